What follows belongs to an exercise in optimizing a design on an open flow for small area and few clock cycles per item; a production flow would make more cautious choices.
The RTL was checked by simulation tests, not by an equivalence proof against the original design.
Order is by start time. A run may have started before the one above it ended, and the first run may already hold edits.
Not every run is shown, and edits may drop behaviour that the tests do not exercise.
Power figures rest on the tool's default switching activity, not on a simulated workload.

File: config.mk
export PLATFORM = sky130hd
export DESIGN_NAME = neural_network
export DESIGN_NICKNAME = neural_network
export VERILOG_FILES = /design/flow/design.v
export SDC_FILE = /design/flow/constraint.sdc
export NUM_CORES = 4
export LEC_CHECK = 0
export CAP_MARGIN = 20
export CORE_MARGIN = 2
export CORE_UTILIZATION = 40
export SLEW_MARGIN = 20
File: constraint.sdc
create_clock -name core_clock -period 25.0 [get_ports {clk}]
set_input_delay 5.0000 -clock core_clock [delete_from_list [all_inputs] [get_ports {clk}]]
set_output_delay 5.0000 -clock core_clock [all_outputs]
set_load 0.01 [all_outputs]
File: design.v
module mac(clk, clr, pe, w, acc);
input clk, clr;
input [7:0] pe;
input [9:0] w;
output reg [24:0] acc;
wire [24:0] base = clr ? 25'd0 : acc;
wire m1 = base[9] ^ ~(pe[0] & w[9]);
wire m2 = base[9] & ~(pe[0] & w[9]);
wire m3 = base[5] ^ (pe[0] & w[5]);
wire m4 = base[5] & (pe[0] & w[5]);
wire m5 = base[6] ^ (pe[0] & w[6]) ^ (pe[1] & w[5]);
wire m6 = (base[6] & (pe[0] & w[6])) | ((pe[1] & w[5]) & (base[6] ^ (pe[0] & w[6])));
wire m7 = (pe[2] & w[4]) ^ (pe[3] & w[3]);
wire m8 = (pe[2] & w[4]) & (pe[3] & w[3]);
wire m9 = base[7] ^ (pe[0] & w[7]) ^ (pe[1] & w[6]);
wire m10 = (base[7] & (pe[0] & w[7])) | ((pe[1] & w[6]) & (base[7] ^ (pe[0] & w[7])));
wire m11 = (pe[2] & w[5]) ^ (pe[3] & w[4]) ^ (pe[4] & w[3]);
wire m12 = ((pe[2] & w[5]) & (pe[3] & w[4])) | ((pe[4] & w[3]) & ((pe[2] & w[5]) ^ (pe[3] & w[4])));
wire m13 = (pe[5] & w[2]) ^ (pe[6] & w[1]);
wire m14 = (pe[5] & w[2]) & (pe[6] & w[1]);
wire m15 = base[8] ^ (pe[0] & w[8]) ^ (pe[1] & w[7]);
wire m16 = (base[8] & (pe[0] & w[8])) | ((pe[1] & w[7]) & (base[8] ^ (pe[0] & w[8])));
wire m17 = (pe[2] & w[6]) ^ (pe[3] & w[5]) ^ (pe[4] & w[4]);
wire m18 = ((pe[2] & w[6]) & (pe[3] & w[5])) | ((pe[4] & w[4]) & ((pe[2] & w[6]) ^ (pe[3] & w[5])));
wire m19 = (pe[5] & w[3]) ^ (pe[6] & w[2]) ^ (pe[7] & w[1]);
wire m20 = ((pe[5] & w[3]) & (pe[6] & w[2])) | ((pe[7] & w[1]) & ((pe[5] & w[3]) ^ (pe[6] & w[2])));
wire m21 = m1 ^ (pe[1] & w[8]) ^ (pe[2] & w[7]);
wire m22 = (m1 & (pe[1] & w[8])) | ((pe[2] & w[7]) & (m1 ^ (pe[1] & w[8])));
wire m23 = (pe[3] & w[6]) ^ (pe[4] & w[5]) ^ (pe[5] & w[4]);
wire m24 = ((pe[3] & w[6]) & (pe[4] & w[5])) | ((pe[5] & w[4]) & ((pe[3] & w[6]) ^ (pe[4] & w[5])));
wire m25 = (pe[6] & w[3]) ^ (pe[7] & w[2]) ^ 1'b1;
wire m26 = ((pe[6] & w[3]) & (pe[7] & w[2])) | (1'b1 & ((pe[6] & w[3]) ^ (pe[7] & w[2])));
wire m27 = m2 ^ base[10] ^ ~(pe[1] & w[9]);
wire m28 = (m2 & base[10]) | (~(pe[1] & w[9]) & (m2 ^ base[10]));
wire m29 = (pe[2] & w[8]) ^ (pe[3] & w[7]) ^ (pe[4] & w[6]);
wire m30 = ((pe[2] & w[8]) & (pe[3] & w[7])) | ((pe[4] & w[6]) & ((pe[2] & w[8]) ^ (pe[3] & w[7])));
wire m31 = (pe[5] & w[5]) ^ (pe[6] & w[4]) ^ (pe[7] & w[3]);
wire m32 = ((pe[5] & w[5]) & (pe[6] & w[4])) | ((pe[7] & w[3]) & ((pe[5] & w[5]) ^ (pe[6] & w[4])));
wire m33 = base[11] ^ ~(pe[2] & w[9]) ^ (pe[3] & w[8]);
wire m34 = (base[11] & ~(pe[2] & w[9])) | ((pe[3] & w[8]) & (base[11] ^ ~(pe[2] & w[9])));
wire m35 = (pe[4] & w[7]) ^ (pe[5] & w[6]) ^ (pe[6] & w[5]);
wire m36 = ((pe[4] & w[7]) & (pe[5] & w[6])) | ((pe[6] & w[5]) & ((pe[4] & w[7]) ^ (pe[5] & w[6])));
wire m37 = base[12] ^ ~(pe[3] & w[9]) ^ (pe[4] & w[8]);
wire m38 = (base[12] & ~(pe[3] & w[9])) | ((pe[4] & w[8]) & (base[12] ^ ~(pe[3] & w[9])));
wire m39 = base[3] ^ (pe[0] & w[3]);
wire m40 = base[3] & (pe[0] & w[3]);
wire m41 = base[4] ^ (pe[0] & w[4]) ^ (pe[1] & w[3]);
wire m42 = (base[4] & (pe[0] & w[4])) | ((pe[1] & w[3]) & (base[4] ^ (pe[0] & w[4])));
wire m43 = (pe[2] & w[2]) ^ (pe[3] & w[1]);
wire m44 = (pe[2] & w[2]) & (pe[3] & w[1]);
wire m45 = m3 ^ (pe[1] & w[4]) ^ (pe[2] & w[3]);
wire m46 = (m3 & (pe[1] & w[4])) | ((pe[2] & w[3]) & (m3 ^ (pe[1] & w[4])));
wire m47 = (pe[3] & w[2]) ^ (pe[4] & w[1]) ^ (pe[5] & w[0]);
wire m48 = ((pe[3] & w[2]) & (pe[4] & w[1])) | ((pe[5] & w[0]) & ((pe[3] & w[2]) ^ (pe[4] & w[1])));
wire m49 = m4 ^ m5 ^ m7;
wire m50 = (m4 & m5) | (m7 & (m4 ^ m5));
wire m51 = (pe[4] & w[2]) ^ (pe[5] & w[1]) ^ (pe[6] & w[0]);
wire m52 = ((pe[4] & w[2]) & (pe[5] & w[1])) | ((pe[6] & w[0]) & ((pe[4] & w[2]) ^ (pe[5] & w[1])));
wire m53 = m6 ^ m8 ^ m9;
wire m54 = (m6 & m8) | (m9 & (m6 ^ m8));
wire m55 = m11 ^ m13 ^ (pe[7] & w[0]);
wire m56 = (m11 & m13) | ((pe[7] & w[0]) & (m11 ^ m13));
wire m57 = m10 ^ m12 ^ m14;
wire m58 = (m10 & m12) | (m14 & (m10 ^ m12));
wire m59 = m15 ^ m17 ^ m19;
wire m60 = (m15 & m17) | (m19 & (m15 ^ m17));
wire m61 = m16 ^ m18 ^ m20;
wire m62 = (m16 & m18) | (m20 & (m16 ^ m18));
wire m63 = m21 ^ m23 ^ m25;
wire m64 = (m21 & m23) | (m25 & (m21 ^ m23));
wire m65 = m22 ^ m24 ^ m26;
wire m66 = (m22 & m24) | (m26 & (m22 ^ m24));
wire m67 = m27 ^ m29 ^ m31;
wire m68 = (m27 & m29) | (m31 & (m27 ^ m29));
wire m69 = m28 ^ m30 ^ m32;
wire m70 = (m28 & m30) | (m32 & (m28 ^ m30));
wire m71 = m33 ^ m35 ^ (pe[7] & w[4]);
wire m72 = (m33 & m35) | ((pe[7] & w[4]) & (m33 ^ m35));
wire m73 = m34 ^ m36 ^ m37;
wire m74 = (m34 & m36) | (m37 & (m34 ^ m36));
wire m75 = (pe[5] & w[7]) ^ (pe[6] & w[6]) ^ (pe[7] & w[5]);
wire m76 = ((pe[5] & w[7]) & (pe[6] & w[6])) | ((pe[7] & w[5]) & ((pe[5] & w[7]) ^ (pe[6] & w[6])));
wire m77 = m38 ^ base[13] ^ ~(pe[4] & w[9]);
wire m78 = (m38 & base[13]) | (~(pe[4] & w[9]) & (m38 ^ base[13]));
wire m79 = (pe[5] & w[8]) ^ (pe[6] & w[7]) ^ (pe[7] & w[6]);
wire m80 = ((pe[5] & w[8]) & (pe[6] & w[7])) | ((pe[7] & w[6]) & ((pe[5] & w[8]) ^ (pe[6] & w[7])));
wire m81 = base[14] ^ ~(pe[5] & w[9]) ^ (pe[6] & w[8]);
wire m82 = (base[14] & ~(pe[5] & w[9])) | ((pe[6] & w[8]) & (base[14] ^ ~(pe[5] & w[9])));
wire m83 = base[2] ^ (pe[0] & w[2]);
wire m84 = base[2] & (pe[0] & w[2]);
wire m85 = m39 ^ (pe[1] & w[2]) ^ (pe[2] & w[1]);
wire m86 = (m39 & (pe[1] & w[2])) | ((pe[2] & w[1]) & (m39 ^ (pe[1] & w[2])));
wire m87 = m40 ^ m41 ^ m43;
wire m88 = (m40 & m41) | (m43 & (m40 ^ m41));
wire m89 = m42 ^ m44 ^ m45;
wire m90 = (m42 & m44) | (m45 & (m42 ^ m44));
wire m91 = m46 ^ m48 ^ m49;
wire m92 = (m46 & m48) | (m49 & (m46 ^ m48));
wire m93 = m50 ^ m52 ^ m53;
wire m94 = (m50 & m52) | (m53 & (m50 ^ m52));
wire m95 = m54 ^ m56 ^ m57;
wire m96 = (m54 & m56) | (m57 & (m54 ^ m56));
wire m97 = m58 ^ m60 ^ m61;
wire m98 = (m58 & m60) | (m61 & (m58 ^ m60));
wire m99 = m62 ^ m64 ^ m65;
wire m100 = (m62 & m64) | (m65 & (m62 ^ m64));
wire m101 = m66 ^ m68 ^ m69;
wire m102 = (m66 & m68) | (m69 & (m66 ^ m68));
wire m103 = m70 ^ m72 ^ m73;
wire m104 = (m70 & m72) | (m73 & (m70 ^ m72));
wire m105 = m74 ^ m76 ^ m77;
wire m106 = (m74 & m76) | (m77 & (m74 ^ m76));
wire m107 = m78 ^ m80 ^ m81;
wire m108 = (m78 & m80) | (m81 & (m78 ^ m80));
wire m109 = m82 ^ base[15] ^ ~(pe[6] & w[9]);
wire m110 = (m82 & base[15]) | (~(pe[6] & w[9]) & (m82 ^ base[15]));
wire m111 = base[1] ^ (pe[0] & w[1]);
wire m112 = base[1] & (pe[0] & w[1]);
wire m113 = m83 ^ (pe[1] & w[1]) ^ (pe[2] & w[0]);
wire m114 = (m83 & (pe[1] & w[1])) | ((pe[2] & w[0]) & (m83 ^ (pe[1] & w[1])));
wire m115 = m84 ^ m85 ^ (pe[3] & w[0]);
wire m116 = (m84 & m85) | ((pe[3] & w[0]) & (m84 ^ m85));
wire m117 = m86 ^ m87 ^ (pe[4] & w[0]);
wire m118 = (m86 & m87) | ((pe[4] & w[0]) & (m86 ^ m87));
wire m119 = m88 ^ m89 ^ m47;
wire m120 = (m88 & m89) | (m47 & (m88 ^ m89));
wire m121 = m90 ^ m91 ^ m51;
wire m122 = (m90 & m91) | (m51 & (m90 ^ m91));
wire m123 = m92 ^ m93 ^ m55;
wire m124 = (m92 & m93) | (m55 & (m92 ^ m93));
wire m125 = m94 ^ m95 ^ m59;
wire m126 = (m94 & m95) | (m59 & (m94 ^ m95));
wire m127 = m96 ^ m97 ^ m63;
wire m128 = (m96 & m97) | (m63 & (m96 ^ m97));
wire m129 = m98 ^ m99 ^ m67;
wire m130 = (m98 & m99) | (m67 & (m98 ^ m99));
wire m131 = m100 ^ m101 ^ m71;
wire m132 = (m100 & m101) | (m71 & (m100 ^ m101));
wire m133 = m102 ^ m103 ^ m75;
wire m134 = (m102 & m103) | (m75 & (m102 ^ m103));
wire m135 = m104 ^ m105 ^ m79;
wire m136 = (m104 & m105) | (m79 & (m104 ^ m105));
wire m137 = m106 ^ m107 ^ (pe[7] & w[7]);
wire m138 = (m106 & m107) | ((pe[7] & w[7]) & (m106 ^ m107));
wire m139 = m108 ^ m109 ^ (pe[7] & w[8]);
wire m140 = (m108 & m109) | ((pe[7] & w[8]) & (m108 ^ m109));
wire m141 = m110 ^ base[16] ^ ~(pe[7] & w[9]);
wire m142 = (m110 & base[16]) | (~(pe[7] & w[9]) & (m110 ^ base[16]));
wire m143 = base[17] ^ 1'b1;
wire m144 = base[17] & 1'b1;
wire m145 = base[18] ^ 1'b1;
wire m146 = base[18] & 1'b1;
wire m147 = base[19] ^ 1'b1;
wire m148 = base[19] & 1'b1;
wire m149 = base[20] ^ 1'b1;
wire m150 = base[20] & 1'b1;
wire m151 = base[21] ^ 1'b1;
wire m152 = base[21] & 1'b1;
wire m153 = base[22] ^ 1'b1;
wire m154 = base[22] & 1'b1;
wire m155 = base[23] ^ 1'b1;
wire m156 = base[23] & 1'b1;
wire m157 = base[24] ^ 1'b1;
wire m158 = base[24] & 1'b1;
wire m159 = base[0] ^ (pe[0] & w[0]);
wire m160 = base[0] & (pe[0] & w[0]);
wire m161 = m111 ^ (pe[1] & w[0]) ^ m160;
wire m162 = (m111 & (pe[1] & w[0])) | (m160 & (m111 ^ (pe[1] & w[0])));
wire m163 = m112 ^ m113 ^ m162;
wire m164 = (m112 & m113) | (m162 & (m112 ^ m113));
wire m165 = m114 ^ m115 ^ m164;
wire m166 = (m114 & m115) | (m164 & (m114 ^ m115));
wire m167 = m116 ^ m117 ^ m166;
wire m168 = (m116 & m117) | (m166 & (m116 ^ m117));
wire m169 = m118 ^ m119 ^ m168;
wire m170 = (m118 & m119) | (m168 & (m118 ^ m119));
wire m171 = m120 ^ m121 ^ m170;
wire m172 = (m120 & m121) | (m170 & (m120 ^ m121));
wire m173 = m122 ^ m123 ^ m172;
wire m174 = (m122 & m123) | (m172 & (m122 ^ m123));
wire m175 = m124 ^ m125 ^ m174;
wire m176 = (m124 & m125) | (m174 & (m124 ^ m125));
wire m177 = m126 ^ m127 ^ m176;
wire m178 = (m126 & m127) | (m176 & (m126 ^ m127));
wire m179 = m128 ^ m129 ^ m178;
wire m180 = (m128 & m129) | (m178 & (m128 ^ m129));
wire m181 = m130 ^ m131 ^ m180;
wire m182 = (m130 & m131) | (m180 & (m130 ^ m131));
wire m183 = m132 ^ m133 ^ m182;
wire m184 = (m132 & m133) | (m182 & (m132 ^ m133));
wire m185 = m134 ^ m135 ^ m184;
wire m186 = (m134 & m135) | (m184 & (m134 ^ m135));
wire m187 = m136 ^ m137 ^ m186;
wire m188 = (m136 & m137) | (m186 & (m136 ^ m137));
wire m189 = m138 ^ m139 ^ m188;
wire m190 = (m138 & m139) | (m188 & (m138 ^ m139));
wire m191 = m140 ^ m141 ^ m190;
wire m192 = (m140 & m141) | (m190 & (m140 ^ m141));
wire m193 = m142 ^ m143 ^ m192;
wire m194 = (m142 & m143) | (m192 & (m142 ^ m143));
wire m195 = m144 ^ m145 ^ m194;
wire m196 = (m144 & m145) | (m194 & (m144 ^ m145));
wire m197 = m146 ^ m147 ^ m196;
wire m198 = (m146 & m147) | (m196 & (m146 ^ m147));
wire m199 = m148 ^ m149 ^ m198;
wire m200 = (m148 & m149) | (m198 & (m148 ^ m149));
wire m201 = m150 ^ m151 ^ m200;
wire m202 = (m150 & m151) | (m200 & (m150 ^ m151));
wire m203 = m152 ^ m153 ^ m202;
wire m204 = (m152 & m153) | (m202 & (m152 ^ m153));
wire m205 = m154 ^ m155 ^ m204;
wire m206 = (m154 & m155) | (m204 & (m154 ^ m155));
wire m207 = m156 ^ m157 ^ m206;
wire m208 = (m156 & m157) | (m206 & (m156 ^ m157));
wire [24:0] sum = {m207, m205, m203, m201, m199, m197, m195, m193, m191, m189, m187, m185, m183, m181, m179, m177, m175, m173, m171, m169, m167, m165, m163, m161, m159};
always @(posedge clk) acc <= sum;
endmodule
module mac2(h, w, base, out);
input [23:0] h;
input [9:0] w;
input [24:0] base;
output [24:0] out;
wire n1 = w[9] ^ (w[0] & h[8]);
wire n2 = w[9] & (w[0] & h[8]);
wire n3 = base[0] ^ (w[0] & h[9]) ^ (w[1] & h[8]);
wire n4 = (base[0] & (w[0] & h[9])) | ((w[1] & h[8]) & (base[0] ^ (w[0] & h[9])));
wire n5 = (w[2] & h[7]) ^ (w[3] & h[6]) ^ (w[4] & h[5]);
wire n6 = ((w[2] & h[7]) & (w[3] & h[6])) | ((w[4] & h[5]) & ((w[2] & h[7]) ^ (w[3] & h[6])));
wire n7 = base[1] ^ (w[0] & h[10]) ^ (w[1] & h[9]);
wire n8 = (base[1] & (w[0] & h[10])) | ((w[1] & h[9]) & (base[1] ^ (w[0] & h[10])));
wire n9 = (w[2] & h[8]) ^ (w[3] & h[7]) ^ (w[4] & h[6]);
wire n10 = ((w[2] & h[8]) & (w[3] & h[7])) | ((w[4] & h[6]) & ((w[2] & h[8]) ^ (w[3] & h[7])));
wire n11 = base[2] ^ (w[0] & h[11]) ^ (w[1] & h[10]);
wire n12 = (base[2] & (w[0] & h[11])) | ((w[1] & h[10]) & (base[2] ^ (w[0] & h[11])));
wire n13 = (w[2] & h[9]) ^ (w[3] & h[8]) ^ (w[4] & h[7]);
wire n14 = ((w[2] & h[9]) & (w[3] & h[8])) | ((w[4] & h[7]) & ((w[2] & h[9]) ^ (w[3] & h[8])));
wire n15 = base[3] ^ (w[0] & h[12]) ^ (w[1] & h[11]);
wire n16 = (base[3] & (w[0] & h[12])) | ((w[1] & h[11]) & (base[3] ^ (w[0] & h[12])));
wire n17 = (w[2] & h[10]) ^ (w[3] & h[9]) ^ (w[4] & h[8]);
wire n18 = ((w[2] & h[10]) & (w[3] & h[9])) | ((w[4] & h[8]) & ((w[2] & h[10]) ^ (w[3] & h[9])));
wire n19 = base[4] ^ (w[0] & h[13]) ^ (w[1] & h[12]);
wire n20 = (base[4] & (w[0] & h[13])) | ((w[1] & h[12]) & (base[4] ^ (w[0] & h[13])));
wire n21 = (w[2] & h[11]) ^ (w[3] & h[10]) ^ (w[4] & h[9]);
wire n22 = ((w[2] & h[11]) & (w[3] & h[10])) | ((w[4] & h[9]) & ((w[2] & h[11]) ^ (w[3] & h[10])));
wire n23 = base[5] ^ (w[0] & h[14]) ^ (w[1] & h[13]);
wire n24 = (base[5] & (w[0] & h[14])) | ((w[1] & h[13]) & (base[5] ^ (w[0] & h[14])));
wire n25 = (w[2] & h[12]) ^ (w[3] & h[11]) ^ (w[4] & h[10]);
wire n26 = ((w[2] & h[12]) & (w[3] & h[11])) | ((w[4] & h[10]) & ((w[2] & h[12]) ^ (w[3] & h[11])));
wire n27 = base[6] ^ (w[0] & h[15]) ^ (w[1] & h[14]);
wire n28 = (base[6] & (w[0] & h[15])) | ((w[1] & h[14]) & (base[6] ^ (w[0] & h[15])));
wire n29 = (w[2] & h[13]) ^ (w[3] & h[12]) ^ (w[4] & h[11]);
wire n30 = ((w[2] & h[13]) & (w[3] & h[12])) | ((w[4] & h[11]) & ((w[2] & h[13]) ^ (w[3] & h[12])));
wire n31 = base[7] ^ (w[0] & h[16]) ^ (w[1] & h[15]);
wire n32 = (base[7] & (w[0] & h[16])) | ((w[1] & h[15]) & (base[7] ^ (w[0] & h[16])));
wire n33 = (w[2] & h[14]) ^ (w[3] & h[13]) ^ (w[4] & h[12]);
wire n34 = ((w[2] & h[14]) & (w[3] & h[13])) | ((w[4] & h[12]) & ((w[2] & h[14]) ^ (w[3] & h[13])));
wire n35 = base[8] ^ (w[0] & h[17]) ^ (w[1] & h[16]);
wire n36 = (base[8] & (w[0] & h[17])) | ((w[1] & h[16]) & (base[8] ^ (w[0] & h[17])));
wire n37 = (w[2] & h[15]) ^ (w[3] & h[14]) ^ (w[4] & h[13]);
wire n38 = ((w[2] & h[15]) & (w[3] & h[14])) | ((w[4] & h[13]) & ((w[2] & h[15]) ^ (w[3] & h[14])));
wire n39 = base[9] ^ (w[0] & h[18]) ^ (w[1] & h[17]);
wire n40 = (base[9] & (w[0] & h[18])) | ((w[1] & h[17]) & (base[9] ^ (w[0] & h[18])));
wire n41 = (w[2] & h[16]) ^ (w[3] & h[15]) ^ (w[4] & h[14]);
wire n42 = ((w[2] & h[16]) & (w[3] & h[15])) | ((w[4] & h[14]) & ((w[2] & h[16]) ^ (w[3] & h[15])));
wire n43 = base[10] ^ (w[0] & h[19]) ^ (w[1] & h[18]);
wire n44 = (base[10] & (w[0] & h[19])) | ((w[1] & h[18]) & (base[10] ^ (w[0] & h[19])));
wire n45 = (w[2] & h[17]) ^ (w[3] & h[16]) ^ (w[4] & h[15]);
wire n46 = ((w[2] & h[17]) & (w[3] & h[16])) | ((w[4] & h[15]) & ((w[2] & h[17]) ^ (w[3] & h[16])));
wire n47 = base[11] ^ (w[0] & h[20]) ^ (w[1] & h[19]);
wire n48 = (base[11] & (w[0] & h[20])) | ((w[1] & h[19]) & (base[11] ^ (w[0] & h[20])));
wire n49 = (w[2] & h[18]) ^ (w[3] & h[17]) ^ (w[4] & h[16]);
wire n50 = ((w[2] & h[18]) & (w[3] & h[17])) | ((w[4] & h[16]) & ((w[2] & h[18]) ^ (w[3] & h[17])));
wire n51 = base[12] ^ (w[0] & h[21]) ^ (w[1] & h[20]);
wire n52 = (base[12] & (w[0] & h[21])) | ((w[1] & h[20]) & (base[12] ^ (w[0] & h[21])));
wire n53 = (w[2] & h[19]) ^ (w[3] & h[18]) ^ (w[4] & h[17]);
wire n54 = ((w[2] & h[19]) & (w[3] & h[18])) | ((w[4] & h[17]) & ((w[2] & h[19]) ^ (w[3] & h[18])));
wire n55 = base[13] ^ (w[0] & h[22]) ^ (w[1] & h[21]);
wire n56 = (base[13] & (w[0] & h[22])) | ((w[1] & h[21]) & (base[13] ^ (w[0] & h[22])));
wire n57 = (w[2] & h[20]) ^ (w[3] & h[19]) ^ (w[4] & h[18]);
wire n58 = ((w[2] & h[20]) & (w[3] & h[19])) | ((w[4] & h[18]) & ((w[2] & h[20]) ^ (w[3] & h[19])));
wire n59 = base[14] ^ (w[0] & h[23]) ^ (w[1] & h[22]);
wire n60 = (base[14] & (w[0] & h[23])) | ((w[1] & h[22]) & (base[14] ^ (w[0] & h[23])));
wire n61 = (w[2] & h[21]) ^ (w[3] & h[20]) ^ (w[4] & h[19]);
wire n62 = ((w[2] & h[21]) & (w[3] & h[20])) | ((w[4] & h[19]) & ((w[2] & h[21]) ^ (w[3] & h[20])));
wire n63 = base[15] ^ (w[1] & h[23]) ^ (w[2] & h[22]);
wire n64 = (base[15] & (w[1] & h[23])) | ((w[2] & h[22]) & (base[15] ^ (w[1] & h[23])));
wire n65 = (w[3] & h[21]) ^ (w[4] & h[20]);
wire n66 = (w[3] & h[21]) & (w[4] & h[20]);
wire n67 = base[16] ^ (w[2] & h[23]) ^ (w[3] & h[22]);
wire n68 = (base[16] & (w[2] & h[23])) | ((w[3] & h[22]) & (base[16] ^ (w[2] & h[23])));
wire n69 = w[9] ^ (w[0] & h[5]);
wire n70 = w[9] & (w[0] & h[5]);
wire n71 = w[9] ^ (w[0] & h[6]) ^ (w[1] & h[5]);
wire n72 = (w[9] & (w[0] & h[6])) | ((w[1] & h[5]) & (w[9] ^ (w[0] & h[6])));
wire n73 = (w[2] & h[4]) ^ (w[3] & h[3]);
wire n74 = (w[2] & h[4]) & (w[3] & h[3]);
wire n75 = w[9] ^ (w[0] & h[7]) ^ (w[1] & h[6]);
wire n76 = (w[9] & (w[0] & h[7])) | ((w[1] & h[6]) & (w[9] ^ (w[0] & h[7])));
wire n77 = (w[2] & h[5]) ^ (w[3] & h[4]) ^ (w[4] & h[3]);
wire n78 = ((w[2] & h[5]) & (w[3] & h[4])) | ((w[4] & h[3]) & ((w[2] & h[5]) ^ (w[3] & h[4])));
wire n79 = (w[5] & h[2]) ^ (w[6] & h[1]);
wire n80 = (w[5] & h[2]) & (w[6] & h[1]);
wire n81 = n1 ^ (w[1] & h[7]) ^ (w[2] & h[6]);
wire n82 = (n1 & (w[1] & h[7])) | ((w[2] & h[6]) & (n1 ^ (w[1] & h[7])));
wire n83 = (w[3] & h[5]) ^ (w[4] & h[4]) ^ (w[5] & h[3]);
wire n84 = ((w[3] & h[5]) & (w[4] & h[4])) | ((w[5] & h[3]) & ((w[3] & h[5]) ^ (w[4] & h[4])));
wire n85 = (w[6] & h[2]) ^ (w[7] & h[1]) ^ (w[8] & h[0]);
wire n86 = ((w[6] & h[2]) & (w[7] & h[1])) | ((w[8] & h[0]) & ((w[6] & h[2]) ^ (w[7] & h[1])));
wire n87 = n2 ^ n3 ^ n5;
wire n88 = (n2 & n3) | (n5 & (n2 ^ n3));
wire n89 = (w[5] & h[4]) ^ (w[6] & h[3]) ^ (w[7] & h[2]);
wire n90 = ((w[5] & h[4]) & (w[6] & h[3])) | ((w[7] & h[2]) & ((w[5] & h[4]) ^ (w[6] & h[3])));
wire n91 = (w[8] & h[1]) ^ ~(w[9] & h[0]) ^ 1'b1;
wire n92 = ((w[8] & h[1]) & ~(w[9] & h[0])) | (1'b1 & ((w[8] & h[1]) ^ ~(w[9] & h[0])));
wire n93 = n4 ^ n6 ^ n7;
wire n94 = (n4 & n6) | (n7 & (n4 ^ n6));
wire n95 = n9 ^ (w[5] & h[5]) ^ (w[6] & h[4]);
wire n96 = (n9 & (w[5] & h[5])) | ((w[6] & h[4]) & (n9 ^ (w[5] & h[5])));
wire n97 = (w[7] & h[3]) ^ (w[8] & h[2]) ^ ~(w[9] & h[1]);
wire n98 = ((w[7] & h[3]) & (w[8] & h[2])) | (~(w[9] & h[1]) & ((w[7] & h[3]) ^ (w[8] & h[2])));
wire n99 = n8 ^ n10 ^ n11;
wire n100 = (n8 & n10) | (n11 & (n8 ^ n10));
wire n101 = n13 ^ (w[5] & h[6]) ^ (w[6] & h[5]);
wire n102 = (n13 & (w[5] & h[6])) | ((w[6] & h[5]) & (n13 ^ (w[5] & h[6])));
wire n103 = (w[7] & h[4]) ^ (w[8] & h[3]) ^ ~(w[9] & h[2]);
wire n104 = ((w[7] & h[4]) & (w[8] & h[3])) | (~(w[9] & h[2]) & ((w[7] & h[4]) ^ (w[8] & h[3])));
wire n105 = n12 ^ n14 ^ n15;
wire n106 = (n12 & n14) | (n15 & (n12 ^ n14));
wire n107 = n17 ^ (w[5] & h[7]) ^ (w[6] & h[6]);
wire n108 = (n17 & (w[5] & h[7])) | ((w[6] & h[6]) & (n17 ^ (w[5] & h[7])));
wire n109 = (w[7] & h[5]) ^ (w[8] & h[4]) ^ ~(w[9] & h[3]);
wire n110 = ((w[7] & h[5]) & (w[8] & h[4])) | (~(w[9] & h[3]) & ((w[7] & h[5]) ^ (w[8] & h[4])));
wire n111 = n16 ^ n18 ^ n19;
wire n112 = (n16 & n18) | (n19 & (n16 ^ n18));
wire n113 = n21 ^ (w[5] & h[8]) ^ (w[6] & h[7]);
wire n114 = (n21 & (w[5] & h[8])) | ((w[6] & h[7]) & (n21 ^ (w[5] & h[8])));
wire n115 = (w[7] & h[6]) ^ (w[8] & h[5]) ^ ~(w[9] & h[4]);
wire n116 = ((w[7] & h[6]) & (w[8] & h[5])) | (~(w[9] & h[4]) & ((w[7] & h[6]) ^ (w[8] & h[5])));
wire n117 = n20 ^ n22 ^ n23;
wire n118 = (n20 & n22) | (n23 & (n20 ^ n22));
wire n119 = n25 ^ (w[5] & h[9]) ^ (w[6] & h[8]);
wire n120 = (n25 & (w[5] & h[9])) | ((w[6] & h[8]) & (n25 ^ (w[5] & h[9])));
wire n121 = (w[7] & h[7]) ^ (w[8] & h[6]) ^ ~(w[9] & h[5]);
wire n122 = ((w[7] & h[7]) & (w[8] & h[6])) | (~(w[9] & h[5]) & ((w[7] & h[7]) ^ (w[8] & h[6])));
wire n123 = n24 ^ n26 ^ n27;
wire n124 = (n24 & n26) | (n27 & (n24 ^ n26));
wire n125 = n29 ^ (w[5] & h[10]) ^ (w[6] & h[9]);
wire n126 = (n29 & (w[5] & h[10])) | ((w[6] & h[9]) & (n29 ^ (w[5] & h[10])));
wire n127 = (w[7] & h[8]) ^ (w[8] & h[7]) ^ ~(w[9] & h[6]);
wire n128 = ((w[7] & h[8]) & (w[8] & h[7])) | (~(w[9] & h[6]) & ((w[7] & h[8]) ^ (w[8] & h[7])));
wire n129 = n28 ^ n30 ^ n31;
wire n130 = (n28 & n30) | (n31 & (n28 ^ n30));
wire n131 = n33 ^ (w[5] & h[11]) ^ (w[6] & h[10]);
wire n132 = (n33 & (w[5] & h[11])) | ((w[6] & h[10]) & (n33 ^ (w[5] & h[11])));
wire n133 = (w[7] & h[9]) ^ (w[8] & h[8]) ^ ~(w[9] & h[7]);
wire n134 = ((w[7] & h[9]) & (w[8] & h[8])) | (~(w[9] & h[7]) & ((w[7] & h[9]) ^ (w[8] & h[8])));
wire n135 = n32 ^ n34 ^ n35;
wire n136 = (n32 & n34) | (n35 & (n32 ^ n34));
wire n137 = n37 ^ (w[5] & h[12]) ^ (w[6] & h[11]);
wire n138 = (n37 & (w[5] & h[12])) | ((w[6] & h[11]) & (n37 ^ (w[5] & h[12])));
wire n139 = (w[7] & h[10]) ^ (w[8] & h[9]) ^ ~(w[9] & h[8]);
wire n140 = ((w[7] & h[10]) & (w[8] & h[9])) | (~(w[9] & h[8]) & ((w[7] & h[10]) ^ (w[8] & h[9])));
wire n141 = n36 ^ n38 ^ n39;
wire n142 = (n36 & n38) | (n39 & (n36 ^ n38));
wire n143 = n41 ^ (w[5] & h[13]) ^ (w[6] & h[12]);
wire n144 = (n41 & (w[5] & h[13])) | ((w[6] & h[12]) & (n41 ^ (w[5] & h[13])));
wire n145 = (w[7] & h[11]) ^ (w[8] & h[10]) ^ ~(w[9] & h[9]);
wire n146 = ((w[7] & h[11]) & (w[8] & h[10])) | (~(w[9] & h[9]) & ((w[7] & h[11]) ^ (w[8] & h[10])));
wire n147 = n40 ^ n42 ^ n43;
wire n148 = (n40 & n42) | (n43 & (n40 ^ n42));
wire n149 = n45 ^ (w[5] & h[14]) ^ (w[6] & h[13]);
wire n150 = (n45 & (w[5] & h[14])) | ((w[6] & h[13]) & (n45 ^ (w[5] & h[14])));
wire n151 = (w[7] & h[12]) ^ (w[8] & h[11]) ^ ~(w[9] & h[10]);
wire n152 = ((w[7] & h[12]) & (w[8] & h[11])) | (~(w[9] & h[10]) & ((w[7] & h[12]) ^ (w[8] & h[11])));
wire n153 = n44 ^ n46 ^ n47;
wire n154 = (n44 & n46) | (n47 & (n44 ^ n46));
wire n155 = n49 ^ (w[5] & h[15]) ^ (w[6] & h[14]);
wire n156 = (n49 & (w[5] & h[15])) | ((w[6] & h[14]) & (n49 ^ (w[5] & h[15])));
wire n157 = (w[7] & h[13]) ^ (w[8] & h[12]) ^ ~(w[9] & h[11]);
wire n158 = ((w[7] & h[13]) & (w[8] & h[12])) | (~(w[9] & h[11]) & ((w[7] & h[13]) ^ (w[8] & h[12])));
wire n159 = n48 ^ n50 ^ n51;
wire n160 = (n48 & n50) | (n51 & (n48 ^ n50));
wire n161 = n53 ^ (w[5] & h[16]) ^ (w[6] & h[15]);
wire n162 = (n53 & (w[5] & h[16])) | ((w[6] & h[15]) & (n53 ^ (w[5] & h[16])));
wire n163 = (w[7] & h[14]) ^ (w[8] & h[13]) ^ ~(w[9] & h[12]);
wire n164 = ((w[7] & h[14]) & (w[8] & h[13])) | (~(w[9] & h[12]) & ((w[7] & h[14]) ^ (w[8] & h[13])));
wire n165 = n52 ^ n54 ^ n55;
wire n166 = (n52 & n54) | (n55 & (n52 ^ n54));
wire n167 = n57 ^ (w[5] & h[17]) ^ (w[6] & h[16]);
wire n168 = (n57 & (w[5] & h[17])) | ((w[6] & h[16]) & (n57 ^ (w[5] & h[17])));
wire n169 = (w[7] & h[15]) ^ (w[8] & h[14]) ^ ~(w[9] & h[13]);
wire n170 = ((w[7] & h[15]) & (w[8] & h[14])) | (~(w[9] & h[13]) & ((w[7] & h[15]) ^ (w[8] & h[14])));
wire n171 = n56 ^ n58 ^ n59;
wire n172 = (n56 & n58) | (n59 & (n56 ^ n58));
wire n173 = n61 ^ (w[5] & h[18]) ^ (w[6] & h[17]);
wire n174 = (n61 & (w[5] & h[18])) | ((w[6] & h[17]) & (n61 ^ (w[5] & h[18])));
wire n175 = (w[7] & h[16]) ^ (w[8] & h[15]) ^ ~(w[9] & h[14]);
wire n176 = ((w[7] & h[16]) & (w[8] & h[15])) | (~(w[9] & h[14]) & ((w[7] & h[16]) ^ (w[8] & h[15])));
wire n177 = n60 ^ n62 ^ n63;
wire n178 = (n60 & n62) | (n63 & (n60 ^ n62));
wire n179 = n65 ^ (w[5] & h[19]) ^ (w[6] & h[18]);
wire n180 = (n65 & (w[5] & h[19])) | ((w[6] & h[18]) & (n65 ^ (w[5] & h[19])));
wire n181 = (w[7] & h[17]) ^ (w[8] & h[16]) ^ ~(w[9] & h[15]);
wire n182 = ((w[7] & h[17]) & (w[8] & h[16])) | (~(w[9] & h[15]) & ((w[7] & h[17]) ^ (w[8] & h[16])));
wire n183 = n64 ^ n66 ^ n67;
wire n184 = (n64 & n66) | (n67 & (n64 ^ n66));
wire n185 = (w[4] & h[21]) ^ (w[5] & h[20]) ^ (w[6] & h[19]);
wire n186 = ((w[4] & h[21]) & (w[5] & h[20])) | ((w[6] & h[19]) & ((w[4] & h[21]) ^ (w[5] & h[20])));
wire n187 = (w[7] & h[18]) ^ (w[8] & h[17]) ^ ~(w[9] & h[16]);
wire n188 = ((w[7] & h[18]) & (w[8] & h[17])) | (~(w[9] & h[16]) & ((w[7] & h[18]) ^ (w[8] & h[17])));
wire n189 = n68 ^ base[17] ^ (w[3] & h[23]);
wire n190 = (n68 & base[17]) | ((w[3] & h[23]) & (n68 ^ base[17]));
wire n191 = (w[4] & h[22]) ^ (w[5] & h[21]) ^ (w[6] & h[20]);
wire n192 = ((w[4] & h[22]) & (w[5] & h[21])) | ((w[6] & h[20]) & ((w[4] & h[22]) ^ (w[5] & h[21])));
wire n193 = (w[7] & h[19]) ^ (w[8] & h[18]) ^ ~(w[9] & h[17]);
wire n194 = ((w[7] & h[19]) & (w[8] & h[18])) | (~(w[9] & h[17]) & ((w[7] & h[19]) ^ (w[8] & h[18])));
wire n195 = base[18] ^ (w[4] & h[23]) ^ (w[5] & h[22]);
wire n196 = (base[18] & (w[4] & h[23])) | ((w[5] & h[22]) & (base[18] ^ (w[4] & h[23])));
wire n197 = (w[6] & h[21]) ^ (w[7] & h[20]) ^ (w[8] & h[19]);
wire n198 = ((w[6] & h[21]) & (w[7] & h[20])) | ((w[8] & h[19]) & ((w[6] & h[21]) ^ (w[7] & h[20])));
wire n199 = base[19] ^ (w[5] & h[23]) ^ (w[6] & h[22]);
wire n200 = (base[19] & (w[5] & h[23])) | ((w[6] & h[22]) & (base[19] ^ (w[5] & h[23])));
wire n201 = w[9] ^ (w[0] & h[3]);
wire n202 = w[9] & (w[0] & h[3]);
wire n203 = w[9] ^ (w[0] & h[4]) ^ (w[1] & h[3]);
wire n204 = (w[9] & (w[0] & h[4])) | ((w[1] & h[3]) & (w[9] ^ (w[0] & h[4])));
wire n205 = (w[2] & h[2]) ^ (w[3] & h[1]);
wire n206 = (w[2] & h[2]) & (w[3] & h[1]);
wire n207 = n69 ^ (w[1] & h[4]) ^ (w[2] & h[3]);
wire n208 = (n69 & (w[1] & h[4])) | ((w[2] & h[3]) & (n69 ^ (w[1] & h[4])));
wire n209 = (w[3] & h[2]) ^ (w[4] & h[1]) ^ (w[5] & h[0]);
wire n210 = ((w[3] & h[2]) & (w[4] & h[1])) | ((w[5] & h[0]) & ((w[3] & h[2]) ^ (w[4] & h[1])));
wire n211 = n70 ^ n71 ^ n73;
wire n212 = (n70 & n71) | (n73 & (n70 ^ n71));
wire n213 = (w[4] & h[2]) ^ (w[5] & h[1]) ^ (w[6] & h[0]);
wire n214 = ((w[4] & h[2]) & (w[5] & h[1])) | ((w[6] & h[0]) & ((w[4] & h[2]) ^ (w[5] & h[1])));
wire n215 = n72 ^ n74 ^ n75;
wire n216 = (n72 & n74) | (n75 & (n72 ^ n74));
wire n217 = n77 ^ n79 ^ (w[7] & h[0]);
wire n218 = (n77 & n79) | ((w[7] & h[0]) & (n77 ^ n79));
wire n219 = n76 ^ n78 ^ n80;
wire n220 = (n76 & n78) | (n80 & (n76 ^ n78));
wire n221 = n81 ^ n83 ^ n85;
wire n222 = (n81 & n83) | (n85 & (n81 ^ n83));
wire n223 = n82 ^ n84 ^ n86;
wire n224 = (n82 & n84) | (n86 & (n82 ^ n84));
wire n225 = n87 ^ n89 ^ n91;
wire n226 = (n87 & n89) | (n91 & (n87 ^ n89));
wire n227 = n88 ^ n90 ^ n92;
wire n228 = (n88 & n90) | (n92 & (n88 ^ n90));
wire n229 = n93 ^ n95 ^ n97;
wire n230 = (n93 & n95) | (n97 & (n93 ^ n95));
wire n231 = n94 ^ n96 ^ n98;
wire n232 = (n94 & n96) | (n98 & (n94 ^ n96));
wire n233 = n99 ^ n101 ^ n103;
wire n234 = (n99 & n101) | (n103 & (n99 ^ n101));
wire n235 = n100 ^ n102 ^ n104;
wire n236 = (n100 & n102) | (n104 & (n100 ^ n102));
wire n237 = n105 ^ n107 ^ n109;
wire n238 = (n105 & n107) | (n109 & (n105 ^ n107));
wire n239 = n106 ^ n108 ^ n110;
wire n240 = (n106 & n108) | (n110 & (n106 ^ n108));
wire n241 = n111 ^ n113 ^ n115;
wire n242 = (n111 & n113) | (n115 & (n111 ^ n113));
wire n243 = n112 ^ n114 ^ n116;
wire n244 = (n112 & n114) | (n116 & (n112 ^ n114));
wire n245 = n117 ^ n119 ^ n121;
wire n246 = (n117 & n119) | (n121 & (n117 ^ n119));
wire n247 = n118 ^ n120 ^ n122;
wire n248 = (n118 & n120) | (n122 & (n118 ^ n120));
wire n249 = n123 ^ n125 ^ n127;
wire n250 = (n123 & n125) | (n127 & (n123 ^ n125));
wire n251 = n124 ^ n126 ^ n128;
wire n252 = (n124 & n126) | (n128 & (n124 ^ n126));
wire n253 = n129 ^ n131 ^ n133;
wire n254 = (n129 & n131) | (n133 & (n129 ^ n131));
wire n255 = n130 ^ n132 ^ n134;
wire n256 = (n130 & n132) | (n134 & (n130 ^ n132));
wire n257 = n135 ^ n137 ^ n139;
wire n258 = (n135 & n137) | (n139 & (n135 ^ n137));
wire n259 = n136 ^ n138 ^ n140;
wire n260 = (n136 & n138) | (n140 & (n136 ^ n138));
wire n261 = n141 ^ n143 ^ n145;
wire n262 = (n141 & n143) | (n145 & (n141 ^ n143));
wire n263 = n142 ^ n144 ^ n146;
wire n264 = (n142 & n144) | (n146 & (n142 ^ n144));
wire n265 = n147 ^ n149 ^ n151;
wire n266 = (n147 & n149) | (n151 & (n147 ^ n149));
wire n267 = n148 ^ n150 ^ n152;
wire n268 = (n148 & n150) | (n152 & (n148 ^ n150));
wire n269 = n153 ^ n155 ^ n157;
wire n270 = (n153 & n155) | (n157 & (n153 ^ n155));
wire n271 = n154 ^ n156 ^ n158;
wire n272 = (n154 & n156) | (n158 & (n154 ^ n156));
wire n273 = n159 ^ n161 ^ n163;
wire n274 = (n159 & n161) | (n163 & (n159 ^ n161));
wire n275 = n160 ^ n162 ^ n164;
wire n276 = (n160 & n162) | (n164 & (n160 ^ n162));
wire n277 = n165 ^ n167 ^ n169;
wire n278 = (n165 & n167) | (n169 & (n165 ^ n167));
wire n279 = n166 ^ n168 ^ n170;
wire n280 = (n166 & n168) | (n170 & (n166 ^ n168));
wire n281 = n171 ^ n173 ^ n175;
wire n282 = (n171 & n173) | (n175 & (n171 ^ n173));
wire n283 = n172 ^ n174 ^ n176;
wire n284 = (n172 & n174) | (n176 & (n172 ^ n174));
wire n285 = n177 ^ n179 ^ n181;
wire n286 = (n177 & n179) | (n181 & (n177 ^ n179));
wire n287 = n178 ^ n180 ^ n182;
wire n288 = (n178 & n180) | (n182 & (n178 ^ n180));
wire n289 = n183 ^ n185 ^ n187;
wire n290 = (n183 & n185) | (n187 & (n183 ^ n185));
wire n291 = n184 ^ n186 ^ n188;
wire n292 = (n184 & n186) | (n188 & (n184 ^ n186));
wire n293 = n189 ^ n191 ^ n193;
wire n294 = (n189 & n191) | (n193 & (n189 ^ n191));
wire n295 = n190 ^ n192 ^ n194;
wire n296 = (n190 & n192) | (n194 & (n190 ^ n192));
wire n297 = n195 ^ n197 ^ ~(w[9] & h[18]);
wire n298 = (n195 & n197) | (~(w[9] & h[18]) & (n195 ^ n197));
wire n299 = n196 ^ n198 ^ n199;
wire n300 = (n196 & n198) | (n199 & (n196 ^ n198));
wire n301 = (w[7] & h[21]) ^ (w[8] & h[20]) ^ ~(w[9] & h[19]);
wire n302 = ((w[7] & h[21]) & (w[8] & h[20])) | (~(w[9] & h[19]) & ((w[7] & h[21]) ^ (w[8] & h[20])));
wire n303 = n200 ^ base[20] ^ (w[6] & h[23]);
wire n304 = (n200 & base[20]) | ((w[6] & h[23]) & (n200 ^ base[20]));
wire n305 = (w[7] & h[22]) ^ (w[8] & h[21]) ^ ~(w[9] & h[20]);
wire n306 = ((w[7] & h[22]) & (w[8] & h[21])) | (~(w[9] & h[20]) & ((w[7] & h[22]) ^ (w[8] & h[21])));
wire n307 = base[21] ^ (w[7] & h[23]) ^ (w[8] & h[22]);
wire n308 = (base[21] & (w[7] & h[23])) | ((w[8] & h[22]) & (base[21] ^ (w[7] & h[23])));
wire n309 = w[9] ^ (w[0] & h[2]);
wire n310 = w[9] & (w[0] & h[2]);
wire n311 = n201 ^ (w[1] & h[2]) ^ (w[2] & h[1]);
wire n312 = (n201 & (w[1] & h[2])) | ((w[2] & h[1]) & (n201 ^ (w[1] & h[2])));
wire n313 = n202 ^ n203 ^ n205;
wire n314 = (n202 & n203) | (n205 & (n202 ^ n203));
wire n315 = n204 ^ n206 ^ n207;
wire n316 = (n204 & n206) | (n207 & (n204 ^ n206));
wire n317 = n208 ^ n210 ^ n211;
wire n318 = (n208 & n210) | (n211 & (n208 ^ n210));
wire n319 = n212 ^ n214 ^ n215;
wire n320 = (n212 & n214) | (n215 & (n212 ^ n214));
wire n321 = n216 ^ n218 ^ n219;
wire n322 = (n216 & n218) | (n219 & (n216 ^ n218));
wire n323 = n220 ^ n222 ^ n223;
wire n324 = (n220 & n222) | (n223 & (n220 ^ n222));
wire n325 = n224 ^ n226 ^ n227;
wire n326 = (n224 & n226) | (n227 & (n224 ^ n226));
wire n327 = n228 ^ n230 ^ n231;
wire n328 = (n228 & n230) | (n231 & (n228 ^ n230));
wire n329 = n232 ^ n234 ^ n235;
wire n330 = (n232 & n234) | (n235 & (n232 ^ n234));
wire n331 = n236 ^ n238 ^ n239;
wire n332 = (n236 & n238) | (n239 & (n236 ^ n238));
wire n333 = n240 ^ n242 ^ n243;
wire n334 = (n240 & n242) | (n243 & (n240 ^ n242));
wire n335 = n244 ^ n246 ^ n247;
wire n336 = (n244 & n246) | (n247 & (n244 ^ n246));
wire n337 = n248 ^ n250 ^ n251;
wire n338 = (n248 & n250) | (n251 & (n248 ^ n250));
wire n339 = n252 ^ n254 ^ n255;
wire n340 = (n252 & n254) | (n255 & (n252 ^ n254));
wire n341 = n256 ^ n258 ^ n259;
wire n342 = (n256 & n258) | (n259 & (n256 ^ n258));
wire n343 = n260 ^ n262 ^ n263;
wire n344 = (n260 & n262) | (n263 & (n260 ^ n262));
wire n345 = n264 ^ n266 ^ n267;
wire n346 = (n264 & n266) | (n267 & (n264 ^ n266));
wire n347 = n268 ^ n270 ^ n271;
wire n348 = (n268 & n270) | (n271 & (n268 ^ n270));
wire n349 = n272 ^ n274 ^ n275;
wire n350 = (n272 & n274) | (n275 & (n272 ^ n274));
wire n351 = n276 ^ n278 ^ n279;
wire n352 = (n276 & n278) | (n279 & (n276 ^ n278));
wire n353 = n280 ^ n282 ^ n283;
wire n354 = (n280 & n282) | (n283 & (n280 ^ n282));
wire n355 = n284 ^ n286 ^ n287;
wire n356 = (n284 & n286) | (n287 & (n284 ^ n286));
wire n357 = n288 ^ n290 ^ n291;
wire n358 = (n288 & n290) | (n291 & (n288 ^ n290));
wire n359 = n292 ^ n294 ^ n295;
wire n360 = (n292 & n294) | (n295 & (n292 ^ n294));
wire n361 = n296 ^ n298 ^ n299;
wire n362 = (n296 & n298) | (n299 & (n296 ^ n298));
wire n363 = n300 ^ n302 ^ n303;
wire n364 = (n300 & n302) | (n303 & (n300 ^ n302));
wire n365 = n304 ^ n306 ^ n307;
wire n366 = (n304 & n306) | (n307 & (n304 ^ n306));
wire n367 = n308 ^ base[22] ^ (w[8] & h[23]);
wire n368 = (n308 & base[22]) | ((w[8] & h[23]) & (n308 ^ base[22]));
wire n369 = w[9] ^ (w[0] & h[1]);
wire n370 = w[9] & (w[0] & h[1]);
wire n371 = n309 ^ (w[1] & h[1]) ^ (w[2] & h[0]);
wire n372 = (n309 & (w[1] & h[1])) | ((w[2] & h[0]) & (n309 ^ (w[1] & h[1])));
wire n373 = n310 ^ n311 ^ (w[3] & h[0]);
wire n374 = (n310 & n311) | ((w[3] & h[0]) & (n310 ^ n311));
wire n375 = n312 ^ n313 ^ (w[4] & h[0]);
wire n376 = (n312 & n313) | ((w[4] & h[0]) & (n312 ^ n313));
wire n377 = n314 ^ n315 ^ n209;
wire n378 = (n314 & n315) | (n209 & (n314 ^ n315));
wire n379 = n316 ^ n317 ^ n213;
wire n380 = (n316 & n317) | (n213 & (n316 ^ n317));
wire n381 = n318 ^ n319 ^ n217;
wire n382 = (n318 & n319) | (n217 & (n318 ^ n319));
wire n383 = n320 ^ n321 ^ n221;
wire n384 = (n320 & n321) | (n221 & (n320 ^ n321));
wire n385 = n322 ^ n323 ^ n225;
wire n386 = (n322 & n323) | (n225 & (n322 ^ n323));
wire n387 = n324 ^ n325 ^ n229;
wire n388 = (n324 & n325) | (n229 & (n324 ^ n325));
wire n389 = n326 ^ n327 ^ n233;
wire n390 = (n326 & n327) | (n233 & (n326 ^ n327));
wire n391 = n328 ^ n329 ^ n237;
wire n392 = (n328 & n329) | (n237 & (n328 ^ n329));
wire n393 = n330 ^ n331 ^ n241;
wire n394 = (n330 & n331) | (n241 & (n330 ^ n331));
wire n395 = n332 ^ n333 ^ n245;
wire n396 = (n332 & n333) | (n245 & (n332 ^ n333));
wire n397 = n334 ^ n335 ^ n249;
wire n398 = (n334 & n335) | (n249 & (n334 ^ n335));
wire n399 = n336 ^ n337 ^ n253;
wire n400 = (n336 & n337) | (n253 & (n336 ^ n337));
wire n401 = n338 ^ n339 ^ n257;
wire n402 = (n338 & n339) | (n257 & (n338 ^ n339));
wire n403 = n340 ^ n341 ^ n261;
wire n404 = (n340 & n341) | (n261 & (n340 ^ n341));
wire n405 = n342 ^ n343 ^ n265;
wire n406 = (n342 & n343) | (n265 & (n342 ^ n343));
wire n407 = n344 ^ n345 ^ n269;
wire n408 = (n344 & n345) | (n269 & (n344 ^ n345));
wire n409 = n346 ^ n347 ^ n273;
wire n410 = (n346 & n347) | (n273 & (n346 ^ n347));
wire n411 = n348 ^ n349 ^ n277;
wire n412 = (n348 & n349) | (n277 & (n348 ^ n349));
wire n413 = n350 ^ n351 ^ n281;
wire n414 = (n350 & n351) | (n281 & (n350 ^ n351));
wire n415 = n352 ^ n353 ^ n285;
wire n416 = (n352 & n353) | (n285 & (n352 ^ n353));
wire n417 = n354 ^ n355 ^ n289;
wire n418 = (n354 & n355) | (n289 & (n354 ^ n355));
wire n419 = n356 ^ n357 ^ n293;
wire n420 = (n356 & n357) | (n293 & (n356 ^ n357));
wire n421 = n358 ^ n359 ^ n297;
wire n422 = (n358 & n359) | (n297 & (n358 ^ n359));
wire n423 = n360 ^ n361 ^ n301;
wire n424 = (n360 & n361) | (n301 & (n360 ^ n361));
wire n425 = n362 ^ n363 ^ n305;
wire n426 = (n362 & n363) | (n305 & (n362 ^ n363));
wire n427 = n364 ^ n365 ^ ~(w[9] & h[21]);
wire n428 = (n364 & n365) | (~(w[9] & h[21]) & (n364 ^ n365));
wire n429 = n366 ^ n367 ^ ~(w[9] & h[22]);
wire n430 = (n366 & n367) | (~(w[9] & h[22]) & (n366 ^ n367));
wire n431 = n368 ^ base[23] ^ ~(w[9] & h[23]);
wire n432 = (n368 & base[23]) | (~(w[9] & h[23]) & (n368 ^ base[23]));
wire n433 = base[24] ^ 1'b1;
wire n434 = base[24] & 1'b1;
wire n435 = w[9] ^ (w[0] & h[0]);
wire n436 = w[9] & (w[0] & h[0]);
wire n437 = n369 ^ (w[1] & h[0]) ^ n436;
wire n438 = (n369 & (w[1] & h[0])) | (n436 & (n369 ^ (w[1] & h[0])));
wire n439 = n370 ^ n371 ^ n438;
wire n440 = (n370 & n371) | (n438 & (n370 ^ n371));
wire n441 = n372 ^ n373 ^ n440;
wire n442 = (n372 & n373) | (n440 & (n372 ^ n373));
wire n443 = n374 ^ n375 ^ n442;
wire n444 = (n374 & n375) | (n442 & (n374 ^ n375));
wire n445 = n376 ^ n377 ^ n444;
wire n446 = (n376 & n377) | (n444 & (n376 ^ n377));
wire n447 = n378 ^ n379 ^ n446;
wire n448 = (n378 & n379) | (n446 & (n378 ^ n379));
wire n449 = n380 ^ n381 ^ n448;
wire n450 = (n380 & n381) | (n448 & (n380 ^ n381));
wire n451 = n382 ^ n383 ^ n450;
wire n452 = (n382 & n383) | (n450 & (n382 ^ n383));
wire n453 = n384 ^ n385 ^ n452;
wire n454 = (n384 & n385) | (n452 & (n384 ^ n385));
wire n455 = n386 ^ n387 ^ n454;
wire n456 = (n386 & n387) | (n454 & (n386 ^ n387));
wire n457 = n388 ^ n389 ^ n456;
wire n458 = (n388 & n389) | (n456 & (n388 ^ n389));
wire n459 = n390 ^ n391 ^ n458;
wire n460 = (n390 & n391) | (n458 & (n390 ^ n391));
wire n461 = n392 ^ n393 ^ n460;
wire n462 = (n392 & n393) | (n460 & (n392 ^ n393));
wire n463 = n394 ^ n395 ^ n462;
wire n464 = (n394 & n395) | (n462 & (n394 ^ n395));
wire n465 = n396 ^ n397 ^ n464;
wire n466 = (n396 & n397) | (n464 & (n396 ^ n397));
wire n467 = n398 ^ n399 ^ n466;
wire n468 = (n398 & n399) | (n466 & (n398 ^ n399));
wire n469 = n400 ^ n401 ^ n468;
wire n470 = (n400 & n401) | (n468 & (n400 ^ n401));
wire n471 = n402 ^ n403 ^ n470;
wire n472 = (n402 & n403) | (n470 & (n402 ^ n403));
wire n473 = n404 ^ n405 ^ n472;
wire n474 = (n404 & n405) | (n472 & (n404 ^ n405));
wire n475 = n406 ^ n407 ^ n474;
wire n476 = (n406 & n407) | (n474 & (n406 ^ n407));
wire n477 = n408 ^ n409 ^ n476;
wire n478 = (n408 & n409) | (n476 & (n408 ^ n409));
wire n479 = n410 ^ n411 ^ n478;
wire n480 = (n410 & n411) | (n478 & (n410 ^ n411));
wire n481 = n412 ^ n413 ^ n480;
wire n482 = (n412 & n413) | (n480 & (n412 ^ n413));
wire n483 = n414 ^ n415 ^ n482;
wire n484 = (n414 & n415) | (n482 & (n414 ^ n415));
wire n485 = n416 ^ n417 ^ n484;
wire n486 = (n416 & n417) | (n484 & (n416 ^ n417));
wire n487 = n418 ^ n419 ^ n486;
wire n488 = (n418 & n419) | (n486 & (n418 ^ n419));
wire n489 = n420 ^ n421 ^ n488;
wire n490 = (n420 & n421) | (n488 & (n420 ^ n421));
wire n491 = n422 ^ n423 ^ n490;
wire n492 = (n422 & n423) | (n490 & (n422 ^ n423));
wire n493 = n424 ^ n425 ^ n492;
wire n494 = (n424 & n425) | (n492 & (n424 ^ n425));
wire n495 = n426 ^ n427 ^ n494;
wire n496 = (n426 & n427) | (n494 & (n426 ^ n427));
wire n497 = n428 ^ n429 ^ n496;
wire n498 = (n428 & n429) | (n496 & (n428 ^ n429));
wire n499 = n430 ^ n431 ^ n498;
wire n500 = (n430 & n431) | (n498 & (n430 ^ n431));
wire n501 = n432 ^ n433 ^ n500;
wire n502 = (n432 & n433) | (n500 & (n432 ^ n433));
assign out = {n501, n499, n497, n495, n493, n491, n489, n487, n485, n483, n481, n479, n477, n475, n473, n471, n469, n467, n465, n463, n461, n459, n457, n455, n453};
endmodule
module compare(clk,act,first,pos,r0,r1,max_number,max_value_out);
input clk,act,first;
input [2:0] pos;
input [24:0] r0,r1;
output reg [3:0] max_number;
output reg [24:0] max_value_out;
wire [24:0] o0=r0[24]?25'd0:r0;
wire [24:0] o1=r1[24]?25'd0:r1;
wire c1=(o1>o0);
wire [24:0] cv=c1?o1:o0;
wire [3:0] ci={pos,c1};
wire [24:0] bv=first?25'd0:max_value_out;
wire [3:0] bi=first?4'd0:max_number;
always@(posedge clk)
begin
if(act)
begin
if(cv>bv)
begin
max_value_out<=cv;
max_number<=ci;
end
else
begin
max_value_out<=bv;
max_number<=bi;
end
end
end
endmodule
module signal_control(clk,rst,in_valid,in_ready,cnt,pos,l1_clr,l1_en,l2_act,l2_first,l2_bias,
  cmp_first,cmp_act,done);
input clk,rst,in_valid;
output in_ready;
output reg [9:0] cnt;
output reg [2:0] pos;
output l1_clr,l1_en,l2_act,l2_first,l2_bias,cmp_first,cmp_act;
output reg done;
reg [2:0] q;
reg pend,run;
wire l2=(cnt>=10'd785);
assign in_ready=~l2|(q==3'd4);
wire accept=in_valid&in_ready;
assign l1_clr=in_valid&&(cnt==10'd0);
assign l1_en=in_valid&&!l2&&(cnt!=10'd0);
assign l2_act=in_valid&&l2&&(cnt!=10'd805);
assign l2_bias=in_valid&&(cnt==10'd805);
assign l2_first=in_valid&&(cnt==10'd785);
assign cmp_first=pend&&(pos==3'd0);
assign cmp_act=cmp_first|run;
always@(posedge clk)
begin
if(rst)
begin
cnt<=10'd0;
q<=3'd0;
pos<=3'd0;
pend<=1'b0;
run<=1'b0;
done<=1'b0;
end
else
begin
pos<=(pos==3'd4)?3'd0:pos+3'd1;
if(accept)
cnt<=(cnt==10'd805)?10'd0:cnt+10'd1;
if(l2&&in_valid)
q<=(q==3'd4)?3'd0:q+3'd1;
if(accept&&(cnt==10'd805))
pend<=1'b1;
else if(cmp_first)
pend<=1'b0;
if(cmp_first)
run<=1'b1;
else if(pos==3'd4)
run<=1'b0;
done<=run&&(pos==3'd4);
end
end
endmodule
module neural_network(clk,rst,in_valid,in_ready,in_pixel,in_weights,done,result,score);
input clk,rst,in_valid;
output in_ready;
input [7:0]in_pixel;
input [199:0]in_weights;
output done;
output [3:0]result;
output [24:0]score;
wire [9:0] cnt;
wire [2:0] pos;
wire l1_clr,l1_en,l2_act,l2_first,l2_bias,cmp_first,cmp_act;
signal_control ctl(clk,rst,in_valid,in_ready,cnt,pos,l1_clr,l1_en,l2_act,l2_first,l2_bias,
  cmp_first,cmp_act,done);
wire [7:0] pe=l1_clr?8'd1:(l1_en?in_pixel:8'd0);
wire [24:0] acc [0:19];
genvar g;
generate
for(g=0;g<20;g=g+1) begin : l1
mac neu(clk,l1_clr,pe,in_weights[10*g+9:10*g],acc[g]);
end
endgenerate
wire [9:0] jw=cnt-10'd785;
wire [24:0] asel=acc[jw[4:0]];
wire [23:0] h=l2_bias?24'd512:((l2_act&&!asel[24])?asel[23:0]:24'd0);
reg [249:0] ring;
wire [24:0] u0,u1;
wire [24:0] base0=l2_first?25'd0:ring[24:0];
wire [24:0] base1=l2_first?25'd0:ring[49:25];
reg [9:0] w0,w1;
always@(*)
begin
case(pos)
3'd0: begin w0=in_weights[9:0]; w1=in_weights[19:10]; end
3'd1: begin w0=in_weights[29:20]; w1=in_weights[39:30]; end
3'd2: begin w0=in_weights[49:40]; w1=in_weights[59:50]; end
3'd3: begin w0=in_weights[69:60]; w1=in_weights[79:70]; end
default: begin w0=in_weights[89:80]; w1=in_weights[99:90]; end
endcase
end
mac2 un0(h,w0,base0,u0);
mac2 un1(h,w1,base1,u1);
always@(posedge clk)
ring<={u1,u0,ring[249:50]};
compare cmp(clk,cmp_act,cmp_first,pos,ring[24:0],ring[49:25],result,score);
endmodule
File: run.sh
#!/bin/bash
# synth_recipe.tcl (not shown) runs the flow's synth.tcl, then flattens the netlist and writes it again
# the make line also repeats each setting of config.mk as NAME=value (left out here)
make -C /OpenROAD-flow-scripts/flow DESIGN_CONFIG=/design/flow/config.mk WORK_HOME=/design/flow/orfs CLKGATE_MAP_FILE= SYNTH_SCRIPT=/design/flow/synth_recipe.tcl finish
==> results.toml, run 1 <==
[critical_path]
cp_num_buf_inv = 2
cp-end-kind = "register"
start_kind = "input pin"
worstSetupPathType = "in2reg"
critPathMostFrequentCell = "fa_1"
crit_fanout = 22
required_ns = 25.73
cpLargestDelayFamily = "adder cells"
max_stage_delay_ns = 0.98
cp_slowest_cell = "nor3_4"
cp.arrival_ns = 21.09

[clock_tree]
insertion_delay_ns = 0.81
cts_tree = "built"
cts_buffer_depth = 3
holdBufCountCts = 0
cts_buffers = 106
path_clk_slew_ns = 0.06
h-tree-depth = 3
cts_setup_buffers = 0
cts_resized = 0
cts-root-buf = "clkbuf_16"
clock_sinks = 798

[power]
powerDensity_nw_per_um2 = 92.2
leakagePower_nw = 48.9
ir_drop_v = 0.0000653

[layout]
fin_area_um2 = 104000
register_area_um2 = 16300
multiInputGateArea_um2 = 68000
drive_above_1_share_pct = 4.27
fin_util_pct = 44.3
fillers = 22300
area_delta_synth_final_pct = 10.1
fin_nets = 12200

[timing]
period_minus_slack_ns = 20.36
finalSetupViolations = 0
tightestPinTransition_ns = 1.21
slew-limit-headroom_pct = 19.2
fmax_mhz = 49.1
tns_ns = 0
drv_slew = 0
period_share_pct = 81.4
fin_skew_ns = 0.0788
hold_viol_final = 0
rsz0062_at_grt = "false"
setup_ws_ns = 4.64

[floorplan]
core_area_um2 = 235000
fp-row-count = 178
die_y_um = 490
die_w_um = 490
die-area_um2 = 240000
boundaryPins = 242
start_util_pct = 40.2

[detailed_routing]
vias = 68500
wl_met1_um = 132000
dr_wl_met2_um = 143000
dr.pass1.iters = 8
routed_via_density = 5.37
drt-initial-drc-count = 6183
antenna_left = 0
routed.top_layer = "met5"
wl_um = 329000
met3_length_um = 36700
avgRoutedWirePerCell_um = 25.8
drcViolationCount = 0

[yosys]
yosys-top-cells-area = "fa_1, dfxtp_1, inv_1"
synth-main-ff-cell = "dfxtp_1"
synth-seq-cells = 798
syn_inst = 9540
synth_top_area_share_pct = 45.8
seq_area_frac_synth_pct = 17.2
ys_top_cells_by_count = "inv_1, fa_1, and3_1, nand2_1, dfxtp_1"
syn_area_per_cell_um2 = 9.90
synthArstFlopShare_pct = 0
synth_area_um2 = 94500
synth_nets = 12200
synth.distinct_cells = 79
yosysTopAreaCell = "fa_1"
synthMostInstantiatedCell = "inv_1"
synth_warnings = 4
synth_edf_count = 29

[placed_design]
place_area_um2 = 99900
io_buffers = 241
dpl.hpwl_um = 251000
preCtsSetupSlack_ns = 3.83
place.gp.congestion = 0.979

[global_routing]
grt_max_degree = 200
grt_pass1_vias = 74900
overflow = 0
grt_pass1_wl_um = 497000
antenna_found_initial = 65
grt_usage_pct = 27.9

[hold_path]
hp-class = "reg2reg"

[job]
drv_cap = 0

[status]
outcome = "complete, no violations"
## flip-flops by register name, summed over array words and instances, names as in the netlist
signal and cells:
ctl.q 3, cmp.max_value_out 25, ctl.run 1, ring 250
ctl.pos 3, l1.neu.acc 500, ctl.pend 1, ctl.cnt 10
cmp.max_number 4, ctl.done 1
## layer usage
layer,vias up,global-route usage [%]
met1,35900,37.2
met2,3176,41.7
li1,28600,-
met3,746,8.66
met5,-,0
met4,68,12.5
## worst reg2reg max path: cells and delay by family (launching register included)
| kind | cells | cell delay [ns] |
|---|---|---|
| flops | 1 | 0.53 |
| xor+xnor | 3 | 0.89 |
| buf+inv | 3 | 0.32 |
| fa+ha+maj | 30 | 12.36 |
| compound gates | 4 | 1.68 |
| simple gates | 6 | 2.68 |
## path summary, 6_finish.rpt
path | startpoint | to | slack [ns] | cells after the start
worst max register to register | ctl.cnt[0]$_SDFFE_PP0P_ | ring[224]$_DFF_P_ | 6.44 | 46
worst min-delay path | ring[69]$_DFF_P_ | ring[19]$_DFF_P_ | 0.32 | 0
worst min register to register | ring[69]$_DFF_P_ | ring[19]$_DFF_P_ | 0.32 | 0
worst max-delay path | in_valid | ring[224]$_DFF_P_ | 4.64 | 43
## power breakdown
group | internal [mW] | switching (mW) | total, mW
clock network | 1.04 | 0.707 | 1.75
logic | 2.15 | 3.22 | 5.37
registers | 1.84 | 0.638 | 2.48
## cell usage in the layout (no fill, tap or decap), types with 107 or more instances in the layout
cell / n
inv_1: 2176
fa_1: 2160
and3_1: 1078
nand2_1: 937
dfxtp_1: 769
and2_1: 526
ha_1: 294
clkdlybuf4s50_1: 234
nor2b_1: 172
buf_4: 139
a22oi_1: 126
clkbuf_16: 107
## area by class of cell
type | instances | area share (%)
tap | 3150 | 3.79
antenna | 25 | 0.0602
sequential | 798 | 15.6
multi-input combinational | 6020 | 65.4
clock buffer | 127 | 2.76
clock inverter | 70 | 1.06
inverter | 2176 | 7.85
timing repair buffer | 387 | 3.44
## metrics by stage
step	total power, mW	hold WS (ns)	cells
2_1_floorplan	5.77	0.310	9540
3_3_place_gp	7.59	0.310	12500
3_5_place_dp	7.79	0.312	12500
4_1_cts	9.60	0.307	12700
5_1_grt	10.6	0.324	12700
6_report	9.59	0.321	12800
## cell families after synthesis
family | after synthesis | synth area share, %
buffers and inverters | 2722 | 11.0
DFF | 798 | 17.2
xor gates and xnor gates | 51 | 0.473
AOI/OAI and AO/OA | 430 | 3.49
and+or+nand+nor | 3005 | 17.3
adders and majority gates | 2457 | 49.7
muxes | 77 | 0.826
Testbench counts, summed over its fixed seeds: cycles 21,448, items 24.
==> run 2: changes to the inputs <==
--- a/design.v
+++ b/design.v
@@ -730,27 +730,28 @@
 input [24:0] r0,r1;
 output reg [3:0] max_number;
 output reg [24:0] max_value_out;
-wire [24:0] o0=r0[24]?25'd0:r0;
-wire [24:0] o1=r1[24]?25'd0:r1;
-wire c1=(o1>o0);
-wire [24:0] cv=c1?o1:o0;
-wire [3:0] ci={pos,c1};
-wire [24:0] bv=first?25'd0:max_value_out;
-wire [3:0] bi=first?4'd0:max_number;
+wire [23:0] o0=r0[24]?24'd0:r0[23:0];
+wire [23:0] o1=r1[24]?24'd0:r1[23:0];
+wire [24:0] g1,g2;
+assign g1[0]=1'b0;
+assign g2[0]=1'b0;
+wire [23:0] cv;
+genvar i;
+generate
+for(i=0;i<24;i=i+1) begin : cmp
+assign g1[i+1]=(o1[i]&~o0[i])|(o1[i]&g1[i])|(~o0[i]&g1[i]);
+assign cv[i]=g1[24]?o1[i]:o0[i];
+assign g2[i+1]=(cv[i]&~max_value_out[i])|(cv[i]&g2[i])|(~max_value_out[i]&g2[i]);
+end
+endgenerate
+wire c1=g1[24];
+wire gt=g2[24];
 always@(posedge clk)
 begin
-if(act)
-begin
-if(cv>bv)
+if(act&&(first||gt))
 begin
-max_value_out<=cv;
-max_number<=ci;
-end
-else
-begin
-max_value_out<=bv;
-max_number<=bi;
-end
+max_value_out<={1'b0,cv};
+max_number<={pos,c1};
 end
 end
 endmodule
--- a/config.mk
+++ b/config.mk
@@ -7,5 +7,6 @@
 export LEC_CHECK = 0
 export CAP_MARGIN = 20
 export CORE_MARGIN = 2
-export CORE_UTILIZATION = 40
+export CORE_UTILIZATION = 60
+export PLACE_DENSITY = 0.7
 export SLEW_MARGIN = 20
==> results.toml, run 2 <==
[placed_design]
place_area_um2 = 96900
place.gp.congestion = 0.981
io_buffers = 240
preCtsSetupSlack_ns = 3.79
placedCellCount = 11300
dpl.hpwl_um = 218000

[clock_tree]
h-tree-depth = 3
cts_tree = "built"
path_clk_slew_ns = 0.06
holdBufCountCts = 0
cts_resized = 0
cts-root-buf = "clkbuf_16"
cts_setup_buffers = 0
insertion_delay_ns = 0.77
clock_sinks = 797
cts_buffer_depth = 3
cts_buffers = 93

[floorplan]
core_area_um2 = 154000
boundaryPins = 242
die_w_um = 396
die-area_um2 = 157000
start_util_pct = 60.2
die_y_um = 396
fp-row-count = 144

[critical_path]
cpLargestDelayFamily = "adder cells"
critPathMostFrequentCell = "fa_1"
crit_fanout = 33
r2r_cells = 53
cp.arrival_ns = 21.15
timing.rr.end = "ring[224]$_DFF_P_"
cp_num_buf_inv = 6
cp_slowest_cell = "a21oi_2"
max_stage_delay_ns = 0.84
regToRegStartpoint = "ctl.cnt[0]$_SDFFE_PP0P_"
required_ns = 25.61
r2r_setup_slack_ns = 7.19
cp-end-kind = "register"
worstSetupPathType = "in2reg"
start_kind = "input pin"

[timing]
finalSetupViolations = 0
fmax_mhz = 48.7
period_minus_slack_ns = 20.54
drv_slew = 0
tns_ns = 0
tightestPinTransition_ns = 1.24
setup_ws_ns = 4.46
rsz0062_at_grt = "false"
fin_skew_ns = 0.0644
hold_viol_final = 0
slew-limit-headroom_pct = 17.7
period_share_pct = 82.2

[layout]
area_delta_synth_final_pct = 8.49
largest_reg_flops = 500
fin_area_um2 = 100000
fin_nets = 12000
reg.largest.list = "l1.neu.acc: 500 flops, ring: 250 flops, cmp.max_value_out: 24 flops"
final_cells = 11500
largest_register = "l1.neu.acc"
drive_above_1_share_pct = 3.77
final_common_cell = "inv_1"
mostFrequentLayoutCells = "inv_1, fa_1, and2_1"

[power]
seqPwrFrac_pct = 26.8
swShare_pct = 46.2
pwr-share-clk_pct = 16.9
leakagePower_nw = 44.9
pwr-share-comb_pct = 56.3
internal-power_mw = 4.73
ir_drop_v = 0.0000745
powerDensity_nw_per_um2 = 87.6
netSwitchingPower_mw = 4.06

[detailed_routing]
vias = 64800
drcViolationCount = 0
antenna_left = 0
wl_um = 284000
avgRoutedWirePerCell_um = 24.7
dr.pass1.iters = 8
drt-initial-drc-count = 5649
routed_via_density = 5.62

[yosys]
synth-seq-cells = 797
synth.distinct_cells = 79
syn_inst = 9331
ys_top_cells_by_count = "inv_1, fa_1, and2_1, nand2_1, dfxtp_1"
synth_fa_ha_area_share_pct = 50.2
synth_nets = 12000
synth_warnings = 4
synthMostInstantiatedCell = "inv_1"
synth_compound_area_share_pct = 3.86
synth_area_um2 = 92400
synth_top_area_share_pct = 46.8
yosys-top-cells-area = "fa_1, dfxtp_1, and2_1"
synthSimpleGateAreaFrac_pct = 16.6
syn_area_per_cell_um2 = 9.90
synth_edf_count = 28
seq_area_frac_synth_pct = 17.6
synth_top_family_by_area = "adder cells"
synth_xor_area_share_pct = 0.493
synthArstFlopShare_pct = 0
muxShareOfSynthArea_pct = 0.486
yosysTopAreaCell = "fa_1"
synth-main-ff-cell = "dfxtp_1"

[hold_path]
hp-class = "reg2reg"
worstHoldStart = "ring[108]$_DFF_P_"
hold-path-endpoint = "ring[58]$_DFF_P_"
holdPathStages = 0

[global_routing]
overflow = 0
antenna_found_initial = 55
grt_max_degree = 144
grt_pass1_vias = 71200
grt_usage_pct = 38.0
grt_pass1_wl_um = 441000

[job]
drv_cap = 0

[status]
outcome = "complete, no violations"
[run 2: how the worst max path moves through the flow]
stage / slack [ns] / startpoint / cells after the start / end
2_1_floorplan: 6.11 / in_valid / 48 / ring[249]$_DFF_P_
3_3_place_gp: 3.98 / in_valid / 48 / ring[224]$_DFF_P_
3_5_place_dp: 3.79 / in_valid / 48 / ring[224]$_DFF_P_
4_1_cts: 4.54 / in_valid / 48 / ring[224]$_DFF_P_
5_1_grt: 3.97 / in_valid / 48 / ring[224]$_DFF_P_
6_report: 4.46 / in_valid / 48 / ring[224]$_DFF_P_
[run 2: power by group through the flow]
| stage | logic (mW) | registers [mW] | clock network, mW |
|---|---|---|---|
| floorplan | 3.56 | 2.01 | 0 |
| global placement | 4.68 | 2.34 | 0 |
| detailed placement | 4.91 | 2.34 | 0 |
| CTS | 4.98 | 2.32 | 1.49 |
| global route | 5.80 | 2.37 | 1.55 |
| finish | 4.95 | 2.36 | 1.48 |
[run 2: cell type report]
type,instances,area [µm²]
multi-input cells,5924,66500
fillers,12600,53300
flip-flops and latches,797,16200
inverters,2209,8290
repair buffers,352,3340
clock buffers,130,2710
well taps,2044,2560
clock inverters,40,586
diodes,23,57.6
[run 2: metrics by stage]
step	hold WS, ns	power [mW]	util, %
final	0.303	8.78	65.3
after floorplan	0.310	5.57	-
after global placement	0.310	7.02	63.1
after detailed placement	0.312	7.25	63.1
after CTS	0.308	8.80	65.2
after global routing	0.319	9.72	65.3
[run 2: cells by family (layout without fill, tap and decap cells)]
family,after synthesis,count (layout)
AOI/OAI and AO/OA,467,467
xor gates and xnor gates,52,52
adders and majority gates,2413,2413
buffers and inverters,2610,2731
DFF,797,797
muxes,43,43
other,1,24
and+or+nand+nor,2948,2948
[run 2: layer usage]
layer  track usage, %  vias to the layer above  share of wire (%)
li1                 -                    27100                  -
met1             50.2                    33800                 38
met2             58.6                     3103                 45
met3             9.65                      692                 11
met4             18.9                       38                5.8
met5                0                        -              0.089
[run 2: worst reg2reg max path: cells and delay by family (launching register included)]
| kind | cells | cell delay, ns |
|---|---|---|
| adders and majority gates | 30 | 12.12 |
| AOI/OAI and AO/OA | 7 | 2.19 |
| and+or+nand+nor | 7 | 1.33 |
| buffers and inverters | 6 | 1.13 |
| xor gates and xnor gates | 3 | 0.51 |
| DFF | 1 | 0.44 |
Testbench counts for the RTL of run 2, summed over its fixed seeds: cycles 21,448, items 24.
==> run 3: changes to the inputs <==
==> flow/run.sh (new file) <==
#!/bin/bash
# Standard layout, with one extra step between synthesis and floorplan:
# flow/polopt.py removes the inverters Yosys leaves between full adders by
# choosing, per full adder, whether it works on complemented signals (a full
# adder is self-dual), and adds back one inverter per signal that still needs
# both polarities. Registers and ports are untouched; the netlist stays
# equivalent. Every tool writes its full output to a log in this folder.
set -euo pipefail
R=orfs/results/${FLOW_PLATFORM}/neural_network/base
bash standard.sh synth > synth.log 2>&1
cp $R/1_2_yosys.v 1_2_yosys.standard.v
python3 flow/polopt.py 1_2_yosys.standard.v $R/1_2_yosys.v > polopt.log 2>&1
rm -f $R/1_synth.odb $R/1_synth.sdc
bash standard.sh finish > finish.log 2>&1
==> flow/polopt.py (new file) <==
#!/usr/bin/env python3
"""Inverter-polarity optimisation of a Yosys gate-level netlist (sky130hd).

Full adders are self-dual: FA(~a,~b,~c) = (~sum, ~cout). Yosys's adder
extraction leaves many inverters between full adders. This pass removes all
inverters and buffers that drive internal nets, chooses for every full adder
(and maj3) whether it works on complemented signals, swaps gates for their
complement (and2 <-> nand2 ...) where that saves area, and adds back one
inverter per signal that still needs its other polarity. Registers, ports and
every cell's function are kept; the netlist stays equivalent.

usage: polopt.py in.v out.v
"""
import re, sys, random

PFX = "sky130_fd_sc_hd__"
OUT_PINS = {"X", "Y", "Q", "Q_N", "SUM", "COUT", "HI", "LO"}

AREA = {}
OUTPIN = {}
def load_areas(lib):
    t = open(lib).read()
    for m in re.finditer(r'cell \("?' + PFX + r'(\w+)"?\)', t):
        nxt = t.find("cell (", m.end())
        seg = t[m.end():nxt if nxt > 0 else len(t)]
        outs = re.findall(r'pin \("?(\w+)"?\)\s*\{[^{}]*?direction\s*:\s*"?output', seg)
        OUTPIN[m.group(1)] = outs
    starts = [(m.start(), m.group(1)) for m in re.finditer(r'cell \("?' + PFX + r'(\w+)"?\)', t)]
    for st, name in starts:
        m = re.compile(r'area\s*:\s*([\d.]+)').search(t, st)
        AREA[name] = float(m.group(1))

PAIRS = [("and2", "nand2"), ("and3", "nand3"), ("and4", "nand4"), ("or2", "nor2"), ("or3", "nor3"),
         ("or4", "nor4"), ("xor2", "xnor2"), ("xor3", "xnor3"), ("a21o", "a21oi"), ("a22o", "a22oi"),
         ("a31o", "a31oi"), ("a32o", "a32oi"), ("a41o", "a41oi"), ("a211o", "a211oi"),
         ("a221o", "a221oi"), ("a311o", "a311oi"), ("a2111o", "a2111oi"), ("o21a", "o21ai"),
         ("o22a", "o22ai"), ("o31a", "o31ai"), ("o32a", "o32ai"), ("o41a", "o41ai"),
         ("o211a", "o211ai"), ("o221a", "o221ai"), ("o311a", "o311ai"), ("o2111a", "o2111ai"),
         ("a2bb2o", "a2bb2oi"), ("o2bb2a", "o2bb2ai"), ("a21bo", "a21boi"), ("o21ba", "o21bai"),
         ("mux2", "mux2i"), ("and2b", "nand2b"), ("or2b", "nor2b"), ("and3b", "nand3b"),
         ("and4b", "nand4b"), ("and4bb", "nand4bb"), ("or3b", "nor3b"), ("or4b", "nor4b"),
         ("or4bb", "nor4bb")]
COMP = {}
for a, b in PAIRS:
    COMP[a] = b
    COMP[b] = a
SELF_DUAL = {"fa", "maj3"}

def split_type(t):
    base, _, size = t.rpartition("_")
    return base, size

def comp_cell(t):
    """complement cell type and new output pin name, or None"""
    base, size = split_type(t)
    if base not in COMP:
        return None
    cb = COMP[base]
    cands = [c for c in AREA if split_type(c)[0] == cb]
    if not cands:
        return None
    best = cb + "_" + size if (cb + "_" + size) in AREA else None
    if best is None:
        # nearest drive: prefer _1
        best = cb + "_1" if (cb + "_1") in AREA else sorted(cands)[0]
    return best

def outpin(t):
    base, _ = split_type(t)
    if base in ("fa", "ha"):
        return None
    # inverting outputs are Y, others X
    return None

def parse(text):
    m = re.search(r"^module\s+(\S+)\s*\((.*?)\);", text, re.M | re.S)
    head_end = m.end()
    endm = text.rfind("endmodule")
    body = text[head_end:endm]
    cells = []
    decls = []
    pos = 0
    cell_re = re.compile(r"\s*(" + PFX + r"\w+)\s+(\S+)\s*\((.*?)\);\s*$", re.S)
    # split body into statements by ';'
    stmts = []
    cur = []
    i = 0
    # statements end with ';' but escaped names never contain ';'
    for part in body.split(";"):
        stmts.append(part)
    stmts = stmts[:-1] if stmts and not stmts[-1].strip() else stmts
    for s in stmts:
        st = s.strip()
        if not st:
            continue
        if st.startswith(PFX):
            mm = re.match(r"(" + PFX + r"\w+)\s+(\S+)\s*\((.*)\)\s*$", st, re.S)
            if not mm:
                raise SystemExit("cannot parse cell: " + st[:200])
            typ, name, pins = mm.group(1), mm.group(2), mm.group(3)
            conns = []
            for pm in re.finditer(r"\.(\w+)\(\s*((?:\\\S+\s)|[^()\s]+(?:\[\d+\])?)\s*\)", pins):
                conns.append([pm.group(1), pm.group(2).strip()])
            npins = len(re.findall(r"(?m)^\s*\.\w+\(", pins))
            if len(conns) != npins:
                raise SystemExit("pin parse mismatch: " + st[:300])
            cells.append({"type": typ[len(PFX):], "name": name, "pins": conns})
        else:
            if st.startswith("assign"):
                raise SystemExit("assign statements not supported: " + st[:200])
            decls.append(st)
    return text[:head_end], decls, cells, text[endm:]

def netname(n):
    # normalise escaped names: keep as written without trailing space
    return n.strip()

def main():
    src, dst = sys.argv[1], sys.argv[2]
    lib = sys.argv[3] if len(sys.argv) > 3 else "/OpenROAD-flow-scripts/flow/platforms/sky130hd/lib/sky130_fd_sc_hd__tt_025C_1v80.lib"
    load_areas(lib)
    text = open(src).read()
    head, decls, cells, tail = parse(text)
    ports = set()
    for d in decls:
        mm = re.match(r"(input|output|inout)\s+(\[\d+:\d+\]\s+)?(\S+)", d)
        if mm:
            ports.add(mm.group(3))
    def is_port(net):
        base = re.sub(r"\[\d+\]$", "", net)
        return base in ports or net in ports
    driver = {}
    for ci, c in enumerate(cells):
        for p, n in c["pins"]:
            if p in OUT_PINS:
                n = netname(n)
                if n in driver:
                    raise SystemExit("multiple drivers " + n)
                driver[n] = (ci, p)
    # removable cells: inverters / buffers whose output is not a port
    removable = set()
    for ci, c in enumerate(cells):
        b, _ = split_type(c["type"])
        if b in ("inv", "clkinv", "buf", "clkbuf"):
            out = [n for p, n in c["pins"] if p in OUT_PINS][0]
            inp = [n for p, n in c["pins"] if p == "A"][0]
            if not is_port(out) and not inp.startswith(("1'", "0'")):
                removable.add(ci)
    def parity_of(c):
        return 1 if split_type(c["type"])[0] in ("inv", "clkinv") else 0
    rootcache = {}
    def root(net):
        net = netname(net)
        if net in rootcache:
            return rootcache[net]
        par = 0
        n = net
        seen = 0
        while n in driver and driver[n][0] in removable:
            c = cells[driver[n][0]]
            par ^= parity_of(c)
            n = netname([x for p, x in c["pins"] if p == "A"][0])
            seen += 1
            if seen > 1000:
                raise SystemExit("loop")
        rootcache[net] = (n, par)
        return n, par
    # references: (cell index, pin index) -> (root, parity)
    refs = {}  # root -> list of [ci, pi, parity]
    for ci, c in enumerate(cells):
        if ci in removable:
            continue
        for pi, (p, n) in enumerate(c["pins"]):
            if p in OUT_PINS:
                continue
            if n.startswith(("1'", "0'")):
                continue
            r, par = root(n)
            refs.setdefault(r, []).append([ci, pi, par])
    # output ports driven by removable cells would have been excluded; ports are fixed consumers
    # output-port nets driven through removable chains: treat the port net itself as root consumer
    # (only if a port net is the output of a removable cell, which we excluded above)
    flip = [0] * len(cells)
    selfdual = [split_type(c["type"])[0] in SELF_DUAL for c in cells]
    # root driver info
    def drv_cell(r):
        d = driver.get(r)
        return d[0] if d else None
    swappable = {}
    for r in refs:
        ci = drv_cell(r)
        if ci is not None and not selfdual[ci]:
            cc = comp_cell(cells[ci]["type"])
            if cc:
                # only if the cell has a single output
                outs = [p for p, n in cells[ci]["pins"] if p in OUT_PINS]
                if len(outs) == 1:
                    swappable[r] = cc
    INV = AREA["inv_1"]
    def root_cost(r):
        ci = drv_cell(r)
        fd = flip[ci] if (ci is not None and selfdual[ci]) else 0
        need0 = need1 = False
        for cj, pi, par in refs[r]:
            q = par ^ fd ^ (flip[cj] if selfdual[cj] else 0)
            if q:
                need1 = True
            else:
                need0 = True
        if not need1:
            return 0.0, 0
        if not need0 and r in swappable:
            d = AREA[swappable[r]] - AREA[cells[ci]["type"]]
            if d < INV:
                return d, 2
        return INV, 1
    # roots touched by each self-dual cell
    touch = {}
    for ci, c in enumerate(cells):
        if not selfdual[ci]:
            continue
        rs = set()
        for p, n in c["pins"]:
            if p in OUT_PINS:
                if netname(n) in refs:
                    rs.add(netname(n))
            elif not n.startswith(("1'", "0'")):
                rs.add(root(n)[0])
        touch[ci] = [r for r in rs if r in refs]
    def total():
        return sum(root_cost(r)[0] for r in refs)
    before = total()
    removed_area = sum(AREA[cells[ci]["type"]] for ci in removable)
    order = [ci for ci in range(len(cells)) if selfdual[ci]]
    rng = random.Random(1)
    for it in range(30):
        improved = 0
        rng.shuffle(order)
        for ci in order:
            rs = touch[ci]
            old = sum(root_cost(r)[0] for r in rs)
            flip[ci] ^= 1
            new = sum(root_cost(r)[0] for r in rs)
            if new < old - 1e-9:
                improved += 1
            else:
                flip[ci] ^= 1
        if not improved:
            break
    # simulated annealing on top of the greedy result
    import math
    cur = total()
    best = cur
    bestflip = flip[:]
    T = 4.0
    steps = int(__import__("os").environ.get("POLOPT_STEPS", "2000000"))
    for st in range(steps):
        T = 4.0 * (1 - st / steps) + 0.05
        ci = order[rng.randrange(len(order))]
        rs = touch[ci]
        old = sum(root_cost(r)[0] for r in rs)
        flip[ci] ^= 1
        new = sum(root_cost(r)[0] for r in rs)
        dlt = new - old
        if dlt <= 0 or rng.random() < math.exp(-dlt / T):
            cur += dlt
            if cur < best - 1e-9:
                best = cur
                bestflip = flip[:]
        else:
            flip[ci] ^= 1
    flip[:] = bestflip
    after = total()
    # rebuild
    newcells = []
    newwires = []
    k = 0
    invnet = {}
    for r in refs:
        cost, kind = root_cost(r)
        ci = drv_cell(r)
        fd = flip[ci] if (ci is not None and selfdual[ci]) else 0
        if kind == 2:
            # swap driver to complement; physical polarity of r inverts
            c = cells[ci]
            old_t = c["type"]
            new_t = swappable[r]
            oldb = split_type(old_t)[0]
            c["type"] = new_t
            assert len(OUTPIN[new_t]) == 1, new_t
            newout = OUTPIN[new_t][0]
            for pp in c["pins"]:
                if pp[0] in OUT_PINS:
                    pp[0] = newout
            fd ^= 1
        for cj, pi, par in refs[r]:
            q = par ^ fd ^ (flip[cj] if selfdual[cj] else 0)
            if q:
                if r not in invnet:
                    k += 1
                    w = "_polinv_%d_" % k
                    newwires.append(w)
                    invnet[r] = w
                    newcells.append({"type": "inv_1", "name": "_polinvc_%d_" % k,
                                     "pins": [["A", r], ["Y", w]]})
                cells[cj]["pins"][pi][1] = invnet[r]
            else:
                cells[cj]["pins"][pi][1] = r
    out = [head]
    for d in decls:
        out.append("  " + d + " ;")
    for w in newwires:
        out.append("  wire %s;" % w)
    def fmt(n):
        return n + " " if n.startswith("\\") else n
    for ci, c in enumerate(cells + newcells):
        if ci < len(cells) and ci in removable:
            continue
        pins = ",\n".join("    .%s(%s)" % (p, fmt(n)) for p, n in c["pins"])
        out.append("  %s%s %s (\n%s\n  );" % (PFX, c["type"], c["name"], pins))
    out.append(tail)
    open(dst, "w").write("\n".join(out))
    nflip = sum(flip)
    sys.stderr.write("removed %d inv/buf cells (%.1f um2); added %d inverters; flipped %d self-dual cells; "
                     "cost before %.1f after %.1f\n" % (len(removable), removed_area, k, nflip, before, after))

if __name__ == "__main__":
    main()
==> standard.sh (new file) <==
#!/bin/bash
# synth_recipe.tcl (not shown) runs the flow's synth.tcl, then flattens the netlist and writes it again
# the make line also repeats each setting of config.mk as NAME=value (left out here)
make -C /OpenROAD-flow-scripts/flow DESIGN_CONFIG=/design/flow/config.mk WORK_HOME=/design/flow/orfs CLKGATE_MAP_FILE= SYNTH_SCRIPT=/design/flow/synth_recipe.tcl "${@:-finish}"
removed: run.sh
==> results.toml, run 3 <==
[status]
outcome = "complete, no violations"

[power]
pwr-share-clk_pct = 16.3
seqPwrFrac_pct = 25.9
p_total_mw = 9.12
leakagePower_nw = 33.4
ir_drop_v = 0.000101
internal-power_mw = 5.04
powerDensity_nw_per_um2 = 97.5
netSwitchingPower_mw = 4.09
swShare_pct = 44.8
pwr-share-comb_pct = 57.8

[clock_tree]
cts_buffers = 92
cts_setup_buffers = 0
insertion_delay_ns = 0.74
holdBufCountCts = 0
cts_resized = 0
clock_sinks = 797
path_clk_slew_ns = 0.06
cts-root-buf = "clkbuf_16"
cts_buffer_depth = 3
h-tree-depth = 3
cts_tree = "built"

[timing]
whs_ns = 0.318
rsz0062_at_grt = "false"
hold_viol_final = 0
tns_ns = 0
fin_skew_ns = 0.0559
period_share_pct = 77.7
period_minus_slack_ns = 19.43
setup_ws_ns = 5.57
finalSetupViolations = 0
drv_slew = 0
fmax_mhz = 51.5
slew-limit-headroom_pct = 17.7
tightestPinTransition_ns = 1.23

[layout]
largest_register = "l1.neu.acc"
drive_above_1_share_pct = 9.34
fin_area_um2 = 93600
fin_util_pct = 67.9
area_delta_synth_final_pct = 12.0
final_common_cell = "nand2_1"
fin_nets = 10600
final_cells = 9896
mostFrequentLayoutCells = "nand2_1, fa_1, inv_1"
largest_reg_flops = 500
fillers = 10600
reg.largest.list = "l1.neu.acc: 500 flops, ring: 250 flops, cmp.max_value_out: 24 flops"

[critical_path]
cp_slowest_cell = "a41oi_4"
cp.arrival_ns = 20.02
regToRegStartpoint = "ctl.cnt[0]$_SDFFE_PP0P_"
crit_start = "in_valid"
r2r_setup_slack_ns = 7.32
timing.rr.end = "ring[224]$_DFF_P_"
worstSetupPathType = "in2reg"
critPathMostFrequentCell = "fa_1"
max_stage_delay_ns = 0.66
cpLargestDelayFamily = "adder cells"
required_ns = 25.59
cp-end-kind = "register"
r2r_cells = 49
cp_num_buf_inv = 6
crit_fanout = 33
start_kind = "input pin"

[yosys]
synth_warnings = 4
synth_area_um2 = 83600
synth_nets = 10200
syn_inst = 7556
syn_area_per_cell_um2 = 11.1

[floorplan]
fp-row-count = 136
core_area_um2 = 138000
die-area_um2 = 142000
boundaryPins = 242
start_util_pct = 60.6
die_w_um = 377
die_y_um = 377

[placed_design]
io_buffers = 240
place_area_um2 = 90300
place.gp.congestion = 0.989
placedCellCount = 9699
dpl.hpwl_um = 210000
preCtsSetupSlack_ns = 4.73

[global_routing]
grt_pass1_wl_um = 417000
grt_usage_pct = 40.1
grt_pass1_vias = 66600
grt_max_degree = 123
antenna_found_initial = 42
overflow = 0

[hold_path]
worstHoldStart = "ring[200]$_DFF_P_"
hp-class = "reg2reg"
hold-path-endpoint = "ring[150]$_DFF_P_"
holdPathStages = 0

[detailed_routing]
drcViolationCount = 0
avgRoutedWirePerCell_um = 27.2
wl_um = 269000
dr.pass1.iters = 7
routed_via_density = 6.04
drt-initial-drc-count = 6107
antenna_left = 0
vias = 59700

[job]
drv_cap = 0
run 3: per-layer routing:
metal	track usage (%)	part of all wire, %
met1	53.6	37
met4	22.2	6.7
met3	10.8	11
met2	60.0	45
met5	0	0.035
run 3: worst max path at each step:
stage	endpoint	slack (ns)	cells after the start
3_3_place_gp	ring[249]$_DFF_P_	5.01	44
3_5_place_dp	ring[248]$_DFF_P_	4.73	42
4_1_cts	ring[248]$_DFF_P_	5.52	42
6_report	ring[224]$_DFF_P_	5.57	45
5_1_grt	ring[249]$_DFF_P_	5.00	44
2_1_floorplan	l1[3].neu.acc[23]$_DFF_P_	-2.48	31
run 3: cell type report:
cell class	count	area (µm²)	share of cell area (%)
clock inverter	50	687	0.734
timing repair buffer	352	3350	3.58
antenna	26	65.1	0.0695
tap	1794	2240	2.40
inverter	834	3130	3.34
clock buffer	119	2570	2.74
multi-input combinational	5924	65300	69.8
sequential	797	16200	17.3
run 3: worst register-to-register path: cells and delay by family, from the launching register on:
kind            cells  cell delay (ns)
compound gates      4             2.42
xor+xnor            3             0.39
fa+ha+maj          30            11.84
buf+inv             6             1.12
flops               1             0.45
simple gates        6             1.32
run 3: power groups by stage:
stage	clock, mW	sequential (mW)	combinational (mW)
3_3_place_gp	0	2.35	5.02
4_1_cts	1.50	2.33	5.32
6_report	1.49	2.36	5.27
5_1_grt	1.55	2.37	6.10
2_1_floorplan	0	2.02	3.91
3_5_place_dp	0	2.35	5.25
==> run 4: changes to the inputs <==
==> flow/run.sh (replaced) <==
#!/bin/bash
# Standard layout, with one extra step between synthesis and floorplan:
# flow/polopt.py removes the inverters Yosys leaves between full adders by
# choosing, per full adder, whether it works on complemented signals (a full
# adder is self-dual), and adds back one inverter per signal that still needs
# both polarities. Registers and ports are untouched; the netlist stays
# equivalent. Port buffers use the smallest buffer cell. Every tool writes
# its full output to a log in this folder.
set -euo pipefail
R=orfs/results/${FLOW_PLATFORM}/neural_network/base
bash standard.sh synth > synth.log 2>&1
cp $R/1_2_yosys.v 1_2_yosys.standard.v
python3 flow/polopt.py 1_2_yosys.standard.v $R/1_2_yosys.v > polopt.log 2>&1
rm -f $R/1_synth.odb $R/1_synth.sdc
bash standard.sh finish "BUFFER_PORTS_ARGS=-buffer_cell sky130_fd_sc_hd__buf_1" > finish.log 2>&1
--- a/flow/polopt.py
+++ b/flow/polopt.py
@@ -44,7 +44,7 @@
 for a, b in PAIRS:
     COMP[a] = b
     COMP[b] = a
-SELF_DUAL = {"fa", "maj3"}
+SELF_DUAL = {"fa", "maj3", "buf", "clkbuf"}
 
 def split_type(t):
     base, _, size = t.rpartition("_")
@@ -129,6 +129,8 @@
     def is_port(net):
         base = re.sub(r"\[\d+\]$", "", net)
         return base in ports or net in ports
+    def is_const(n):
+        return n.startswith(("1'", "0'"))
     driver = {}
     for ci, c in enumerate(cells):
         for p, n in c["pins"]:
@@ -137,17 +139,14 @@
                 if n in driver:
                     raise SystemExit("multiple drivers " + n)
                 driver[n] = (ci, p)
-    # removable cells: inverters / buffers whose output is not a port
+    base_of = [split_type(c["type"])[0] for c in cells]
     removable = set()
     for ci, c in enumerate(cells):
-        b, _ = split_type(c["type"])
-        if b in ("inv", "clkinv", "buf", "clkbuf"):
+        if base_of[ci] in ("inv", "clkinv"):
             out = [n for p, n in c["pins"] if p in OUT_PINS][0]
             inp = [n for p, n in c["pins"] if p == "A"][0]
-            if not is_port(out) and not inp.startswith(("1'", "0'")):
+            if not is_port(netname(out)) and not is_const(inp):
                 removable.add(ci)
-    def parity_of(c):
-        return 1 if split_type(c["type"])[0] in ("inv", "clkinv") else 0
     rootcache = {}
     def root(net):
         net = netname(net)
@@ -155,115 +154,182 @@
             return rootcache[net]
         par = 0
         n = net
-        seen = 0
         while n in driver and driver[n][0] in removable:
             c = cells[driver[n][0]]
-            par ^= parity_of(c)
+            par ^= 1
             n = netname([x for p, x in c["pins"] if p == "A"][0])
-            seen += 1
-            if seen > 1000:
-                raise SystemExit("loop")
         rootcache[net] = (n, par)
         return n, par
-    # references: (cell index, pin index) -> (root, parity)
-    refs = {}  # root -> list of [ci, pi, parity]
+    SD, HA, FIX = 1, 2, 0
+    kind = []
+    for ci, c in enumerate(cells):
+        b = base_of[ci]
+        if b in SELF_DUAL:
+            kind.append(SD)
+        elif b == "ha" and c["type"] == "ha_1":
+            kind.append(HA)
+        else:
+            kind.append(FIX)
+    refs = {}
     for ci, c in enumerate(cells):
         if ci in removable:
             continue
         for pi, (p, n) in enumerate(c["pins"]):
-            if p in OUT_PINS:
-                continue
-            if n.startswith(("1'", "0'")):
+            if p in OUT_PINS or is_const(n):
                 continue
             r, par = root(n)
-            refs.setdefault(r, []).append([ci, pi, par])
-    # output ports driven by removable cells would have been excluded; ports are fixed consumers
-    # output-port nets driven through removable chains: treat the port net itself as root consumer
-    # (only if a port net is the output of a removable cell, which we excluded above)
+            refs.setdefault(r, []).append((ci, pi, par))
     flip = [0] * len(cells)
-    selfdual = [split_type(c["type"])[0] in SELF_DUAL for c in cells]
-    # root driver info
     def drv_cell(r):
         d = driver.get(r)
         return d[0] if d else None
     swappable = {}
     for r in refs:
         ci = drv_cell(r)
-        if ci is not None and not selfdual[ci]:
+        if ci is not None and kind[ci] == FIX:
             cc = comp_cell(cells[ci]["type"])
-            if cc:
-                # only if the cell has a single output
-                outs = [p for p, n in cells[ci]["pins"] if p in OUT_PINS]
-                if len(outs) == 1:
-                    swappable[r] = cc
+            outs = [p for p, n in cells[ci]["pins"] if p in OUT_PINS]
+            if cc and len(outs) == 1 and len(OUTPIN.get(cc, [])) == 1:
+                swappable[r] = (cc, AREA[cc] - AREA[cells[ci]["type"]])
     INV = AREA["inv_1"]
-    def root_cost(r):
-        ci = drv_cell(r)
-        fd = flip[ci] if (ci is not None and selfdual[ci]) else 0
-        need0 = need1 = False
-        for cj, pi, par in refs[r]:
-            q = par ^ fd ^ (flip[cj] if selfdual[cj] else 0)
+    HA_EXTRA = AREA["xnor2_1"] + AREA["or2_1"] - AREA["ha_1"]
+    def needs(r, ph):
+        """(any consumer wants phase 0, any wants 1) when r is driven with phase ph"""
+        n0 = n1 = False
+        for cj, pi, par in refs.get(r, ()):
+            q = par ^ ph ^ (flip[cj] if kind[cj] else 0)
             if q:
-                need1 = True
+                n1 = True
             else:
-                need0 = True
-        if not need1:
-            return 0.0, 0
-        if not need0 and r in swappable:
-            d = AREA[swappable[r]] - AREA[cells[ci]["type"]]
-            if d < INV:
-                return d, 2
-        return INV, 1
-    # roots touched by each self-dual cell
-    touch = {}
+                n0 = True
+        return n0, n1
+    def root_cost(r):
+        """cost, phase for a root not driven by a half adder"""
+        ci = drv_cell(r)
+        if ci is not None and kind[ci] == SD:
+            ph = flip[ci]
+            return (INV if needs(r, ph)[1] else 0.0), ph
+        n0, n1 = needs(r, 0)
+        c0 = INV if n1 else 0.0
+        if r in swappable:
+            c1 = swappable[r][1] + (INV if n0 else 0.0)
+            if c1 < c0 - 1e-9:
+                return c1, 1
+        return c0, 0
+    ha_out = {}
     for ci, c in enumerate(cells):
-        if not selfdual[ci]:
-            continue
-        rs = set()
-        for p, n in c["pins"]:
-            if p in OUT_PINS:
-                if netname(n) in refs:
-                    rs.add(netname(n))
-            elif not n.startswith(("1'", "0'")):
-                rs.add(root(n)[0])
-        touch[ci] = [r for r in rs if r in refs]
+        if kind[ci] == HA:
+            pins = dict((p, netname(n)) for p, n in c["pins"])
+            ha_out[ci] = (pins["SUM"], pins["COUT"])
+    def ha_extra(f, phs, phc):
+        if f == 0:
+            return HA_EXTRA if (phs == 1 and phc == 0) else 0.0
+        return HA_EXTRA if phc == 1 else 0.0
+    def ha_cost(h):
+        rs, rc = ha_out[h]
+        f = flip[h]
+        best = None
+        for phs in (0, 1):
+            ns = needs(rs, phs)
+            cs = INV if ns[1] else 0.0
+            for phc in (0, 1):
+                nc = needs(rc, phc)
+                cc = INV if nc[1] else 0.0
+                v = ha_extra(f, phs, phc) + cs + cc
+                if best is None or v < best[0] - 1e-9:
+                    best = (v, phs, phc)
+        return best
+    ha_driven = {}
+    for h, (rs, rc) in ha_out.items():
+        ha_driven[rs] = h
+        ha_driven[rc] = h
+    var = [ci for ci in range(len(cells)) if kind[ci] in (SD, HA)]
+    affected = {}
+    for ci in var:
+        items = set()
+        for p, n in cells[ci]["pins"]:
+            if is_const(n):
+                continue
+            r = netname(n) if p in OUT_PINS else root(n)[0]
+            if r in ha_driven:
+                items.add(("h", ha_driven[r]))
+            elif r in refs:
+                items.add(("r", r))
+        if kind[ci] == HA:
+            items.add(("h", ci))
+        affected[ci] = list(items)
+    def item_cost(it):
+        return ha_cost(it[1])[0] if it[0] == "h" else root_cost(it[1])[0]
     def total():
-        return sum(root_cost(r)[0] for r in refs)
+        t = sum(ha_cost(h)[0] for h in ha_out)
+        t += sum(root_cost(r)[0] for r in refs if r not in ha_driven)
+        return t
     before = total()
-    removed_area = sum(AREA[cells[ci]["type"]] for ci in removable)
-    order = [ci for ci in range(len(cells)) if selfdual[ci]]
-    rng = random.Random(1)
-    for it in range(30):
-        improved = 0
-        rng.shuffle(order)
-        for ci in order:
-            rs = touch[ci]
-            old = sum(root_cost(r)[0] for r in rs)
+    # 1. 2-colour self-dual cells (and half adders) joined by signals from self-dual cells
+    adj = {}
+    for r, lst in refs.items():
+        u = drv_cell(r)
+        if u is None or kind[u] != SD:
+            continue
+        for cj, pi, par in lst:
+            if kind[cj] in (SD, HA):
+                adj.setdefault(u, []).append((cj, par))
+                adj.setdefault(cj, []).append((u, par))
+    comp_of = {}
+    comps = []
+    for s0 in var:
+        if s0 in comp_of or s0 not in adj:
+            continue
+        comp = [s0]
+        comp_of[s0] = len(comps)
+        flip[s0] = 0
+        stack = [s0]
+        while stack:
+            u = stack.pop()
+            for v, par in adj[u]:
+                if v not in comp_of:
+                    comp_of[v] = len(comps)
+                    flip[v] = flip[u] ^ par
+                    comp.append(v)
+                    stack.append(v)
+        comps.append(comp)
+    def move_delta(cis):
+        items = set()
+        for ci in cis:
+            items.update(affected[ci])
+        old = sum(item_cost(it) for it in items)
+        for ci in cis:
             flip[ci] ^= 1
-            new = sum(root_cost(r)[0] for r in rs)
-            if new < old - 1e-9:
+        new = sum(item_cost(it) for it in items)
+        return new - old
+    for it in range(20):
+        improved = 0
+        for comp in comps:
+            if move_delta(comp) < -1e-9:
+                improved += 1
+            else:
+                for ci in comp:
+                    flip[ci] ^= 1
+        for ci in var:
+            if move_delta([ci]) < -1e-9:
                 improved += 1
             else:
                 flip[ci] ^= 1
         if not improved:
             break
-    # simulated annealing on top of the greedy result
+    # 2. annealing from there, keeping the best state
     import math
+    rng = random.Random(1)
     cur = total()
     best = cur
     bestflip = flip[:]
-    T = 4.0
-    steps = int(__import__("os").environ.get("POLOPT_STEPS", "2000000"))
+    steps = int(__import__("os").environ.get("POLOPT_STEPS", "1000000"))
     for st in range(steps):
-        T = 4.0 * (1 - st / steps) + 0.05
-        ci = order[rng.randrange(len(order))]
-        rs = touch[ci]
-        old = sum(root_cost(r)[0] for r in rs)
-        flip[ci] ^= 1
-        new = sum(root_cost(r)[0] for r in rs)
-        dlt = new - old
-        if dlt <= 0 or rng.random() < math.exp(-dlt / T):
-            cur += dlt
+        T = 2.0 * (1 - st / steps) + 0.02
+        ci = var[rng.randrange(len(var))]
+        d = move_delta([ci])
+        if d <= 0 or rng.random() < math.exp(-d / T):
+            cur += d
             if cur < best - 1e-9:
                 best = cur
                 bestflip = flip[:]
@@ -274,38 +340,60 @@
     # rebuild
     newcells = []
     newwires = []
-    k = 0
+    counter = [0]
     invnet = {}
-    for r in refs:
-        cost, kind = root_cost(r)
-        ci = drv_cell(r)
-        fd = flip[ci] if (ci is not None and selfdual[ci]) else 0
-        if kind == 2:
-            # swap driver to complement; physical polarity of r inverts
-            c = cells[ci]
-            old_t = c["type"]
-            new_t = swappable[r]
-            oldb = split_type(old_t)[0]
-            c["type"] = new_t
-            assert len(OUTPIN[new_t]) == 1, new_t
-            newout = OUTPIN[new_t][0]
-            for pp in c["pins"]:
-                if pp[0] in OUT_PINS:
-                    pp[0] = newout
-            fd ^= 1
-        for cj, pi, par in refs[r]:
-            q = par ^ fd ^ (flip[cj] if selfdual[cj] else 0)
+    def connect(r, ph):
+        for cj, pi, par in refs.get(r, ()):
+            q = par ^ ph ^ (flip[cj] if kind[cj] else 0)
             if q:
                 if r not in invnet:
-                    k += 1
-                    w = "_polinv_%d_" % k
+                    counter[0] += 1
+                    w = "_polinv_%d_" % counter[0]
                     newwires.append(w)
                     invnet[r] = w
-                    newcells.append({"type": "inv_1", "name": "_polinvc_%d_" % k,
+                    newcells.append({"type": "inv_1", "name": "_polinvc_%d_" % counter[0],
                                      "pins": [["A", r], ["Y", w]]})
                 cells[cj]["pins"][pi][1] = invnet[r]
             else:
                 cells[cj]["pins"][pi][1] = r
+    for r in refs:
+        if r in ha_driven:
+            continue
+        cost, ph = root_cost(r)
+        ci = drv_cell(r)
+        if ph == 1 and (ci is None or kind[ci] != SD):
+            c = cells[ci]
+            new_t = swappable[r][0]
+            c["type"] = new_t
+            for pp in c["pins"]:
+                if pp[0] in OUT_PINS:
+                    pp[0] = OUTPIN[new_t][0]
+        connect(r, ph)
+    ha_plan = {}
+    for h in ha_out:
+        v, phs, phc = ha_cost(h)
+        ha_plan[h] = (phs, phc)
+        rs, rc = ha_out[h]
+        connect(rs, phs)
+        connect(rc, phc)
+    dropped = set()
+    for h, (phs, phc) in ha_plan.items():
+        f = flip[h]
+        if f == 0 and phs == 0 and phc == 0:
+            continue
+        pins = dict((p, n) for p, n in cells[h]["pins"])
+        a, b = pins["A"], pins["B"]
+        rs, rc = ha_out[h]
+        st = "xnor2_1" if phs else "xor2_1"
+        if f == 0:
+            ct = "nand2_1" if phc else "and2_1"
+        else:
+            ct = "or2_1" if phc else "nor2_1"
+        dropped.add(h)
+        newcells.append({"type": st, "name": cells[h]["name"] + "_s",
+                         "pins": [["A", a], ["B", b], [OUTPIN[st][0], rs]]})
+        newcells.append({"type": ct, "name": cells[h]["name"] + "_c",
+                         "pins": [["A", a], ["B", b], [OUTPIN[ct][0], rc]]})
     out = [head]
     for d in decls:
         out.append("  " + d + " ;")
@@ -314,15 +402,14 @@
     def fmt(n):
         return n + " " if n.startswith("\\") else n
     for ci, c in enumerate(cells + newcells):
-        if ci < len(cells) and ci in removable:
+        if ci < len(cells) and (ci in removable or ci in dropped):
             continue
         pins = ",\n".join("    .%s(%s)" % (p, fmt(n)) for p, n in c["pins"])
         out.append("  %s%s %s (\n%s\n  );" % (PFX, c["type"], c["name"], pins))
     out.append(tail)
     open(dst, "w").write("\n".join(out))
-    nflip = sum(flip)
-    sys.stderr.write("removed %d inv/buf cells (%.1f um2); added %d inverters; flipped %d self-dual cells; "
-                     "cost before %.1f after %.1f\n" % (len(removable), removed_area, k, nflip, before, after))
+    sys.stderr.write("removed %d inverters; added %d; flipped %d cells; decomposed %d half adders; "
+                     "cost before %.1f after %.1f\n" % (len(removable), counter[0], sum(flip), len(dropped), before, after))
 
 if __name__ == "__main__":
     main()
--- a/config.mk
+++ b/config.mk
@@ -8,5 +8,8 @@
 export CAP_MARGIN = 20
 export CORE_MARGIN = 2
 export CORE_UTILIZATION = 60
+export CTS_BUF_LIST = sky130_fd_sc_hd__clkbuf_8 sky130_fd_sc_hd__clkbuf_16
+export CTS_CLUSTER_DIAMETER = 60
+export CTS_CLUSTER_SIZE = 30
 export PLACE_DENSITY = 0.7
 export SLEW_MARGIN = 20
==> results.toml, run 4 <==
[global_routing]
use_met2_pct = 58.3
antenna_found_initial = 40
overflow = 0
grt_pass1_vias = 65600
grtUsageMet1_pct = 52.8
grt_pass1_wl_um = 409000
busiest_layer = "met2"
grt.met3_usage_pct = 12.4
grt_usage_pct = 39.2
grt_max_degree = 114

[critical_path]
r2r_setup_slack_ns = 7.16
cp_num_buf_inv = 5
crit_fanout = 33
max_stage_delay_ns = 0.75
cp_slowest_cell = "a21oi_2"
cp-end-kind = "register"
critPathMostFrequentCell = "fa_1"
start_kind = "input pin"
cpLargestDelayFamily = "adder cells"
cp.arrival_ns = 20.35
worstSetupPathType = "in2reg"
required_ns = 25.64

[power]
leakagePower_nw = 29.9
pwr-share-clk_pct = 18.1
seqPwrFrac_pct = 26.1
internal-power_mw = 4.84
p_total_mw = 9.00
powerDensity_nw_per_um2 = 99.8
swShare_pct = 46.2
ir_drop_v = 0.0000661
netSwitchingPower_mw = 4.16
pwr-share-comb_pct = 55.9

[clock_tree]
cts_setup_buffers = 0
holdBufCountCts = 0
cts_buffers = 95
clock_sinks = 797
cts_tree = "built"
h-tree-depth = 3
insertion_delay_ns = 0.76
cts-root-buf = "clkbuf_16"
cts_buffer_depth = 3
path_clk_slew_ns = 0.10
cts_resized = 0

[layout]
reg.largest.list = "l1.neu.acc: 500 flops, ring: 250 flops, cmp.max_value_out: 24 flops"
fillers = 10800
fin_nets = 10400
largest_reg_flops = 500
fin_util_pct = 65.4
mostFrequentLayoutCells = "nand2_1, fa_1, dfxtp_1"
largest_register = "l1.neu.acc"
area_delta_synth_final_pct = 7.80
register_area_um2 = 16200
drive_above_1_share_pct = 4.61
multiInputGateArea_um2 = 63500
final_common_cell = "nand2_1"

[floorplan]
core_area_um2 = 138000
die-area_um2 = 142000
start_util_pct = 60.6
die_y_um = 377
fp-row-count = 136
boundaryPins = 242
die_w_um = 377

[yosys]
syn_area_per_cell_um2 = 10.5
synth_area_um2 = 83600
synth_warnings = 4
syn_inst = 7973
synth_nets = 10400

[timing]
slew-limit-headroom_pct = 13.3
drv_slew = 0
tightestPinTransition_ns = 1.30
whs_ns = 0.305
period_minus_slack_ns = 19.71
hold_viol_final = 0
fmax_mhz = 50.7
period_share_pct = 78.8
fin_skew_ns = 0.0476
setup_ws_ns = 5.29
tns_ns = 0
finalSetupViolations = 0
rsz0062_at_grt = "false"

[placed_design]
place.gp.congestion = 1.02
dpl.hpwl_um = 204000
preCtsSetupSlack_ns = 4.57
io_buffers = 240

[detailed_routing]
wl_um = 265000
routed_via_density = 6.05
drcViolationCount = 0
vias = 60000
drt-initial-drc-count = 6371
avgRoutedWirePerCell_um = 26.7
dr.pass1.iters = 8
antenna_left = 0

[status]
outcome = "complete, no violations"

[hold_path]
hp-class = "reg2reg"

[job]
drv_cap = 0
-- run 4: final cells by class --
class | instances | area share, %
Sequential cell | 797 | 18.0
Inverter | 650 | 2.71
Tap cell | 1794 | 2.49
Clock buffer | 95 | 2.64
Multi-Input combinational cell | 6125 | 70.5
Antenna cell | 21 | 0.0583
Clock inverter | 84 | 1.55
Timing Repair Buffer | 348 | 2.02
-- run 4: path summary, 6_finish.rpt --
kind,cells past startpoint,to,start
worst min-delay path,0,ring[176]$_DFF_P_,ring[226]$_DFF_P_
worst max-delay path,45,ring[223]$_DFF_P_,in_valid
worst min register to register,0,ring[176]$_DFF_P_,ring[226]$_DFF_P_
worst max register to register,49,ring[223]$_DFF_P_,ctl.cnt[0]$_SDFFE_PP0P_
-- run 4: routing by layer --
metal	share of wire, %	up-vias	wire (µm)
met2	44	3595	117000
met5	0.076	-	200
li1	-	24400	-
met1	37	31300	99100
met4	5.4	32	14400
met3	13	644	34000
-- run 4: power groups by stage --
stage	Clock (mW)	Sequential, mW	Combinational, mW
finish	1.63	2.34	5.03
global route	1.69	2.36	5.86
CTS	1.64	2.31	5.07
detailed placement	0	2.33	5.00
global placement	0	2.33	4.78
floorplan	0	2.03	3.70
-- run 4: metrics by stage --
stage | area (µm²) | instances
2_1_floorplan | 83600 | 7973
3_3_place_gp | 86300 | 9713
3_5_place_dp | 86300 | 9714
4_1_cts | 90100 | 9893
5_1_grt | 90100 | 9906
6_report | 90100 | 9914
-- run 4: worst reg2reg max path, delay by kind of cell (launching register included) --
family	cells	cell delay (ns)
AND/OR/NAND/NOR	8	2.52
buffers and inverters	4	1.07
AO/OA/AOI/OAI	7	1.83
XOR/XNOR	2	0.33
flip-flops	1	0.46
adder cells (fa/ha/maj)	28	11.55
==> run 5: changes to the inputs <==
--- a/design.v
+++ b/design.v
@@ -4,215 +4,197 @@
 input [9:0] w;
 output reg [24:0] acc;
 wire [24:0] base = clr ? 25'd0 : acc;
-wire m1 = base[9] ^ ~(pe[0] & w[9]);
-wire m2 = base[9] & ~(pe[0] & w[9]);
-wire m3 = base[5] ^ (pe[0] & w[5]);
-wire m4 = base[5] & (pe[0] & w[5]);
-wire m5 = base[6] ^ (pe[0] & w[6]) ^ (pe[1] & w[5]);
-wire m6 = (base[6] & (pe[0] & w[6])) | ((pe[1] & w[5]) & (base[6] ^ (pe[0] & w[6])));
-wire m7 = (pe[2] & w[4]) ^ (pe[3] & w[3]);
-wire m8 = (pe[2] & w[4]) & (pe[3] & w[3]);
-wire m9 = base[7] ^ (pe[0] & w[7]) ^ (pe[1] & w[6]);
-wire m10 = (base[7] & (pe[0] & w[7])) | ((pe[1] & w[6]) & (base[7] ^ (pe[0] & w[7])));
-wire m11 = (pe[2] & w[5]) ^ (pe[3] & w[4]) ^ (pe[4] & w[3]);
-wire m12 = ((pe[2] & w[5]) & (pe[3] & w[4])) | ((pe[4] & w[3]) & ((pe[2] & w[5]) ^ (pe[3] & w[4])));
-wire m13 = (pe[5] & w[2]) ^ (pe[6] & w[1]);
-wire m14 = (pe[5] & w[2]) & (pe[6] & w[1]);
-wire m15 = base[8] ^ (pe[0] & w[8]) ^ (pe[1] & w[7]);
-wire m16 = (base[8] & (pe[0] & w[8])) | ((pe[1] & w[7]) & (base[8] ^ (pe[0] & w[8])));
-wire m17 = (pe[2] & w[6]) ^ (pe[3] & w[5]) ^ (pe[4] & w[4]);
-wire m18 = ((pe[2] & w[6]) & (pe[3] & w[5])) | ((pe[4] & w[4]) & ((pe[2] & w[6]) ^ (pe[3] & w[5])));
-wire m19 = (pe[5] & w[3]) ^ (pe[6] & w[2]) ^ (pe[7] & w[1]);
-wire m20 = ((pe[5] & w[3]) & (pe[6] & w[2])) | ((pe[7] & w[1]) & ((pe[5] & w[3]) ^ (pe[6] & w[2])));
-wire m21 = m1 ^ (pe[1] & w[8]) ^ (pe[2] & w[7]);
-wire m22 = (m1 & (pe[1] & w[8])) | ((pe[2] & w[7]) & (m1 ^ (pe[1] & w[8])));
-wire m23 = (pe[3] & w[6]) ^ (pe[4] & w[5]) ^ (pe[5] & w[4]);
-wire m24 = ((pe[3] & w[6]) & (pe[4] & w[5])) | ((pe[5] & w[4]) & ((pe[3] & w[6]) ^ (pe[4] & w[5])));
-wire m25 = (pe[6] & w[3]) ^ (pe[7] & w[2]) ^ 1'b1;
-wire m26 = ((pe[6] & w[3]) & (pe[7] & w[2])) | (1'b1 & ((pe[6] & w[3]) ^ (pe[7] & w[2])));
-wire m27 = m2 ^ base[10] ^ ~(pe[1] & w[9]);
-wire m28 = (m2 & base[10]) | (~(pe[1] & w[9]) & (m2 ^ base[10]));
-wire m29 = (pe[2] & w[8]) ^ (pe[3] & w[7]) ^ (pe[4] & w[6]);
-wire m30 = ((pe[2] & w[8]) & (pe[3] & w[7])) | ((pe[4] & w[6]) & ((pe[2] & w[8]) ^ (pe[3] & w[7])));
-wire m31 = (pe[5] & w[5]) ^ (pe[6] & w[4]) ^ (pe[7] & w[3]);
-wire m32 = ((pe[5] & w[5]) & (pe[6] & w[4])) | ((pe[7] & w[3]) & ((pe[5] & w[5]) ^ (pe[6] & w[4])));
-wire m33 = base[11] ^ ~(pe[2] & w[9]) ^ (pe[3] & w[8]);
-wire m34 = (base[11] & ~(pe[2] & w[9])) | ((pe[3] & w[8]) & (base[11] ^ ~(pe[2] & w[9])));
-wire m35 = (pe[4] & w[7]) ^ (pe[5] & w[6]) ^ (pe[6] & w[5]);
-wire m36 = ((pe[4] & w[7]) & (pe[5] & w[6])) | ((pe[6] & w[5]) & ((pe[4] & w[7]) ^ (pe[5] & w[6])));
-wire m37 = base[12] ^ ~(pe[3] & w[9]) ^ (pe[4] & w[8]);
-wire m38 = (base[12] & ~(pe[3] & w[9])) | ((pe[4] & w[8]) & (base[12] ^ ~(pe[3] & w[9])));
-wire m39 = base[3] ^ (pe[0] & w[3]);
-wire m40 = base[3] & (pe[0] & w[3]);
-wire m41 = base[4] ^ (pe[0] & w[4]) ^ (pe[1] & w[3]);
-wire m42 = (base[4] & (pe[0] & w[4])) | ((pe[1] & w[3]) & (base[4] ^ (pe[0] & w[4])));
-wire m43 = (pe[2] & w[2]) ^ (pe[3] & w[1]);
-wire m44 = (pe[2] & w[2]) & (pe[3] & w[1]);
-wire m45 = m3 ^ (pe[1] & w[4]) ^ (pe[2] & w[3]);
-wire m46 = (m3 & (pe[1] & w[4])) | ((pe[2] & w[3]) & (m3 ^ (pe[1] & w[4])));
-wire m47 = (pe[3] & w[2]) ^ (pe[4] & w[1]) ^ (pe[5] & w[0]);
-wire m48 = ((pe[3] & w[2]) & (pe[4] & w[1])) | ((pe[5] & w[0]) & ((pe[3] & w[2]) ^ (pe[4] & w[1])));
-wire m49 = m4 ^ m5 ^ m7;
-wire m50 = (m4 & m5) | (m7 & (m4 ^ m5));
-wire m51 = (pe[4] & w[2]) ^ (pe[5] & w[1]) ^ (pe[6] & w[0]);
-wire m52 = ((pe[4] & w[2]) & (pe[5] & w[1])) | ((pe[6] & w[0]) & ((pe[4] & w[2]) ^ (pe[5] & w[1])));
-wire m53 = m6 ^ m8 ^ m9;
-wire m54 = (m6 & m8) | (m9 & (m6 ^ m8));
-wire m55 = m11 ^ m13 ^ (pe[7] & w[0]);
-wire m56 = (m11 & m13) | ((pe[7] & w[0]) & (m11 ^ m13));
-wire m57 = m10 ^ m12 ^ m14;
-wire m58 = (m10 & m12) | (m14 & (m10 ^ m12));
-wire m59 = m15 ^ m17 ^ m19;
-wire m60 = (m15 & m17) | (m19 & (m15 ^ m17));
-wire m61 = m16 ^ m18 ^ m20;
-wire m62 = (m16 & m18) | (m20 & (m16 ^ m18));
-wire m63 = m21 ^ m23 ^ m25;
-wire m64 = (m21 & m23) | (m25 & (m21 ^ m23));
-wire m65 = m22 ^ m24 ^ m26;
-wire m66 = (m22 & m24) | (m26 & (m22 ^ m24));
-wire m67 = m27 ^ m29 ^ m31;
-wire m68 = (m27 & m29) | (m31 & (m27 ^ m29));
-wire m69 = m28 ^ m30 ^ m32;
-wire m70 = (m28 & m30) | (m32 & (m28 ^ m30));
-wire m71 = m33 ^ m35 ^ (pe[7] & w[4]);
-wire m72 = (m33 & m35) | ((pe[7] & w[4]) & (m33 ^ m35));
-wire m73 = m34 ^ m36 ^ m37;
-wire m74 = (m34 & m36) | (m37 & (m34 ^ m36));
-wire m75 = (pe[5] & w[7]) ^ (pe[6] & w[6]) ^ (pe[7] & w[5]);
-wire m76 = ((pe[5] & w[7]) & (pe[6] & w[6])) | ((pe[7] & w[5]) & ((pe[5] & w[7]) ^ (pe[6] & w[6])));
-wire m77 = m38 ^ base[13] ^ ~(pe[4] & w[9]);
-wire m78 = (m38 & base[13]) | (~(pe[4] & w[9]) & (m38 ^ base[13]));
-wire m79 = (pe[5] & w[8]) ^ (pe[6] & w[7]) ^ (pe[7] & w[6]);
-wire m80 = ((pe[5] & w[8]) & (pe[6] & w[7])) | ((pe[7] & w[6]) & ((pe[5] & w[8]) ^ (pe[6] & w[7])));
-wire m81 = base[14] ^ ~(pe[5] & w[9]) ^ (pe[6] & w[8]);
-wire m82 = (base[14] & ~(pe[5] & w[9])) | ((pe[6] & w[8]) & (base[14] ^ ~(pe[5] & w[9])));
-wire m83 = base[2] ^ (pe[0] & w[2]);
-wire m84 = base[2] & (pe[0] & w[2]);
-wire m85 = m39 ^ (pe[1] & w[2]) ^ (pe[2] & w[1]);
-wire m86 = (m39 & (pe[1] & w[2])) | ((pe[2] & w[1]) & (m39 ^ (pe[1] & w[2])));
-wire m87 = m40 ^ m41 ^ m43;
-wire m88 = (m40 & m41) | (m43 & (m40 ^ m41));
-wire m89 = m42 ^ m44 ^ m45;
-wire m90 = (m42 & m44) | (m45 & (m42 ^ m44));
-wire m91 = m46 ^ m48 ^ m49;
-wire m92 = (m46 & m48) | (m49 & (m46 ^ m48));
-wire m93 = m50 ^ m52 ^ m53;
-wire m94 = (m50 & m52) | (m53 & (m50 ^ m52));
-wire m95 = m54 ^ m56 ^ m57;
-wire m96 = (m54 & m56) | (m57 & (m54 ^ m56));
-wire m97 = m58 ^ m60 ^ m61;
-wire m98 = (m58 & m60) | (m61 & (m58 ^ m60));
-wire m99 = m62 ^ m64 ^ m65;
-wire m100 = (m62 & m64) | (m65 & (m62 ^ m64));
-wire m101 = m66 ^ m68 ^ m69;
-wire m102 = (m66 & m68) | (m69 & (m66 ^ m68));
-wire m103 = m70 ^ m72 ^ m73;
-wire m104 = (m70 & m72) | (m73 & (m70 ^ m72));
-wire m105 = m74 ^ m76 ^ m77;
-wire m106 = (m74 & m76) | (m77 & (m74 ^ m76));
-wire m107 = m78 ^ m80 ^ m81;
-wire m108 = (m78 & m80) | (m81 & (m78 ^ m80));
-wire m109 = m82 ^ base[15] ^ ~(pe[6] & w[9]);
-wire m110 = (m82 & base[15]) | (~(pe[6] & w[9]) & (m82 ^ base[15]));
-wire m111 = base[1] ^ (pe[0] & w[1]);
-wire m112 = base[1] & (pe[0] & w[1]);
-wire m113 = m83 ^ (pe[1] & w[1]) ^ (pe[2] & w[0]);
-wire m114 = (m83 & (pe[1] & w[1])) | ((pe[2] & w[0]) & (m83 ^ (pe[1] & w[1])));
-wire m115 = m84 ^ m85 ^ (pe[3] & w[0]);
-wire m116 = (m84 & m85) | ((pe[3] & w[0]) & (m84 ^ m85));
-wire m117 = m86 ^ m87 ^ (pe[4] & w[0]);
-wire m118 = (m86 & m87) | ((pe[4] & w[0]) & (m86 ^ m87));
-wire m119 = m88 ^ m89 ^ m47;
-wire m120 = (m88 & m89) | (m47 & (m88 ^ m89));
-wire m121 = m90 ^ m91 ^ m51;
-wire m122 = (m90 & m91) | (m51 & (m90 ^ m91));
-wire m123 = m92 ^ m93 ^ m55;
-wire m124 = (m92 & m93) | (m55 & (m92 ^ m93));
-wire m125 = m94 ^ m95 ^ m59;
-wire m126 = (m94 & m95) | (m59 & (m94 ^ m95));
-wire m127 = m96 ^ m97 ^ m63;
-wire m128 = (m96 & m97) | (m63 & (m96 ^ m97));
-wire m129 = m98 ^ m99 ^ m67;
-wire m130 = (m98 & m99) | (m67 & (m98 ^ m99));
-wire m131 = m100 ^ m101 ^ m71;
-wire m132 = (m100 & m101) | (m71 & (m100 ^ m101));
-wire m133 = m102 ^ m103 ^ m75;
-wire m134 = (m102 & m103) | (m75 & (m102 ^ m103));
-wire m135 = m104 ^ m105 ^ m79;
-wire m136 = (m104 & m105) | (m79 & (m104 ^ m105));
-wire m137 = m106 ^ m107 ^ (pe[7] & w[7]);
-wire m138 = (m106 & m107) | ((pe[7] & w[7]) & (m106 ^ m107));
-wire m139 = m108 ^ m109 ^ (pe[7] & w[8]);
-wire m140 = (m108 & m109) | ((pe[7] & w[8]) & (m108 ^ m109));
-wire m141 = m110 ^ base[16] ^ ~(pe[7] & w[9]);
-wire m142 = (m110 & base[16]) | (~(pe[7] & w[9]) & (m110 ^ base[16]));
-wire m143 = base[17] ^ 1'b1;
-wire m144 = base[17] & 1'b1;
-wire m145 = base[18] ^ 1'b1;
-wire m146 = base[18] & 1'b1;
-wire m147 = base[19] ^ 1'b1;
-wire m148 = base[19] & 1'b1;
-wire m149 = base[20] ^ 1'b1;
-wire m150 = base[20] & 1'b1;
-wire m151 = base[21] ^ 1'b1;
-wire m152 = base[21] & 1'b1;
-wire m153 = base[22] ^ 1'b1;
-wire m154 = base[22] & 1'b1;
-wire m155 = base[23] ^ 1'b1;
-wire m156 = base[23] & 1'b1;
-wire m157 = base[24] ^ 1'b1;
-wire m158 = base[24] & 1'b1;
-wire m159 = base[0] ^ (pe[0] & w[0]);
-wire m160 = base[0] & (pe[0] & w[0]);
-wire m161 = m111 ^ (pe[1] & w[0]) ^ m160;
-wire m162 = (m111 & (pe[1] & w[0])) | (m160 & (m111 ^ (pe[1] & w[0])));
-wire m163 = m112 ^ m113 ^ m162;
-wire m164 = (m112 & m113) | (m162 & (m112 ^ m113));
-wire m165 = m114 ^ m115 ^ m164;
-wire m166 = (m114 & m115) | (m164 & (m114 ^ m115));
-wire m167 = m116 ^ m117 ^ m166;
-wire m168 = (m116 & m117) | (m166 & (m116 ^ m117));
-wire m169 = m118 ^ m119 ^ m168;
-wire m170 = (m118 & m119) | (m168 & (m118 ^ m119));
-wire m171 = m120 ^ m121 ^ m170;
-wire m172 = (m120 & m121) | (m170 & (m120 ^ m121));
-wire m173 = m122 ^ m123 ^ m172;
-wire m174 = (m122 & m123) | (m172 & (m122 ^ m123));
-wire m175 = m124 ^ m125 ^ m174;
-wire m176 = (m124 & m125) | (m174 & (m124 ^ m125));
-wire m177 = m126 ^ m127 ^ m176;
-wire m178 = (m126 & m127) | (m176 & (m126 ^ m127));
-wire m179 = m128 ^ m129 ^ m178;
-wire m180 = (m128 & m129) | (m178 & (m128 ^ m129));
-wire m181 = m130 ^ m131 ^ m180;
-wire m182 = (m130 & m131) | (m180 & (m130 ^ m131));
-wire m183 = m132 ^ m133 ^ m182;
-wire m184 = (m132 & m133) | (m182 & (m132 ^ m133));
-wire m185 = m134 ^ m135 ^ m184;
-wire m186 = (m134 & m135) | (m184 & (m134 ^ m135));
-wire m187 = m136 ^ m137 ^ m186;
-wire m188 = (m136 & m137) | (m186 & (m136 ^ m137));
-wire m189 = m138 ^ m139 ^ m188;
-wire m190 = (m138 & m139) | (m188 & (m138 ^ m139));
-wire m191 = m140 ^ m141 ^ m190;
-wire m192 = (m140 & m141) | (m190 & (m140 ^ m141));
-wire m193 = m142 ^ m143 ^ m192;
-wire m194 = (m142 & m143) | (m192 & (m142 ^ m143));
-wire m195 = m144 ^ m145 ^ m194;
-wire m196 = (m144 & m145) | (m194 & (m144 ^ m145));
-wire m197 = m146 ^ m147 ^ m196;
-wire m198 = (m146 & m147) | (m196 & (m146 ^ m147));
-wire m199 = m148 ^ m149 ^ m198;
-wire m200 = (m148 & m149) | (m198 & (m148 ^ m149));
-wire m201 = m150 ^ m151 ^ m200;
-wire m202 = (m150 & m151) | (m200 & (m150 ^ m151));
-wire m203 = m152 ^ m153 ^ m202;
-wire m204 = (m152 & m153) | (m202 & (m152 ^ m153));
-wire m205 = m154 ^ m155 ^ m204;
-wire m206 = (m154 & m155) | (m204 & (m154 ^ m155));
-wire m207 = m156 ^ m157 ^ m206;
-wire m208 = (m156 & m157) | (m206 & (m156 ^ m157));
-wire [24:0] sum = {m207, m205, m203, m201, m199, m197, m195, m193, m191, m189, m187, m185, m183, m181, m179, m177, m175, m173, m171, m169, m167, m165, m163, m161, m159};
+wire m1 = base[5] ^ (pe[0] & w[5]);
+wire m2 = base[5] & (pe[0] & w[5]);
+wire m3 = base[6] ^ (pe[0] & w[6]) ^ (pe[1] & w[5]);
+wire m4 = (base[6] & (pe[0] & w[6])) | ((pe[1] & w[5]) & (base[6] ^ (pe[0] & w[6])));
+wire m5 = (pe[2] & w[4]) ^ (pe[3] & w[3]);
+wire m6 = (pe[2] & w[4]) & (pe[3] & w[3]);
+wire m7 = base[7] ^ (pe[0] & w[7]) ^ (pe[1] & w[6]);
+wire m8 = (base[7] & (pe[0] & w[7])) | ((pe[1] & w[6]) & (base[7] ^ (pe[0] & w[7])));
+wire m9 = (pe[2] & w[5]) ^ (pe[3] & w[4]) ^ (pe[4] & w[3]);
+wire m10 = ((pe[2] & w[5]) & (pe[3] & w[4])) | ((pe[4] & w[3]) & ((pe[2] & w[5]) ^ (pe[3] & w[4])));
+wire m11 = (pe[5] & w[2]) ^ (pe[6] & w[1]);
+wire m12 = (pe[5] & w[2]) & (pe[6] & w[1]);
+wire m13 = base[8] ^ (pe[0] & w[8]) ^ (pe[1] & w[7]);
+wire m14 = (base[8] & (pe[0] & w[8])) | ((pe[1] & w[7]) & (base[8] ^ (pe[0] & w[8])));
+wire m15 = (pe[2] & w[6]) ^ (pe[3] & w[5]) ^ (pe[4] & w[4]);
+wire m16 = ((pe[2] & w[6]) & (pe[3] & w[5])) | ((pe[4] & w[4]) & ((pe[2] & w[6]) ^ (pe[3] & w[5])));
+wire m17 = (pe[5] & w[3]) ^ (pe[6] & w[2]) ^ (pe[7] & w[1]);
+wire m18 = ((pe[5] & w[3]) & (pe[6] & w[2])) | ((pe[7] & w[1]) & ((pe[5] & w[3]) ^ (pe[6] & w[2])));
+wire m19 = base[9] ^ (pe[0] & ~w[9]) ^ (pe[1] & w[8]);
+wire m20 = (base[9] & (pe[0] & ~w[9])) | ((pe[1] & w[8]) & (base[9] ^ (pe[0] & ~w[9])));
+wire m21 = (pe[2] & w[7]) ^ (pe[3] & w[6]) ^ (pe[4] & w[5]);
+wire m22 = ((pe[2] & w[7]) & (pe[3] & w[6])) | ((pe[4] & w[5]) & ((pe[2] & w[7]) ^ (pe[3] & w[6])));
+wire m23 = (pe[5] & w[4]) ^ (pe[6] & w[3]) ^ (pe[7] & w[2]);
+wire m24 = ((pe[5] & w[4]) & (pe[6] & w[3])) | ((pe[7] & w[2]) & ((pe[5] & w[4]) ^ (pe[6] & w[3])));
+wire m25 = base[10] ^ (pe[1] & ~w[9]) ^ (pe[2] & w[8]);
+wire m26 = (base[10] & (pe[1] & ~w[9])) | ((pe[2] & w[8]) & (base[10] ^ (pe[1] & ~w[9])));
+wire m27 = (pe[3] & w[7]) ^ (pe[4] & w[6]) ^ (pe[5] & w[5]);
+wire m28 = ((pe[3] & w[7]) & (pe[4] & w[6])) | ((pe[5] & w[5]) & ((pe[3] & w[7]) ^ (pe[4] & w[6])));
+wire m29 = (pe[6] & w[4]) ^ (pe[7] & w[3]);
+wire m30 = (pe[6] & w[4]) & (pe[7] & w[3]);
+wire m31 = base[11] ^ (pe[2] & ~w[9]) ^ (pe[3] & w[8]);
+wire m32 = (base[11] & (pe[2] & ~w[9])) | ((pe[3] & w[8]) & (base[11] ^ (pe[2] & ~w[9])));
+wire m33 = (pe[4] & w[7]) ^ (pe[5] & w[6]) ^ (pe[6] & w[5]);
+wire m34 = ((pe[4] & w[7]) & (pe[5] & w[6])) | ((pe[6] & w[5]) & ((pe[4] & w[7]) ^ (pe[5] & w[6])));
+wire m35 = base[12] ^ (pe[3] & ~w[9]) ^ (pe[4] & w[8]);
+wire m36 = (base[12] & (pe[3] & ~w[9])) | ((pe[4] & w[8]) & (base[12] ^ (pe[3] & ~w[9])));
+wire m37 = base[3] ^ (pe[0] & w[3]);
+wire m38 = base[3] & (pe[0] & w[3]);
+wire m39 = base[4] ^ (pe[0] & w[4]) ^ (pe[1] & w[3]);
+wire m40 = (base[4] & (pe[0] & w[4])) | ((pe[1] & w[3]) & (base[4] ^ (pe[0] & w[4])));
+wire m41 = (pe[2] & w[2]) ^ (pe[3] & w[1]);
+wire m42 = (pe[2] & w[2]) & (pe[3] & w[1]);
+wire m43 = m1 ^ (pe[1] & w[4]) ^ (pe[2] & w[3]);
+wire m44 = (m1 & (pe[1] & w[4])) | ((pe[2] & w[3]) & (m1 ^ (pe[1] & w[4])));
+wire m45 = (pe[3] & w[2]) ^ (pe[4] & w[1]) ^ (pe[5] & w[0]);
+wire m46 = ((pe[3] & w[2]) & (pe[4] & w[1])) | ((pe[5] & w[0]) & ((pe[3] & w[2]) ^ (pe[4] & w[1])));
+wire m47 = m2 ^ m3 ^ m5;
+wire m48 = (m2 & m3) | (m5 & (m2 ^ m3));
+wire m49 = (pe[4] & w[2]) ^ (pe[5] & w[1]) ^ (pe[6] & w[0]);
+wire m50 = ((pe[4] & w[2]) & (pe[5] & w[1])) | ((pe[6] & w[0]) & ((pe[4] & w[2]) ^ (pe[5] & w[1])));
+wire m51 = m4 ^ m6 ^ m7;
+wire m52 = (m4 & m6) | (m7 & (m4 ^ m6));
+wire m53 = m9 ^ m11 ^ (pe[7] & w[0]);
+wire m54 = (m9 & m11) | ((pe[7] & w[0]) & (m9 ^ m11));
+wire m55 = m8 ^ m10 ^ m12;
+wire m56 = (m8 & m10) | (m12 & (m8 ^ m10));
+wire m57 = m13 ^ m15 ^ m17;
+wire m58 = (m13 & m15) | (m17 & (m13 ^ m15));
+wire m59 = m14 ^ m16 ^ m18;
+wire m60 = (m14 & m16) | (m18 & (m14 ^ m16));
+wire m61 = m19 ^ m21 ^ m23;
+wire m62 = (m19 & m21) | (m23 & (m19 ^ m21));
+wire m63 = m20 ^ m22 ^ m24;
+wire m64 = (m20 & m22) | (m24 & (m20 ^ m22));
+wire m65 = m25 ^ m27 ^ m29;
+wire m66 = (m25 & m27) | (m29 & (m25 ^ m27));
+wire m67 = m26 ^ m28 ^ m30;
+wire m68 = (m26 & m28) | (m30 & (m26 ^ m28));
+wire m69 = m31 ^ m33 ^ (pe[7] & w[4]);
+wire m70 = (m31 & m33) | ((pe[7] & w[4]) & (m31 ^ m33));
+wire m71 = m32 ^ m34 ^ m35;
+wire m72 = (m32 & m34) | (m35 & (m32 ^ m34));
+wire m73 = (pe[5] & w[7]) ^ (pe[6] & w[6]) ^ (pe[7] & w[5]);
+wire m74 = ((pe[5] & w[7]) & (pe[6] & w[6])) | ((pe[7] & w[5]) & ((pe[5] & w[7]) ^ (pe[6] & w[6])));
+wire m75 = m36 ^ base[13] ^ (pe[4] & ~w[9]);
+wire m76 = (m36 & base[13]) | ((pe[4] & ~w[9]) & (m36 ^ base[13]));
+wire m77 = (pe[5] & w[8]) ^ (pe[6] & w[7]) ^ (pe[7] & w[6]);
+wire m78 = ((pe[5] & w[8]) & (pe[6] & w[7])) | ((pe[7] & w[6]) & ((pe[5] & w[8]) ^ (pe[6] & w[7])));
+wire m79 = base[14] ^ (pe[5] & ~w[9]) ^ (pe[6] & w[8]);
+wire m80 = (base[14] & (pe[5] & ~w[9])) | ((pe[6] & w[8]) & (base[14] ^ (pe[5] & ~w[9])));
+wire m81 = base[2] ^ (pe[0] & w[2]);
+wire m82 = base[2] & (pe[0] & w[2]);
+wire m83 = m37 ^ (pe[1] & w[2]) ^ (pe[2] & w[1]);
+wire m84 = (m37 & (pe[1] & w[2])) | ((pe[2] & w[1]) & (m37 ^ (pe[1] & w[2])));
+wire m85 = m38 ^ m39 ^ m41;
+wire m86 = (m38 & m39) | (m41 & (m38 ^ m39));
+wire m87 = m40 ^ m42 ^ m43;
+wire m88 = (m40 & m42) | (m43 & (m40 ^ m42));
+wire m89 = m44 ^ m46 ^ m47;
+wire m90 = (m44 & m46) | (m47 & (m44 ^ m46));
+wire m91 = m48 ^ m50 ^ m51;
+wire m92 = (m48 & m50) | (m51 & (m48 ^ m50));
+wire m93 = m52 ^ m54 ^ m55;
+wire m94 = (m52 & m54) | (m55 & (m52 ^ m54));
+wire m95 = m56 ^ m58 ^ m59;
+wire m96 = (m56 & m58) | (m59 & (m56 ^ m58));
+wire m97 = m60 ^ m62 ^ m63;
+wire m98 = (m60 & m62) | (m63 & (m60 ^ m62));
+wire m99 = m64 ^ m66 ^ m67;
+wire m100 = (m64 & m66) | (m67 & (m64 ^ m66));
+wire m101 = m68 ^ m70 ^ m71;
+wire m102 = (m68 & m70) | (m71 & (m68 ^ m70));
+wire m103 = m72 ^ m74 ^ m75;
+wire m104 = (m72 & m74) | (m75 & (m72 ^ m74));
+wire m105 = m76 ^ m78 ^ m79;
+wire m106 = (m76 & m78) | (m79 & (m76 ^ m78));
+wire m107 = m80 ^ base[15] ^ (pe[6] & ~w[9]);
+wire m108 = (m80 & base[15]) | ((pe[6] & ~w[9]) & (m80 ^ base[15]));
+wire m109 = base[1] ^ (pe[0] & w[1]);
+wire m110 = base[1] & (pe[0] & w[1]);
+wire m111 = m81 ^ (pe[1] & w[1]) ^ (pe[2] & w[0]);
+wire m112 = (m81 & (pe[1] & w[1])) | ((pe[2] & w[0]) & (m81 ^ (pe[1] & w[1])));
+wire m113 = m82 ^ m83 ^ (pe[3] & w[0]);
+wire m114 = (m82 & m83) | ((pe[3] & w[0]) & (m82 ^ m83));
+wire m115 = m84 ^ m85 ^ (pe[4] & w[0]);
+wire m116 = (m84 & m85) | ((pe[4] & w[0]) & (m84 ^ m85));
+wire m117 = m86 ^ m87 ^ m45;
+wire m118 = (m86 & m87) | (m45 & (m86 ^ m87));
+wire m119 = m88 ^ m89 ^ m49;
+wire m120 = (m88 & m89) | (m49 & (m88 ^ m89));
+wire m121 = m90 ^ m91 ^ m53;
+wire m122 = (m90 & m91) | (m53 & (m90 ^ m91));
+wire m123 = m92 ^ m93 ^ m57;
+wire m124 = (m92 & m93) | (m57 & (m92 ^ m93));
+wire m125 = m94 ^ m95 ^ m61;
+wire m126 = (m94 & m95) | (m61 & (m94 ^ m95));
+wire m127 = m96 ^ m97 ^ m65;
+wire m128 = (m96 & m97) | (m65 & (m96 ^ m97));
+wire m129 = m98 ^ m99 ^ m69;
+wire m130 = (m98 & m99) | (m69 & (m98 ^ m99));
+wire m131 = m100 ^ m101 ^ m73;
+wire m132 = (m100 & m101) | (m73 & (m100 ^ m101));
+wire m133 = m102 ^ m103 ^ m77;
+wire m134 = (m102 & m103) | (m77 & (m102 ^ m103));
+wire m135 = m104 ^ m105 ^ (pe[7] & w[7]);
+wire m136 = (m104 & m105) | ((pe[7] & w[7]) & (m104 ^ m105));
+wire m137 = m106 ^ m107 ^ (pe[7] & w[8]);
+wire m138 = (m106 & m107) | ((pe[7] & w[8]) & (m106 ^ m107));
+wire m139 = m108 ^ base[16] ^ (pe[7] & ~w[9]);
+wire m140 = (m108 & base[16]) | ((pe[7] & ~w[9]) & (m108 ^ base[16]));
+wire m141 = base[0] ^ (pe[0] & w[0]);
+wire m142 = base[0] & (pe[0] & w[0]);
+wire m143 = m109 ^ (pe[1] & w[0]) ^ m142;
+wire m144 = (m109 & (pe[1] & w[0])) | (m142 & (m109 ^ (pe[1] & w[0])));
+wire m145 = m110 ^ m111 ^ m144;
+wire m146 = (m110 & m111) | (m144 & (m110 ^ m111));
+wire m147 = m112 ^ m113 ^ m146;
+wire m148 = (m112 & m113) | (m146 & (m112 ^ m113));
+wire m149 = m114 ^ m115 ^ m148;
+wire m150 = (m114 & m115) | (m148 & (m114 ^ m115));
+wire m151 = m116 ^ m117 ^ m150;
+wire m152 = (m116 & m117) | (m150 & (m116 ^ m117));
+wire m153 = m118 ^ m119 ^ m152;
+wire m154 = (m118 & m119) | (m152 & (m118 ^ m119));
+wire m155 = m120 ^ m121 ^ m154;
+wire m156 = (m120 & m121) | (m154 & (m120 ^ m121));
+wire m157 = m122 ^ m123 ^ m156;
+wire m158 = (m122 & m123) | (m156 & (m122 ^ m123));
+wire m159 = m124 ^ m125 ^ m158;
+wire m160 = (m124 & m125) | (m158 & (m124 ^ m125));
+wire m161 = m126 ^ m127 ^ m160;
+wire m162 = (m126 & m127) | (m160 & (m126 ^ m127));
+wire m163 = m128 ^ m129 ^ m162;
+wire m164 = (m128 & m129) | (m162 & (m128 ^ m129));
+wire m165 = m130 ^ m131 ^ m164;
+wire m166 = (m130 & m131) | (m164 & (m130 ^ m131));
+wire m167 = m132 ^ m133 ^ m166;
+wire m168 = (m132 & m133) | (m166 & (m132 ^ m133));
+wire m169 = m134 ^ m135 ^ m168;
+wire m170 = (m134 & m135) | (m168 & (m134 ^ m135));
+wire m171 = m136 ^ m137 ^ m170;
+wire m172 = (m136 & m137) | (m170 & (m136 ^ m137));
+wire m173 = m138 ^ m139 ^ m172;
+wire m174 = (m138 & m139) | (m172 & (m138 ^ m139));
+wire m175 = m140 ^ base[17] ^ m174;
+wire m176 = (m140 & base[17]) | (m174 & (m140 ^ base[17]));
+wire m177 = base[18] ^ m176;
+wire m178 = base[18] & m176;
+wire m179 = base[19] ^ m178;
+wire m180 = base[19] & m178;
+wire m181 = base[20] ^ m180;
+wire m182 = base[20] & m180;
+wire m183 = base[21] ^ m182;
+wire m184 = base[21] & m182;
+wire m185 = base[22] ^ m184;
+wire m186 = base[22] & m184;
+wire m187 = base[23] ^ m186;
+wire m188 = base[23] & m186;
+wire m189 = base[24] ^ m188;
+wire m190 = base[24] & m188;
+wire [24:0] sum = {m189, m187, m185, m183, m181, m179, m177, m175, m173, m171, m169, m167, m165, m163, m161, m159, m157, m155, m153, m151, m149, m147, m145, m143, m141};
 always @(posedge clk) acc <= sum;
 endmodule
 module mac2(h, w, base, out);
@@ -826,9 +808,22 @@
 mac neu(clk,l1_clr,pe,in_weights[10*g+9:10*g],acc[g]);
 end
 endgenerate
+reg [15:0] psum;
+wire [15:0] pbase=l1_clr?16'd0:psum;
+wire [16:0] pc;
+assign pc[0]=1'b0;
+generate
+for(g=0;g<16;g=g+1) begin : pacc
+wire pb=(g<8)?pe[g]:1'b0;
+assign pc[g+1]=(pbase[g]&pb)|(pc[g]&(pbase[g]^pb));
+end
+endgenerate
+always@(posedge clk)
+psum<=pbase^{8'd0,pe}^pc[15:0];
 wire [9:0] jw=cnt-10'd785;
 wire [24:0] asel=acc[jw[4:0]];
-wire [23:0] h=l2_bias?24'd512:((l2_act&&!asel[24])?asel[23:0]:24'd0);
+wire [24:0] hid={asel[24:9]-psum,asel[8:0]};
+wire [23:0] h=l2_bias?24'd512:((l2_act&&!hid[24])?hid[23:0]:24'd0);
 reg [249:0] ring;
 wire [24:0] u0,u1;
 wire [24:0] base0=l2_first?25'd0:ring[24:0];
--- a/config.mk
+++ b/config.mk
@@ -5,6 +5,7 @@
 export SDC_FILE = /design/flow/constraint.sdc
 export NUM_CORES = 4
 export LEC_CHECK = 0
+export ABC_AREA = 1
 export CAP_MARGIN = 20
 export CORE_MARGIN = 2
 export CORE_UTILIZATION = 60
==> results.toml, run 5 <==
[status]
outcome = "complete, no violations"

[critical_path]
required_ns = 25.69
worstSetupPathType = "reg2reg"
start_kind = "register"
cpLargestDelayFamily = "adder cells"
cp_slowest_cell = "nor2_1"
max_stage_delay_ns = 0.76
cp-end-kind = "register"
cp_num_buf_inv = 7
crit_fanout = 30
cp.arrival_ns = 20.82
critPathMostFrequentCell = "fa_1"

[global_routing]
grtUsageMet1_pct = 49.9
grt_max_degree = 146
busiest_layer = "met2"
use_met2_pct = 58.3
grt_pass1_vias = 65600
overflow = 0
grt.met3_usage_pct = 10.3
antenna_found_initial = 22
grt_usage_pct = 37.6
grt_pass1_wl_um = 395000

[timing]
tightestPinTransition_ns = 1.19
fmax_mhz = 49.7
period_share_pct = 80.5
rsz0062_at_grt = "false"
setup_ws_ns = 4.87
hold_viol_final = 0
tns_ns = 0
slew-limit-headroom_pct = 20.7
fin_skew_ns = 0.0674
drv_slew = 0
finalSetupViolations = 0
period_minus_slack_ns = 20.13

[yosys]
synth_warnings = 4
synth_nets = 10700
syn_inst = 8097
synth_area_um2 = 83000
syn_area_per_cell_um2 = 10.3

[floorplan]
fp-row-count = 136
core_area_um2 = 137000
die_y_um = 376
start_util_pct = 60.4
die-area_um2 = 141000
die_w_um = 376
boundaryPins = 242

[clock_tree]
path_clk_slew_ns = 0.09
cts_resized = 0
insertion_delay_ns = 0.76
cts_buffers = 94
clock_sinks = 813
cts_buffer_depth = 3
cts_setup_buffers = 0
cts-root-buf = "clkbuf_16"
holdBufCountCts = 0
h-tree-depth = 3
cts_tree = "built"

[placed_design]
io_buffers = 240
dpl.hpwl_um = 200000
preCtsSetupSlack_ns = 5.09
place.gp.congestion = 0.998
placedCellCount = 9893

[hold_path]
hp-class = "reg2reg"

[detailed_routing]
wl_um = 252000
drt-initial-drc-count = 5551
antenna_left = 0
dr.pass1.iters = 6
vias = 59200
drcViolationCount = 0
avgRoutedWirePerCell_um = 25.0
routed_via_density = 5.88

[layout]
fin_nets = 10800
mostFrequentLayoutCells = "fa_1, nor2_1, inv_1"
largest_register = "l1.neu.acc"
reg.largest.list = "l1.neu.acc: 500 flops, ring: 250 flops, cmp.max_value_out: 24 flops"
multiInputGateArea_um2 = 61900
final_cells = 10100
final_common_cell = "fa_1"
fillers = 11000
largest_reg_flops = 500
drive_above_1_share_pct = 4.07
fin_util_pct = 65.0
register_area_um2 = 16600
area_delta_synth_final_pct = 7.59

[power]
leakagePower_nw = 42.6
powerDensity_nw_per_um2 = 86.3
ir_drop_v = 0.0000653

[job]
drv_cap = 0
[run 5: cell types whose count changed in the layout (fill, tap and decap cells not counted), moves of 52 or more]
cell	before	now
a222oi_1	52	0
a22oi_1	140	15
and2_1	229	294
fa_1	2160	2048
ha_1	44	340
inv_1	651	892
nand2_1	2363	622
nor2_1	209	2042
o22ai_1	14	158
or2_1	171	73
xnor2_1	169	38
xor2_1	82	30
[run 5: through the flow]
stage	area [µm²]	hold WS (ns)	power, mW
6_report	89300	0.321	7.71
3_5_place_dp	85800	0.312	6.17
3_3_place_gp	85800	0.310	6.00
5_1_grt	89300	0.328	8.42
2_1_floorplan	83000	0.310	4.82
4_1_cts	89300	0.312	7.74
[run 5: cell type report]
cell class | count | share of cell area (%)
diodes | 11 | 0.0308
clock buffers | 100 | 2.75
clock inverters | 75 | 1.16
inverters | 891 | 3.75
multi-input cells | 6049 | 69.3
flip-flops and latches | 813 | 18.5
well taps | 1794 | 2.51
repair buffers | 346 | 1.93
[run 5: path summary, 6_finish.rpt]
| path | slack, ns | cells after the start | startpoint | end |
|---|---|---|---|---|
| setup / recovery | 4.87 | 75 | ctl.cnt[0]$_SDFFE_PP0P_ | ring[249]$_DFF_P_ |
| hold / removal | 0.32 | 0 | ring[200]$_DFF_P_ | ring[150]$_DFF_P_ |
| setup reg to reg | 4.87 | 75 | ctl.cnt[0]$_SDFFE_PP0P_ | ring[249]$_DFF_P_ |
| hold reg to reg | 0.32 | 0 | ring[200]$_DFF_P_ | ring[150]$_DFF_P_ |
[run 5: worst reg2reg max path, delay by kind of cell, from the launching register on]
family	cells	cell delay, ns
AOI/OAI and AO/OA	10	1.25
xor gates and xnor gates	3	0.64
adders and majority gates	30	11.71
buffers and inverters	7	2.11
DFF	1	0.36
and+or+nand+nor	25	4.01
[run 5: where the power goes]
group	leakage [nW]	internal, mW	switching (mW)
combinational	34.2	1.67	2.54
clock	1.70	0.801	0.742
sequential	6.75	1.73	0.227
total	42.6	4.19	3.51
[run 5: metal layers]
layer / up-vias / part of all wire, %
met5: - / 0.046
met4: 18 / 5.5
met3: 637 / 11
met2: 3028 / 46
met1: 30800 / 38
li1: 24700 / -
Testbench counts for the RTL of run 5, summed over its fixed seeds: cycles 21,448, items 24.
==> run 6: changes to the inputs <==
==> design.v: back to that of run 2 <==
==> results.toml, run 6 <==
[detailed_routing]
antenna_left = 0
vias = 59100
dr.pass1.iters = 6
routed_via_density = 5.93
wl_um = 259000
drcViolationCount = 0
drt-initial-drc-count = 5399
avgRoutedWirePerCell_um = 25.9

[yosys]
synth_nets = 10500
synth_area_um2 = 83500
syn_inst = 7998
syn_area_per_cell_um2 = 10.4
synth_warnings = 4

[timing]
period_share_pct = 75.3
whs_ns = 0.281
finalSetupViolations = 0
hold_viol_final = 0
drv_slew = 0
tightestPinTransition_ns = 1.03
rsz0062_at_grt = "false"
setup_ws_ns = 6.18
period_minus_slack_ns = 18.82
fmax_mhz = 53.1
slew-limit-headroom_pct = 30.6
tns_ns = 0
fin_skew_ns = 0.0533

[global_routing]
antenna_found_initial = 29
grt_max_degree = 148
overflow = 0
grt_usage_pct = 38.7
grt_pass1_vias = 66200
grt_pass1_wl_um = 403000

[critical_path]
r2r_setup_slack_ns = 7.52
crit_fanout = 24
crit_start = "in_valid"
cp-end-kind = "register"
worstSetupPathType = "in2reg"
start_kind = "input pin"
cp-endpoint = "ring[248]$_DFF_P_"
cp_slowest_cell = "inv_1"
regToRegStartpoint = "ctl.cnt[1]$_SDFFE_PP0P_"
timing.rr.end = "ring[248]$_DFF_P_"
cp_num_buf_inv = 8
cp.arrival_ns = 19.47
required_ns = 25.64
r2r_cells = 55
cpLargestDelayFamily = "adder cells"
critPathMostFrequentCell = "fa_1"
worst-path-stages = 44
max_stage_delay_ns = 0.54

[floorplan]
die-area_um2 = 142000
die_y_um = 377
boundaryPins = 242
start_util_pct = 60.5
core_area_um2 = 138000
fp-row-count = 136
die_w_um = 377

[layout]
mostFrequentLayoutCells = "fa_1, nor2_1, nand2_1"
area_delta_synth_final_pct = 7.52
largest_register = "l1.neu.acc"
drive_above_1_share_pct = 3.93
fin_nets = 10600
fin_area_um2 = 89700
final_common_cell = "fa_1"
final_cells = 9968
register_area_um2 = 16200
reg.largest.list = "l1.neu.acc: 500 flops, ring: 250 flops, cmp.max_value_out: 24 flops"
fillers = 10900
largest_reg_flops = 500
multiInputGateArea_um2 = 63500

[power]
leakagePower_nw = 40.8
ir_drop_v = 0.0000723
powerDensity_nw_per_um2 = 97.0

[placed_design]
place_area_um2 = 86100
io_buffers = 240
placedCellCount = 9777
preCtsSetupSlack_ns = 5.32
place.gp.congestion = 1.00
dpl.hpwl_um = 201000

[job]
drv_cap = 0

[clock_tree]
cts-root-buf = "clkbuf_16"
insertion_delay_ns = 0.76
cts_buffers = 94
cts_tree = "built"
path_clk_slew_ns = 0.10
cts_buffer_depth = 3
holdBufCountCts = 0
cts_setup_buffers = 0
cts_resized = 0
h-tree-depth = 3
clock_sinks = 797

[hold_path]
hp-class = "reg2reg"
worstHoldStart = "ring[243]$_DFF_P_"
holdPathStages = 0

[status]
outcome = "complete, no violations"
## run 6: per-layer routing
layer	vias to the layer above	track usage, %	part of all wire [%]
li1	24300	-	-
met4	24	19.4	6.2
met1	30600	50.6	37
met2	3351	57.8	44
met5	-	0	0.061
met3	783	13.2	13
## run 6: worst min-delay path by stage
stage | slack (ns) | to
after CTS | 0.29 | ring[193]$_DFF_P_
after floorplan | 0.31 | ring[0]$_DFF_P_
final | 0.28 | ring[193]$_DFF_P_
after global placement | 0.31 | ring[137]$_DFF_P_
after global routing | 0.29 | ring[193]$_DFF_P_
after detailed placement | 0.31 | ring[108]$_DFF_P_
## run 6: layout make-up
class / instances / area share (%)
clock inverter: 77 / 1.23
antenna: 15 / 0.0418
sequential: 797 / 18.1
tap: 1794 / 2.50
inverter: 652 / 2.74
clock buffer: 99 / 2.72
timing repair buffer: 332 / 1.86
multi-input combinational: 6202 / 70.8
## run 6: metrics by stage
step / power [mW] / utilization [%]
5_1_grt: 9.57 / 65.1
3_3_place_gp: 6.87 / 62.5
2_1_floorplan: 5.56 / -
3_5_place_dp: 7.10 / 62.5
4_1_cts: 8.72 / 65.1
6_report: 8.70 / 65.1
## run 6: power breakdown
group / switching [mW] / total (mW) / internal (mW)
Sequential: 0.365 / 2.21 / 1.85
Combinational: 2.78 / 4.94 / 2.16
Clock: 0.732 / 1.55 / 0.816
Testbench counts for the RTL of run 6, summed over its fixed seeds: cycles 21,448, items 24.
==> run 7: changes to the inputs <==
--- a/design.v
+++ b/design.v
@@ -4,215 +4,197 @@
 input [9:0] w;
 output reg [24:0] acc;
 wire [24:0] base = clr ? 25'd0 : acc;
-wire m1 = base[9] ^ ~(pe[0] & w[9]);
-wire m2 = base[9] & ~(pe[0] & w[9]);
-wire m3 = base[5] ^ (pe[0] & w[5]);
-wire m4 = base[5] & (pe[0] & w[5]);
-wire m5 = base[6] ^ (pe[0] & w[6]) ^ (pe[1] & w[5]);
-wire m6 = (base[6] & (pe[0] & w[6])) | ((pe[1] & w[5]) & (base[6] ^ (pe[0] & w[6])));
-wire m7 = (pe[2] & w[4]) ^ (pe[3] & w[3]);
-wire m8 = (pe[2] & w[4]) & (pe[3] & w[3]);
-wire m9 = base[7] ^ (pe[0] & w[7]) ^ (pe[1] & w[6]);
-wire m10 = (base[7] & (pe[0] & w[7])) | ((pe[1] & w[6]) & (base[7] ^ (pe[0] & w[7])));
-wire m11 = (pe[2] & w[5]) ^ (pe[3] & w[4]) ^ (pe[4] & w[3]);
-wire m12 = ((pe[2] & w[5]) & (pe[3] & w[4])) | ((pe[4] & w[3]) & ((pe[2] & w[5]) ^ (pe[3] & w[4])));
-wire m13 = (pe[5] & w[2]) ^ (pe[6] & w[1]);
-wire m14 = (pe[5] & w[2]) & (pe[6] & w[1]);
-wire m15 = base[8] ^ (pe[0] & w[8]) ^ (pe[1] & w[7]);
-wire m16 = (base[8] & (pe[0] & w[8])) | ((pe[1] & w[7]) & (base[8] ^ (pe[0] & w[8])));
-wire m17 = (pe[2] & w[6]) ^ (pe[3] & w[5]) ^ (pe[4] & w[4]);
-wire m18 = ((pe[2] & w[6]) & (pe[3] & w[5])) | ((pe[4] & w[4]) & ((pe[2] & w[6]) ^ (pe[3] & w[5])));
-wire m19 = (pe[5] & w[3]) ^ (pe[6] & w[2]) ^ (pe[7] & w[1]);
-wire m20 = ((pe[5] & w[3]) & (pe[6] & w[2])) | ((pe[7] & w[1]) & ((pe[5] & w[3]) ^ (pe[6] & w[2])));
-wire m21 = m1 ^ (pe[1] & w[8]) ^ (pe[2] & w[7]);
-wire m22 = (m1 & (pe[1] & w[8])) | ((pe[2] & w[7]) & (m1 ^ (pe[1] & w[8])));
-wire m23 = (pe[3] & w[6]) ^ (pe[4] & w[5]) ^ (pe[5] & w[4]);
-wire m24 = ((pe[3] & w[6]) & (pe[4] & w[5])) | ((pe[5] & w[4]) & ((pe[3] & w[6]) ^ (pe[4] & w[5])));
-wire m25 = (pe[6] & w[3]) ^ (pe[7] & w[2]) ^ 1'b1;
-wire m26 = ((pe[6] & w[3]) & (pe[7] & w[2])) | (1'b1 & ((pe[6] & w[3]) ^ (pe[7] & w[2])));
-wire m27 = m2 ^ base[10] ^ ~(pe[1] & w[9]);
-wire m28 = (m2 & base[10]) | (~(pe[1] & w[9]) & (m2 ^ base[10]));
-wire m29 = (pe[2] & w[8]) ^ (pe[3] & w[7]) ^ (pe[4] & w[6]);
-wire m30 = ((pe[2] & w[8]) & (pe[3] & w[7])) | ((pe[4] & w[6]) & ((pe[2] & w[8]) ^ (pe[3] & w[7])));
-wire m31 = (pe[5] & w[5]) ^ (pe[6] & w[4]) ^ (pe[7] & w[3]);
-wire m32 = ((pe[5] & w[5]) & (pe[6] & w[4])) | ((pe[7] & w[3]) & ((pe[5] & w[5]) ^ (pe[6] & w[4])));
-wire m33 = base[11] ^ ~(pe[2] & w[9]) ^ (pe[3] & w[8]);
-wire m34 = (base[11] & ~(pe[2] & w[9])) | ((pe[3] & w[8]) & (base[11] ^ ~(pe[2] & w[9])));
-wire m35 = (pe[4] & w[7]) ^ (pe[5] & w[6]) ^ (pe[6] & w[5]);
-wire m36 = ((pe[4] & w[7]) & (pe[5] & w[6])) | ((pe[6] & w[5]) & ((pe[4] & w[7]) ^ (pe[5] & w[6])));
-wire m37 = base[12] ^ ~(pe[3] & w[9]) ^ (pe[4] & w[8]);
-wire m38 = (base[12] & ~(pe[3] & w[9])) | ((pe[4] & w[8]) & (base[12] ^ ~(pe[3] & w[9])));
-wire m39 = base[3] ^ (pe[0] & w[3]);
-wire m40 = base[3] & (pe[0] & w[3]);
-wire m41 = base[4] ^ (pe[0] & w[4]) ^ (pe[1] & w[3]);
-wire m42 = (base[4] & (pe[0] & w[4])) | ((pe[1] & w[3]) & (base[4] ^ (pe[0] & w[4])));
-wire m43 = (pe[2] & w[2]) ^ (pe[3] & w[1]);
-wire m44 = (pe[2] & w[2]) & (pe[3] & w[1]);
-wire m45 = m3 ^ (pe[1] & w[4]) ^ (pe[2] & w[3]);
-wire m46 = (m3 & (pe[1] & w[4])) | ((pe[2] & w[3]) & (m3 ^ (pe[1] & w[4])));
-wire m47 = (pe[3] & w[2]) ^ (pe[4] & w[1]) ^ (pe[5] & w[0]);
-wire m48 = ((pe[3] & w[2]) & (pe[4] & w[1])) | ((pe[5] & w[0]) & ((pe[3] & w[2]) ^ (pe[4] & w[1])));
-wire m49 = m4 ^ m5 ^ m7;
-wire m50 = (m4 & m5) | (m7 & (m4 ^ m5));
-wire m51 = (pe[4] & w[2]) ^ (pe[5] & w[1]) ^ (pe[6] & w[0]);
-wire m52 = ((pe[4] & w[2]) & (pe[5] & w[1])) | ((pe[6] & w[0]) & ((pe[4] & w[2]) ^ (pe[5] & w[1])));
-wire m53 = m6 ^ m8 ^ m9;
-wire m54 = (m6 & m8) | (m9 & (m6 ^ m8));
-wire m55 = m11 ^ m13 ^ (pe[7] & w[0]);
-wire m56 = (m11 & m13) | ((pe[7] & w[0]) & (m11 ^ m13));
-wire m57 = m10 ^ m12 ^ m14;
-wire m58 = (m10 & m12) | (m14 & (m10 ^ m12));
-wire m59 = m15 ^ m17 ^ m19;
-wire m60 = (m15 & m17) | (m19 & (m15 ^ m17));
-wire m61 = m16 ^ m18 ^ m20;
-wire m62 = (m16 & m18) | (m20 & (m16 ^ m18));
-wire m63 = m21 ^ m23 ^ m25;
-wire m64 = (m21 & m23) | (m25 & (m21 ^ m23));
-wire m65 = m22 ^ m24 ^ m26;
-wire m66 = (m22 & m24) | (m26 & (m22 ^ m24));
-wire m67 = m27 ^ m29 ^ m31;
-wire m68 = (m27 & m29) | (m31 & (m27 ^ m29));
-wire m69 = m28 ^ m30 ^ m32;
-wire m70 = (m28 & m30) | (m32 & (m28 ^ m30));
-wire m71 = m33 ^ m35 ^ (pe[7] & w[4]);
-wire m72 = (m33 & m35) | ((pe[7] & w[4]) & (m33 ^ m35));
-wire m73 = m34 ^ m36 ^ m37;
-wire m74 = (m34 & m36) | (m37 & (m34 ^ m36));
-wire m75 = (pe[5] & w[7]) ^ (pe[6] & w[6]) ^ (pe[7] & w[5]);
-wire m76 = ((pe[5] & w[7]) & (pe[6] & w[6])) | ((pe[7] & w[5]) & ((pe[5] & w[7]) ^ (pe[6] & w[6])));
-wire m77 = m38 ^ base[13] ^ ~(pe[4] & w[9]);
-wire m78 = (m38 & base[13]) | (~(pe[4] & w[9]) & (m38 ^ base[13]));
-wire m79 = (pe[5] & w[8]) ^ (pe[6] & w[7]) ^ (pe[7] & w[6]);
-wire m80 = ((pe[5] & w[8]) & (pe[6] & w[7])) | ((pe[7] & w[6]) & ((pe[5] & w[8]) ^ (pe[6] & w[7])));
-wire m81 = base[14] ^ ~(pe[5] & w[9]) ^ (pe[6] & w[8]);
-wire m82 = (base[14] & ~(pe[5] & w[9])) | ((pe[6] & w[8]) & (base[14] ^ ~(pe[5] & w[9])));
-wire m83 = base[2] ^ (pe[0] & w[2]);
-wire m84 = base[2] & (pe[0] & w[2]);
-wire m85 = m39 ^ (pe[1] & w[2]) ^ (pe[2] & w[1]);
-wire m86 = (m39 & (pe[1] & w[2])) | ((pe[2] & w[1]) & (m39 ^ (pe[1] & w[2])));
-wire m87 = m40 ^ m41 ^ m43;
-wire m88 = (m40 & m41) | (m43 & (m40 ^ m41));
-wire m89 = m42 ^ m44 ^ m45;
-wire m90 = (m42 & m44) | (m45 & (m42 ^ m44));
-wire m91 = m46 ^ m48 ^ m49;
-wire m92 = (m46 & m48) | (m49 & (m46 ^ m48));
-wire m93 = m50 ^ m52 ^ m53;
-wire m94 = (m50 & m52) | (m53 & (m50 ^ m52));
-wire m95 = m54 ^ m56 ^ m57;
-wire m96 = (m54 & m56) | (m57 & (m54 ^ m56));
-wire m97 = m58 ^ m60 ^ m61;
-wire m98 = (m58 & m60) | (m61 & (m58 ^ m60));
-wire m99 = m62 ^ m64 ^ m65;
-wire m100 = (m62 & m64) | (m65 & (m62 ^ m64));
-wire m101 = m66 ^ m68 ^ m69;
-wire m102 = (m66 & m68) | (m69 & (m66 ^ m68));
-wire m103 = m70 ^ m72 ^ m73;
-wire m104 = (m70 & m72) | (m73 & (m70 ^ m72));
-wire m105 = m74 ^ m76 ^ m77;
-wire m106 = (m74 & m76) | (m77 & (m74 ^ m76));
-wire m107 = m78 ^ m80 ^ m81;
-wire m108 = (m78 & m80) | (m81 & (m78 ^ m80));
-wire m109 = m82 ^ base[15] ^ ~(pe[6] & w[9]);
-wire m110 = (m82 & base[15]) | (~(pe[6] & w[9]) & (m82 ^ base[15]));
-wire m111 = base[1] ^ (pe[0] & w[1]);
-wire m112 = base[1] & (pe[0] & w[1]);
-wire m113 = m83 ^ (pe[1] & w[1]) ^ (pe[2] & w[0]);
-wire m114 = (m83 & (pe[1] & w[1])) | ((pe[2] & w[0]) & (m83 ^ (pe[1] & w[1])));
-wire m115 = m84 ^ m85 ^ (pe[3] & w[0]);
-wire m116 = (m84 & m85) | ((pe[3] & w[0]) & (m84 ^ m85));
-wire m117 = m86 ^ m87 ^ (pe[4] & w[0]);
-wire m118 = (m86 & m87) | ((pe[4] & w[0]) & (m86 ^ m87));
-wire m119 = m88 ^ m89 ^ m47;
-wire m120 = (m88 & m89) | (m47 & (m88 ^ m89));
-wire m121 = m90 ^ m91 ^ m51;
-wire m122 = (m90 & m91) | (m51 & (m90 ^ m91));
-wire m123 = m92 ^ m93 ^ m55;
-wire m124 = (m92 & m93) | (m55 & (m92 ^ m93));
-wire m125 = m94 ^ m95 ^ m59;
-wire m126 = (m94 & m95) | (m59 & (m94 ^ m95));
-wire m127 = m96 ^ m97 ^ m63;
-wire m128 = (m96 & m97) | (m63 & (m96 ^ m97));
-wire m129 = m98 ^ m99 ^ m67;
-wire m130 = (m98 & m99) | (m67 & (m98 ^ m99));
-wire m131 = m100 ^ m101 ^ m71;
-wire m132 = (m100 & m101) | (m71 & (m100 ^ m101));
-wire m133 = m102 ^ m103 ^ m75;
-wire m134 = (m102 & m103) | (m75 & (m102 ^ m103));
-wire m135 = m104 ^ m105 ^ m79;
-wire m136 = (m104 & m105) | (m79 & (m104 ^ m105));
-wire m137 = m106 ^ m107 ^ (pe[7] & w[7]);
-wire m138 = (m106 & m107) | ((pe[7] & w[7]) & (m106 ^ m107));
-wire m139 = m108 ^ m109 ^ (pe[7] & w[8]);
-wire m140 = (m108 & m109) | ((pe[7] & w[8]) & (m108 ^ m109));
-wire m141 = m110 ^ base[16] ^ ~(pe[7] & w[9]);
-wire m142 = (m110 & base[16]) | (~(pe[7] & w[9]) & (m110 ^ base[16]));
-wire m143 = base[17] ^ 1'b1;
-wire m144 = base[17] & 1'b1;
-wire m145 = base[18] ^ 1'b1;
-wire m146 = base[18] & 1'b1;
-wire m147 = base[19] ^ 1'b1;
-wire m148 = base[19] & 1'b1;
-wire m149 = base[20] ^ 1'b1;
-wire m150 = base[20] & 1'b1;
-wire m151 = base[21] ^ 1'b1;
-wire m152 = base[21] & 1'b1;
-wire m153 = base[22] ^ 1'b1;
-wire m154 = base[22] & 1'b1;
-wire m155 = base[23] ^ 1'b1;
-wire m156 = base[23] & 1'b1;
-wire m157 = base[24] ^ 1'b1;
-wire m158 = base[24] & 1'b1;
-wire m159 = base[0] ^ (pe[0] & w[0]);
-wire m160 = base[0] & (pe[0] & w[0]);
-wire m161 = m111 ^ (pe[1] & w[0]) ^ m160;
-wire m162 = (m111 & (pe[1] & w[0])) | (m160 & (m111 ^ (pe[1] & w[0])));
-wire m163 = m112 ^ m113 ^ m162;
-wire m164 = (m112 & m113) | (m162 & (m112 ^ m113));
-wire m165 = m114 ^ m115 ^ m164;
-wire m166 = (m114 & m115) | (m164 & (m114 ^ m115));
-wire m167 = m116 ^ m117 ^ m166;
-wire m168 = (m116 & m117) | (m166 & (m116 ^ m117));
-wire m169 = m118 ^ m119 ^ m168;
-wire m170 = (m118 & m119) | (m168 & (m118 ^ m119));
-wire m171 = m120 ^ m121 ^ m170;
-wire m172 = (m120 & m121) | (m170 & (m120 ^ m121));
-wire m173 = m122 ^ m123 ^ m172;
-wire m174 = (m122 & m123) | (m172 & (m122 ^ m123));
-wire m175 = m124 ^ m125 ^ m174;
-wire m176 = (m124 & m125) | (m174 & (m124 ^ m125));
-wire m177 = m126 ^ m127 ^ m176;
-wire m178 = (m126 & m127) | (m176 & (m126 ^ m127));
-wire m179 = m128 ^ m129 ^ m178;
-wire m180 = (m128 & m129) | (m178 & (m128 ^ m129));
-wire m181 = m130 ^ m131 ^ m180;
-wire m182 = (m130 & m131) | (m180 & (m130 ^ m131));
-wire m183 = m132 ^ m133 ^ m182;
-wire m184 = (m132 & m133) | (m182 & (m132 ^ m133));
-wire m185 = m134 ^ m135 ^ m184;
-wire m186 = (m134 & m135) | (m184 & (m134 ^ m135));
-wire m187 = m136 ^ m137 ^ m186;
-wire m188 = (m136 & m137) | (m186 & (m136 ^ m137));
-wire m189 = m138 ^ m139 ^ m188;
-wire m190 = (m138 & m139) | (m188 & (m138 ^ m139));
-wire m191 = m140 ^ m141 ^ m190;
-wire m192 = (m140 & m141) | (m190 & (m140 ^ m141));
-wire m193 = m142 ^ m143 ^ m192;
-wire m194 = (m142 & m143) | (m192 & (m142 ^ m143));
-wire m195 = m144 ^ m145 ^ m194;
-wire m196 = (m144 & m145) | (m194 & (m144 ^ m145));
-wire m197 = m146 ^ m147 ^ m196;
-wire m198 = (m146 & m147) | (m196 & (m146 ^ m147));
-wire m199 = m148 ^ m149 ^ m198;
-wire m200 = (m148 & m149) | (m198 & (m148 ^ m149));
-wire m201 = m150 ^ m151 ^ m200;
-wire m202 = (m150 & m151) | (m200 & (m150 ^ m151));
-wire m203 = m152 ^ m153 ^ m202;
-wire m204 = (m152 & m153) | (m202 & (m152 ^ m153));
-wire m205 = m154 ^ m155 ^ m204;
-wire m206 = (m154 & m155) | (m204 & (m154 ^ m155));
-wire m207 = m156 ^ m157 ^ m206;
-wire m208 = (m156 & m157) | (m206 & (m156 ^ m157));
-wire [24:0] sum = {m207, m205, m203, m201, m199, m197, m195, m193, m191, m189, m187, m185, m183, m181, m179, m177, m175, m173, m171, m169, m167, m165, m163, m161, m159};
+wire m1 = base[5] ^ (pe[0] & w[5]);
+wire m2 = base[5] & (pe[0] & w[5]);
+wire m3 = base[6] ^ (pe[0] & w[6]) ^ (pe[1] & w[5]);
+wire m4 = (base[6] & (pe[0] & w[6])) | ((pe[1] & w[5]) & (base[6] ^ (pe[0] & w[6])));
+wire m5 = (pe[2] & w[4]) ^ (pe[3] & w[3]);
+wire m6 = (pe[2] & w[4]) & (pe[3] & w[3]);
+wire m7 = base[7] ^ (pe[0] & w[7]) ^ (pe[1] & w[6]);
+wire m8 = (base[7] & (pe[0] & w[7])) | ((pe[1] & w[6]) & (base[7] ^ (pe[0] & w[7])));
+wire m9 = (pe[2] & w[5]) ^ (pe[3] & w[4]) ^ (pe[4] & w[3]);
+wire m10 = ((pe[2] & w[5]) & (pe[3] & w[4])) | ((pe[4] & w[3]) & ((pe[2] & w[5]) ^ (pe[3] & w[4])));
+wire m11 = (pe[5] & w[2]) ^ (pe[6] & w[1]);
+wire m12 = (pe[5] & w[2]) & (pe[6] & w[1]);
+wire m13 = base[8] ^ (pe[0] & w[8]) ^ (pe[1] & w[7]);
+wire m14 = (base[8] & (pe[0] & w[8])) | ((pe[1] & w[7]) & (base[8] ^ (pe[0] & w[8])));
+wire m15 = (pe[2] & w[6]) ^ (pe[3] & w[5]) ^ (pe[4] & w[4]);
+wire m16 = ((pe[2] & w[6]) & (pe[3] & w[5])) | ((pe[4] & w[4]) & ((pe[2] & w[6]) ^ (pe[3] & w[5])));
+wire m17 = (pe[5] & w[3]) ^ (pe[6] & w[2]) ^ (pe[7] & w[1]);
+wire m18 = ((pe[5] & w[3]) & (pe[6] & w[2])) | ((pe[7] & w[1]) & ((pe[5] & w[3]) ^ (pe[6] & w[2])));
+wire m19 = base[9] ^ (pe[0] & ~w[9]) ^ (pe[1] & w[8]);
+wire m20 = (base[9] & (pe[0] & ~w[9])) | ((pe[1] & w[8]) & (base[9] ^ (pe[0] & ~w[9])));
+wire m21 = (pe[2] & w[7]) ^ (pe[3] & w[6]) ^ (pe[4] & w[5]);
+wire m22 = ((pe[2] & w[7]) & (pe[3] & w[6])) | ((pe[4] & w[5]) & ((pe[2] & w[7]) ^ (pe[3] & w[6])));
+wire m23 = (pe[5] & w[4]) ^ (pe[6] & w[3]) ^ (pe[7] & w[2]);
+wire m24 = ((pe[5] & w[4]) & (pe[6] & w[3])) | ((pe[7] & w[2]) & ((pe[5] & w[4]) ^ (pe[6] & w[3])));
+wire m25 = base[10] ^ (pe[1] & ~w[9]) ^ (pe[2] & w[8]);
+wire m26 = (base[10] & (pe[1] & ~w[9])) | ((pe[2] & w[8]) & (base[10] ^ (pe[1] & ~w[9])));
+wire m27 = (pe[3] & w[7]) ^ (pe[4] & w[6]) ^ (pe[5] & w[5]);
+wire m28 = ((pe[3] & w[7]) & (pe[4] & w[6])) | ((pe[5] & w[5]) & ((pe[3] & w[7]) ^ (pe[4] & w[6])));
+wire m29 = (pe[6] & w[4]) ^ (pe[7] & w[3]);
+wire m30 = (pe[6] & w[4]) & (pe[7] & w[3]);
+wire m31 = base[11] ^ (pe[2] & ~w[9]) ^ (pe[3] & w[8]);
+wire m32 = (base[11] & (pe[2] & ~w[9])) | ((pe[3] & w[8]) & (base[11] ^ (pe[2] & ~w[9])));
+wire m33 = (pe[4] & w[7]) ^ (pe[5] & w[6]) ^ (pe[6] & w[5]);
+wire m34 = ((pe[4] & w[7]) & (pe[5] & w[6])) | ((pe[6] & w[5]) & ((pe[4] & w[7]) ^ (pe[5] & w[6])));
+wire m35 = base[12] ^ (pe[3] & ~w[9]) ^ (pe[4] & w[8]);
+wire m36 = (base[12] & (pe[3] & ~w[9])) | ((pe[4] & w[8]) & (base[12] ^ (pe[3] & ~w[9])));
+wire m37 = base[3] ^ (pe[0] & w[3]);
+wire m38 = base[3] & (pe[0] & w[3]);
+wire m39 = base[4] ^ (pe[0] & w[4]) ^ (pe[1] & w[3]);
+wire m40 = (base[4] & (pe[0] & w[4])) | ((pe[1] & w[3]) & (base[4] ^ (pe[0] & w[4])));
+wire m41 = (pe[2] & w[2]) ^ (pe[3] & w[1]);
+wire m42 = (pe[2] & w[2]) & (pe[3] & w[1]);
+wire m43 = m1 ^ (pe[1] & w[4]) ^ (pe[2] & w[3]);
+wire m44 = (m1 & (pe[1] & w[4])) | ((pe[2] & w[3]) & (m1 ^ (pe[1] & w[4])));
+wire m45 = (pe[3] & w[2]) ^ (pe[4] & w[1]) ^ (pe[5] & w[0]);
+wire m46 = ((pe[3] & w[2]) & (pe[4] & w[1])) | ((pe[5] & w[0]) & ((pe[3] & w[2]) ^ (pe[4] & w[1])));
+wire m47 = m2 ^ m3 ^ m5;
+wire m48 = (m2 & m3) | (m5 & (m2 ^ m3));
+wire m49 = (pe[4] & w[2]) ^ (pe[5] & w[1]) ^ (pe[6] & w[0]);
+wire m50 = ((pe[4] & w[2]) & (pe[5] & w[1])) | ((pe[6] & w[0]) & ((pe[4] & w[2]) ^ (pe[5] & w[1])));
+wire m51 = m4 ^ m6 ^ m7;
+wire m52 = (m4 & m6) | (m7 & (m4 ^ m6));
+wire m53 = m9 ^ m11 ^ (pe[7] & w[0]);
+wire m54 = (m9 & m11) | ((pe[7] & w[0]) & (m9 ^ m11));
+wire m55 = m8 ^ m10 ^ m12;
+wire m56 = (m8 & m10) | (m12 & (m8 ^ m10));
+wire m57 = m13 ^ m15 ^ m17;
+wire m58 = (m13 & m15) | (m17 & (m13 ^ m15));
+wire m59 = m14 ^ m16 ^ m18;
+wire m60 = (m14 & m16) | (m18 & (m14 ^ m16));
+wire m61 = m19 ^ m21 ^ m23;
+wire m62 = (m19 & m21) | (m23 & (m19 ^ m21));
+wire m63 = m20 ^ m22 ^ m24;
+wire m64 = (m20 & m22) | (m24 & (m20 ^ m22));
+wire m65 = m25 ^ m27 ^ m29;
+wire m66 = (m25 & m27) | (m29 & (m25 ^ m27));
+wire m67 = m26 ^ m28 ^ m30;
+wire m68 = (m26 & m28) | (m30 & (m26 ^ m28));
+wire m69 = m31 ^ m33 ^ (pe[7] & w[4]);
+wire m70 = (m31 & m33) | ((pe[7] & w[4]) & (m31 ^ m33));
+wire m71 = m32 ^ m34 ^ m35;
+wire m72 = (m32 & m34) | (m35 & (m32 ^ m34));
+wire m73 = (pe[5] & w[7]) ^ (pe[6] & w[6]) ^ (pe[7] & w[5]);
+wire m74 = ((pe[5] & w[7]) & (pe[6] & w[6])) | ((pe[7] & w[5]) & ((pe[5] & w[7]) ^ (pe[6] & w[6])));
+wire m75 = m36 ^ base[13] ^ (pe[4] & ~w[9]);
+wire m76 = (m36 & base[13]) | ((pe[4] & ~w[9]) & (m36 ^ base[13]));
+wire m77 = (pe[5] & w[8]) ^ (pe[6] & w[7]) ^ (pe[7] & w[6]);
+wire m78 = ((pe[5] & w[8]) & (pe[6] & w[7])) | ((pe[7] & w[6]) & ((pe[5] & w[8]) ^ (pe[6] & w[7])));
+wire m79 = base[14] ^ (pe[5] & ~w[9]) ^ (pe[6] & w[8]);
+wire m80 = (base[14] & (pe[5] & ~w[9])) | ((pe[6] & w[8]) & (base[14] ^ (pe[5] & ~w[9])));
+wire m81 = base[2] ^ (pe[0] & w[2]);
+wire m82 = base[2] & (pe[0] & w[2]);
+wire m83 = m37 ^ (pe[1] & w[2]) ^ (pe[2] & w[1]);
+wire m84 = (m37 & (pe[1] & w[2])) | ((pe[2] & w[1]) & (m37 ^ (pe[1] & w[2])));
+wire m85 = m38 ^ m39 ^ m41;
+wire m86 = (m38 & m39) | (m41 & (m38 ^ m39));
+wire m87 = m40 ^ m42 ^ m43;
+wire m88 = (m40 & m42) | (m43 & (m40 ^ m42));
+wire m89 = m44 ^ m46 ^ m47;
+wire m90 = (m44 & m46) | (m47 & (m44 ^ m46));
+wire m91 = m48 ^ m50 ^ m51;
+wire m92 = (m48 & m50) | (m51 & (m48 ^ m50));
+wire m93 = m52 ^ m54 ^ m55;
+wire m94 = (m52 & m54) | (m55 & (m52 ^ m54));
+wire m95 = m56 ^ m58 ^ m59;
+wire m96 = (m56 & m58) | (m59 & (m56 ^ m58));
+wire m97 = m60 ^ m62 ^ m63;
+wire m98 = (m60 & m62) | (m63 & (m60 ^ m62));
+wire m99 = m64 ^ m66 ^ m67;
+wire m100 = (m64 & m66) | (m67 & (m64 ^ m66));
+wire m101 = m68 ^ m70 ^ m71;
+wire m102 = (m68 & m70) | (m71 & (m68 ^ m70));
+wire m103 = m72 ^ m74 ^ m75;
+wire m104 = (m72 & m74) | (m75 & (m72 ^ m74));
+wire m105 = m76 ^ m78 ^ m79;
+wire m106 = (m76 & m78) | (m79 & (m76 ^ m78));
+wire m107 = m80 ^ base[15] ^ (pe[6] & ~w[9]);
+wire m108 = (m80 & base[15]) | ((pe[6] & ~w[9]) & (m80 ^ base[15]));
+wire m109 = base[1] ^ (pe[0] & w[1]);
+wire m110 = base[1] & (pe[0] & w[1]);
+wire m111 = m81 ^ (pe[1] & w[1]) ^ (pe[2] & w[0]);
+wire m112 = (m81 & (pe[1] & w[1])) | ((pe[2] & w[0]) & (m81 ^ (pe[1] & w[1])));
+wire m113 = m82 ^ m83 ^ (pe[3] & w[0]);
+wire m114 = (m82 & m83) | ((pe[3] & w[0]) & (m82 ^ m83));
+wire m115 = m84 ^ m85 ^ (pe[4] & w[0]);
+wire m116 = (m84 & m85) | ((pe[4] & w[0]) & (m84 ^ m85));
+wire m117 = m86 ^ m87 ^ m45;
+wire m118 = (m86 & m87) | (m45 & (m86 ^ m87));
+wire m119 = m88 ^ m89 ^ m49;
+wire m120 = (m88 & m89) | (m49 & (m88 ^ m89));
+wire m121 = m90 ^ m91 ^ m53;
+wire m122 = (m90 & m91) | (m53 & (m90 ^ m91));
+wire m123 = m92 ^ m93 ^ m57;
+wire m124 = (m92 & m93) | (m57 & (m92 ^ m93));
+wire m125 = m94 ^ m95 ^ m61;
+wire m126 = (m94 & m95) | (m61 & (m94 ^ m95));
+wire m127 = m96 ^ m97 ^ m65;
+wire m128 = (m96 & m97) | (m65 & (m96 ^ m97));
+wire m129 = m98 ^ m99 ^ m69;
+wire m130 = (m98 & m99) | (m69 & (m98 ^ m99));
+wire m131 = m100 ^ m101 ^ m73;
+wire m132 = (m100 & m101) | (m73 & (m100 ^ m101));
+wire m133 = m102 ^ m103 ^ m77;
+wire m134 = (m102 & m103) | (m77 & (m102 ^ m103));
+wire m135 = m104 ^ m105 ^ (pe[7] & w[7]);
+wire m136 = (m104 & m105) | ((pe[7] & w[7]) & (m104 ^ m105));
+wire m137 = m106 ^ m107 ^ (pe[7] & w[8]);
+wire m138 = (m106 & m107) | ((pe[7] & w[8]) & (m106 ^ m107));
+wire m139 = m108 ^ base[16] ^ (pe[7] & ~w[9]);
+wire m140 = (m108 & base[16]) | ((pe[7] & ~w[9]) & (m108 ^ base[16]));
+wire m141 = base[0] ^ (pe[0] & w[0]);
+wire m142 = base[0] & (pe[0] & w[0]);
+wire m143 = m109 ^ (pe[1] & w[0]) ^ m142;
+wire m144 = (m109 & (pe[1] & w[0])) | (m142 & (m109 ^ (pe[1] & w[0])));
+wire m145 = m110 ^ m111 ^ m144;
+wire m146 = (m110 & m111) | (m144 & (m110 ^ m111));
+wire m147 = m112 ^ m113 ^ m146;
+wire m148 = (m112 & m113) | (m146 & (m112 ^ m113));
+wire m149 = m114 ^ m115 ^ m148;
+wire m150 = (m114 & m115) | (m148 & (m114 ^ m115));
+wire m151 = m116 ^ m117 ^ m150;
+wire m152 = (m116 & m117) | (m150 & (m116 ^ m117));
+wire m153 = m118 ^ m119 ^ m152;
+wire m154 = (m118 & m119) | (m152 & (m118 ^ m119));
+wire m155 = m120 ^ m121 ^ m154;
+wire m156 = (m120 & m121) | (m154 & (m120 ^ m121));
+wire m157 = m122 ^ m123 ^ m156;
+wire m158 = (m122 & m123) | (m156 & (m122 ^ m123));
+wire m159 = m124 ^ m125 ^ m158;
+wire m160 = (m124 & m125) | (m158 & (m124 ^ m125));
+wire m161 = m126 ^ m127 ^ m160;
+wire m162 = (m126 & m127) | (m160 & (m126 ^ m127));
+wire m163 = m128 ^ m129 ^ m162;
+wire m164 = (m128 & m129) | (m162 & (m128 ^ m129));
+wire m165 = m130 ^ m131 ^ m164;
+wire m166 = (m130 & m131) | (m164 & (m130 ^ m131));
+wire m167 = m132 ^ m133 ^ m166;
+wire m168 = (m132 & m133) | (m166 & (m132 ^ m133));
+wire m169 = m134 ^ m135 ^ m168;
+wire m170 = (m134 & m135) | (m168 & (m134 ^ m135));
+wire m171 = m136 ^ m137 ^ m170;
+wire m172 = (m136 & m137) | (m170 & (m136 ^ m137));
+wire m173 = m138 ^ m139 ^ m172;
+wire m174 = (m138 & m139) | (m172 & (m138 ^ m139));
+wire m175 = m140 ^ base[17] ^ m174;
+wire m176 = (m140 & base[17]) | (m174 & (m140 ^ base[17]));
+wire m177 = base[18] ^ m176;
+wire m178 = base[18] & m176;
+wire m179 = base[19] ^ m178;
+wire m180 = base[19] & m178;
+wire m181 = base[20] ^ m180;
+wire m182 = base[20] & m180;
+wire m183 = base[21] ^ m182;
+wire m184 = base[21] & m182;
+wire m185 = base[22] ^ m184;
+wire m186 = base[22] & m184;
+wire m187 = base[23] ^ m186;
+wire m188 = base[23] & m186;
+wire m189 = base[24] ^ m188;
+wire m190 = base[24] & m188;
+wire [24:0] sum = {m189, m187, m185, m183, m181, m179, m177, m175, m173, m171, m169, m167, m165, m163, m161, m159, m157, m155, m153, m151, m149, m147, m145, m143, m141};
 always @(posedge clk) acc <= sum;
 endmodule
 module mac2(h, w, base, out);
@@ -826,9 +808,22 @@
 mac neu(clk,l1_clr,pe,in_weights[10*g+9:10*g],acc[g]);
 end
 endgenerate
+reg [15:0] psum;
+wire [15:0] pbase=l1_clr?16'd0:psum;
+wire [15:0] pex={8'd0,pe};
+wire [16:0] pc;
+assign pc[0]=1'b0;
+generate
+for(g=0;g<16;g=g+1) begin : pacc
+assign pc[g+1]=(pbase[g]&pex[g])|(pc[g]&(pbase[g]^pex[g]));
+end
+endgenerate
+always@(posedge clk)
+psum<=pbase^pex^pc[15:0];
 wire [9:0] jw=cnt-10'd785;
 wire [24:0] asel=acc[jw[4:0]];
-wire [23:0] h=l2_bias?24'd512:((l2_act&&!asel[24])?asel[23:0]:24'd0);
+wire [24:0] hid={asel[24:9]-psum,asel[8:0]};
+wire [23:0] h=l2_bias?24'd512:((l2_act&&!hid[24])?hid[23:0]:24'd0);
 reg [249:0] ring;
 wire [24:0] u0,u1;
 wire [24:0] base0=l2_first?25'd0:ring[24:0];
==> flow/run.sh (replaced) <==
#!/bin/bash
# Standard layout, with one extra step between synthesis and floorplan:
# flow/polopt.py removes the inverters Yosys leaves around full and half adders.
# A full adder is self-dual, so each one may work on complemented signals; a
# half adder may become an XOR/XNOR plus a NAND/NOR/AND/OR gate; gates may be
# swapped for their complement, or for a form with one inverted input. One
# inverter is added back for each signal that still needs both polarities.
# Registers and ports are untouched and the netlist stays equivalent.
# Port buffers use the smallest buffer cell. Every tool writes its full
# output to a log in this folder.
set -euo pipefail
R=orfs/results/${FLOW_PLATFORM}/neural_network/base
bash standard.sh synth > synth.log 2>&1
cp $R/1_2_yosys.v 1_2_yosys.standard.v
python3 flow/polopt.py 1_2_yosys.standard.v $R/1_2_yosys.v > polopt.log 2>&1
rm -f $R/1_synth.odb $R/1_synth.sdc
bash standard.sh finish "BUFFER_PORTS_ARGS=-buffer_cell sky130_fd_sc_hd__buf_1" > finish.log 2>&1
--- a/flow/polopt.py
+++ b/flow/polopt.py
@@ -3,11 +3,13 @@
 
 Full adders are self-dual: FA(~a,~b,~c) = (~sum, ~cout). Yosys's adder
 extraction leaves many inverters between full adders. This pass removes all
-inverters and buffers that drive internal nets, chooses for every full adder
-(and maj3) whether it works on complemented signals, swaps gates for their
-complement (and2 <-> nand2 ...) where that saves area, and adds back one
-inverter per signal that still needs its other polarity. Registers, ports and
-every cell's function are kept; the netlist stays equivalent.
+inverters that drive internal nets, chooses for every full adder, maj3 and
+buffer whether it works on complemented signals (2-colouring the adder trees,
+then local moves and annealing), lets a half adder become XOR/XNOR plus a
+NAND/NOR/AND/OR gate, swaps gates for their complement (and2 <-> nand2 ...)
+or for a form with an inverted input (nor2 <-> nor2b ...) where that saves
+area, and adds back one inverter per signal that still needs its other
+polarity. Registers and ports are kept; the netlist stays equivalent.
 
 usage: polopt.py in.v out.v
 """
@@ -342,10 +344,55 @@
     newwires = []
     counter = [0]
     invnet = {}
+    ABSORB = {("nor2", "A"): ("nor2b", {"A": "B_N", "B": "A"}), ("nor2", "B"): ("nor2b", {"B": "B_N"}),
+              ("nand2", "A"): ("nand2b", {"A": "A_N"}), ("nand2", "B"): ("nand2b", {"B": "A_N", "A": "B"}),
+              ("and2", "A"): ("and2b", {"A": "A_N"}), ("and2", "B"): ("and2b", {"B": "A_N", "A": "B"}),
+              ("or2", "A"): ("or2b", {"A": "B_N", "B": "A"}), ("or2", "B"): ("or2b", {"B": "B_N"}),
+              ("nor2b", "B_N"): ("nor2", {"B_N": "B"}), ("nand2b", "A_N"): ("nand2", {"A_N": "A"}),
+              ("and2b", "A_N"): ("and2", {"A_N": "A"}), ("or2b", "B_N"): ("or2", {"B_N": "B"})}
+    modified = set()
+    def absorb_option(cj, pi):
+        """(new type, renames, area delta) to take an inverted input at pin pi, or None"""
+        if kind[cj] != FIX or cj in modified or cj in removable:
+            return None
+        t = cells[cj]["type"]
+        b, size = split_type(t)
+        key = (b, cells[cj]["pins"][pi][0])
+        if key not in ABSORB:
+            return None
+        nb, ren = ABSORB[key]
+        nt = nb + "_" + size if (nb + "_" + size) in AREA else nb + "_1"
+        if nt not in AREA:
+            return None
+        return nt, ren, AREA[nt] - AREA[t]
+    absorbed = [0]
     def connect(r, ph):
+        inv_need = []
         for cj, pi, par in refs.get(r, ()):
             q = par ^ ph ^ (flip[cj] if kind[cj] else 0)
             if q:
+                inv_need.append((cj, pi))
+            else:
+                cells[cj]["pins"][pi][1] = r
+        if not inv_need:
+            return
+        opts = [absorb_option(cj, pi) for cj, pi in inv_need]
+        if all(o is not None for o in opts) and len(set(cj for cj, pi in inv_need)) == len(inv_need) \
+                and sum(o[2] for o in opts) < INV:
+            take = [True] * len(inv_need)
+        else:
+            take = [o is not None and o[2] < 0 for o in opts]
+        for (cj, pi), o, tk in zip(inv_need, opts, take):
+            if tk and cj not in modified:
+                nt, ren, d = o
+                modified.add(cj)
+                cells[cj]["type"] = nt
+                for pp in cells[cj]["pins"]:
+                    if pp[0] in ren:
+                        pp[0] = ren[pp[0]]
+                cells[cj]["pins"][pi][1] = r
+                absorbed[0] += 1
+            else:
                 if r not in invnet:
                     counter[0] += 1
                     w = "_polinv_%d_" % counter[0]
@@ -354,8 +401,7 @@
                     newcells.append({"type": "inv_1", "name": "_polinvc_%d_" % counter[0],
                                      "pins": [["A", r], ["Y", w]]})
                 cells[cj]["pins"][pi][1] = invnet[r]
-            else:
-                cells[cj]["pins"][pi][1] = r
+    phases = {}
     for r in refs:
         if r in ha_driven:
             continue
@@ -368,6 +414,8 @@
             for pp in c["pins"]:
                 if pp[0] in OUT_PINS:
                     pp[0] = OUTPIN[new_t][0]
+        phases[r] = ph
+    for r, ph in phases.items():
         connect(r, ph)
     ha_plan = {}
     for h in ha_out:
@@ -409,7 +457,7 @@
     out.append(tail)
     open(dst, "w").write("\n".join(out))
     sys.stderr.write("removed %d inverters; added %d; flipped %d cells; decomposed %d half adders; "
-                     "cost before %.1f after %.1f\n" % (len(removable), counter[0], sum(flip), len(dropped), before, after))
+                     "cost before %.1f after %.1f; %d inverted inputs absorbed\n" % (len(removable), counter[0], sum(flip), len(dropped), before, after, absorbed[0]))
 
 if __name__ == "__main__":
     main()
--- a/config.mk
+++ b/config.mk
@@ -8,9 +8,9 @@
 export ABC_AREA = 1
 export CAP_MARGIN = 20
 export CORE_MARGIN = 2
-export CORE_UTILIZATION = 60
+export CORE_UTILIZATION = 65
 export CTS_BUF_LIST = sky130_fd_sc_hd__clkbuf_8 sky130_fd_sc_hd__clkbuf_16
 export CTS_CLUSTER_DIAMETER = 60
 export CTS_CLUSTER_SIZE = 30
-export PLACE_DENSITY = 0.7
+export PLACE_DENSITY = 0.75
 export SLEW_MARGIN = 20
==> results.toml, run 7 <==
[floorplan]
core_area_um2 = 126000
start_util_pct = 65.7
boundaryPins = 242
die-area_um2 = 130000
die_w_um = 361
die_y_um = 361
fp-row-count = 130

[timing]
hold_viol_final = 0
period_share_pct = 82.5
fin_skew_ns = 0.0597
period_minus_slack_ns = 20.64
fmax_mhz = 48.5
rsz0062_at_grt = "false"
finalSetupViolations = 0
drv_slew = 0
tightestPinTransition_ns = 1.08
slew-limit-headroom_pct = 28.0
tns_ns = 0

[clock_tree]
cts_buffer_depth = 3
clock_sinks = 813
cts_buffers = 90
holdBufCountCts = 0
cts_tree = "built"
cts_setup_buffers = 0
h-tree-depth = 3
cts_resized = 0
path_clk_slew_ns = 0.09
insertion_delay_ns = 0.76
cts-root-buf = "clkbuf_16"

[detailed_routing]
drt-initial-drc-count = 6174
routed_via_density = 6.13
antenna_left = 0
dr.pass1.iters = 6
vias = 60000
avgRoutedWirePerCell_um = 26.6
drcViolationCount = 0
wl_um = 260000

[critical_path]
cp-end-kind = "register"
r2r_cells = 80
cp.arrival_ns = 21.25
worstSetupPathType = "reg2reg"
required_ns = 25.62
critPathMostFrequentCell = "fa_1"
crit_fanout = 23
start_kind = "register"
max_stage_delay_ns = 0.61
cp_slowest_cell = "nor2_1"

[layout]
drive_above_1_share_pct = 3.93
fin_nets = 10600
fillers = 9254
fin_util_pct = 70.4
area_delta_synth_final_pct = 7.17
register_area_um2 = 16600
final_cells = 9785
largest_reg_flops = 500
multiInputGateArea_um2 = 62300
final_common_cell = "fa_1"
largest_register = "l1.neu.acc"
mostFrequentLayoutCells = "fa_1, nor2_1, dfxtp_1"
reg.largest.list = "l1.neu.acc: 500 flops, ring: 250 flops, cmp.max_value_out: 24 flops"

[placed_design]
io_buffers = 240
place.gp.congestion = 1.02
placedCellCount = 9597
dpl.hpwl_um = 202000

[power]
leakagePower_nw = 42.2
ir_drop_v = 0.0000636
powerDensity_nw_per_um2 = 86.8

[status]
outcome = "complete, no violations"

[global_routing]
grt_max_degree = 144
antenna_found_initial = 25
grt_pass1_vias = 66000
grt_pass1_wl_um = 404000
grt_usage_pct = 41.9
overflow = 0

[hold_path]
hp-class = "reg2reg"
holdPathStages = 0

[yosys]
synth_nets = 10600
synth_warnings = 4
syn_inst = 7971
synth_area_um2 = 82800
syn_area_per_cell_um2 = 10.4

[job]
drv_cap = 0
[run 7: final cells by class]
class                   count  area share, %
diodes                     20         0.0564
clock buffers              94           2.61
clock inverters            74           1.27
inverters                 719           3.05
multi-input cells        6089           70.2
flip-flops and latches    813           18.7
well taps                1650           2.33
repair buffers            326           1.80
[run 7: worst max-delay path, delay by kind of cell (launching register included)]
family / cells / cell delay (ns)
AO/OA/AOI/OAI: 10 / 1.52
XOR/XNOR: 2 / 0.34
adder cells (fa/ha/maj): 29 / 11.76
buffers and inverters: 9 / 2.57
flip-flops: 1 / 0.36
AND/OR/NAND/NOR: 30 / 3.95
[run 7: routing by layer]
layer	share of wire, %	GRT usage (%)	up-vias
met4	6.5	22.1	18
met5	0.048	0	-
met3	12	12.2	850
met1	36	55.7	30900
li1	-	-	24400
met2	45	63.2	3798
[run 7: metrics by stage]
| stage | worst slack [ns] | instance area, µm² | power [mW] | hold slack [ns] |
|---|---|---|---|---|
| final | 4.36 | 88800 | 7.71 | 0.309 |
| after global placement | 4.92 | 85200 | 5.96 | 0.310 |
| after floorplan | 6.37 | 82800 | 4.76 | 0.310 |
| after detailed placement | 4.64 | 85300 | 6.13 | 0.312 |
| after CTS | 4.53 | 88700 | 7.67 | 0.313 |
| after global routing | 2.83 | 88700 | 8.34 | 0.315 |
[run 7: worst paths after layout]
check,slack [ns],start,endpoint
worst min register to register,0.31,ring[130]$_DFF_P_,ring[80]$_DFF_P_
worst max-delay path,4.36,ctl.cnt[0]$_SDFFE_PP0P_,ring[248]$_DFF_P_
worst min-delay path,0.31,ring[130]$_DFF_P_,ring[80]$_DFF_P_
worst max register to register,4.36,ctl.cnt[0]$_SDFFE_PP0P_,ring[248]$_DFF_P_
[run 7: power by group]
| part | total [mW] | leakage [nW] | switching, mW | internal [mW] |
|---|---|---|---|---|
| clock network | 1.52 | 1.64 | 0.741 | 0.775 |
| logic | 4.21 | 33.8 | 2.56 | 1.64 |
| registers | 1.98 | 6.75 | 0.262 | 1.72 |
Testbench counts for the RTL of run 7, summed over its fixed seeds: cycles 21,448, items 24.
==> run 8: changes to the inputs <==
--- a/config.mk
+++ b/config.mk
@@ -10,7 +10,7 @@
 export CORE_MARGIN = 2
 export CORE_UTILIZATION = 65
 export CTS_BUF_LIST = sky130_fd_sc_hd__clkbuf_8 sky130_fd_sc_hd__clkbuf_16
-export CTS_CLUSTER_DIAMETER = 60
+export CTS_CLUSTER_DIAMETER = 80
 export CTS_CLUSTER_SIZE = 30
 export PLACE_DENSITY = 0.75
 export SLEW_MARGIN = 20
==> results.toml, run 8 <==
[hold_path]
hp-class = "reg2reg"
worstHoldStart = "ring[211]$_DFF_P_"
holdPathStages = 0
hold-path-endpoint = "ring[161]$_DFF_P_"

[clock_tree]
cts_buffers = 55
cts_buffer_depth = 3
cts_setup_buffers = 0
clock_sinks = 813
holdBufCountCts = 0
path_clk_slew_ns = 0.11
insertion_delay_ns = 0.74
cts_tree = "built"
cts_resized = 0
cts-root-buf = "clkbuf_16"
h-tree-depth = 2

[timing]
period_minus_slack_ns = 20.60
fin_skew_ns = 0.0474
slew-limit-headroom_pct = 22.4
whs_ns = 0.311
drv_slew = 0
hold_viol_final = 0
tightestPinTransition_ns = 1.16
period_share_pct = 82.4
rsz0062_at_grt = "false"
fmax_mhz = 48.5
tns_ns = 0
finalSetupViolations = 0
setup_ws_ns = 4.40

[power]
internal-power_mw = 3.85
powerDensity_nw_per_um2 = 83.6
pwr-share-clk_pct = 15.5
netSwitchingPower_mw = 3.46
leakagePower_nw = 41.7
ir_drop_v = 0.0000533
seqPwrFrac_pct = 27.1
swShare_pct = 47.3
pwr-share-comb_pct = 57.4

[critical_path]
cp_num_buf_inv = 9
cp_slowest_cell = "nor2_1"
worstSetupPathType = "reg2reg"
r2r_cells = 80
crit_start = "ctl.cnt[0]$_SDFFE_PP0P_"
regToRegStartpoint = "ctl.cnt[0]$_SDFFE_PP0P_"
cp.arrival_ns = 21.21
required_ns = 25.61
critPathMostFrequentCell = "fa_1"
cp-end-kind = "register"
start_kind = "register"
r2r_setup_slack_ns = 4.40
max_stage_delay_ns = 0.69
timing.rr.end = "ring[248]$_DFF_P_"
cpLargestDelayFamily = "adder cells"
crit_fanout = 23

[detailed_routing]
antenna_left = 0
vias = 59600
drcViolationCount = 0
routed_via_density = 6.13
dr.pass1.iters = 6
wl_um = 258000
drt-initial-drc-count = 6029
avgRoutedWirePerCell_um = 26.6

[layout]
final_common_cell = "fa_1"
final_cells = 9716
area_delta_synth_final_pct = 5.65
mostFrequentLayoutCells = "fa_1, nor2_1, dfxtp_1"
fin_nets = 10600
drive_above_1_share_pct = 3.14
largest_register = "l1.neu.acc"
reg.largest.list = "l1.neu.acc: 500 flops, ring: 250 flops, cmp.max_value_out: 24 flops"
largest_reg_flops = 500
fillers = 9385

[status]
outcome = "complete, no violations"

[placed_design]
dpl.hpwl_um = 202000
preCtsSetupSlack_ns = 4.64
io_buffers = 240
placedCellCount = 9597
place.gp.congestion = 1.02

[floorplan]
core_area_um2 = 126000
fp-row-count = 130
start_util_pct = 65.7
die_w_um = 361
boundaryPins = 242
die_y_um = 361
die-area_um2 = 130000

[job]
drv_cap = 0

[global_routing]
grt_pass1_wl_um = 402000
grt_max_degree = 144
grt_usage_pct = 41.7
overflow = 0
antenna_found_initial = 31
grt_pass1_vias = 65600

[yosys]
synth_area_um2 = 82800
syn_inst = 7971
syn_area_per_cell_um2 = 10.4
synth_nets = 10600
synth_warnings = 4
run 8: cell count changes in the layout (fill, tap and decap cells not counted), sizes merged:
cell      delta
clkinvlp     -6
clkinv      -20
diode        -5
bufinv       -2
clkbuf      -36
run 8: worst max-delay path by stage:
stage                         to  cells past startpoint
2_1_floorplan  ring[248]$_DFF_P_                     50
3_3_place_gp   ring[248]$_DFF_P_                     80
3_5_place_dp   ring[248]$_DFF_P_                     80
4_1_cts        ring[249]$_DFF_P_                     82
5_1_grt        ring[249]$_DFF_P_                     82
6_report       ring[248]$_DFF_P_                     80
run 8: layout make-up:
| type | count | area [µm²] | area share [%] |
|---|---|---|---|
| well taps | 1650 | 2060 | 2.36 |
| inverters | 719 | 2700 | 3.09 |
| diodes | 15 | 37.5 | 0.0429 |
| flip-flops and latches | 813 | 16600 | 18.9 |
| repair buffers | 326 | 1600 | 1.82 |
| clock inverters | 46 | 764 | 0.874 |
| clock buffers | 58 | 1440 | 1.65 |
| multi-input cells | 6089 | 62300 | 71.2 |
run 8: power groups by stage:
| stage | Sequential [mW] | Combinational, mW | Clock [mW] |
|---|---|---|---|
| after floorplan | 1.83 | 2.93 | 0 |
| after global placement | 1.99 | 3.97 | 0 |
| after detailed placement | 1.98 | 4.15 | 0 |
| after CTS | 1.96 | 4.19 | 1.14 |
| after global routing | 2.00 | 4.78 | 1.18 |
| final | 1.98 | 4.20 | 1.13 |
run 8: metrics by stage:
step	area [µm²]	power [mW]	utilization, %
after global placement	85200	5.96	67.6
after detailed placement	85300	6.13	67.6
after floorplan	82800	4.76	-
after CTS	87500	7.29	69.4
after global routing	87500	7.95	69.4
final	87500	7.31	69.4
run 8: per-layer routing:
layer,vias up,wire length (µm),track usage [%]
li1,24300,-,-
met1,30600,92400,55.0
met2,3749,115000,62.4
met3,866,33300,12.9
met4,28,17300,22.8
met5,-,196,0
run 8: worst register-to-register path, delay by kind of cell, from the launching register on:
| kind | cells | cell delay, ns |
|---|---|---|
| adders and majority gates | 29 | 11.75 |
| DFF | 1 | 0.36 |
| buffers and inverters | 9 | 2.61 |
| and+or+nand+nor | 31 | 4.24 |
| xor gates and xnor gates | 2 | 0.35 |
| AOI/OAI and AO/OA | 9 | 1.23 |
==> run 9: changes to the inputs <==
--- a/config.mk
+++ b/config.mk
@@ -10,7 +10,7 @@
 export CORE_MARGIN = 2
 export CORE_UTILIZATION = 65
 export CTS_BUF_LIST = sky130_fd_sc_hd__clkbuf_8 sky130_fd_sc_hd__clkbuf_16
-export CTS_CLUSTER_DIAMETER = 80
+export CTS_CLUSTER_DIAMETER = 70
 export CTS_CLUSTER_SIZE = 30
 export PLACE_DENSITY = 0.75
 export SLEW_MARGIN = 20
==> results.toml, run 9 <==
[status]
outcome = "complete, no violations"

[yosys]
synth_nets = 10600
syn_area_per_cell_um2 = 10.4
syn_inst = 7971
synth_area_um2 = 82800
synth_warnings = 4

[clock_tree]
cts-root-buf = "clkbuf_16"
cts_resized = 0
holdBufCountCts = 0
path_clk_slew_ns = 0.10
cts_tree = "built"
cts_buffers = 71
cts_buffer_depth = 3
h-tree-depth = 3
clock_sinks = 813
insertion_delay_ns = 0.74
cts_setup_buffers = 0

[critical_path]
worst-path-stages = 80
cp_num_buf_inv = 9
r2r_cells = 80
max_stage_delay_ns = 0.61
crit_fanout = 23
cpLargestDelayFamily = "adder cells"
critPathMostFrequentCell = "fa_1"
worstSetupPathType = "reg2reg"
cp_slowest_cell = "nor2_1"
required_ns = 25.62
r2r_setup_slack_ns = 4.44
crit_start = "ctl.cnt[0]$_SDFFE_PP0P_"
regToRegStartpoint = "ctl.cnt[0]$_SDFFE_PP0P_"
cp.arrival_ns = 21.17
cp-end-kind = "register"
start_kind = "register"

[timing]
slew-limit-headroom_pct = 23.7
drv_slew = 0
tns_ns = 0
tightestPinTransition_ns = 1.14
fin_skew_ns = 0.0567
fmax_mhz = 48.6
finalSetupViolations = 0
rsz0062_at_grt = "false"
whs_ns = 0.312
hold_viol_final = 0
period_minus_slack_ns = 20.56
period_share_pct = 82.2

[detailed_routing]
wl_um = 259000
avgRoutedWirePerCell_um = 26.6
dr_wl_met2_um = 115000
vias = 59800
antenna_left = 0
routed.top_layer = "met5"
routed_via_density = 6.13
dr.pass1.iters = 7
met3_length_um = 33100
drcViolationCount = 0
wl_met1_um = 93100
drt-initial-drc-count = 6016

[layout]
register_area_um2 = 16600
fin_util_pct = 69.8
fillers = 9339
reg.largest.list = "l1.neu.acc: 500 flops, ring: 250 flops, cmp.max_value_out: 24 flops"
fin_nets = 10600
area_delta_synth_final_pct = 6.29
drive_above_1_share_pct = 3.55
mostFrequentLayoutCells = "fa_1, nor2_1, dfxtp_1"
largest_reg_flops = 500
final_common_cell = "fa_1"
largest_register = "l1.neu.acc"
multiInputGateArea_um2 = 62300

[power]
ir_drop_v = 0.0000560
leakagePower_nw = 41.9
powerDensity_nw_per_um2 = 85.0

[placed_design]
dpl.hpwl_um = 202000
place.gp.congestion = 1.02
io_buffers = 240

[floorplan]
boundaryPins = 242
die_y_um = 361
fp-row-count = 130
start_util_pct = 65.7
core_area_um2 = 126000
die_w_um = 361
die-area_um2 = 130000

[hold_path]
hp-class = "reg2reg"
holdPathStages = 0
worstHoldStart = "ring[230]$_DFF_P_"

[global_routing]
overflow = 0
grt_usage_pct = 41.8
grt_max_degree = 144
grt_pass1_wl_um = 402000
antenna_found_initial = 26
grt_pass1_vias = 65700

[job]
drv_cap = 0
## run 9: layout make-up
| type | count | share of cell area (%) |
|---|---|---|
| Antenna cell | 13 | 0.0370 |
| Clock inverter | 55 | 0.976 |
| Multi-Input combinational cell | 6089 | 70.8 |
| Tap cell | 1650 | 2.35 |
| Timing Repair Buffer | 326 | 1.81 |
| Inverter | 719 | 3.07 |
| Clock buffer | 77 | 2.14 |
| Sequential cell | 813 | 18.8 |
## run 9: per-stage QoR
| step | setup slack, ns | power, mW | instances | area [µm²] |
|---|---|---|---|---|
| 2_1_floorplan | 6.37 | 4.76 | 7971 | 82800 |
| 3_3_place_gp | 4.92 | 5.96 | 9597 | 85200 |
| 3_5_place_dp | 4.64 | 6.13 | 9597 | 85300 |
| 4_1_cts | 4.58 | 7.45 | 9729 | 88000 |
| 5_1_grt | 2.90 | 8.11 | 9738 | 88000 |
| 6_report | 4.44 | 7.48 | 9742 | 88000 |
## run 9: where the power goes
part	internal, mW	total (mW)	switching, mW
clock	0.632	1.29	0.661
combinational	1.64	4.21	2.56
sequential	1.72	1.98	0.262
total	4.00	7.48	3.49
## run 9: final timing paths
path                                          end
worst max-delay path            ring[248]$_DFF_P_
worst min-delay path            ring[180]$_DFF_P_
worst max register to register  ring[248]$_DFF_P_
worst min register to register  ring[180]$_DFF_P_
## run 9: routing by layer
layer	global-route usage, %	vias up
met1	55.3	30700
met2	62.8	3761
met3	12.7	892
li1	-	24400
met4	22.2	26
met5	0	-
## run 9: worst register-to-register path, delay by kind of cell, from the launching register on
family                   cells  cell delay [ns]
XOR/XNOR                     2             0.35
buffers and inverters        9             2.56
AO/OA/AOI/OAI               10             1.53
AND/OR/NAND/NOR             30             3.95
adder cells (fa/ha/maj)     29            11.69
flip-flops                   1             0.35
==> run 10: changes to the inputs <==
--- a/config.mk
+++ b/config.mk
@@ -8,9 +8,9 @@
 export ABC_AREA = 1
 export CAP_MARGIN = 20
 export CORE_MARGIN = 2
-export CORE_UTILIZATION = 65
+export CORE_UTILIZATION = 70
 export CTS_BUF_LIST = sky130_fd_sc_hd__clkbuf_8 sky130_fd_sc_hd__clkbuf_16
 export CTS_CLUSTER_DIAMETER = 70
 export CTS_CLUSTER_SIZE = 30
-export PLACE_DENSITY = 0.75
+export PLACE_DENSITY = 0.8
 export SLEW_MARGIN = 20
==> results.toml, run 10 <==
[status]
outcome = "complete, no violations"

[floorplan]
core_area_um2 = 118000
boundaryPins = 242
start_util_pct = 70.3
die_w_um = 348
die-area_um2 = 121000
die_y_um = 348
fp-row-count = 126

[yosys]
synth_warnings = 4
synth_area_um2 = 82800
syn_inst = 7971
synth_nets = 10600
syn_area_per_cell_um2 = 10.4

[hold_path]
holdPathStages = 0
hold-path-endpoint = "ring[154]$_DFF_P_"
hp-class = "reg2reg"
worstHoldStart = "ring[204]$_DFF_P_"

[detailed_routing]
drcViolationCount = 0
antenna_left = 0
dr.pass1.iters = 6
wl_um = 259000
routed_via_density = 6.26
vias = 60200
avgRoutedWirePerCell_um = 26.9
drt-initial-drc-count = 6774

[timing]
tns_ns = 0
fmax_mhz = 48.9
period_share_pct = 81.8
slew-limit-headroom_pct = 19.3
tightestPinTransition_ns = 1.20
drv_slew = 0
period_minus_slack_ns = 20.45
fin_skew_ns = 0.0598
finalSetupViolations = 0
hold_viol_final = 0
rsz0062_at_grt = "false"

[global_routing]
grt_pass1_wl_um = 401000
grt_pass1_vias = 66200
grt_max_degree = 115
grt_usage_pct = 45.0
overflow = 0
antenna_found_initial = 43

[clock_tree]
clock_sinks = 813
insertion_delay_ns = 0.69
cts_tree = "built"
cts-root-buf = "clkbuf_16"
cts_buffer_depth = 3
path_clk_slew_ns = 0.10
cts_buffers = 66
holdBufCountCts = 0
h-tree-depth = 3
cts_resized = 0
cts_setup_buffers = 0

[critical_path]
crit_fanout = 23
start_kind = "register"
required_ns = 25.61
r2r_cells = 79
timing.rr.end = "ring[224]$_DFF_P_"
cp_slowest_cell = "nor2_1"
regToRegStartpoint = "ctl.cnt[0]$_SDFFE_PP0P_"
critPathMostFrequentCell = "fa_1"
worstSetupPathType = "reg2reg"
max_stage_delay_ns = 0.66
cp-end-kind = "register"
r2r_setup_slack_ns = 4.55
cp.arrival_ns = 21.06

[power]
ir_drop_v = 0.0000600
powerDensity_nw_per_um2 = 84.6
leakagePower_nw = 41.7
p_total_mw = 7.40

[layout]
largest_reg_flops = 500
mostFrequentLayoutCells = "fa_1, nor2_1, dfxtp_1"
drive_above_1_share_pct = 3.25
fin_nets = 10600
final_common_cell = "fa_1"
fin_area_um2 = 87500
area_delta_synth_final_pct = 5.60
largest_register = "l1.neu.acc"
fin_util_pct = 74.3
reg.largest.list = "l1.neu.acc: 500 flops, ring: 250 flops, cmp.max_value_out: 24 flops"

[job]
drv_cap = 0

[placed_design]
place_area_um2 = 85100
dpl.hpwl_um = 203000
place.gp.congestion = 1.03
io_buffers = 240
[run 10: worst max path at each step]
stage	to	slack [ns]	from	cells past startpoint
floorplan	ring[248]$_DFF_P_	6.37	in_valid	50
global placement	ring[248]$_DFF_P_	5.26	ctl.cnt[0]$_SDFFE_PP0P_	76
detailed placement	ring[248]$_DFF_P_	4.82	ctl.cnt[0]$_SDFFE_PP0P_	76
CTS	ring[224]$_DFF_P_	4.83	ctl.cnt[0]$_SDFFE_PP0P_	85
global route	ring[224]$_DFF_P_	3.28	ctl.cnt[0]$_SDFFE_PP0P_	85
finish	ring[224]$_DFF_P_	4.55	ctl.cnt[0]$_SDFFE_PP0P_	79
[run 10: power by group]
| group | total [mW] | leakage (nW) | switching (mW) | internal [mW] |
|---|---|---|---|---|
| Combinational | 4.26 | 33.8 | 2.60 | 1.66 |
| Sequential | 1.98 | 6.75 | 0.258 | 1.72 |
| Clock | 1.16 | 1.13 | 0.589 | 0.568 |
[run 10: area by class of cell]
| cell class | count | area [µm²] |
|---|---|---|
| multi-input combinational | 6089 | 62400 |
| fill | 8074 | 30300 |
| sequential | 813 | 16600 |
| inverter | 719 | 2700 |
| tap | 1536 | 1920 |
| clock buffer | 71 | 1750 |
| timing repair buffer | 323 | 1570 |
| clock inverter | 46 | 551 |
| antenna | 21 | 52.6 |
[run 10: critical path: cells and delay by family (launching register included)]
| family | cells | cell delay (ns) |
|---|---|---|
| AO/OA/AOI/OAI | 10 | 1.55 |
| XOR/XNOR | 4 | 0.61 |
| adder cells (fa/ha/maj) | 29 | 11.44 |
| buffers and inverters | 10 | 2.62 |
| flip-flops | 1 | 0.35 |
| AND/OR/NAND/NOR | 26 | 3.82 |
[run 10: layer usage]
layer,wire (µm),vias to the layer above,global-route usage (%)
li1,-,24400,-
met1,90100,30700,58.3
met2,116000,4132,67.6
met3,33600,1014,13.6
met4,19000,28,26.9
met5,206,-,0
[run 10: per-stage QoR]
| step | setup slack (ns) | std cells | hold WS, ns |
|---|---|---|---|
| 2_1_floorplan | 6.37 | 7971 | 0.310 |
| 3_3_place_gp | 5.26 | 9480 | 0.310 |
| 3_5_place_dp | 4.82 | 9480 | 0.312 |
| 4_1_cts | 4.83 | 9597 | 0.314 |
| 5_1_grt | 3.28 | 9606 | 0.308 |
| 6_report | 4.55 | 9618 | 0.315 |

what the ideal ports hide:
How much do the figures lean on ideal ports? The routed layouts below were timed once more, with nothing changed but the port constraints.
Step 1 sets driving cells, clkbuf_16 on the clock port and buf_2 on the other inputs (assumed; they add their load-dependent delay and slew).
Step 2 moves the port delays by t, midway between the first and last clock arrival at a register: inputs arrive t later, outputs are due t later. That takes back most of the time a late clock gives input paths.
a / b / c = no drivers / after step 1 / after step 2; a / b = the first two.
run | t, ns | setup slack, ns | hold WS [ns] | worst slew at a driven data input, ns
run 1 | 0.881 | 4.641 / 4.631 / 3.751 | 0.321 / 0.321 / 0.321 | 0.22
run 2 | 0.822 | 4.462 / 4.528 / 3.706 | 0.303 / 0.303 / 0.303 | 0.25
run 3 | 0.791 | 5.567 / 5.626 / 4.835 | 0.318 / 0.318 / 0.318 | 0.19
run 4 | 0.810 | 5.294 / 5.342 / 4.532 | 0.305 / 0.305 / 0.305 | 0.20
run 5 | 0.812 | 4.869 / 4.869 / 4.869 | 0.321 / 0.321 / 0.321 | 0.18
run 6 | 0.816 | 6.179 / 6.165 / 5.349 | 0.281 / 0.281 / 0.281 | 0.20
run 7 | 0.811 | 4.365 / 4.365 / 4.365 | 0.309 / 0.309 / 0.309 | 0.14
run 8 | 0.802 | 4.399 / 4.399 / 4.399 | 0.311 / 0.311 / 0.311 | 0.14
run 9 | 0.799 | 4.443 / 4.443 / 4.443 | 0.312 / 0.312 / 0.312 | 0.16
run 10 | 0.745 | 4.551 / 4.551 / 4.551 | 0.315 / 0.315 / 0.315 | 0.15
After both steps setup and hold are still met in every run listed. For run 1, which loses most, drivers alone change the setup slack by -0.010 ns; drivers and shift together by -0.890 ns.
